This is an optimization exercise on Yosys and OpenROAD, whose aim is small area, a short achievable clock period and few clock cycles per item, not a production implementation. Only simulation tests tie the RTL to the original design; equivalence was not proved. The runs stand in the order in which they began. Some may have run side by side, so a run need not build on the results above it, and the first need not be the original design. Some runs may be left out. An edit can pass the tests and still lose a function that they never use. In runs 10 to 18 the design's own scripts or RTL, not TritonCTS, make the clock network. The flow treats the clock pin as an ideal source. Dropping or thinning the clock tree relies on that and would not hold on a real chip.

===== flow/design.v =====
module SORT_IP #(parameter IP_WIDTH = 8) (
    IN_character, IN_weight,
    OUT_character
);
input [IP_WIDTH*4-1:0]  IN_character;
input [IP_WIDTH*5-1:0]  IN_weight;
output reg [IP_WIDTH*4-1:0] OUT_character;
reg [8:0] ch_wei [0:7];
integer i,j,k;
generate
    always @(*) begin
        for (k = IP_WIDTH - 1;k >= 0;k = k - 1 ) begin 
                ch_wei[IP_WIDTH - 1 - k] = {IN_character[4*k+:4],IN_weight[5*k+:5]};
        end
        for (i = 0 ; i < IP_WIDTH - 1 ; i = i + 1 ) begin 
            for (j = i ; j >= 0 ; j = j - 1 ) begin 
                if (ch_wei[j][4:0] < ch_wei[j+1][4:0]) begin
                    {ch_wei[j],ch_wei[j+1]} = {ch_wei[j+1],ch_wei[j]};
                end
            end
        end
    end
endgenerate
always @(*) begin
    case (IP_WIDTH)
        3: OUT_character = {ch_wei[0][8:5],ch_wei[1][8:5],ch_wei[2][8:5]};
        4: OUT_character = {ch_wei[0][8:5],ch_wei[1][8:5],ch_wei[2][8:5],ch_wei[3][8:5]};
        5: OUT_character = {ch_wei[0][8:5],ch_wei[1][8:5],ch_wei[2][8:5],ch_wei[3][8:5],ch_wei[4][8:5]};
        6: OUT_character = {ch_wei[0][8:5],ch_wei[1][8:5],ch_wei[2][8:5],ch_wei[3][8:5],ch_wei[4][8:5],ch_wei[5][8:5]};
        7: OUT_character = {ch_wei[0][8:5],ch_wei[1][8:5],ch_wei[2][8:5],ch_wei[3][8:5],ch_wei[4][8:5],ch_wei[5][8:5],ch_wei[6][8:5]};
        8: OUT_character = {ch_wei[0][8:5],ch_wei[1][8:5],ch_wei[2][8:5],ch_wei[3][8:5],ch_wei[4][8:5],ch_wei[5][8:5],ch_wei[6][8:5],ch_wei[7][8:5]};
        default: OUT_character = 'b0;
    endcase
end
endmodule
module HT_TOP(
    clk,
	rst_n,
	in_valid,
    in_weight, 
	out_mode,
    out_valid, 
	out_code
);
input clk, rst_n, in_valid, out_mode;
input [2:0] in_weight;
output reg out_valid, out_code;
parameter IDLE = 2'd0;
parameter INPUT = 2'd1;
parameter ENCODE = 2'd2;
parameter OUTPUT = 2'd3;
integer i;
reg [4:0] Weight [0:15]; 
reg [1:0] c_state, n_state;
reg [2:0] cnt_tree;  
reg [4:0] cnt_8;
reg [31:0] sort_in_tmp;
reg mode;
wire [39:0] sort_weight_in;
wire [31:0] sort_out_tmp;
wire [7:0] character;
reg [6:0] huffman [0:7];
reg [2:0] tree [0:7];
reg [7:0] subtree_char [0:15];
reg [3:0] subtree_num;
reg [2:0] out_char;  
reg [2:0] out_count;  
assign sort_weight_in = {Weight[sort_in_tmp[31:28]],Weight[sort_in_tmp[27:24]],Weight[sort_in_tmp[23:20]],Weight[sort_in_tmp[19:16]]
                        ,Weight[sort_in_tmp[15:12]],Weight[sort_in_tmp[11:8]],Weight[sort_in_tmp[7:4]],Weight[sort_in_tmp[3:0]]};
assign character = subtree_char[sort_out_tmp[7:4]] | subtree_char[sort_out_tmp[3:0]];                        
SORT_IP #(.IP_WIDTH(8)) sort_8 (.IN_character(sort_in_tmp),.IN_weight(sort_weight_in),.OUT_character(sort_out_tmp));
always @(posedge clk or negedge rst_n) begin  
    if (!rst_n) begin
        c_state <= IDLE;
    end else begin
        c_state <= n_state;
    end
end
always @(*) begin  
    case (c_state)
        IDLE: begin
            if (in_valid) begin
                n_state = INPUT;
            end else begin
                n_state = c_state;
            end
        end 
        INPUT: begin
            if (cnt_8 == 5'd7) begin
                n_state = ENCODE;
            end else begin
                n_state = c_state;
            end
        end 
        ENCODE:begin
            if (cnt_8 == 5'd6) begin
                n_state = OUTPUT;
            end else begin
                n_state = c_state;
            end
        end
        OUTPUT:begin
            if (cnt_tree == tree[out_char] -1'b1 && out_count == 3'd4) begin
                n_state = IDLE;
            end else begin
                n_state = c_state;
            end
        end
        default: n_state = c_state;
    endcase
end
always @(posedge clk or negedge rst_n) begin  
    if (!rst_n) begin
        Weight[15] <= 5'd31;
        for (i = 0;i < 15 ;i = i+1 ) begin
            Weight[i] <= 5'd0;
        end
    end else begin
        case (c_state)
            IDLE: begin
                if (in_valid)
                    Weight[14]  <=  in_weight;
            end
            INPUT: begin
                case (cnt_8)
                    0:begin Weight[14]   <=  in_weight; end 
                    1:begin Weight[13]   <=  in_weight; end 
                    2:begin Weight[12]   <=  in_weight; end 
                    3:begin Weight[11]   <=  in_weight; end 
                    4:begin Weight[10]   <=  in_weight; end 
                    5:begin Weight[9]    <=  in_weight; end 
                    6:begin Weight[8]    <=  in_weight; end  
                    7:begin Weight[7]    <=  in_weight; end 
                    default: Weight[0] <= Weight[0];
                endcase
            end
            ENCODE:begin
                case (cnt_8)
                    0,1,2,3,4,5,6: begin Weight[subtree_num] <= Weight[sort_out_tmp[7:4]] + Weight[sort_out_tmp[3:0]]; end 
                    default: begin end
                endcase
            end
            default: Weight[0] <= Weight[0];
        endcase
    end
end
always @(posedge clk or negedge rst_n) begin  
    if (!rst_n) begin
        sort_in_tmp <= 32'b0;
    end else begin
        case (c_state)
            IDLE: begin
                sort_in_tmp <= {4'd14,4'd13,4'd12,4'd11,4'd10,4'd9,4'd8,4'd7};
            end
            ENCODE:begin
                case (cnt_8)
                    0,1,2,3,4,5,6: begin
                        sort_in_tmp <= {4'd15,sort_out_tmp[31:8],subtree_num};
                    end
                    default: sort_in_tmp <= sort_in_tmp;
                endcase
            end
            default: sort_in_tmp <= sort_in_tmp;
        endcase
    end
end
always @(posedge clk or negedge rst_n) begin  
    if (!rst_n) begin
        mode <= 1'b0;
    end else begin
        if (c_state == IDLE && c_state != n_state)
            mode <= out_mode;
        else
            mode <= mode;    
    end
end
always @(*) begin  
    case ({mode,out_count})
        4'b0000: begin out_char = 3'd3;  end
        4'b0001: begin out_char = 3'd2;  end
        4'b0010: begin out_char = 3'd1;  end
        4'b0011: begin out_char = 3'd0;  end
        4'b0100: begin out_char = 3'd4;  end
        4'b1000: begin out_char = 3'd3;  end
        4'b1001: begin out_char = 3'd5;  end
        4'b1010: begin out_char = 3'd2;  end
        4'b1011: begin out_char = 3'd7;  end
        4'b1100: begin out_char = 3'd6;  end
        default: begin out_char = 3'd0;  end
    endcase
end
always @(posedge clk or negedge rst_n) begin  
    if (!rst_n) begin
        cnt_8 <= 3'd0;
    end else begin
        case (c_state)
            IDLE: begin
                if (in_valid)
                    cnt_8 <= cnt_8 + 1'b1;
                else 
                    cnt_8 <= 3'd0;    
            end
            INPUT: begin 
                if (c_state != n_state)
                    cnt_8 <= 3'd0;
                else
                    cnt_8 <= cnt_8 + 1'b1;    
            end
            ENCODE: begin
               if (cnt_8 == 5'd7) begin
                    cnt_8 <= 5'd0;
               end else begin
                    cnt_8 <= cnt_8 + 1'b1; 
               end      
            end
            OUTPUT: begin 
                cnt_8 <= cnt_8 + 1'b1; 
            end    
            default: cnt_8 <= 3'd0;
        endcase
    end
end
always @(posedge clk or negedge rst_n) begin  
    if (!rst_n) begin
        cnt_tree <= 3'd0;
    end else begin
        case (c_state)
            OUTPUT: begin 
                if (cnt_tree == tree[out_char] -1'b1) begin
                    cnt_tree <= 3'd0;
                end else begin
                    cnt_tree <= cnt_tree + 1'b1;
                end 
            end    
            default: cnt_tree <= 3'd0;
        endcase
    end
end
always @(posedge clk or negedge rst_n) begin  
    if (!rst_n) begin
        out_count <= 3'd0;
    end else begin
        case (c_state)
            OUTPUT: begin 
                if(cnt_tree == tree[out_char] -1'b1)
                    out_count <= out_count + 1'b1; 
                else 
                    out_count <= out_count;    
            end    
            default: out_count <= 3'd0;
        endcase
    end
end
always @(posedge clk or negedge rst_n) begin  
    if (!rst_n) begin
        for (i = 0;i < 8 ;i = i + 1 ) begin
            huffman[i] <= 7'b0;
        end
    end else begin
        case (c_state)
            IDLE:begin
                for (i = 0;i < 8 ;i = i + 1 ) begin
                    huffman[i] <= 7'b0;
                end
            end
            ENCODE: begin
                case (cnt_8)
                    0,1,2,3,4,5,6: begin
                        if (subtree_char[sort_out_tmp[7:4]][7] == 1'b1)      begin  huffman[7] <= {huffman[7][5:0],1'b0}; end 
                        else if (subtree_char[sort_out_tmp[3:0]][7] == 1'b1) begin  huffman[7] <= {huffman[7][5:0],1'b1}; end
                        else begin huffman[7] <= huffman[7];end
                        if (subtree_char[sort_out_tmp[7:4]][6] == 1'b1)      begin  huffman[6] <= {huffman[6][5:0],1'b0}; end 
                        else if (subtree_char[sort_out_tmp[3:0]][6] == 1'b1) begin  huffman[6] <= {huffman[6][5:0],1'b1}; end
                        else begin huffman[6] <= huffman[6];end
                        if (subtree_char[sort_out_tmp[7:4]][5] == 1'b1)      begin  huffman[5] <= {huffman[5][5:0],1'b0}; end 
                        else if (subtree_char[sort_out_tmp[3:0]][5] == 1'b1) begin  huffman[5] <= {huffman[5][5:0],1'b1}; end
                        else begin huffman[5] <= huffman[5];end
                        if (subtree_char[sort_out_tmp[7:4]][4] == 1'b1)      begin  huffman[4] <= {huffman[4][5:0],1'b0}; end 
                        else if (subtree_char[sort_out_tmp[3:0]][4] == 1'b1) begin  huffman[4] <= {huffman[4][5:0],1'b1}; end
                        else begin huffman[4] <= huffman[4];end
                        if (subtree_char[sort_out_tmp[7:4]][3] == 1'b1)      begin  huffman[3] <= {huffman[3][5:0],1'b0}; end 
                        else if (subtree_char[sort_out_tmp[3:0]][3] == 1'b1) begin  huffman[3] <= {huffman[3][5:0],1'b1}; end
                        else begin huffman[3] <= huffman[3];end
                        if (subtree_char[sort_out_tmp[7:4]][2] == 1'b1)      begin  huffman[2] <= {huffman[2][5:0],1'b0}; end 
                        else if (subtree_char[sort_out_tmp[3:0]][2] == 1'b1) begin  huffman[2] <= {huffman[2][5:0],1'b1}; end
                        else begin huffman[2] <= huffman[2];end
                        if (subtree_char[sort_out_tmp[7:4]][1] == 1'b1)      begin  huffman[1] <= {huffman[1][5:0],1'b0}; end 
                        else if (subtree_char[sort_out_tmp[3:0]][1] == 1'b1) begin  huffman[1] <= {huffman[1][5:0],1'b1}; end
                        else begin huffman[1] <= huffman[1];end
                        if (subtree_char[sort_out_tmp[7:4]][0] == 1'b1)      begin  huffman[0] <= {huffman[0][5:0],1'b0}; end 
                        else if (subtree_char[sort_out_tmp[3:0]][0] == 1'b1) begin  huffman[0] <= {huffman[0][5:0],1'b1}; end
                        else begin huffman[0] <= huffman[0];end
                    end
                    default: begin end
                endcase
            end
            default: begin end
        endcase
    end
end
always @(posedge clk or negedge rst_n) begin  
    if (!rst_n) begin
        for (i = 0;i < 8 ;i = i + 1 ) begin
            tree[i] <= 3'b0;
        end
    end else begin
        case (c_state)
            IDLE:begin
                for (i = 0;i < 8 ;i = i + 1 ) begin
                    tree[i] <= 3'b0;
                end 
            end
            ENCODE: begin
                case (cnt_8)
                    0,1,2,3,4,5,6: begin
                        if (subtree_char[sort_out_tmp[7:4]][7] == 1'b1)      begin  tree[7] <= tree[7] + 1'b1; end 
                        else if (subtree_char[sort_out_tmp[3:0]][7] == 1'b1) begin  tree[7] <= tree[7] + 1'b1; end
                        else begin tree[7] <= tree[7];end
                        if (subtree_char[sort_out_tmp[7:4]][6] == 1'b1)      begin  tree[6] <= tree[6] + 1'b1; end 
                        else if (subtree_char[sort_out_tmp[3:0]][6] == 1'b1) begin  tree[6] <= tree[6] + 1'b1; end
                        else begin tree[6] <= tree[6];end
                        if (subtree_char[sort_out_tmp[7:4]][5] == 1'b1)      begin  tree[5] <= tree[5] + 1'b1; end 
                        else if (subtree_char[sort_out_tmp[3:0]][5] == 1'b1) begin  tree[5] <= tree[5] + 1'b1; end
                        else begin tree[5] <= tree[5];end
                        if (subtree_char[sort_out_tmp[7:4]][4] == 1'b1)      begin  tree[4] <= tree[4] + 1'b1; end 
                        else if (subtree_char[sort_out_tmp[3:0]][4] == 1'b1) begin  tree[4] <= tree[4] + 1'b1; end
                        else begin tree[4] <= tree[4];end
                        if (subtree_char[sort_out_tmp[7:4]][3] == 1'b1)      begin  tree[3] <= tree[3] + 1'b1; end 
                        else if (subtree_char[sort_out_tmp[3:0]][3] == 1'b1) begin  tree[3] <= tree[3] + 1'b1; end
                        else begin tree[3] <= tree[3];end
                        if (subtree_char[sort_out_tmp[7:4]][2] == 1'b1)      begin  tree[2] <= tree[2] + 1'b1; end 
                        else if (subtree_char[sort_out_tmp[3:0]][2] == 1'b1) begin  tree[2] <= tree[2] + 1'b1; end
                        else begin tree[2] <= tree[2];end
                        if (subtree_char[sort_out_tmp[7:4]][1] == 1'b1)      begin  tree[1] <= tree[1] + 1'b1; end 
                        else if (subtree_char[sort_out_tmp[3:0]][1] == 1'b1) begin  tree[1] <= tree[1] + 1'b1; end
                        else begin tree[1] <= tree[1];end
                        if (subtree_char[sort_out_tmp[7:4]][0] == 1'b1)      begin  tree[0] <= tree[0] + 1'b1; end 
                        else if (subtree_char[sort_out_tmp[3:0]][0] == 1'b1) begin  tree[0] <= tree[0] + 1'b1; end
                        else begin tree[0] <= tree[0];end
                    end
                    default: begin end
                endcase
            end
            default: begin end
        endcase
    end
end
always @(posedge clk or negedge rst_n) begin  
    if (!rst_n) begin
        subtree_char[15] <= 8'b0;
        subtree_char[14] <= 8'b1000_0000;
        subtree_char[13] <= 8'b0100_0000;
        subtree_char[12] <= 8'b0010_0000;
        subtree_char[11] <= 8'b0001_0000;
        subtree_char[10] <= 8'b0000_1000;
        subtree_char[9]  <= 8'b0000_0100;
        subtree_char[8]  <= 8'b0000_0010;
        subtree_char[7]  <= 8'b0000_0001;
        for (i = 0;i < 7 ;i = i + 1 ) begin
            subtree_char[i] <= 8'b0;
        end
    end else begin
        case (c_state)
            IDLE:begin
                subtree_char[15] <= 8'b0;
                subtree_char[14] <= 8'b1000_0000;
                subtree_char[13] <= 8'b0100_0000;
                subtree_char[12] <= 8'b0010_0000;
                subtree_char[11] <= 8'b0001_0000;
                subtree_char[10] <= 8'b0000_1000;
                subtree_char[9]  <= 8'b0000_0100;
                subtree_char[8]  <= 8'b0000_0010;
                subtree_char[7]  <= 8'b0000_0001;
                for (i = 0;i < 7 ;i = i + 1 ) begin
                    subtree_char[i] <= 8'b0;
                end
            end
            ENCODE: begin
                case (cnt_8)
                    0: begin subtree_char[6] <= character; end
                    1: begin subtree_char[5] <= character; end
                    2: begin subtree_char[4] <= character; end
                    3: begin subtree_char[3] <= character; end
                    4: begin subtree_char[2] <= character; end
                    5: begin subtree_char[1] <= character; end
                    6: begin subtree_char[0] <= character; end
                    default: begin end
                endcase
            end
            default: begin end
        endcase
    end
end
always @(*) begin  
    case (c_state)
        ENCODE: begin
            case (cnt_8)
                0: subtree_num = 3'd6;
                1: subtree_num = 3'd5;
                2: subtree_num = 3'd4;
                3: subtree_num = 3'd3;
                4: subtree_num = 3'd2;
                5: subtree_num = 3'd1;
                6: subtree_num = 3'd0;
                default: subtree_num = 3'd0;
            endcase
        end
        default: subtree_num = 3'd0;
    endcase
end
always @(*) begin  
    if (!rst_n) begin
        out_valid = 1'b0;
    end else begin
        if (c_state == OUTPUT) begin
            out_valid = 1'b1;
        end else begin
            out_valid = 1'b0;
        end
    end
end
always @(*) begin  
    if (!rst_n) begin
        out_code = 1'b0;
    end else begin
        if (c_state == OUTPUT) begin
            out_code = huffman[out_char][cnt_tree];
        end else begin
            out_code = 1'b0;
        end
    end
end
endmodule

===== flow/run.sh =====
#!/bin/bash
# synth_recipe.tcl (not shown) runs the flow's synth.tcl, then flattens the netlist and writes it again
# the make line also repeats each setting of config.mk as NAME=value (left out here)
make -C /OpenROAD-flow-scripts/flow DESIGN_CONFIG=/design/flow/config.mk WORK_HOME=/design/flow/orfs CLKGATE_MAP_FILE= SYNTH_SCRIPT=/design/flow/synth_recipe.tcl finish

===== flow/config.mk =====
export PLATFORM = sky130hd
export DESIGN_NAME = HT_TOP
export DESIGN_NICKNAME = HT_TOP
export VERILOG_FILES = /design/flow/design.v
export SDC_FILE = /design/flow/constraint.sdc
export NUM_CORES = 4
export LEC_CHECK = 0
export CAP_MARGIN = 20
export CORE_MARGIN = 2
export CORE_UTILIZATION = 40
export SLEW_MARGIN = 20

===== flow/constraint.sdc =====
create_clock -name core_clock -period 26.0 [get_ports {clk}]
set_input_delay 5.2000 -clock core_clock [delete_from_list [all_inputs] [get_ports {clk}]]
set_output_delay 5.2000 -clock core_clock [all_outputs]
set_load 0.01 [all_outputs]

==> results of run 1 <==
==> state kept, by name (all words and copies together), names as in the netlist <==
| name | flops |
|---|---|
| Weight | 61 |
| huffman | 56 |
| subtree_char | 56 |
| sort_in_tmp | 29 |
| tree | 24 |
| cnt_8 | 5 |
| cnt_tree | 3 |
| out_count | 3 |
| c_state | 2 |
| mode | 1 |
==> kinds of logic after synthesis <==
family                   after synthesis
XOR/XNOR                              24
AO/OA/AOI/OAI                       1267
AND/OR/NAND/NOR                      943
adder cells (fa/ha/maj)              116
buffers and inverters                386
flip-flops                           240
multiplexers                         344
==> synthesized netlist by cell type (12+ instances only) <==
| master | count |
|---|---|
| and3_1 | 26 |
| nor2_1 | 306 |
| a311oi_1 | 12 |
| and2_1 | 25 |
| a22oi_1 | 78 |
| a21o_1 | 48 |
| o22ai_1 | 59 |
| buf_2 | 14 |
| a31oi_1 | 51 |
| a21oi_1 | 248 |
| o22a_1 | 14 |
| o31ai_1 | 22 |
| xnor2_1 | 15 |
| a221oi_1 | 31 |
| o221ai_1 | 20 |
| clkbuf_1 | 190 |
| buf_1 | 34 |
| a22o_1 | 166 |
| o211ai_1 | 21 |
| o21ai_0 | 254 |
| inv_1 | 138 |
| a211oi_1 | 27 |
| mux2_2 | 119 |
| nor3_1 | 41 |
| nand2b_1 | 26 |
| nand2_1 | 314 |
| or2_2 | 28 |
| o21a_1 | 37 |
| ha_1 | 106 |
| a222oi_1 | 13 |
| dfrtp_1 | 240 |
| nand3b_1 | 16 |
| nand3_1 | 70 |
| mux2i_1 | 207 |
| nor2b_1 | 22 |
| nand4_1 | 23 |
==> worst max-delay path: cells and delay by family, from the launching register on <==
kind | cells | cell delay (ps)
DFF | 1 | 540
AOI/OAI and AO/OA | 52 | 11500
muxes | 9 | 3020
and+or+nand+nor | 13 | 2970
adders and majority gates | 16 | 4920
buffers and inverters | 8 | 1330
==> final cells by class <==
cell class | count | area share, %
timing repair buffer | 114 | 3.16
inverter | 142 | 1.89
multi-input combinational | 2695 | 66.5
clock inverter | 12 | 0.533
tap | 855 | 3.80
antenna | 2 | 0.0178
sequential | 240 | 21.4
clock buffer | 35 | 2.72
==> per-layer routing <==
layer	GRT usage (%)	vias up	routed length (um)
met5	0	-	13
met4	12.9	2	5330
met3	6.76	350	10000
met2	44.1	1417	43300
met1	39.8	12900	43000
li1	-	12400	-
==> per-stage QoR <==
stage	instances	hold slack [ps]	area, sq um	util, %
after global placement	4039	491	27100	42.0
after detailed placement	4039	493	27100	42.0
final	4095	510	28100	43.7
after CTS	4086	512	28000	43.4
after floorplan	3320	468	26100	-
after global routing	4093	523	28100	43.7
==> placed cells by master, fill, tap and decap left out, types with 24 or more instances in the layout <==
cell	netlist	final
nand2_1	314	313
nor2_1	306	304
o21ai_0	254	248
a21oi_1	248	247
dfrtp_1	240	236
mux2i_1	207	207
a22o_1	166	166
inv_1	138	138
mux2_2	119	119
ha_1	106	106
buf_4	4	105
a22oi_1	78	78
nand3_1	70	70
o22ai_1	59	59
a31oi_1	51	51
a21o_1	48	48
nor3_1	41	41
o21a_1	37	37
a221oi_1	31	28
or2_2	28	28
clkbuf_16	0	27
and3_1	26	26
nand2b_1	26	25
and2_1	25	25
a211oi_1	27	24
==> how the worst max path moves through the flow <==
stage | startpoint | endpoint | slack [ps] | depth (start not counted)
after floorplan | sort_in_tmp[26]$_DFFE_PN0P_ | sort_in_tmp[21]$_DFFE_PN0P_ | 990 | 114
after global placement | sort_in_tmp[27]$_DFFE_PN0P_ | sort_in_tmp[27]$_DFFE_PN0P_ | 850 | 98
after detailed placement | sort_in_tmp[27]$_DFFE_PN0P_ | sort_in_tmp[21]$_DFFE_PN0P_ | 160 | 97
after CTS | sort_in_tmp[27]$_DFFE_PN0P_ | sort_in_tmp[21]$_DFFE_PN0P_ | 110 | 97
after global routing | sort_in_tmp[26]$_DFFE_PN0P_ | sort_in_tmp[27]$_DFFE_PN0P_ | -40 | 98
final | sort_in_tmp[26]$_DFFE_PN0P_ | sort_in_tmp[27]$_DFFE_PN0P_ | 1570 | 98
==> what timing repair did <==
| action | 4_1_cts | 5_1_grt |
|---|---|---|
| resized for setup | 0 | 28 |
| setup endpoints to repair | 0 | 9 |
| buffers inserted | 0 | 5 |
| hold buffers | 0 | 0 |
==> flow_metrics.tcl, run 1 <==
set metrics [dict create \
    status "no timing/DRC/antenna violations" \
    core_area_sq_um 64500 \
    setup_slack_ps 1570 \
    grt_remaining_overflow 0 \
    r2r-end "sort_in_tmp[27]$_DFFE_PN0P_" \
    cts.htree.levels 1 \
    drive_above_1_share_pct 12.1 \
    wire_per_inst_um 24.8 \
    path_clk_slew_ps 60 \
    cts_sinks 240 \
    routed_wirelength_mm 102 \
    cts-root-buf "clkbuf_16" \
    critPathMaxFanout 24 \
    grt_pass1_vias 24800 \
    ys.flop_type "dfrtp_1" \
    drt_first_pass_iters 9 \
    end_kind "flop" \
    synth-simple-area-share_pct 16.6 \
    antenna_left 0 \
    crit_arrival_ps 24870 \
    synth-edff-count 0 \
    cp.required_ps 26440 \
    finalHoldViolations 0 \
    maxCapViolCount 0 \
    insertion_delay_ps 570 \
    start_util_pct 40.4 \
    netlist_area_sq_um 26100 \
    synthXorXnorAreaFrac_pct 0.806 \
    reg2reg_depth 98 \
    max_freq_ghz 0.0409 \
    dp_hpwl_mm 74.2 \
    ys_types 114 \
    drc_errors 0 \
    worst_path_max_delay_cell "a2111o_2" \
    grtUsageTotal_pct 29.2 \
    fin_setup_tns_ps 0 \
    synth_top_cell_area_share_pct 23.0 \
    hp-start "huffman[7][6]$_DFFE_PN0P_" \
    finClkSkew_ps 16.3 \
    cts_buffers 27 \
    start_kind "flop" \
    multi_input_area_sq_um 18700 \
    num_io_pins 9 \
    r2r-start "sort_in_tmp[26]$_DFFE_PN0P_" \
    hold_end "huffman[7][6]$_DFFE_PN0P_" \
    r2r_setup_slack_ps 1570 \
    die_x_um 259 \
    dr.first_iter.drc_count 3605 \
    fin_nets 3334 \
    path_class "flop to flop" \
    vias 27000 \
    hold_path_class "flop to flop" \
    synth_top_family_by_area "compound AO/OA/AOI/OAI gates" \
    routabilityCongestion 1.02 \
    async_flop_share_pct 100 \
    seqCellArea_sq_um 6010 \
    worstMarginPinSlew_ps 1140 \
    fin_crit_sh_pct 94.0 \
    cts_tree "yes" \
    slew_viol_final 0 \
    hold_path_depth 1 \
    area_delta_synth_final_pct 7.98 \
    synth.area.top_cells "dfrtp_1 23%, mux2i_1 7.9%, a22o_1 5.6%" \
    rows 93 \
    yosys.area.top_type "dfrtp_1" \
    setup_viol 0 \
    fill_cells 6568 \
    synth_mux_area_share_pct 14.3 \
    slowest_delay_ps 640 \
    die_y_um 259 \
    cts_max_path_buffers 3 \
    drt-vias-per-instance 6.60 \
    period_needed_ps 24430 \
    place_ws_ps 159 \
    worst_path_most_repeated_cell "a21o_1" \
    grt_max_degree 68 \
    ys_seq_area_share_pct 23.0 \
    syn_inst 3320 \
    grt_pass1_wl_mm 154 \
    portBuffers 8 \
    synthAdderAreaFrac_pct 5.52 \
    synth_seq_cells 240 \
    synth_compound_area_share_pct 34.1 \
    die_area_sq_um 67200 \
    syn_avg_cell_area_sq_um 7.85 \
    antenna_found_initial 4 \
    yosys_warnings 7 \
    slew_headroom_pct 23.5 \
]
Testbench counts, summed over its fixed seeds: cycles 80,215, items 2,400.
Power of run 1 is left out: the tool's default activity adds up to more than one toggle a clock period on the data nets, which glitch-free logic cannot reach.
==> run 2, diff against run 1 <==
==> flow/design.v (replaced) <==
module SORT_IP #(parameter IP_WIDTH = 8) (
    IN_character, IN_weight,
    OUT_character
);
input [IP_WIDTH*4-1:0]  IN_character;
input [IP_WIDTH*5-1:0]  IN_weight;
output reg [IP_WIDTH*4-1:0] OUT_character;
reg [8:0] ch_wei [0:7];
integer i,j,k;
generate
    always @(*) begin
        for (k = IP_WIDTH - 1;k >= 0;k = k - 1 ) begin 
                ch_wei[IP_WIDTH - 1 - k] = {IN_character[4*k+:4],IN_weight[5*k+:5]};
        end
        for (i = 0 ; i < IP_WIDTH - 1 ; i = i + 1 ) begin 
            for (j = i ; j >= 0 ; j = j - 1 ) begin 
                if (ch_wei[j][4:0] < ch_wei[j+1][4:0]) begin
                    {ch_wei[j],ch_wei[j+1]} = {ch_wei[j+1],ch_wei[j]};
                end
            end
        end
    end
endgenerate
always @(*) begin
    case (IP_WIDTH)
        3: OUT_character = {ch_wei[0][8:5],ch_wei[1][8:5],ch_wei[2][8:5]};
        4: OUT_character = {ch_wei[0][8:5],ch_wei[1][8:5],ch_wei[2][8:5],ch_wei[3][8:5]};
        5: OUT_character = {ch_wei[0][8:5],ch_wei[1][8:5],ch_wei[2][8:5],ch_wei[3][8:5],ch_wei[4][8:5]};
        6: OUT_character = {ch_wei[0][8:5],ch_wei[1][8:5],ch_wei[2][8:5],ch_wei[3][8:5],ch_wei[4][8:5],ch_wei[5][8:5]};
        7: OUT_character = {ch_wei[0][8:5],ch_wei[1][8:5],ch_wei[2][8:5],ch_wei[3][8:5],ch_wei[4][8:5],ch_wei[5][8:5],ch_wei[6][8:5]};
        8: OUT_character = {ch_wei[0][8:5],ch_wei[1][8:5],ch_wei[2][8:5],ch_wei[3][8:5],ch_wei[4][8:5],ch_wei[5][8:5],ch_wei[6][8:5],ch_wei[7][8:5]};
        default: OUT_character = 'b0;
    endcase
end
endmodule
module HT_TOP(
    clk,
    rst_n,
    in_valid,
    in_weight,
    out_mode,
    out_valid,
    out_code
);
input clk, rst_n, in_valid, out_mode;
input [2:0] in_weight;
output reg out_valid, out_code;
localparam IDLE = 2'd0, INPUT = 2'd1, MERGE = 2'd2, OUTPUT = 2'd3;
reg [1:0] st;
reg [2:0] cnt;
reg       mode;
reg [5:0] W [0:7];    
reg [2:0] P [0:4];    
reg [7:0] C [0:4];    
integer j, s;
wire        ins  = (st != MERGE);
wire        modx = (st == IDLE) ? out_mode : mode;
wire [5:0]  S    = W[0] + W[1];
reg  [9:0]  keep;      
reg  [9:0]  lt;        
reg  [7:0]  isnew;     
reg  [2:0]  np;        
reg  [5:0]  Wn [0:7];
reg  [5:0]  Wx [0:9];
always @(*) begin
    for (j = 0; j < 8; j = j + 1) Wx[j] = W[j];
    Wx[8] = 6'h3f; Wx[9] = 6'h3f;
    keep[9] = 1'b1; keep[8] = 1'b1;
    for (j = 0; j < 8; j = j + 1)
        keep[j] = (j >= 8 - cnt) && (W[j][2:0] >= in_weight);
    lt[0] = 1'b1; lt[1] = 1'b1; lt[8] = 1'b0; lt[9] = 1'b0;
    for (j = 2; j < 8; j = j + 1)
        lt[j] = W[j] < S;
    np = 3'd0;
    for (j = 0; j < 8; j = j + 1) begin
        if (ins) begin
            isnew[j] = !keep[j] && keep[j+1];
            if (keep[j])       Wn[j] = W[j];
            else if (keep[j+1]) Wn[j] = {3'b000, in_weight};
            else               Wn[j] = Wx[j+1];
        end else begin
            isnew[j] = lt[j+1] && !lt[j+2];
            if (lt[j+2])       Wn[j] = Wx[j+2];
            else if (lt[j+1])  Wn[j] = S;
            else               Wn[j] = Wx[j+1];
        end
        if (isnew[j]) np = np | j[2:0];
    end
end
function [2:0] leaf;    
    input       m;
    input [2:0] k;
    begin
        case ({m, k})
            4'b0_000: leaf = 3'd4;
            4'b0_001: leaf = 3'd5;
            4'b0_010: leaf = 3'd6;
            4'b0_011: leaf = 3'd7;
            4'b0_100: leaf = 3'd3;
            4'b1_000: leaf = 3'd4;
            4'b1_001: leaf = 3'd2;
            4'b1_010: leaf = 3'd5;
            4'b1_011: leaf = 3'd0;
            default:  leaf = 3'd1;
        endcase
    end
endfunction
reg [2:0] Pn [0:4];
always @(*) begin
    for (s = 0; s < 5; s = s + 1) begin
        if (ins) begin
            if (cnt == leaf(modx, s[2:0])) Pn[s] = np;
            else                          Pn[s] = P[s] - {2'b00, !keep[P[s]]};
        end else begin
            if (P[s] <= 3'd1)             Pn[s] = np;
            else                          Pn[s] = P[s] - (lt[P[s]] ? 3'd2 : 3'd1);
        end
    end
end
wire last = (st == MERGE) && (cnt == 3'd5);    
wire rS   = !lt[2];                             
always @(posedge clk or negedge rst_n) begin
    if (!rst_n) begin
        st  <= IDLE;
        cnt <= 3'd0;
    end else begin
        case (st)
            IDLE:   if (in_valid) begin st <= INPUT; cnt <= 3'd1; end
            INPUT:  begin
                        cnt <= cnt + 3'd1;
                        if (cnt == 3'd7) st <= MERGE;
                    end
            MERGE:  begin
                        cnt <= cnt + 3'd1;
                        if (last) st <= OUTPUT;
                    end
            OUTPUT: if (C[0] == 8'd0) begin st <= IDLE; cnt <= 3'd0; end
        endcase
    end
end
always @(posedge clk) begin
    if (st == IDLE) mode <= out_mode;
    for (j = 0; j < 8; j = j + 1) W[j] <= Wn[j];
    for (s = 0; s < 5; s = s + 1) P[s] <= Pn[s];
end
wire c0_one  = (C[0][7:1] == 7'd1);            
wire c0_skip = last && (P[0] == 3'd2) && (C[0] == 8'd1);
always @(posedge clk) begin
    case (st)
        IDLE, INPUT: for (s = 0; s < 5; s = s + 1) C[s] <= 8'd1;
        MERGE: begin
            if (!last) begin
                for (s = 0; s < 5; s = s + 1)
                    if (P[s] <= 3'd1) C[s] <= {C[s][6:0], P[s] == 3'd0};
            end else begin
                for (s = 1; s < 5; s = s + 1)
                    if (P[s] <= 3'd1) C[s] <= {C[s][5:0], P[s] == 3'd0, rS};
                    else              C[s] <= {C[s][6:0], !rS};
                if (P[0] <= 3'd1)  C[0] <= {C[0][6:0], P[0] == 3'd0};
                else if (c0_skip)  C[0] <= {C[0][6:0], !rS};
            end
        end
        OUTPUT: begin
            if (c0_one) begin
                C[0] <= C[1]; C[1] <= C[2]; C[2] <= C[3]; C[3] <= C[4]; C[4] <= 8'd0;
            end else begin
                C[0] <= {1'b0, C[0][7:1]};
            end
        end
    endcase
end
always @(posedge clk or negedge rst_n) begin
    if (!rst_n) begin
        out_valid <= 1'b0;
        out_code  <= 1'b0;
    end else if (last) begin
        out_valid <= !c0_skip;
        out_code  <= !c0_skip && ((P[0] <= 3'd1) ? rS : !rS);
    end else if (st == OUTPUT && C[0] != 8'd0) begin
        out_valid <= 1'b1;
        out_code  <= C[0][0];
    end else begin
        out_valid <= 1'b0;
        out_code  <= 1'b0;
    end
end
endmodule
==> flow_metrics.tcl, run 2 <==
set metrics [dict create \
    die_area_sq_um 24500 \
    netlist_area_sq_um 9300 \
    crit_buf_inv 1 \
    start_kind "input port" \
    post-cts-setup-buffers 0 \
    max_freq_ghz 0.112 \
    wire_per_inst_um 21.8 \
    synth_mux_area_share_pct 5.43 \
    dr.first_iter.drc_count 1008 \
    yosys.area.top_type "edfxtp_1" \
    insertion_delay_ps 370 \
    grt_max_degree 70 \
    synthXorXnorAreaFrac_pct 1.40 \
    cts_tree "yes" \
    worst_path_most_repeated_cell "ha_1" \
    period_needed_ps 8910 \
    cp_cell_sequence "clkdlybuf4s50_1 -> ha_1 -> nand2b_1 -> a21o_1 -> a21oi_1 -> nor2_1 -> mux4_2 -> a21oi_1 -> ha_1 -> ha_1 -> or4b_2 -> o211ai_1" \
    rows 55 \
    grtUsageTotal_pct 24.3 \
    setup_viol 0 \
    routabilityCongestion 0.904 \
    grt_pass1_wl_mm 46.3 \
    finClkSkew_ps 15.7 \
    drt-vias-per-instance 6.45 \
    synth.area.top_cells "edfxtp_1 26%, ha_1 11%, nand2_1 5.8%" \
    ys.flop_type "edfxtp_1" \
    start_util_pct 41.0 \
    layout_common_cells "144 x nand2_1, 98 x nor2_1, 88 x o21ai_0" \
    antenna_found_initial 0 \
    largest_reg_flops 46 \
    fin_crit_sh_pct 34.3 \
    drive_above_1_share_pct 6.92 \
    synth-edff-count 82 \
    cts-root-buf "clkbuf_16" \
    cts_sinks 109 \
    ys_seq_area_share_pct 32.7 \
    yosys_warnings 7 \
    fill_cells 2252 \
    grt_remaining_overflow 0 \
    insertedDiodeCount 0 \
    synthMostInstantiatedCell "nand2_1" \
    slew_viol_final 0 \
    path_class "input port to flop" \
    slowest_delay_ps 1050 \
    portBuffers 8 \
    status "no timing/DRC/antenna violations" \
    synth-simple-area-share_pct 16.9 \
    antenna_left 0 \
    synth_top_family_by_area "compound AO/OA/AOI/OAI gates" \
    vias 8549 \
    synth_compound_area_share_pct 27.5 \
    die_x_um 157 \
    cpLargestDelayFamily "buffers and inverters" \
    die_y_um 157 \
    dp_hpwl_mm 20.2 \
    timing.hold.ws_ps 540 \
    cts_max_path_buffers 2 \
    cts_resized 0 \
    reg_top3 "W x46, C x40, P x15" \
    core_area_sq_um 22700 \
    syn_avg_cell_area_sq_um 8.64 \
    async_flop_share_pct 6.42 \
    synthAdderAreaFrac_pct 11.1 \
    grt_setup_unrepaired "false" \
    syn_inst 1077 \
    routed_wirelength_mm 28.9 \
    maxCapViolCount 0 \
    drc_errors 0 \
    hold_path_class "flop to flop" \
    synth_seq_cells 109 \
    grt_pass1_vias 7987 \
    layout_commonest_cell "nand2_1" \
    ys_types 84 \
    crit_arrival_ps 9190 \
    path_clk_slew_ps 70 \
    drt_first_pass_iters 5 \
    worst_path_max_delay_cell "clkdlybuf4s50_1" \
    cp.required_ps 26290 \
    fin_setup_tns_ps 0 \
    worstMarginPinSlew_ps 1040 \
    regMostFlops "W" \
    end_kind "flop" \
    area_delta_synth_final_pct 5.78 \
    critPathMaxFanout 16 \
    ys_top_cells_by_count "144 x nand2_1, 98 x nor2_1, 88 x o21ai_0, 82 x edfxtp_1, 81 x ha_1" \
    slew_headroom_pct 30.1 \
    fin_nets 1124 \
    cts.htree.levels 3 \
    cts_buffers 9 \
    hold_buffers 0 \
    synth_top_cell_area_share_pct 26.5 \
    finalHoldViolations 0 \
    num_io_pins 9 \
]
## run 2: cell count changes in the layout (fill, tap and decap cells not counted), moves of 169 or more
cell     change
dfrtp_1    -229
a21oi_1    -177
nand2_1    -169
nor2_1     -206
mux2i_1    -188
## run 2: path summary, 6_finish.rpt
check	start	end	slack [ps]	cells after the start
min reg2reg	W[7][0]$_SDFFE_PP1N_	W[7][0]$_SDFFE_PP1N_	540	2
max	in_weight[0]	P[0][2]$_DFF_P_	17090	12
max reg2reg	W[0][2]$_DFFE_PP_	P[1][2]$_DFF_P_	20000	19
min	W[7][0]$_SDFFE_PP1N_	W[7][0]$_SDFFE_PP1N_	540	2
max in group asynchronous	rst_n	cnt[1]$_DFFE_PN0P_	20550	1
min in group asynchronous	rst_n	out_valid$_DFF_PN0_	5140	1
## run 2: area by class of cell
| class | instances | area (sq um) | share of cell area (%) |
|---|---|---|---|
| multi-input combinational | 850 | 5830 | 59.2 |
| sequential | 109 | 3040 | 30.9 |
| tap | 285 | 357 | 3.62 |
| clock buffer | 10 | 229 | 2.33 |
| timing repair buffer | 20 | 170 | 1.73 |
| inverter | 45 | 169 | 1.72 |
| clock inverter | 6 | 52.6 | 0.534 |
## run 2: routing by layer
metal  track usage (%)  share of wire [%]
met1              35.9                 46
met2              36.9                 44
met3              4.21                8.6
met4              5.90                1.7
met5                 0                  0
## run 2: worst min-delay path, cell delays in order, from the launching register on
cell	delay (ps)
dfxtp_1	350
nand2_1	70
nand3_1	70
## run 2: cells by family after synthesis
logic type / Yosys count
flops: 109
simple gates: 348
xor+xnor: 14
fa+ha+maj: 82
compound gates: 370
buf+inv: 118
mux: 36
## run 2: stage by stage
stage	area [sq um]	worst slack, ps	std cells	util [%]
global route	9840	16910	1325	43.3
global placement	9560	16760	1309	42.1
detailed placement	9560	16780	1309	42.1
floorplan	9300	17970	1077	-
CTS	9840	17150	1325	43.3
finish	9840	17090	1325	43.3
Testbench counts for the RTL of run 2, summed over its fixed seeds: cycles 77,829, items 2,400.
Power of run 2 is left out for the same reason.
==> run 3, diff against run 2 <==
==> flow/design.v (replaced) <==
module SORT_IP #(parameter IP_WIDTH = 8) (
    IN_character, IN_weight,
    OUT_character
);
input [IP_WIDTH*4-1:0]  IN_character;
input [IP_WIDTH*5-1:0]  IN_weight;
output reg [IP_WIDTH*4-1:0] OUT_character;
reg [8:0] ch_wei [0:7];
integer i,j,k;
generate
    always @(*) begin
        for (k = IP_WIDTH - 1;k >= 0;k = k - 1 ) begin 
                ch_wei[IP_WIDTH - 1 - k] = {IN_character[4*k+:4],IN_weight[5*k+:5]};
        end
        for (i = 0 ; i < IP_WIDTH - 1 ; i = i + 1 ) begin 
            for (j = i ; j >= 0 ; j = j - 1 ) begin 
                if (ch_wei[j][4:0] < ch_wei[j+1][4:0]) begin
                    {ch_wei[j],ch_wei[j+1]} = {ch_wei[j+1],ch_wei[j]};
                end
            end
        end
    end
endgenerate
always @(*) begin
    case (IP_WIDTH)
        3: OUT_character = {ch_wei[0][8:5],ch_wei[1][8:5],ch_wei[2][8:5]};
        4: OUT_character = {ch_wei[0][8:5],ch_wei[1][8:5],ch_wei[2][8:5],ch_wei[3][8:5]};
        5: OUT_character = {ch_wei[0][8:5],ch_wei[1][8:5],ch_wei[2][8:5],ch_wei[3][8:5],ch_wei[4][8:5]};
        6: OUT_character = {ch_wei[0][8:5],ch_wei[1][8:5],ch_wei[2][8:5],ch_wei[3][8:5],ch_wei[4][8:5],ch_wei[5][8:5]};
        7: OUT_character = {ch_wei[0][8:5],ch_wei[1][8:5],ch_wei[2][8:5],ch_wei[3][8:5],ch_wei[4][8:5],ch_wei[5][8:5],ch_wei[6][8:5]};
        8: OUT_character = {ch_wei[0][8:5],ch_wei[1][8:5],ch_wei[2][8:5],ch_wei[3][8:5],ch_wei[4][8:5],ch_wei[5][8:5],ch_wei[6][8:5],ch_wei[7][8:5]};
        default: OUT_character = 'b0;
    endcase
end
endmodule
module HT_TOP(
    clk,
    rst_n,
    in_valid,
    in_weight,
    out_mode,
    out_valid,
    out_code
);
input clk, rst_n, in_valid, out_mode;
input [2:0] in_weight;
output reg out_valid, out_code;
localparam IDLE = 2'd0, INPUT = 2'd1, MERGE = 2'd2, OUTPUT = 2'd3;
reg [1:0] st;
reg       vin;        
reg [2:0] win;
reg       min;
reg [2:0] cnt;
reg       mode;
reg [5:0] W [0:7];    
reg [2:0] P [0:4];    
reg [2:0] NP0, NP1, NP2;
reg [1:0] NP3, NP4;
reg       NP5;        
reg [2:0] k;          
reg [2:0] t;          
integer j, s;
function ge3;           
    input [2:0] a, b;
    integer i;
    reg c;
    begin
        c = 1'b1;
        for (i = 0; i < 3; i = i + 1)
            c = (a[i] & ~b[i]) | (a[i] & c) | (~b[i] & c);
        ge3 = c;
    end
endfunction
function ge6;           
    input [5:0] a, b;
    integer i;
    reg c;
    begin
        c = 1'b1;
        for (i = 0; i < 6; i = i + 1)
            c = (a[i] & ~b[i]) | (a[i] & c) | (~b[i] & c);
        ge6 = c;
    end
endfunction
wire        ins  = (st != MERGE);
wire        modx = (st == IDLE) ? min : mode;
wire [5:0]  S    = W[0] + W[1];
wire [5:0]  NEWW = ins ? {3'b000, win} : S;
reg  [8:0]  keep;      
reg  [9:0]  lt;        
reg  [7:0]  selN, selA, selC;
reg  [2:0]  np;        
reg  [5:0]  Wn [0:7];
reg  [5:0]  Wx [0:9];
always @(*) begin
    for (j = 0; j < 8; j = j + 1) Wx[j] = W[j];
    Wx[8] = 6'd0; Wx[9] = 6'd0;
    keep[8] = 1'b1;
    for (j = 0; j < 8; j = j + 1)
        keep[j] = (j >= 8 - cnt) && ge3(W[j][2:0], win);
    lt[0] = 1'b1; lt[1] = 1'b1; lt[8] = 1'b0; lt[9] = 1'b0;
    for (j = 2; j < 8; j = j + 1)
        lt[j] = (j < 8 - cnt) && !ge6(W[j], S);
    np = 3'd0;
    for (j = 0; j < 8; j = j + 1) begin
        selA[j] = ins && keep[j];
        selC[j] = !ins && lt[j+2];
        selN[j] = ins ? (!keep[j] && keep[j+1]) : (lt[j+1] && !lt[j+2]);
        Wn[j] = selA[j] ? Wx[j] : selC[j] ? Wx[j+2] : selN[j] ? NEWW : Wx[j+1];
        if (selN[j]) np = np | j[2:0];
    end
end
function [2:0] leaf;    
    input       m;
    input [2:0] kk;
    begin
        case ({m, kk})
            4'b0_000: leaf = 3'd4;
            4'b0_001: leaf = 3'd5;
            4'b0_010: leaf = 3'd6;
            4'b0_011: leaf = 3'd7;
            4'b0_100: leaf = 3'd3;
            4'b1_000: leaf = 3'd4;
            4'b1_001: leaf = 3'd2;
            4'b1_010: leaf = 3'd5;
            4'b1_011: leaf = 3'd0;
            default:  leaf = 3'd1;
        endcase
    end
endfunction
wire last = (st == MERGE) && (cnt == 3'd5);    
always @(posedge clk or negedge rst_n) begin
    if (!rst_n) begin
        st  <= IDLE;
        cnt <= 3'd0;
    end else begin
        case (st)
            IDLE:   if (vin) begin st <= INPUT; cnt <= 3'd1; end
            INPUT:  begin
                        cnt <= cnt + 3'd1;
                        if (cnt == 3'd7) st <= MERGE;
                    end
            MERGE:  begin
                        cnt <= cnt + 3'd1;
                        if (last) st <= OUTPUT;
                    end
            OUTPUT: if (k == 3'd5) begin st <= IDLE; cnt <= 3'd0; end
        endcase
    end
end
always @(posedge clk or negedge rst_n) begin
    if (!rst_n) vin <= 1'b0;
    else        vin <= in_valid;
end
always @(posedge clk) begin
    win <= in_weight;
    min <= out_mode;
end
always @(posedge clk) begin
    if (st == IDLE) mode <= min;
    for (j = 0; j < 4; j = j + 1) W[j] <= Wn[j];
    W[4] <= {1'b0, Wn[4][4:0]};
    W[5] <= {1'b0, Wn[5][4:0]};
    W[6] <= {2'b0, Wn[6][3:0]};
    W[7] <= {3'b0, Wn[7][2:0]};
    if (st == IDLE || st == INPUT)
        for (s = 0; s < 5; s = s + 1) begin
            if (cnt == leaf(modx, s[2:0])) P[s] <= np;
            else if (ge3(np, P[s]))       P[s] <= P[s] - 3'd1;
        end
    if (st == MERGE)
        case (cnt)
            3'd0: NP0 <= np;
            3'd1: NP1 <= np;
            3'd2: NP2 <= np;
            3'd3: NP3 <= np[1:0];
            3'd4: NP4 <= np[1:0];
            default: NP5 <= np[0];
        endcase
end
function [2:0] move;
    input [2:0] p;
    input [2:0] n;
    begin
        if (p <= 3'd1)          move = n;
        else if (!ge3(p - 3'd2, n)) move = p - 3'd2;
        else                    move = p - 3'd1;
    end
endfunction
wire       np5 = last ? np[0] : NP5;
reg  [2:0] pp [0:6];
reg  [6:0] inv, cb, below;
reg  [2:0] m;
reg        rest;
always @(*) begin
    case (k)
        3'd0: pp[0] = P[0];
        3'd1: pp[0] = P[1];
        3'd2: pp[0] = P[2];
        3'd3: pp[0] = P[3];
        default: pp[0] = P[4];
    endcase
    pp[1] = move(pp[0], NP0);
    pp[2] = move(pp[1], NP1);
    pp[3] = move(pp[2], NP2);
    pp[4] = move(pp[3], {1'b0, NP3});
    pp[5] = move(pp[4], {1'b0, NP4});
    pp[6] = move(pp[5], {2'b00, np5});
    for (j = 0; j < 7; j = j + 1) begin
        inv[j] = (pp[j] <= 3'd1);
        cb[j]  = (pp[j] == 3'd0);
    end
    inv[6] = 1'b1;
    m = 3'd0;
    for (j = 0; j < 7; j = j + 1)
        if (inv[j] && j <= t) m = j[2:0];
    rest = 1'b0;
    for (j = 0; j < 7; j = j + 1)
        if (inv[j] && j < m) rest = 1'b1;
end
always @(posedge clk or negedge rst_n) begin
    if (!rst_n) begin
        out_valid <= 1'b0;
        out_code  <= 1'b0;
        k <= 3'd0;
        t <= 3'd6;
    end else if (last || (st == OUTPUT && k != 3'd5)) begin
        out_valid <= 1'b1;
        out_code  <= cb[m];
        if (rest) t <= m - 3'd1;
        else begin t <= 3'd6; k <= k + 3'd1; end
    end else begin
        out_valid <= 1'b0;
        out_code  <= 1'b0;
        k <= 3'd0;
        t <= 3'd6;
    end
end
endmodule
==> flow_metrics.tcl, run 3 <==
set metrics [dict create \
    area_delta_synth_final_pct 8.15 \
    ys.flop_type "edfxtp_1" \
    antenna_found_initial 0 \
    post-cts-setup-buffers 0 \
    grt_pass1_vias 5704 \
    dr.first_iter.drc_count 409 \
    finalHoldViolations 0 \
    grtUsageMet1_pct 26.2 \
    cts_sinks 89 \
    insertion_delay_ps 360 \
    yosys_warnings 6 \
    grt_pass1_wl_mm 29.9 \
    timing.hold.ws_ps 574 \
    cts_resized 0 \
    synthMostInstantiatedCell "nand2_1" \
    grtUsageTotal_pct 19.0 \
    stdcell_area_sq_um 7890 \
    slowest_delay_ps 520 \
    end_kind "flop" \
    critPathMaxFanout 17 \
    place_ws_ps 15910 \
    regMostFlops "W" \
    crit_arrival_ps 10470 \
    status "no timing/DRC/antenna violations" \
    routabilityCongestion 0.910 \
    synth-edff-count 70 \
    start_kind "flop" \
    drt_first_pass_iters 7 \
    worst_path_max_delay_cell "dfrtp_1" \
    ys_top_cells_by_count "79 x nand2_1, 70 x edfxtp_1, 63 x a21oi_1, 59 x inv_1, 52 x o21ai_0" \
    cp.required_ps 26220 \
    cts_tree "yes" \
    vias 5952 \
    netlist_area_sq_um 7290 \
    place_area_sq_um 7570 \
    ys_types 101 \
    setup_viol 0 \
    grt.busiest_layer "met2" \
    grt_setup_unrepaired "false" \
    grt_max_degree 28 \
    fin_nets 843 \
    syn_avg_cell_area_sq_um 9.21 \
    synth.area.top_cells "edfxtp_1 29%, ha_1 7.9%, mux2i_1 6.0%" \
    cts.htree.levels 3 \
    slew_headroom_pct 39.8 \
    worst_path_most_repeated_cell "ha_1" \
    period_needed_ps 10250 \
    hold_buffers 0 \
    num_io_pins 9 \
    synth_seq_cells 89 \
    ys_seq_area_share_pct 35.0 \
    synth_top_cell_area_share_pct 28.8 \
    drt-vias-per-instance 5.82 \
    layout_common_cells "79 x nand2_1, 70 x edfxtp_1, 63 x a21oi_1" \
    fin_crit_sh_pct 39.4 \
    routed_wirelength_mm 18.4 \
    path_clk_slew_ps 60 \
    grt_remaining_overflow 0 \
    yosys.area.top_type "edfxtp_1" \
    cts-root-buf "clkbuf_16" \
    reg_top3 "W x41, P x15" \
    cts_buffers 9 \
    setup_slack_ps 15750 \
    hold_path_class "flop to flop" \
    maxCapViolCount 0 \
    async_flop_share_pct 15.7 \
    start_util_pct 40.7 \
    fin_setup_tns_ps 0 \
    rows 49 \
    largest_reg_flops 41 \
    drc_errors 0 \
    worstMarginPinSlew_ps 903 \
    core_area_sq_um 17900 \
    die_y_um 139 \
    syn_inst 792 \
    antenna_left 0 \
    cts_max_path_buffers 2 \
    slew_viol_final 0 \
    insertedDiodeCount 0 \
    wire_per_inst_um 18.0 \
    dp_hpwl_mm 13.9 \
    grt_util_met2_pct 31.3 \
    path_class "flop to flop" \
    drive_above_1_share_pct 8.56 \
    finClkSkew_ps 16.4 \
    grtUsageMet3_pct 2.87 \
    die_x_um 139 \
    layout_commonest_cell "nand2_1" \
    fill_cells 1764 \
    max_freq_ghz 0.0976 \
    die_area_sq_um 19300 \
    portBuffers 8 \
]
## run 3: cell count changes after synthesis, sizes merged, moves of 33 or more
cell	delta
clkbuf	-36
nand2	-64
ha	-35
nor2	-47
o21ai	-37
maj3	+33
## run 3: layout make-up
class | instances | area (sq um) | share of cell area [%]
inverter | 65 | 249 | 3.16
sequential | 89 | 2550 | 32.4
multi-input combinational | 611 | 4380 | 55.5
timing repair buffer | 13 | 118 | 1.49
clock buffer | 10 | 229 | 2.90
tap | 229 | 287 | 3.63
clock inverter | 6 | 72.6 | 0.920
## run 3: final timing paths
path	startpoint	end	slack (ps)	cells after the start
max in group asynchronous	rst_n	st[0]$_DFFE_PN0P_	20230	1
min in group asynchronous	rst_n	cnt[1]$_DFFE_PN0P_	5290	1
hold reg to reg	st[1]$_DFFE_PN0P_	st[1]$_DFFE_PN0P_	570	2
hold / removal	st[1]$_DFFE_PN0P_	st[1]$_DFFE_PN0P_	570	2
setup reg to reg	k[2]$_DFFE_PN0P_	out_code$_DFF_PN0_	15750	43
setup / recovery	k[2]$_DFFE_PN0P_	out_code$_DFF_PN0_	15750	43
## run 3: cells by family after synthesis
logic type	after synthesis	synth area share [%]
mux	50	6.97
buf+inv	92	5.06
flops	89	35.0
fa+ha+maj	80	12.7
xor+xnor	16	1.92
simple gates	229	15.7
compound gates	236	22.6
## run 3: stage by stage
step / utilization (%) / std cells
after floorplan: - / 792
after global placement: 42.3 / 1007
after detailed placement: 42.3 / 1007
after CTS: 44.0 / 1023
after global routing: 44.0 / 1023
final: 44.0 / 1023
## run 3: critical path: cells and delay by family, from the launching register on
family	cells	cell delay [ps]
AOI/OAI and AO/OA	19	4130
adders and majority gates	7	2450
buffers and inverters	4	470
DFF	1	520
muxes	1	400
and+or+nand+nor	12	2110
## run 3: metal layers
layer	wire, um	up-vias
met5	0	-
li1	-	2945
met2	8780	148
met1	8660	2840
met3	733	19
met4	226	0
Testbench counts for the RTL of run 3, summed over its fixed seeds: cycles 80,215, items 2,400.
Power of run 3 is left out for the same reason.
==> run 4, diff against run 3 <==
--- a/flow/design.v
+++ b/flow/design.v
@@ -86,6 +86,7 @@
 wire        modx = (st == IDLE) ? min : mode;
 wire [5:0]  S    = W[0] + W[1];
 wire [5:0]  NEWW = ins ? {3'b000, win} : S;
+reg  [9:0]  g;         
 reg  [8:0]  keep;      
 reg  [9:0]  lt;        
 reg  [7:0]  selN, selA, selC;
@@ -95,12 +96,16 @@
 always @(*) begin
     for (j = 0; j < 8; j = j + 1) Wx[j] = W[j];
     Wx[8] = 6'd0; Wx[9] = 6'd0;
+    g[0] = ge3(W[0][2:0], win);
+    g[1] = ge3(W[1][2:0], win);
+    for (j = 2; j < 8; j = j + 1)
+        g[j] = ge6(W[j], NEWW);
     keep[8] = 1'b1;
     for (j = 0; j < 8; j = j + 1)
-        keep[j] = (j >= 8 - cnt) && ge3(W[j][2:0], win);
+        keep[j] = (j >= 8 - cnt) && g[j];
     lt[0] = 1'b1; lt[1] = 1'b1; lt[8] = 1'b0; lt[9] = 1'b0;
     for (j = 2; j < 8; j = j + 1)
-        lt[j] = (j < 8 - cnt) && !ge6(W[j], S);
+        lt[j] = (j < 8 - cnt) && !g[j];
     np = 3'd0;
     for (j = 0; j < 8; j = j + 1) begin
         selA[j] = ins && keep[j];
@@ -178,37 +183,45 @@
             default: NP5 <= np[0];
         endcase
 end
-function [2:0] move;
-    input [2:0] p;
-    input [2:0] n;
-    begin
-        if (p <= 3'd1)          move = n;
-        else if (!ge3(p - 3'd2, n)) move = p - 3'd2;
-        else                    move = p - 3'd1;
+function [7:0] mv;
+    input [7:0] h;
+    input [2:0] q;
+    integer i;
+    reg [8:0] a;
+    begin
+        for (i = 0; i < 9; i = i + 1) a[i] = (i <= q + 1);    
+        mv = 8'd0;
+        for (i = 0; i < 8; i = i + 1) begin
+            if (i + 2 < 8) mv[i] = mv[i] | (h[i+2] & a[i+2]);
+            if (i + 1 < 8 && i + 1 >= 2) mv[i] = mv[i] | (h[i+1] & !a[i+1]);
+            if (i == q) mv[i] = mv[i] | h[0] | h[1];
+        end
     end
 endfunction
 wire       np5 = last ? np[0] : NP5;
-reg  [2:0] pp [0:6];
-reg  [6:0] inv, cb, below;
+reg  [2:0] p0;
+reg  [7:0] h [0:6];
+reg  [6:0] inv, cb;
 reg  [2:0] m;
 reg        rest;
 always @(*) begin
     case (k)
-        3'd0: pp[0] = P[0];
-        3'd1: pp[0] = P[1];
-        3'd2: pp[0] = P[2];
-        3'd3: pp[0] = P[3];
-        default: pp[0] = P[4];
+        3'd0: p0 = P[0];
+        3'd1: p0 = P[1];
+        3'd2: p0 = P[2];
+        3'd3: p0 = P[3];
+        default: p0 = P[4];
     endcase
-    pp[1] = move(pp[0], NP0);
-    pp[2] = move(pp[1], NP1);
-    pp[3] = move(pp[2], NP2);
-    pp[4] = move(pp[3], {1'b0, NP3});
-    pp[5] = move(pp[4], {1'b0, NP4});
-    pp[6] = move(pp[5], {2'b00, np5});
+    h[0] = 8'd1 << p0;
+    h[1] = mv(h[0], NP0) & 8'h7f;
+    h[2] = mv(h[1], NP1) & 8'h3f;
+    h[3] = mv(h[2], NP2) & 8'h1f;
+    h[4] = mv(h[3], {1'b0, NP3}) & 8'h0f;
+    h[5] = mv(h[4], {1'b0, NP4}) & 8'h07;
+    h[6] = mv(h[5], {2'b00, np5}) & 8'h03;
     for (j = 0; j < 7; j = j + 1) begin
-        inv[j] = (pp[j] <= 3'd1);
-        cb[j]  = (pp[j] == 3'd0);
+        inv[j] = h[j][0] | h[j][1];
+        cb[j]  = h[j][0];
     end
     inv[6] = 1'b1;
     m = 3'd0;
--- a/flow/config.mk
+++ b/flow/config.mk
@@ -5,6 +5,7 @@
 export SDC_FILE = /design/flow/constraint.sdc
 export NUM_CORES = 4
 export LEC_CHECK = 0
+export ABC_AREA = 1
 export CAP_MARGIN = 20
 export CORE_MARGIN = 2
 export CORE_UTILIZATION = 40
==> flow_metrics.tcl, run 4 <==
set metrics [dict create \
    status "no timing/DRC/antenna violations" \
    grt_max_degree 24 \
    wire_per_inst_um 13.9 \
    core_area_sq_um 16600 \
    start_util_pct 41.0 \
    drc_errors 0 \
    crit_cells 1 \
    die_x_um 135 \
    grt_pass1_vias 5455 \
    insertion_delay_ps 360 \
    netlist_area_sq_um 6830 \
    layout_commonest_cell "nand2_1" \
    layout_common_cells "228 x nand2_1, 143 x inv_1, 91 x o21ai_0" \
    vias 5891 \
    routabilityCongestion 0.827 \
    worst_path_max_delay_cell "clkdlybuf4s50_1" \
    hold_path_class "flop to flop" \
    cts_buffers 9 \
    ys_types 46 \
    cts_resized 0 \
    r2r_setup_slack_ps 20480 \
    syn_avg_cell_area_sq_um 7.41 \
    cts_max_path_buffers 2 \
    drt-vias-per-instance 5.10 \
    portBuffers 8 \
    critPathLaunch "out_code$_DFF_PN0_" \
    fin_nets 988 \
    slew_viol_final 0 \
    grt_setup_unrepaired "false" \
    yosys.area.top_type "edfxtp_1" \
    cts.htree.levels 3 \
    synth.area.top_cells "edfxtp_1 31%, nand2_1 13%, ha_1 9.0%" \
    crit_arrival_ps 1190 \
    largest_reg_flops 41 \
    num_io_pins 9 \
    fill_cells 1691 \
    post-cts-setup-buffers 0 \
    r2r-end "P[2][1]$_DFFE_PP_" \
    slew_headroom_pct 50.2 \
    die_y_um 135 \
    grtUsageTotal_pct 18.6 \
    reg_top3 "W x41, P x15" \
    ys.flop_type "edfxtp_1" \
    critPathMaxFanout 1 \
    fin_setup_tns_ps 0 \
    grt_remaining_overflow 0 \
    grt_pass1_wl_mm 27.0 \
    cts_sinks 89 \
    finClkSkew_ps 9.43 \
    synth_seq_cells 89 \
    antenna_left 0 \
    drt_first_pass_iters 5 \
    finalHoldViolations 0 \
    hold_buffers 0 \
    antenna_found_initial 0 \
    path_class "flop to primary output" \
    cp.required_ps 20800 \
    cp-endpoint "out_code" \
    synthMostInstantiatedCell "nand2_1" \
    routed_wirelength_mm 16.1 \
    cts-root-buf "clkbuf_16" \
    start_kind "flop" \
    drive_above_1_share_pct 7.59 \
    cp_cell_sequence "clkdlybuf4s50_1" \
    synth_top_cell_area_share_pct 30.8 \
    maxCapViolCount 0 \
    rows 47 \
    insertedDiodeCount 0 \
    setup_viol 0 \
    ys_seq_area_share_pct 37.4 \
    area_delta_synth_final_pct 9.20 \
    hp-start "P[4][0]$_DFFE_PP_" \
    path_clk_slew_ps 70 \
    slowest_delay_ps 520 \
    period_needed_ps 6390 \
    reg2reg_depth 20 \
    die_area_sq_um 18100 \
    crit_buf_inv 1 \
    dr.first_iter.drc_count 502 \
    end_kind "primary output" \
    cts_tree "yes" \
    fin_crit_sh_pct 24.6 \
    ys_top_cells_by_count "228 x nand2_1, 143 x inv_1, 91 x o21ai_0, 70 x edfxtp_1, 64 x nor2_1" \
    regMostFlops "W" \
    dp_hpwl_mm 12.5 \
    r2r-start "st[0]$_DFFE_PN0P_" \
    cpLargestDelayFamily "buffers and inverters" \
    syn_inst 922 \
    worstMarginPinSlew_ps 742 \
    synth-edff-count 70 \
    max_freq_ghz 0.156 \
    async_flop_share_pct 15.7 \
    yosys_warnings 6 \
]
-- run 4: cell count changes after synthesis, moves of 13 or more --
| cell | before | now |
|---|---|---|
| nand3_1 | 16 | 52 |
| clkbuf_1 | 20 | 4 |
| nor2_1 | 51 | 64 |
| maj3_1 | 33 | 1 |
| mux2i_1 | 44 | 0 |
| o21ai_0 | 52 | 91 |
| nand2_1 | 79 | 228 |
| inv_1 | 59 | 143 |
-- run 4: cell families (layout without fill, tap and decap cells) --
logic type	Yosys count	count (layout)	share of synthesized area (%)
buf+inv	166	180	9.27
xor+xnor	8	8	1.03
flops	89	89	37.4
compound gates	200	200	16.0
fa+ha+maj	51	51	9.42
simple gates	408	408	26.9
-- run 4: layout make-up --
cell class	count	area, sq um	area share (%)
clock inverters	6	73.8	0.990
well taps	220	275	3.69
clock buffers	10	239	3.20
repair buffers	10	95.1	1.27
flip-flops and latches	89	2550	34.3
inverters	154	578	7.75
multi-input cells	667	3640	48.8
-- run 4: how the worst min path moves through the flow --
stage / cells after the start / slack, ps / to
3_5_place_dp: 2 / 590 / k[1]$_DFFE_PN0P_
4_1_cts: 1 / 600 / P[4][0]$_DFFE_PP_
5_1_grt: 2 / 650 / k[1]$_DFFE_PN0P_
3_3_place_gp: 1 / 580 / P[4][0]$_DFFE_PP_
2_1_floorplan: 2 / 530 / k[1]$_DFFE_PN0P_
6_report: 1 / 600 / P[4][0]$_DFFE_PP_
-- run 4: through the flow --
stage               cells  hold WS (ps)  instance area, sq um  util, %  worst slack [ps]
global route         1156           651                  7460     44.8             19560
detailed placement   1140           587                  7150     42.9             19850
CTS                  1156           600                  7460     44.8             19600
floorplan             922           527                  6830        -             20420
finish               1156           600                  7460     44.8             19610
global placement     1140           584                  7150     42.9             19860
-- run 4: worst reg2reg max path: cells and delay by family (launching register included) --
family          cells  cell delay [ps]
compound gates     11             2170
fa+ha+maj           1              590
simple gates        3              910
buf+inv             5             1120
flops               1              420
-- run 4: layer usage --
| metal | up-vias | routed length (um) | track usage, % |
|---|---|---|---|
| met5 | - | 0 | 0 |
| met4 | 0 | 168 | 4.97 |
| met3 | 11 | 485 | 2.78 |
| met2 | 85 | 7050 | 28.7 |
| met1 | 2716 | 8370 | 27.3 |
| li1 | 3079 | - | - |
Testbench counts for the RTL of run 4, summed over its fixed seeds: cycles 80,215, items 2,400.
Power of run 4 is left out for the same reason.
==> run 5, diff against run 4 <==
--- a/flow/design.v
+++ b/flow/design.v
@@ -45,12 +45,12 @@
 input clk, rst_n, in_valid, out_mode;
 input [2:0] in_weight;
 output reg out_valid, out_code;
-localparam IDLE = 2'd0, INPUT = 2'd1, MERGE = 2'd2, OUTPUT = 2'd3;
+localparam IDLE = 2'd0, INPUT = 2'd1, MERGE = 2'd3, OUTPUT = 2'd2;    
 reg [1:0] st;
 reg       vin;        
 reg [2:0] win;
-reg       min;
-reg [2:0] cnt;
+reg [3:0] cnt;        
+wire [7:0] c;         
 reg       mode;
 reg [5:0] W [0:7];    
 reg [2:0] P [0:4];    
@@ -60,6 +60,23 @@
 reg [2:0] k;          
 reg [2:0] t;          
 integer j, s;
+assign c[0] = !cnt[3] && !cnt[0];
+assign c[1] =  cnt[0] && !cnt[1];
+assign c[2] =  cnt[1] && !cnt[2];
+assign c[3] =  cnt[2] && !cnt[3];
+assign c[4] =  cnt[3] &&  cnt[0];
+assign c[5] = !cnt[0] &&  cnt[1];
+assign c[6] = !cnt[1] &&  cnt[2];
+assign c[7] = !cnt[2] &&  cnt[3];
+wire [3:0] cnt_inc = {cnt[2:0], !cnt[3]};
+wire [5:0] kd;        
+assign kd[0] = !k[2] && !k[0];
+assign kd[1] =  k[0] && !k[1];
+assign kd[2] =  k[1] && !k[2];
+assign kd[3] =  k[2] &&  k[0];
+assign kd[4] = !k[0] &&  k[1];
+assign kd[5] = !k[1] &&  k[2];
+wire [2:0] k_inc = {k[1:0], !k[2]};
 function ge3;           
     input [2:0] a, b;
     integer i;
@@ -83,10 +100,15 @@
     end
 endfunction
 wire        ins  = (st != MERGE);
-wire        modx = (st == IDLE) ? min : mode;
 wire [5:0]  S    = W[0] + W[1];
 wire [5:0]  NEWW = ins ? {3'b000, win} : S;
 reg  [9:0]  g;         
+reg  [7:0]  below;     
+always @(*)
+    for (j = 0; j < 8; j = j + 1) begin
+        below[j] = 1'b0;
+        for (s = 0; s < 8 - j; s = s + 1) below[j] = below[j] | c[s];
+    end
 reg  [8:0]  keep;      
 reg  [9:0]  lt;        
 reg  [7:0]  selN, selA, selC;
@@ -102,10 +124,10 @@
         g[j] = ge6(W[j], NEWW);
     keep[8] = 1'b1;
     for (j = 0; j < 8; j = j + 1)
-        keep[j] = (j >= 8 - cnt) && g[j];
+        keep[j] = !below[j] && g[j];
     lt[0] = 1'b1; lt[1] = 1'b1; lt[8] = 1'b0; lt[9] = 1'b0;
     for (j = 2; j < 8; j = j + 1)
-        lt[j] = (j < 8 - cnt) && !g[j];
+        lt[j] = below[j] && !g[j];
     np = 3'd0;
     for (j = 0; j < 8; j = j + 1) begin
         selA[j] = ins && keep[j];
@@ -115,41 +137,45 @@
         if (selN[j]) np = np | j[2:0];
     end
 end
-function [2:0] leaf;    
+function isleaf;        
     input       m;
+    input [7:0] cd;
     input [2:0] kk;
     begin
         case ({m, kk})
-            4'b0_000: leaf = 3'd4;
-            4'b0_001: leaf = 3'd5;
-            4'b0_010: leaf = 3'd6;
-            4'b0_011: leaf = 3'd7;
-            4'b0_100: leaf = 3'd3;
-            4'b1_000: leaf = 3'd4;
-            4'b1_001: leaf = 3'd2;
-            4'b1_010: leaf = 3'd5;
-            4'b1_011: leaf = 3'd0;
-            default:  leaf = 3'd1;
+            4'b0_000: isleaf = cd[4];
+            4'b0_001: isleaf = cd[5];
+            4'b0_010: isleaf = cd[6];
+            4'b0_011: isleaf = cd[7];
+            4'b0_100: isleaf = cd[3];
+            4'b1_000: isleaf = cd[4];
+            4'b1_001: isleaf = cd[2];
+            4'b1_010: isleaf = cd[5];
+            4'b1_011: isleaf = cd[0];
+            default:  isleaf = cd[1];
         endcase
     end
 endfunction
-wire last = (st == MERGE) && (cnt == 3'd5);    
+wire last = (st == MERGE) && c[5];    
 always @(posedge clk or negedge rst_n) begin
     if (!rst_n) begin
         st  <= IDLE;
-        cnt <= 3'd0;
+        cnt <= 4'd0;
     end else begin
         case (st)
-            IDLE:   if (vin) begin st <= INPUT; cnt <= 3'd1; end
+            IDLE:   if (vin) begin st <= INPUT; cnt <= cnt_inc; end
             INPUT:  begin
-                        cnt <= cnt + 3'd1;
-                        if (cnt == 3'd7) st <= MERGE;
+                        cnt <= cnt_inc;
+                        if (c[7]) st <= MERGE;
                     end
             MERGE:  begin
-                        cnt <= cnt + 3'd1;
+                        cnt <= cnt_inc;
                         if (last) st <= OUTPUT;
                     end
-            OUTPUT: if (k == 3'd5) begin st <= IDLE; cnt <= 3'd0; end
+            OUTPUT: begin
+                        cnt <= 4'd0;
+                        if (kd[5]) st <= IDLE;
+                    end
         endcase
     end
 end
@@ -159,10 +185,9 @@
 end
 always @(posedge clk) begin
     win <= in_weight;
-    min <= out_mode;
 end
 always @(posedge clk) begin
-    if (st == IDLE) mode <= min;
+    if (st == IDLE && !vin) mode <= out_mode;    
     for (j = 0; j < 4; j = j + 1) W[j] <= Wn[j];
     W[4] <= {1'b0, Wn[4][4:0]};
     W[5] <= {1'b0, Wn[5][4:0]};
@@ -170,18 +195,18 @@
     W[7] <= {3'b0, Wn[7][2:0]};
     if (st == IDLE || st == INPUT)
         for (s = 0; s < 5; s = s + 1) begin
-            if (cnt == leaf(modx, s[2:0])) P[s] <= np;
+            if (isleaf(mode, c, s))      P[s] <= np;
             else if (ge3(np, P[s]))       P[s] <= P[s] - 3'd1;
         end
     if (st == MERGE)
-        case (cnt)
-            3'd0: NP0 <= np;
-            3'd1: NP1 <= np;
-            3'd2: NP2 <= np;
-            3'd3: NP3 <= np[1:0];
-            3'd4: NP4 <= np[1:0];
-            default: NP5 <= np[0];
-        endcase
+    begin
+        if (c[0]) NP0 <= np;
+        if (c[1]) NP1 <= np;
+        if (c[2]) NP2 <= np;
+        if (c[3]) NP3 <= np[1:0];
+        if (c[4]) NP4 <= np[1:0];
+        if (c[5]) NP5 <= np[0];
+    end
 end
 function [7:0] mv;
     input [7:0] h;
@@ -189,7 +214,16 @@
     integer i;
     reg [8:0] a;
     begin
-        for (i = 0; i < 9; i = i + 1) a[i] = (i <= q + 1);    
+        case (q)                                   
+            3'd0: a = 9'b0_0000_0011;
+            3'd1: a = 9'b0_0000_0111;
+            3'd2: a = 9'b0_0000_1111;
+            3'd3: a = 9'b0_0001_1111;
+            3'd4: a = 9'b0_0011_1111;
+            3'd5: a = 9'b0_0111_1111;
+            3'd6: a = 9'b0_1111_1111;
+            default: a = 9'b1_1111_1111;
+        endcase
         mv = 8'd0;
         for (i = 0; i < 8; i = i + 1) begin
             if (i + 2 < 8) mv[i] = mv[i] | (h[i+2] & a[i+2]);
@@ -201,17 +235,11 @@
 wire       np5 = last ? np[0] : NP5;
 reg  [2:0] p0;
 reg  [7:0] h [0:6];
-reg  [6:0] inv, cb;
+reg  [6:0] inv, cb, upto;
 reg  [2:0] m;
 reg        rest;
 always @(*) begin
-    case (k)
-        3'd0: p0 = P[0];
-        3'd1: p0 = P[1];
-        3'd2: p0 = P[2];
-        3'd3: p0 = P[3];
-        default: p0 = P[4];
-    endcase
+    p0 = kd[0] ? P[0] : kd[1] ? P[1] : kd[2] ? P[2] : kd[3] ? P[3] : P[4];
     h[0] = 8'd1 << p0;
     h[1] = mv(h[0], NP0) & 8'h7f;
     h[2] = mv(h[1], NP1) & 8'h3f;
@@ -224,9 +252,18 @@
         cb[j]  = h[j][0];
     end
     inv[6] = 1'b1;
+    case (t)
+        3'd0: upto = 7'b000_0001;
+        3'd1: upto = 7'b000_0011;
+        3'd2: upto = 7'b000_0111;
+        3'd3: upto = 7'b000_1111;
+        3'd4: upto = 7'b001_1111;
+        3'd5: upto = 7'b011_1111;
+        default: upto = 7'b111_1111;
+    endcase
     m = 3'd0;
     for (j = 0; j < 7; j = j + 1)
-        if (inv[j] && j <= t) m = j[2:0];
+        if (inv[j] && upto[j]) m = j[2:0];
     rest = 1'b0;
     for (j = 0; j < 7; j = j + 1)
         if (inv[j] && j < m) rest = 1'b1;
@@ -237,11 +274,11 @@
         out_code  <= 1'b0;
         k <= 3'd0;
         t <= 3'd6;
-    end else if (last || (st == OUTPUT && k != 3'd5)) begin
+    end else if (last || (st == OUTPUT && !kd[5])) begin
         out_valid <= 1'b1;
         out_code  <= cb[m];
         if (rest) t <= m - 3'd1;
-        else begin t <= 3'd6; k <= k + 3'd1; end
+        else begin t <= 3'd6; k <= k_inc; end
     end else begin
         out_valid <= 1'b0;
         out_code  <= 1'b0;
==> flow_metrics.tcl, run 5 <==
set metrics [dict create \
    cts_tree "yes" \
    synthMostInstantiatedCell "nand2_1" \
    cts.htree.levels 3 \
    cts_buffers 9 \
    dr.first_iter.drc_count 311 \
    slew_headroom_pct 35.9 \
    end_kind "primary output" \
    regMostFlops "W" \
    vias 5520 \
    drt-vias-per-instance 5.08 \
    insertion_delay_ps 350 \
    fin_setup_tns_ps 0 \
    die_y_um 130 \
    die_x_um 130 \
    routabilityCongestion 0.849 \
    slew_viol_final 0 \
    netlist_area_sq_um 6400 \
    crit_buf_inv 1 \
    antenna_left 0 \
    setup_viol 0 \
    hold_buffers 0 \
    multi_input_area_sq_um 3230 \
    post-cts-setup-buffers 0 \
    yosys_warnings 6 \
    synth_top_cell_area_share_pct 33.3 \
    ys_types 52 \
    grt_max_degree 30 \
    start_kind "flop" \
    async_flop_share_pct 16.9 \
    critPathMaxFanout 1 \
    seqCellArea_sq_um 2570 \
    grt_setup_unrepaired "false" \
    drc_errors 0 \
    synth-edff-count 71 \
    ys_top_cells_by_count "190 x nand2_1, 125 x inv_1, 84 x o21ai_0, 72 x nor2_1, 71 x edfxtp_1" \
    area_delta_synth_final_pct 8.59 \
    largest_reg_flops 41 \
    hold_path_class "flop to flop" \
    layout_common_cells "190 x nand2_1, 125 x inv_1, 84 x o21ai_0" \
    path_clk_slew_ps 60 \
    fin_nets 893 \
    layout_commonest_cell "nand2_1" \
    cts_resized 0 \
    num_io_pins 9 \
    die_area_sq_um 17000 \
    drt_first_pass_iters 5 \
    status "no timing/DRC/antenna violations" \
    hold_path_depth 2 \
    core_area_sq_um 15800 \
    cp.required_ps 20800 \
    critPathLaunch "out_code$_DFF_PN0_" \
    fin_crit_sh_pct 24.6 \
    syn_avg_cell_area_sq_um 7.46 \
    max_freq_ghz 0.156 \
    grt_pass1_vias 4899 \
    ys_seq_area_share_pct 40.2 \
    hp-start "st[0]$_DFFE_PN0P_" \
    reg_top3 "W x41, P x15, cnt x4" \
    worstMarginPinSlew_ps 956 \
    rows 46 \
    maxCapViolCount 0 \
    yosys.area.top_type "edfxtp_1" \
    portBuffers 8 \
    fill_cells 1646 \
    routed_wirelength_mm 15.3 \
    slowest_delay_ps 530 \
    r2r-start "st[1]$_DFFE_PN0P_" \
    cts-root-buf "clkbuf_16" \
    synth_seq_cells 89 \
    path_class "flop to primary output" \
    dp_hpwl_mm 11.6 \
    worst_path_max_delay_cell "clkdlybuf4s50_1" \
    ys.flop_type "edfxtp_1" \
    synth.area.top_cells "edfxtp_1 33%, nand2_1 11%, inv_1 7.3%" \
    grt_remaining_overflow 0 \
    reg2reg_depth 19 \
    antenna_found_initial 0 \
    finalHoldViolations 0 \
    syn_inst 858 \
    cpLargestDelayFamily "buffers and inverters" \
    start_util_pct 40.6 \
    cts_sinks 89 \
    insertedDiodeCount 0 \
    grtUsageTotal_pct 18.8 \
    grt_pass1_wl_mm 24.7 \
    crit_cells 1 \
    period_needed_ps 6410 \
    wire_per_inst_um 14.1 \
    drive_above_1_share_pct 8.04 \
    cp_cell_sequence "clkdlybuf4s50_1" \
    crit_arrival_ps 1210 \
    finClkSkew_ps 10.8 \
    cts_max_path_buffers 2 \
]
==> run 5: final timing paths <==
check	endpoint	slack (ps)
hold / removal	st[0]$_DFFE_PN0P_	580
max in group asynchronous	cnt[1]$_DFFE_PN0P_	20250
hold reg to reg	st[0]$_DFFE_PN0P_	580
setup reg to reg	P[3][0]$_DFFE_PP_	20750
setup / recovery	out_code	19590
min in group asynchronous	t[0]$_DFF_PN0_	5290
==> run 5: layout make-up <==
type | count | share of cell area, %
clock buffer | 13 | 3.76
timing repair buffer | 9 | 1.26
multi-input combinational | 620 | 46.5
sequential | 89 | 37.0
clock inverter | 3 | 0.234
tap | 216 | 3.89
inverter | 137 | 7.40
==> run 5: logic make-up (layout without fill, tap and decap cells) <==
group | count (synthesis) | after routing | share of synthesized area [%]
AOI/OAI and AO/OA | 192 | 192 | 16.2
xor gates and xnor gates | 8 | 8 | 1.10
adders and majority gates | 27 | 27 | 5.22
buffers and inverters | 154 | 162 | 9.68
DFF | 89 | 89 | 40.2
other | 1 | 6 | 0.0586
and+or+nand+nor | 387 | 387 | 27.6
==> run 5: metrics by stage <==
step	std cells	cell area [sq um]	worst slack (ps)	utilization (%)	hold WS (ps)
after detailed placement	1071	6670	19840	42.3	569
after global placement	1071	6670	19820	42.3	541
after CTS	1087	6950	19580	44.0	582
after floorplan	863	6420	20420	-	507
after global routing	1087	6950	19540	44.0	601
final	1087	6950	19590	44.0	579
==> run 5: metal layers <==
layer	global-route usage [%]	vias to the layer above	wire length, um
met3	2.44	17	509
met5	0	-	0
li1	-	2875	-
met4	6.82	0	264
met2	31.7	120	7260
met1	25.1	2508	7300
Testbench counts for the RTL of run 5, summed over its fixed seeds: cycles 80,215, items 2,400.
Power of run 5 is not shown: the default activity estimate is doubtful for this run.
==> run 6, diff against run 5 <==
==> flow/flow/run.sh (new file) <==
#!/bin/bash
# The standard layout, with plain buffers (buf_2) on the ports in place of the
# delay-cell buffers the port buffering picks by default.
set -euo pipefail
bash standard.sh BUFFER_PORTS_ARGS="-buffer_cell sky130_fd_sc_hd__buf_2" finish > flow_make.log 2>&1
==> flow/standard.sh (new file) <==
#!/bin/bash
# synth_recipe.tcl (not shown) runs the flow's synth.tcl, then flattens the netlist and writes it again
# the make line also repeats each setting of config.mk as NAME=value (left out here)
make -C /OpenROAD-flow-scripts/flow DESIGN_CONFIG=/design/flow/config.mk WORK_HOME=/design/flow/orfs CLKGATE_MAP_FILE= SYNTH_SCRIPT=/design/flow/synth_recipe.tcl "${@:-finish}"
removed: flow/run.sh
==> flow_metrics.tcl, run 6 <==
set metrics [dict create \
    die_x_um 130 \
    cp.required_ps 20800 \
    fin_crit_sh_pct 23.2 \
    max_freq_ghz 0.166 \
    grt_setup_unrepaired "false" \
    grtUsageMet1_pct 24.7 \
    worstMarginPinSlew_ps 1020 \
    yosys_warnings 6 \
    grt_remaining_overflow 0 \
    dp_hpwl_mm 11.6 \
    path_clk_slew_ps 70 \
    crit_buf_inv 1 \
    finalHoldViolations 0 \
    ys_seq_area_share_pct 40.2 \
    layout_common_cells "190 x nand2_1, 125 x inv_1, 84 x o21ai_0" \
    ys.flop_type "edfxtp_1" \
    start_kind "flop" \
    insertedDiodeCount 0 \
    maxCapViolCount 0 \
    syn_inst 858 \
    synth-edff-count 71 \
    fin_nets 893 \
    r2r-start "st[1]$_DFFE_PN0P_" \
    rows 46 \
    hold_path_depth 2 \
    period_needed_ps 6040 \
    async_flop_share_pct 16.9 \
    routed_wirelength_mm 15.3 \
    fin_setup_tns_ps 0 \
    ys_types 52 \
    cts-root-buf "clkbuf_16" \
    cpLargestDelayFamily "flip-flops" \
    dp_cells 1071 \
    antenna_found_initial 0 \
    grtUsageTotal_pct 19.0 \
    cts_max_path_buffers 2 \
    num_io_pins 9 \
    yosys.area.top_type "edfxtp_1" \
    end_kind "primary output" \
    slew_viol_final 0 \
    timing.hold.ws_ps 557 \
    crit_arrival_ps 840 \
    slew_headroom_pct 31.9 \
    routabilityCongestion 0.878 \
    layout_commonest_cell "nand2_1" \
    cts_tree "yes" \
    setup_viol 0 \
    cts.htree.levels 3 \
    die_y_um 130 \
    layoutNonFillerInstCount 1087 \
    start_util_pct 40.6 \
    critPathMaxFanout 1 \
    grt_pass1_vias 5097 \
    syn_avg_cell_area_sq_um 7.46 \
    drt-vias-per-instance 5.04 \
    area_delta_synth_final_pct 8.41 \
    largest_reg_flops 41 \
    core_area_sq_um 15800 \
    synth_top_cell_area_share_pct 33.3 \
    regMostFlops "W" \
    cts_resized 0 \
    worst_path_max_delay_cell "dfrtp_1" \
    cts_buffers 9 \
    post-cts-setup-buffers 0 \
    reg_top3 "W x41, P x15, cnt x4" \
    vias 5475 \
    cts_sinks 89 \
    crit_cells 1 \
    reg2reg_depth 19 \
    netlist_area_sq_um 6400 \
    drc_errors 0 \
    drt_first_pass_iters 5 \
    synthMostInstantiatedCell "nand2_1" \
    ys_top_cells_by_count "190 x nand2_1, 125 x inv_1, 84 x o21ai_0, 72 x nor2_1, 71 x edfxtp_1" \
    grt_pass1_wl_mm 25.0 \
    wire_per_inst_um 14.1 \
    status "no timing/DRC/antenna violations" \
    insertion_delay_ps 350 \
    finClkSkew_ps 10.7 \
    grtUsageMet3_pct 3.05 \
    synth_seq_cells 89 \
    slowest_delay_ps 360 \
    hold_buffers 0 \
    critPathLaunch "out_code$_DFF_PN0_" \
    grt_util_met2_pct 32.1 \
    cp-endpoint "out_code" \
    drive_above_1_share_pct 9.18 \
    r2r_setup_slack_ps 20720 \
    path_class "flop to primary output" \
    hold_path_class "flop to flop" \
    cp_cell_sequence "buf_2" \
    portBuffers 8 \
    grt_max_degree 30 \
    grt.busiest_layer "met2" \
    antenna_left 0 \
    r2r-end "P[0][0]$_DFFE_PP_" \
    dr.first_iter.drc_count 359 \
    synth.area.top_cells "edfxtp_1 33%, nand2_1 11%, inv_1 7.3%" \
    die_area_sq_um 17000 \
]
## run 6: logic make-up (layout without fill, tap and decap cells)
logic type / count (synthesis) / count (layout) / synth area share (%)
compound gates: 192 / 192 / 16.2
simple gates: 387 / 387 / 27.6
xor+xnor: 8 / 8 / 1.10
flops: 89 / 89 / 40.2
other cells: 1 / 6 / 0.0586
fa+ha+maj: 27 / 27 / 5.22
buf+inv: 154 / 162 / 9.68
## run 6: per-layer routing
metal,vias to the layer above,routed length [um]
met5,-,0
met4,0,371
met3,24,537
met2,117,7150
met1,2462,7270
li1,2872,-
## run 6: cell type report
class                   count  area, sq um
repair buffers              9         47.5
multi-input cells         620         3230
well taps                 216          270
fillers                  1617         8830
flip-flops and latches     89         2570
inverters                 137          514
clock inverters             5         63.8
clock buffers              11          243
## run 6: worst min-delay path by stage
stage	start	to	slack [ps]
final	st[0]$_DFFE_PN0P_	st[0]$_DFFE_PN0P_	560
after CTS	st[0]$_DFFE_PN0P_	st[0]$_DFFE_PN0P_	560
after detailed placement	st[0]$_DFFE_PN0P_	st[0]$_DFFE_PN0P_	540
after floorplan	st[0]$_DFFE_PN0P_	st[0]$_DFFE_PN0P_	510
after global routing	st[0]$_DFFE_PN0P_	st[0]$_DFFE_PN0P_	600
after global placement	st[0]$_DFFE_PN0P_	st[0]$_DFFE_PN0P_	540
## run 6: worst reg2reg max path: cells and delay by family, from the launching register on
kind / cells / cell delay, ps
AND/OR/NAND/NOR: 6 / 1700
AO/OA/AOI/OAI: 8 / 1180
adder cells (fa/ha/maj): 3 / 990
buffers and inverters: 2 / 710
flip-flops: 1 / 430
## run 6: through the flow
step | worst slack (ps) | cell area, sq um | utilization, %
2_1_floorplan | 20420 | 6420 | -
3_3_place_gp | 20340 | 6630 | 42.0
3_5_place_dp | 20340 | 6630 | 42.0
4_1_cts | 19950 | 6940 | 44.0
5_1_grt | 19910 | 6940 | 44.0
6_report | 19960 | 6940 | 44.0
Power of run 6 is not shown: the default activity estimate is doubtful for this run.
==> run 7, diff against run 6 <==
--- a/flow/design.v
+++ b/flow/design.v
@@ -52,7 +52,7 @@
 reg [3:0] cnt;        
 wire [7:0] c;         
 reg       mode;
-reg [5:0] W [0:7];    
+reg [4:0] W [0:7];    
 reg [2:0] P [0:4];    
 reg [2:0] NP0, NP1, NP2;
 reg [1:0] NP3, NP4;
@@ -88,20 +88,21 @@
         ge3 = c;
     end
 endfunction
-function ge6;           
-    input [5:0] a, b;
+function ge5;           
+    input [4:0] a, b;
     integer i;
     reg c;
     begin
         c = 1'b1;
-        for (i = 0; i < 6; i = i + 1)
+        for (i = 0; i < 5; i = i + 1)
             c = (a[i] & ~b[i]) | (a[i] & c) | (~b[i] & c);
-        ge6 = c;
+        ge5 = c;
     end
 endfunction
 wire        ins  = (st != MERGE);
-wire [5:0]  S    = W[0] + W[1];
-wire [5:0]  NEWW = ins ? {3'b000, win} : S;
+wire [5:0]  S6   = W[0] + W[1];
+wire [4:0]  S    = S6[5] ? 5'd31 : S6[4:0];
+wire [4:0]  NEWW = ins ? {2'b00, win} : S;
 reg  [9:0]  g;         
 reg  [7:0]  below;     
 always @(*)
@@ -113,15 +114,15 @@
 reg  [9:0]  lt;        
 reg  [7:0]  selN, selA, selC;
 reg  [2:0]  np;        
-reg  [5:0]  Wn [0:7];
-reg  [5:0]  Wx [0:9];
+reg  [4:0]  Wn [0:7];
+reg  [4:0]  Wx [0:9];
 always @(*) begin
     for (j = 0; j < 8; j = j + 1) Wx[j] = W[j];
-    Wx[8] = 6'd0; Wx[9] = 6'd0;
+    Wx[8] = 5'd0; Wx[9] = 5'd0;
     g[0] = ge3(W[0][2:0], win);
     g[1] = ge3(W[1][2:0], win);
     for (j = 2; j < 8; j = j + 1)
-        g[j] = ge6(W[j], NEWW);
+        g[j] = ge5(W[j], NEWW);
     keep[8] = 1'b1;
     for (j = 0; j < 8; j = j + 1)
         keep[j] = !below[j] && g[j];
@@ -188,11 +189,9 @@
 end
 always @(posedge clk) begin
     if (st == IDLE && !vin) mode <= out_mode;    
-    for (j = 0; j < 4; j = j + 1) W[j] <= Wn[j];
-    W[4] <= {1'b0, Wn[4][4:0]};
-    W[5] <= {1'b0, Wn[5][4:0]};
-    W[6] <= {2'b0, Wn[6][3:0]};
-    W[7] <= {3'b0, Wn[7][2:0]};
+    for (j = 0; j < 6; j = j + 1) W[j] <= Wn[j];
+    W[6] <= {1'b0, Wn[6][3:0]};     
+    W[7] <= {2'b0, Wn[7][2:0]};     
     if (st == IDLE || st == INPUT)
         for (s = 0; s < 5; s = s + 1) begin
             if (isleaf(mode, c, s))      P[s] <= np;
--- a/flow/config.mk
+++ b/flow/config.mk
@@ -9,4 +9,5 @@
 export CAP_MARGIN = 20
 export CORE_MARGIN = 2
 export CORE_UTILIZATION = 40
+export CTS_BUF_LIST = sky130_fd_sc_hd__clkbuf_8
 export SLEW_MARGIN = 20
==> flow_metrics.tcl, run 7 <==
set metrics [dict create \
    status "no timing/DRC/antenna violations" \
    hold_path_class "flop to flop" \
    die_x_um 129 \
    wire_per_inst_um 13.3 \
    dp_hpwl_mm 11.0 \
    die_y_um 129 \
    cp-endpoint "out_valid" \
    critPathLaunch "out_valid$_DFF_PN0_" \
    grt_pass1_vias 4842 \
    cts.htree.levels 3 \
    cts-root-buf "clkbuf_8" \
    hold_buffers 0 \
    antenna_left 0 \
    setup_viol 0 \
    fin_setup_tns_ps 0 \
    cp_cell_sequence "buf_2" \
    cts_max_path_buffers 2 \
    yosys.area.top_type "edfxtp_1" \
    die_area_sq_um 16500 \
    period_needed_ps 6060 \
    finClkSkew_ps 18.2 \
    place_area_sq_um 6440 \
    hold_path_depth 2 \
    grt_max_degree 26 \
    start_util_pct 40.8 \
    vias 5387 \
    area_delta_synth_final_pct 6.45 \
    post-cts-setup-buffers 0 \
    antenna_found_initial 0 \
    drt_first_pass_iters 5 \
    routed_wirelength_mm 14.2 \
    crit_arrival_ps 860 \
    ys_types 44 \
    grt_setup_unrepaired "false" \
    largest_reg_flops 37 \
    grtUsageMet3_pct 3.24 \
    cp.required_ps 20800 \
    ys_seq_area_share_pct 39.5 \
    end_kind "primary output" \
    slew_viol_final 0 \
    core_area_sq_um 15200 \
    worstMarginPinSlew_ps 840 \
    fin_nets 895 \
    drt-vias-per-instance 5.08 \
    synthMostInstantiatedCell "nand2_1" \
    cts_resized 0 \
    yosys_warnings 6 \
    start_kind "flop" \
    grt_pass1_wl_mm 23.8 \
    insertedDiodeCount 0 \
    fin_crit_sh_pct 23.3 \
    critPathMaxFanout 1 \
    dr.first_iter.drc_count 359 \
    regMostFlops "W" \
    cts_buffers 9 \
    slew_headroom_pct 43.6 \
    synth_seq_cells 85 \
    path_clk_slew_ps 90 \
    reg_top3 "W x37, P x15, cnt x4" \
    async_flop_share_pct 17.6 \
    layout_common_cells "219 x nand2_1, 132 x inv_1, 75 x o21ai_0" \
    max_freq_ghz 0.165 \
    routabilityCongestion 0.837 \
    r2r-end "P[1][2]$_DFFE_PP_" \
    stdcell_area_sq_um 6610 \
    r2r_setup_slack_ps 21270 \
    path_class "flop to primary output" \
    synth.area.top_cells "edfxtp_1 32%, nand2_1 13%, inv_1 7.9%" \
    grtUsageMet1_pct 26.1 \
    netlist_area_sq_um 6210 \
    crit_buf_inv 1 \
    drc_errors 0 \
    cpLargestDelayFamily "flip-flops" \
    grt_util_met2_pct 27.9 \
    synth-edff-count 67 \
    drive_above_1_share_pct 8.82 \
    grtUsageTotal_pct 18.0 \
    maxCapViolCount 0 \
    crit_cells 1 \
    grt.busiest_layer "met2" \
    synth_top_cell_area_share_pct 32.4 \
    worst_path_max_delay_cell "dfrtp_1" \
    slowest_delay_ps 360 \
    rows 45 \
    cts_sinks 85 \
    portBuffers 8 \
    ys.flop_type "edfxtp_1" \
    insertion_delay_ps 370 \
    r2r-start "W[1][2]$_DFFE_PN_" \
    num_io_pins 9 \
    syn_inst 856 \
    layout_commonest_cell "nand2_1" \
    grt_remaining_overflow 0 \
    reg2reg_depth 23 \
    syn_avg_cell_area_sq_um 7.25 \
    finalHoldViolations 0 \
    ys_top_cells_by_count "219 x nand2_1, 131 x inv_1, 75 x o21ai_0, 71 x nor2_1, 67 x edfxtp_1" \
    cts_tree "yes" \
]
run 7: cell count changes after synthesis, sizes merged, moves of 6 or more:
| cell | delta |
|---|---|
| o21ai | -17 |
| nand2 | +35 |
| nand3b | +6 |
| or2 | -7 |
| a21oi | -20 |
| o22ai | +12 |
| inv | +8 |
run 7: cell type report:
| type | count | area (sq um) |
|---|---|---|
| inverters | 148 | 556 |
| clock buffers | 10 | 138 |
| fillers | 1581 | 8590 |
| clock inverters | 6 | 31.3 |
| well taps | 188 | 235 |
| flip-flops and latches | 85 | 2450 |
| repair buffers | 9 | 47.5 |
| multi-input cells | 615 | 3150 |
run 7: cell families (layout without fill, tap and decap cells):
logic type | count (synthesis) | after routing | synth area share [%]
other | 1 | 5 | 0.0604
flip-flops | 85 | 85 | 39.5
adder cells (fa/ha/maj) | 22 | 22 | 4.47
AO/OA/AOI/OAI | 163 | 163 | 14.7
AND/OR/NAND/NOR | 416 | 416 | 30.0
XOR/XNOR | 9 | 9 | 1.27
buffers and inverters | 160 | 173 | 10.0
run 7: metal layers:
layer  wire [um]  vias to the layer above
met5           0                        -
met4         145                        0
met3         418                        9
met2        6230                       72
met1        7360                     2455
li1            -                     2851
run 7: through the flow:
| step | util, % | worst slack (ps) | cells | hold slack (ps) |
|---|---|---|---|---|
| 3_3_place_gp | 42.4 | 20340 | 1045 | 549 |
| 6_report | 43.5 | 19940 | 1061 | 569 |
| 3_5_place_dp | 42.4 | 20340 | 1045 | 556 |
| 4_1_cts | 43.5 | 19910 | 1061 | 578 |
| 5_1_grt | 43.5 | 19900 | 1061 | 594 |
| 2_1_floorplan | - | 20420 | 860 | 507 |
run 7: worst min path at each step:
stage	from	end	slack [ps]
3_3_place_gp	cnt[2]$_DFFE_PN0P_	cnt[3]$_DFFE_PN0P_	550
3_5_place_dp	cnt[2]$_DFFE_PN0P_	cnt[3]$_DFFE_PN0P_	560
5_1_grt	vin$_DFF_PN0_	mode$_DFFE_PP_	590
4_1_cts	cnt[2]$_DFFE_PN0P_	cnt[3]$_DFFE_PN0P_	580
2_1_floorplan	st[0]$_DFFE_PN0P_	st[0]$_DFFE_PN0P_	510
6_report	st[0]$_DFFE_PN0P_	st[0]$_DFFE_PN0P_	570
run 7: worst register-to-register path, stage by stage (launching register included):
cell and delay [ps]:
edfxtp_1 430, ha_1 390, nand3_1 90, nand2_1 110, nand2_1 60, nand2_1 70
a21oi_2 80, nand3_1 70, o21a_1 440, inv_1 280, o22ai_1 170, inv_1 60
a21o_1 170, nand2_1 70, nand2_1 70, nor2_1 400, nand2_1 100, nand2_1 180
nor2_1 70, nand2_1 520, o22ai_1 160, nand2_1 80, nand2_1 50, a21oi_1 290
Testbench counts for the RTL of run 7, summed over its fixed seeds: cycles 80,215, items 2,400.
Power of run 7 is not shown: the default activity estimate is doubtful for this run.
==> run 8, diff against run 7 <==
--- a/flow/config.mk
+++ b/flow/config.mk
@@ -10,4 +10,6 @@
 export CORE_MARGIN = 2
 export CORE_UTILIZATION = 40
 export CTS_BUF_LIST = sky130_fd_sc_hd__clkbuf_8
+export CTS_CLUSTER_DIAMETER = 100
+export CTS_CLUSTER_SIZE = 40
 export SLEW_MARGIN = 20
==> flow_metrics.tcl, run 8 <==
set metrics [dict create \
    status "no timing/DRC/antenna violations" \
    drc_errors 0 \
    drive_above_1_share_pct 8.82 \
    regMostFlops "W" \
    antenna_left 0 \
    slowest_delay_ps 360 \
    antenna_found_initial 0 \
    area_delta_synth_final_pct 6.45 \
    ys_types 44 \
    synth_top_cell_area_share_pct 32.4 \
    portBuffers 8 \
    core_area_sq_um 15200 \
    insertion_delay_ps 370 \
    die_area_sq_um 16500 \
    cts-root-buf "clkbuf_8" \
    synthMostInstantiatedCell "nand2_1" \
    wire_per_inst_um 13.3 \
    cp_cell_sequence "buf_2" \
    slew_viol_final 0 \
    fill_cells 1581 \
    drt_first_pass_iters 5 \
    layout_commonest_cell "nand2_1" \
    grt.busiest_layer "met2" \
    yosys.area.top_type "edfxtp_1" \
    finalHoldViolations 0 \
    cts_buffers 9 \
    async_flop_share_pct 17.6 \
    start_kind "flop" \
    cp.required_ps 20800 \
    layout_common_cells "219 x nand2_1, 132 x inv_1, 75 x o21ai_0" \
    critPathMaxFanout 1 \
    fin_crit_sh_pct 23.3 \
    ys_seq_area_share_pct 39.5 \
    synth.area.top_cells "edfxtp_1 32%, nand2_1 13%, inv_1 7.9%" \
    yosys_warnings 6 \
    insertedDiodeCount 0 \
    syn_avg_cell_area_sq_um 7.25 \
    drt-vias-per-instance 5.08 \
    finish.utilization_pct 43.5 \
    largest_reg_flops 37 \
    num_io_pins 9 \
    cts_resized 0 \
    cts_sinks 85 \
    start_util_pct 40.8 \
    path_clk_slew_ps 90 \
    grtUsageMet1_pct 26.1 \
    cts_max_path_buffers 2 \
    grt_max_degree 26 \
    max_freq_ghz 0.165 \
    ys_top_cells_by_count "219 x nand2_1, 131 x inv_1, 75 x o21ai_0, 71 x nor2_1, 67 x edfxtp_1" \
    syn_inst 856 \
    reg_top3 "W x37, P x15, cnt x4" \
    hold_buffers 0 \
    grt_remaining_overflow 0 \
    dr.first_iter.drc_count 359 \
    netlist_area_sq_um 6210 \
    multi_input_area_sq_um 3150 \
    dp_hpwl_mm 11.0 \
    fin_nets 895 \
    routed_wirelength_mm 14.2 \
    finClkSkew_ps 18.2 \
    cpLargestDelayFamily "flip-flops" \
    synth_seq_cells 85 \
    setup_viol 0 \
    synth-edff-count 67 \
    hold_path_class "flop to flop" \
    vias 5387 \
    grt_util_met2_pct 27.9 \
    grt_setup_unrepaired "false" \
    fin_setup_tns_ps 0 \
    slew_headroom_pct 43.6 \
    cts.htree.levels 3 \
    worstMarginPinSlew_ps 840 \
    end_kind "primary output" \
    crit_arrival_ps 860 \
    rows 45 \
    die_y_um 129 \
    post-cts-setup-buffers 0 \
    maxCapViolCount 0 \
    die_x_um 129 \
    grtUsageMet3_pct 3.24 \
    seqCellArea_sq_um 2450 \
    worst_path_max_delay_cell "dfrtp_1" \
    period_needed_ps 6060 \
    routabilityCongestion 0.837 \
    path_class "flop to primary output" \
    grt_pass1_vias 4842 \
    cts_tree "yes" \
    crit_buf_inv 1 \
    grtUsageTotal_pct 18.0 \
    ys.flop_type "edfxtp_1" \
    grt_pass1_wl_mm 23.8 \
]
run 8: cell families (layout without fill, tap and decap cells):
logic type	Yosys count	in the layout	synth area share (%)
other	1	5	0.0604
AOI/OAI and AO/OA	163	163	14.7
buffers and inverters	160	173	10.0
DFF	85	85	39.5
and+or+nand+nor	416	416	30.0
adders and majority gates	22	22	4.47
xor gates and xnor gates	9	9	1.27
run 8: worst reg2reg max path, delay by kind of cell, from the launching register on:
kind | cells | cell delay (ps)
AOI/OAI and AO/OA | 6 | 1310
adders and majority gates | 1 | 390
buffers and inverters | 2 | 340
DFF | 1 | 430
and+or+nand+nor | 14 | 1940
run 8: per-stage QoR:
stage | worst slack (ps) | hold slack (ps) | area (sq um) | std cells
floorplan | 20420 | 507 | 6220 | 860
global placement | 20340 | 549 | 6440 | 1045
detailed placement | 20340 | 556 | 6440 | 1045
CTS | 19910 | 578 | 6610 | 1061
global route | 19900 | 594 | 6610 | 1061
finish | 19940 | 569 | 6610 | 1061
run 8: path summary, 6_finish.rpt:
kind	endpoint	cells past startpoint	start	slack, ps
max	out_valid	1	out_valid$_DFF_PN0_	19940
min in group asynchronous	out_valid$_DFF_PN0_	1	rst_n	4730
min	st[0]$_DFFE_PN0P_	2	st[0]$_DFFE_PN0P_	570
max in group asynchronous	t[2]$_DFF_PN1_	1	rst_n	20960
min reg2reg	st[0]$_DFFE_PN0P_	2	st[0]$_DFFE_PN0P_	570
max reg2reg	P[1][2]$_DFFE_PP_	23	W[1][2]$_DFFE_PN_	21270
run 8: metal layers:
layer / vias up / routed length, um
li1: 2851 / -
met1: 2455 / 7360
met2: 72 / 6230
met3: 9 / 418
met4: 0 / 145
met5: - / 0
run 8: final cells by class:
type | instances | area share (%)
multi-input cells | 615 | 47.7
well taps | 188 | 3.56
clock inverters | 6 | 0.473
clock buffers | 10 | 2.08
repair buffers | 9 | 0.719
inverters | 148 | 8.40
flip-flops and latches | 85 | 37.1
Power of run 8 is not shown: the default activity estimate is doubtful for this run.
==> run 9, diff against run 8 <==
--- a/flow/design.v
+++ b/flow/design.v
@@ -57,7 +57,6 @@
 reg [2:0] NP0, NP1, NP2;
 reg [1:0] NP3, NP4;
 reg       NP5;        
-reg [2:0] k;          
 reg [2:0] t;          
 integer j, s;
 assign c[0] = !cnt[3] && !cnt[0];
@@ -69,14 +68,6 @@
 assign c[6] = !cnt[1] &&  cnt[2];
 assign c[7] = !cnt[2] &&  cnt[3];
 wire [3:0] cnt_inc = {cnt[2:0], !cnt[3]};
-wire [5:0] kd;        
-assign kd[0] = !k[2] && !k[0];
-assign kd[1] =  k[0] && !k[1];
-assign kd[2] =  k[1] && !k[2];
-assign kd[3] =  k[2] &&  k[0];
-assign kd[4] = !k[0] &&  k[1];
-assign kd[5] = !k[1] &&  k[2];
-wire [2:0] k_inc = {k[1:0], !k[2]};
 function ge3;           
     input [2:0] a, b;
     integer i;
@@ -134,7 +125,8 @@
         selA[j] = ins && keep[j];
         selC[j] = !ins && lt[j+2];
         selN[j] = ins ? (!keep[j] && keep[j+1]) : (lt[j+1] && !lt[j+2]);
-        Wn[j] = selA[j] ? Wx[j] : selC[j] ? Wx[j+2] : selN[j] ? NEWW : Wx[j+1];
+        Wn[j] = ({5{selA[j]}} & Wx[j]) | ({5{selC[j]}} & Wx[j+2]) | ({5{selN[j]}} & NEWW)
+              | ({5{!selA[j] && !selC[j] && !selN[j]}} & Wx[j+1]);
         if (selN[j]) np = np | j[2:0];
     end
 end
@@ -170,12 +162,15 @@
                         if (c[7]) st <= MERGE;
                     end
             MERGE:  begin
-                        cnt <= cnt_inc;
-                        if (last) st <= OUTPUT;
+                        if (!last)     cnt <= cnt_inc;
+                        else begin
+                            st <= OUTPUT;
+                            cnt <= rest ? 4'd0 : 4'd1;   
+                        end
                     end
             OUTPUT: begin
-                        cnt <= 4'd0;
-                        if (kd[5]) st <= IDLE;
+                        if (c[5]) begin st <= IDLE; cnt <= 4'd0; end
+                        else if (!rest) cnt <= cnt_inc;
                     end
         endcase
     end
@@ -238,7 +233,11 @@
 reg  [2:0] m;
 reg        rest;
 always @(*) begin
-    p0 = kd[0] ? P[0] : kd[1] ? P[1] : kd[2] ? P[2] : kd[3] ? P[3] : P[4];
+    if (st != OUTPUT || c[0]) p0 = P[0];
+    else if (c[1])            p0 = P[1];
+    else if (c[2])            p0 = P[2];
+    else if (c[3])            p0 = P[3];
+    else                      p0 = P[4];
     h[0] = 8'd1 << p0;
     h[1] = mv(h[0], NP0) & 8'h7f;
     h[2] = mv(h[1], NP1) & 8'h3f;
@@ -271,17 +270,14 @@
     if (!rst_n) begin
         out_valid <= 1'b0;
         out_code  <= 1'b0;
-        k <= 3'd0;
         t <= 3'd6;
-    end else if (last || (st == OUTPUT && !kd[5])) begin
+    end else if (last || (st == OUTPUT && !c[5])) begin
         out_valid <= 1'b1;
         out_code  <= cb[m];
-        if (rest) t <= m - 3'd1;
-        else begin t <= 3'd6; k <= k_inc; end
+        t <= rest ? m - 3'd1 : 3'd6;
     end else begin
         out_valid <= 1'b0;
         out_code  <= 1'b0;
-        k <= 3'd0;
         t <= 3'd6;
     end
 end
--- a/flow/config.mk
+++ b/flow/config.mk
@@ -10,6 +10,4 @@
 export CORE_MARGIN = 2
 export CORE_UTILIZATION = 40
 export CTS_BUF_LIST = sky130_fd_sc_hd__clkbuf_8
-export CTS_CLUSTER_DIAMETER = 100
-export CTS_CLUSTER_SIZE = 40
 export SLEW_MARGIN = 20
==> flow_metrics.tcl, run 9 <==
set metrics [dict create \
    drc_errors 0 \
    synth-simple-area-share_pct 34.2 \
    dr.first_iter.drc_count 416 \
    antenna_found_initial 0 \
    end_kind "primary output" \
    setup_viol 0 \
    synthXorXnorAreaFrac_pct 1.37 \
    dp_hpwl_mm 10.9 \
    post-cts-setup-buffers 0 \
    routed_wirelength_mm 14.0 \
    critPathLaunch "out_code$_DFF_PN0_" \
    r2r-start "st[0]$_DFFE_PN0P_" \
    ys.flop_type "dfxtp_1" \
    layoutNonFillerInstCount 1034 \
    drt-vias-per-instance 5.15 \
    crit_arrival_ps 870 \
    cts-root-buf "clkbuf_8" \
    slowest_delay_ps 360 \
    ys_top_cells_by_count "252 x nand2_1, 129 x inv_1, 64 x nor2_1, 56 x nand3_1, 44 x o21ai_0" \
    crit_cells 1 \
    layout_common_cells "252 x nand2_1, 131 x inv_1, 64 x nor2_1" \
    insertedDiodeCount 0 \
    r2r-end "P[4][1]$_DFFE_PP_" \
    cp.required_ps 20800 \
    start_kind "flop" \
    async_flop_share_pct 14.6 \
    synth.area.top_cells "nand2_1 16%, edfxtp_1 16%, dfxtp_1 14%" \
    grt_max_degree 22 \
    fin_nets 872 \
    worstMarginPinSlew_ps 765 \
    fill_cells 1526 \
    wire_per_inst_um 13.5 \
    cts_max_path_buffers 2 \
    synthMostInstantiatedCell "nand2_1" \
    multi_input_area_sq_um 3150 \
    slew_viol_final 0 \
    cts_buffers 9 \
    portBuffers 8 \
    stdcell_area_sq_um 6130 \
    hp-start "W[4][2]$_DFF_P_" \
    synth_mux_area_share_pct 0 \
    status "no timing/DRC/antenna violations" \
    place_area_sq_um 5940 \
    cts_sinks 82 \
    grtUsageTotal_pct 19.5 \
    cts.htree.levels 3 \
    synth_top_cell_area_share_pct 16.5 \
    r2r_setup_slack_ps 20940 \
    max_freq_ghz 0.165 \
    hold_path_depth 2 \
    vias 5326 \
    hold_buffers 0 \
    ys_seq_area_share_pct 35.0 \
    drive_above_1_share_pct 8.55 \
    crit_buf_inv 1 \
    reg_top3 "W x37, P x15, cnt x4" \
    fin_crit_sh_pct 23.4 \
    yosys.area.top_type "nand2_1" \
    period_needed_ps 6070 \
    grt_pass1_vias 4817 \
    drt_first_pass_iters 4 \
    die_x_um 124 \
    cts_resized 0 \
    synth-edff-count 30 \
    timing.hold.ws_ps 488 \
    yosys_warnings 6 \
    ys_types 42 \
    area_delta_synth_final_pct 6.87 \
    path_class "flop to primary output" \
    cts_tree "yes" \
    fin_setup_tns_ps 0 \
    maxCapViolCount 0 \
    antenna_left 0 \
    layout_commonest_cell "nand2_1" \
    netlist_area_sq_um 5730 \
    finalHoldViolations 0 \
    cpLargestDelayFamily "flip-flops" \
    cp_cell_sequence "buf_2" \
    syn_avg_cell_area_sq_um 6.82 \
    hold_path_class "flop to flop" \
    regMostFlops "W" \
    synthAdderAreaFrac_pct 4.50 \
    dp_cells 1018 \
    synth_seq_cells 82 \
    die_area_sq_um 15300 \
    worst_path_max_delay_cell "dfrtp_1" \
    seqCellArea_sq_um 2000 \
    core_area_sq_um 13900 \
    slew_headroom_pct 48.7 \
    grt_remaining_overflow 0 \
    num_io_pins 9 \
    die_y_um 124 \
    routabilityCongestion 0.826 \
    syn_inst 840 \
    synth_compound_area_share_pct 14.8 \
    grt_setup_unrepaired "false" \
    reg2reg_depth 15 \
    start_util_pct 41.1 \
    synth_top_family_by_area "simple AND/OR/NAND/NOR gates" \
    largest_reg_flops 37 \
    path_clk_slew_ps 90 \
    insertion_delay_ps 380 \
    hold_end "W[2][2]$_DFF_P_" \
    rows 43 \
    finClkSkew_ps 15.3 \
    grt_pass1_wl_mm 23.4 \
    critPathMaxFanout 1 \
]
==> run 9: cell types whose count changed after synthesis, moves of 5 or more <==
cell / previous run / this run
o22ai_1: 18 / 23
dfxtp_1: 3 / 40
o21ai_0: 75 / 44
o2111ai_1: 1 / 8
a21oi_1: 37 / 22
o221ai_1: 5 / 12
edfxtp_1: 67 / 30
nor2_1: 71 / 64
nand2_1: 219 / 252
==> run 9: worst register-to-register path, cell delays in order (launching register included) <==
cell and delay [ps]:
dfrtp_1 420, ha_1 410, inv_1 610, nand2_1 100
nand2_1 370, clkinv_1 410, o221ai_1 280, o211ai_1 130
nand2_1 120, nand4_1 200, o21ai_1 520, nor2_1 80
nand2_1 440, maj3_1 280, o21ai_1 60, a21oi_1 300
==> run 9: cells by family (layout without fill, tap and decap cells) <==
kind of cell,after synthesis,count (layout)
adder cells (fa/ha/maj),21,21
XOR/XNOR,9,9
flip-flops,82,82
AO/OA/AOI/OAI,136,136
buffers and inverters,150,164
AND/OR/NAND/NOR,442,442
==> run 9: layout make-up <==
class	instances	share of cell area [%]
Clock buffer	11	2.47
Sequential cell	82	32.7
Multi-Input combinational cell	608	51.3
Clock inverter	5	0.511
Inverter	139	8.52
Tap cell	180	3.68
Timing Repair Buffer	9	0.776
==> run 9: how the worst max path moves through the flow <==
| stage | endpoint |
|---|---|
| 2_1_floorplan | out_code |
| 3_3_place_gp | out_valid |
| 3_5_place_dp | out_code |
| 4_1_cts | out_code |
| 5_1_grt | out_code |
| 6_report | out_code |
==> run 9: through the flow <==
stage / util (%) / worst slack [ps]
6_report: 44.0 / 19930
5_1_grt: 44.0 / 19870
4_1_cts: 44.0 / 19900
3_5_place_dp: 42.7 / 20340
3_3_place_gp: 42.7 / 20340
2_1_floorplan: - / 20420
==> run 9: layer usage <==
| layer | track usage, % | routed length, um |
|---|---|---|
| met1 | 28.1 | 7390 |
| met2 | 29.5 | 5980 |
| met3 | 2.98 | 411 |
| met4 | 6.68 | 206 |
| met5 | 0 | 0 |
Testbench counts for the RTL of run 9, summed over its fixed seeds: cycles 80,215, items 2,400.
Power of run 9 is not shown: the default activity estimate is doubtful for this run.
==> run 10, diff against run 9 <==
==> flow/flow/run.sh (replaced) <==
#!/bin/bash
# The standard layout, with two changes:
# - plain buffers (buf_2) on the ports in place of the delay-cell buffers
#   that the port buffering picks by default;
# - after clock tree synthesis, flow/clktree.tcl replaces the two-level
#   clock tree with one level of four clkbuf_16, each driving the registers
#   of one quarter of the core, fed from the clock port.
set -euo pipefail
here=$(pwd)
bash standard.sh BUFFER_PORTS_ARGS="-buffer_cell sky130_fd_sc_hd__buf_2" \
  POST_CTS_TCL="$here/flow/clktree.tcl" CLKTREE_NBUF=4 finish > flow_make.log 2>&1
==> flow/flow/clktree.tcl (new file) <==
# Replace the clock tree that clock_tree_synthesis built with one level of
# NBUF clkbuf_16 buffers, each driving the registers of one region of the
# core, all fed straight from the clock port. All registers get the clock
# through one buffer of the same kind, with balanced loads.
set nbuf 4
if {[info exists ::env(CLKTREE_NBUF)]} { set nbuf $::env(CLKTREE_NBUF) }
set block [ord::get_db_block]
set db [ord::get_db]
set clkport_net [$block findNet clk]
set master [$db findMaster sky130_fd_sc_hd__clkbuf_16]

# the registers' clock pins, and the clock buffers and nets to remove
set sinks {}
set old_insts {}
foreach inst [$block getInsts] {
  set m [[$inst getMaster] getName]
  set n [$inst getName]
  if { [string match "clkbuf_*" $n] || [string match "clkload*" $n] } {
    lappend old_insts $inst
    continue
  }
  set it [$inst findITerm CLK]
  if { $it != "NULL" && $it != "" } {
    lappend sinks $it
  }
}
set old_nets {}
foreach inst $old_insts {
  foreach it [$inst getITerms] {
    set net [$it getNet]
    if { $net != "NULL" && $net != "" && [$net getName] != "clk" } {
      if { [lsearch $old_nets $net] < 0 } { lappend old_nets $net }
    }
  }
}
puts "clktree: [llength $sinks] sinks, removing [llength $old_insts] buffers and [llength $old_nets] nets"
foreach it $sinks { $it disconnect }
foreach inst $old_insts { odb::dbInst_destroy $inst }
foreach net $old_nets { odb::dbNet_destroy $net }

# split the sinks by x into nbuf groups of equal size
set pts {}
foreach it $sinks {
  set inst [$it getInst]
  set loc [$inst getLocation]
  lappend pts [list [lindex $loc 0] [lindex $loc 1] $it]
}
# groups: split by x into nx columns, each column by y into ny rows
set nx [expr {$nbuf == 4 ? 2 : $nbuf}]
set ny [expr {$nbuf / $nx}]
set pts [lsort -integer -index 0 $pts]
set n [llength $pts]
set groups {}
for {set i 0} {$i < $nx} {incr i} {
  set col [lrange $pts [expr {$i * $n / $nx}] [expr {($i + 1) * $n / $nx - 1}]]
  set col [lsort -integer -index 1 $col]
  set m [llength $col]
  for {set j 0} {$j < $ny} {incr j} {
    lappend groups [lrange $col [expr {$j * $m / $ny}] [expr {($j + 1) * $m / $ny - 1}]]
  }
}
set b 0
foreach grp $groups {
  set sx 0; set sy 0
  foreach p $grp { incr sx [lindex $p 0]; incr sy [lindex $p 1] }
  set cx [expr {$sx / [llength $grp]}]
  set cy [expr {$sy / [llength $grp]}]
  set buf [odb::dbInst_create $block $master "clkbuf_m_$b"]
  set net [odb::dbNet_create $block "clknet_m_$b"]
  $net setSigType CLOCK
  [$buf findITerm A] connect $clkport_net
  [$buf findITerm X] connect $net
  foreach p $grp { [lindex $p 2] connect $net }
  $buf setLocation $cx $cy
  $buf setPlacementStatus PLACED
  puts "clktree: buffer $b at $cx $cy drives [llength $grp] sinks"
  incr b
}
detailed_placement
check_placement -verbose
==> flow_metrics.tcl, run 10 <==
set metrics [dict create \
    reg_top3 "W x37, P x15, cnt x4" \
    synth.area.top_cells "nand2_1 16%, edfxtp_1 16%, dfxtp_1 14%" \
    slew_viol_final 0 \
    grtUsageMet1_pct 27.8 \
    fill_cells 1535 \
    grt.busiest_layer "met2" \
    die_x_um 124 \
    grt_util_met2_pct 29.7 \
    core_area_sq_um 13900 \
    finish.utilization_pct 43.4 \
    hp-start "W[4][2]$_DFF_P_" \
    setup_viol 0 \
    drc_errors 0 \
    stdcell_area_sq_um 6040 \
    async_flop_share_pct 14.6 \
    ys_types 42 \
    area_delta_synth_final_pct 5.43 \
    fin_nets 867 \
    portBuffers 8 \
    die_area_sq_um 15300 \
    insertion_delay_ps 160 \
    syn_inst 840 \
    wire_per_inst_um 13.6 \
    ys_top_cells_by_count "252 x nand2_1, 129 x inv_1, 64 x nor2_1, 56 x nand3_1, 44 x o21ai_0" \
    r2r-start "st[0]$_DFFE_PN0P_" \
    syn_avg_cell_area_sq_um 6.82 \
    cp_cell_sequence "buf_2" \
    insertedDiodeCount 0 \
    status "no timing/DRC/antenna violations" \
    path_clk_slew_ps 90 \
    netlist_area_sq_um 5730 \
    synth-edff-count 30 \
    r2r_setup_slack_ps 20930 \
    rows 43 \
    crit_arrival_ps 640 \
    num_io_pins 9 \
    yosys.area.top_type "nand2_1" \
    routed_wirelength_mm 13.9 \
    cp.required_ps 20800 \
    slew_headroom_pct 47.9 \
    regMostFlops "W" \
    largest_reg_flops 37 \
    finalHoldViolations 0 \
    synth_top_cell_area_share_pct 16.5 \
    critPathLaunch "out_valid$_DFF_PN0_" \
    hold_path_class "flop to flop" \
    layout_common_cells "252 x nand2_1, 129 x inv_1, 64 x nor2_1" \
    grt_setup_unrepaired "false" \
    die_y_um 124 \
    crit_buf_inv 1 \
    start_kind "flop" \
    yosys_warnings 6 \
    synthMostInstantiatedCell "nand2_1" \
    ys_seq_area_share_pct 35.0 \
    finClkSkew_ps 14.2 \
    vias 5281 \
    grtUsageMet3_pct 2.70 \
    dr.first_iter.drc_count 391 \
    slowest_delay_ps 360 \
    start_util_pct 41.1 \
    cpLargestDelayFamily "flip-flops" \
    hold_path_depth 2 \
    drt_first_pass_iters 5 \
    fin_setup_tns_ps 0 \
    path_class "flop to primary output" \
    antenna_found_initial 0 \
    ys.flop_type "dfxtp_1" \
    fin_crit_sh_pct 22.5 \
    maxCapViolCount 0 \
    end_kind "primary output" \
    critPathMaxFanout 1 \
    synth_seq_cells 82 \
    worst_path_max_delay_cell "dfrtp_1" \
    cts_sinks 82 \
    crit_cells 1 \
    routabilityCongestion 0.826 \
    grt_pass1_vias 4783 \
    period_needed_ps 5840 \
    reg2reg_depth 15 \
    grt_max_degree 22 \
    antenna_left 0 \
    layout_commonest_cell "nand2_1" \
    drt-vias-per-instance 5.17 \
    worstMarginPinSlew_ps 776 \
    max_freq_ghz 0.171 \
    grtUsageTotal_pct 18.9 \
    place_area_sq_um 5940 \
    drive_above_1_share_pct 7.48 \
    dp_hpwl_mm 10.9 \
    grt_remaining_overflow 0 \
    grt_pass1_wl_mm 23.1 \
]
-- run 10: path summary, 6_finish.rpt --
check                                      to
hold reg to reg               W[2][2]$_DFF_P_
setup reg to reg            P[2][2]$_DFFE_PP_
setup / recovery                    out_valid
hold / removal                W[2][2]$_DFF_P_
max in group asynchronous      t[1]$_DFF_PN1_
min in group asynchronous  cnt[2]$_DFFE_PN0P_
-- run 10: layer usage --
metal | vias up | routed length (um)
li1 | 2773 | -
met1 | 2414 | 7270
met2 | 86 | 6020
met3 | 8 | 478
met4 | 0 | 97
met5 | - | 0
-- run 10: cells by family after synthesis --
| logic type | after synthesis | synth area share, % |
|---|---|---|
| flip-flops | 82 | 35.0 |
| AO/OA/AOI/OAI | 136 | 14.8 |
| adder cells (fa/ha/maj) | 21 | 4.50 |
| buffers and inverters | 150 | 10.2 |
| AND/OR/NAND/NOR | 442 | 34.2 |
| XOR/XNOR | 9 | 1.38 |
-- run 10: layout make-up --
class,instances,area (sq um),area share [%]
Buffer,4,100,1.66
Inverter,139,522,8.63
Multi-Input combinational cell,608,3150,52.0
Sequential cell,82,2000,33.2
Tap cell,180,225,3.73
Timing Repair Buffer,9,47.5,0.787
-- run 10: stage by stage --
stage | setup slack, ps | hold WS, ps | std cells
detailed placement | 20340 | 476 | 1018
global placement | 20340 | 469 | 1018
global route | 20120 | 532 | 1022
floorplan | 20420 | 448 | 840
finish | 20160 | 485 | 1022
Power of run 10 is not shown: the default activity estimate is doubtful for this run.
==> run 11, diff against run 10 <==
--- a/flow/design.v
+++ b/flow/design.v
@@ -54,9 +54,6 @@
 reg       mode;
 reg [4:0] W [0:7];    
 reg [2:0] P [0:4];    
-reg [2:0] NP0, NP1, NP2;
-reg [1:0] NP3, NP4;
-reg       NP5;        
 reg [2:0] t;          
 integer j, s;
 assign c[0] = !cnt[3] && !cnt[0];
@@ -95,15 +92,17 @@
 wire [4:0]  S    = S6[5] ? 5'd31 : S6[4:0];
 wire [4:0]  NEWW = ins ? {2'b00, win} : S;
 reg  [9:0]  g;         
-reg  [7:0]  below;     
-always @(*)
+reg  [8:0]  below;     
+always @(*) begin
+    below[8] = 1'b0;
     for (j = 0; j < 8; j = j + 1) begin
         below[j] = 1'b0;
         for (s = 0; s < 8 - j; s = s + 1) below[j] = below[j] | c[s];
     end
+end
 reg  [8:0]  keep;      
 reg  [9:0]  lt;        
-reg  [7:0]  selN, selA, selC;
+reg  [7:0]  selN, selA, selC, selB, selP;
 reg  [2:0]  np;        
 reg  [4:0]  Wn [0:7];
 reg  [4:0]  Wx [0:9];
@@ -122,13 +121,25 @@
         lt[j] = below[j] && !g[j];
     np = 3'd0;
     for (j = 0; j < 8; j = j + 1) begin
-        selA[j] = ins && keep[j];
-        selC[j] = !ins && lt[j+2];
-        selN[j] = ins ? (!keep[j] && keep[j+1]) : (lt[j+1] && !lt[j+2]);
+        if (st == OUTPUT) begin                  
+            selA[j] = 1'b1; selC[j] = 1'b0; selN[j] = 1'b0; selB[j] = 1'b0; selP[j] = 1'b0;
+        end else if (ins) begin                  
+            selA[j] = keep[j];
+            selN[j] = !keep[j] && keep[j+1];
+            selB[j] = !keep[j] && !keep[j+1];
+            selC[j] = 1'b0; selP[j] = 1'b0;
+        end else begin                           
+            selA[j] = (j == 0) ? 1'b0 : !below[j];
+            selP[j] = (j == 0) ? 1'b0 : below[j] && !below[j+1];
+            selC[j] = below[j+1] && lt[j+2];
+            selN[j] = below[j+1] && lt[j+1] && !lt[j+2];
+            selB[j] = below[j+1] && !lt[j+1];
+        end
+        if (selN[j]) np = np | j[2:0];
+    end
+    for (j = 0; j < 8; j = j + 1)
         Wn[j] = ({5{selA[j]}} & Wx[j]) | ({5{selC[j]}} & Wx[j+2]) | ({5{selN[j]}} & NEWW)
-              | ({5{!selA[j] && !selC[j] && !selN[j]}} & Wx[j+1]);
-        if (selN[j]) np = np | j[2:0];
-    end
+              | ({5{selB[j]}} & Wx[j+1]) | ({5{selP[j]}} & {2'b00, np});
 end
 function isleaf;        
     input       m;
@@ -192,15 +203,6 @@
             if (isleaf(mode, c, s))      P[s] <= np;
             else if (ge3(np, P[s]))       P[s] <= P[s] - 3'd1;
         end
-    if (st == MERGE)
-    begin
-        if (c[0]) NP0 <= np;
-        if (c[1]) NP1 <= np;
-        if (c[2]) NP2 <= np;
-        if (c[3]) NP3 <= np[1:0];
-        if (c[4]) NP4 <= np[1:0];
-        if (c[5]) NP5 <= np[0];
-    end
 end
 function [7:0] mv;
     input [7:0] h;
@@ -226,7 +228,12 @@
         end
     end
 endfunction
-wire       np5 = last ? np[0] : NP5;
+wire [2:0] NP0 = W[7][2:0];
+wire [2:0] NP1 = W[6][2:0];
+wire [2:0] NP2 = W[5][2:0];
+wire [1:0] NP3 = W[4][1:0];
+wire [1:0] NP4 = W[3][1:0];
+wire       np5 = last ? np[0] : W[2][0];
 reg  [2:0] p0;
 reg  [7:0] h [0:6];
 reg  [6:0] inv, cb, upto;
==> flow_metrics.tcl, run 11 <==
set metrics [dict create \
    status "no timing/DRC/antenna violations" \
    antenna_left 0 \
    period_needed_ps 5840 \
    die_x_um 120 \
    drt_first_pass_iters 6 \
    insertedDiodeCount 0 \
    fin_setup_tns_ps 0 \
    synth-edff-count 16 \
    rows 42 \
    routabilityCongestion 0.943 \
    grt_pass1_wl_mm 25.7 \
    synth.area.top_cells "nand2_1 18%, dfxtp_1 15%, edfxtp_1 8.9%" \
    area_delta_synth_final_pct 5.44 \
    layout_commonest_cell "nand2_1" \
    slew_viol_final 0 \
    grt_pass1_vias 5041 \
    yosys_warnings 6 \
    ys_seq_area_share_pct 29.3 \
    stdcell_area_sq_um 5700 \
    end_kind "primary output" \
    reg_top3 "W x37, P x15, cnt x4" \
    finalHoldViolations 0 \
    drt-vias-per-instance 5.47 \
    synthMostInstantiatedCell "nand2_1" \
    max_freq_ghz 0.171 \
    path_clk_slew_ps 80 \
    path_class "flop to primary output" \
    cpLargestDelayFamily "flip-flops" \
    grt_remaining_overflow 0 \
    place_area_sq_um 5600 \
    grtUsageTotal_pct 22.0 \
    hold_path_class "flop to flop" \
    start_kind "flop" \
    async_flop_share_pct 17.6 \
    maxCapViolCount 0 \
    slowest_delay_ps 370 \
    ys_top_cells_by_count "266 x nand2_1, 101 x inv_1, 67 x nor2_1, 61 x nand3_1, 53 x o21ai_0" \
    grt_max_degree 21 \
    die_area_sq_um 14500 \
    vias 5572 \
    worstMarginPinSlew_ps 792 \
    worst_path_max_delay_cell "dfrtp_1" \
    drc_errors 0 \
    antenna_found_initial 0 \
    drive_above_1_share_pct 7.13 \
    portBuffers 8 \
    fin_nets 866 \
    syn_inst 848 \
    setup_viol 0 \
    ys_types 48 \
    cp.required_ps 20800 \
    syn_avg_cell_area_sq_um 6.38 \
    regMostFlops "W" \
    largest_reg_flops 37 \
    critPathMaxFanout 1 \
    slew_headroom_pct 47.0 \
    crit_buf_inv 1 \
    core_area_sq_um 13200 \
    insertion_delay_ps 150 \
    synth_top_cell_area_share_pct 18.5 \
    layout_common_cells "266 x nand2_1, 101 x inv_1, 67 x nor2_1" \
    num_io_pins 9 \
    routed_wirelength_mm 15.7 \
    wire_per_inst_um 15.4 \
    synth_seq_cells 68 \
    start_util_pct 40.8 \
    netlist_area_sq_um 5410 \
    crit_arrival_ps 640 \
    finClkSkew_ps 9.07 \
    cts_sinks 68 \
    timing.hold.ws_ps 502 \
    ys.flop_type "dfxtp_1" \
    yosys.area.top_type "nand2_1" \
    cp_cell_sequence "buf_2" \
    die_y_um 120 \
    dr.first_iter.drc_count 658 \
    fin_crit_sh_pct 22.5 \
    grt_setup_unrepaired "false" \
    dp_hpwl_mm 12.1 \
]
-- run 11: changes by cell type after synthesis, sizes merged, moves of 8 or more --
cell    change
inv        -28
edfxtp     -14
o21ai       +9
a22oi       +8
a21oi      +13
-- run 11: through the flow --
stage,cells,setup WS [ps],utilization (%)
after detailed placement,1014,20320,42.3
final,1018,20160,43.1
after floorplan,848,20420,-
after global routing,1018,20020,43.1
after global placement,1014,20340,42.3
-- run 11: kinds of logic after synthesis --
family                   synth area share [%]
AO/OA/AOI/OAI                            19.4
XOR/XNOR                                 1.46
adder cells (fa/ha/maj)                  3.61
buffers and inverters                    9.39
flip-flops                               29.3
AND/OR/NAND/NOR                          36.8
-- run 11: final timing paths --
| kind | end | slack, ps | cells after the start | start |
|---|---|---|---|---|
| worst max register to register | P[2][1]$_DFFE_PP_ | 20500 | 18 | st[1]$_DFFE_PN0P_ |
| worst min register to register | W[0][3]$_DFF_P_ | 500 | 2 | W[0][3]$_DFF_P_ |
| max in group asynchronous | t[2]$_DFF_PN1_ | 20740 | 1 | rst_n |
| worst min-delay path | W[0][3]$_DFF_P_ | 500 | 2 | W[0][3]$_DFF_P_ |
| min in group asynchronous | t[0]$_DFF_PN0_ | 4960 | 1 | rst_n |
| worst max-delay path | out_code | 20160 | 1 | out_code$_DFF_PN0_ |
-- run 11: layout make-up --
type | instances | area (sq um)
Fill cell | 1497 | 7540
Multi-Input combinational cell | 648 | 3320
Sequential cell | 68 | 1580
Inverter | 112 | 420
Tap cell | 176 | 220
Buffer | 4 | 100
Timing Repair Buffer | 10 | 55.1
-- run 11: layer usage --
layer	vias up	track usage, %	part of all wire [%]
li1	2824	-	-
met1	2524	32.7	48
met3	19	2.12	6.6
met5	-	0	0
met4	0	5.74	1.7
met2	205	33.9	43
Testbench counts for the RTL of run 11, summed over its fixed seeds: cycles 80,215, items 2,400.
Power of run 11 is left out: the tool's default activity adds up to more than one toggle a clock period on the data nets, which glitch-free logic cannot reach.
==> run 12, diff against run 11 <==
--- a/flow/design.v
+++ b/flow/design.v
@@ -47,15 +47,17 @@
 output reg out_valid, out_code;
 localparam IDLE = 2'd0, INPUT = 2'd1, MERGE = 2'd3, OUTPUT = 2'd2;    
 reg [1:0] st;
-reg       vin;        
-reg [2:0] win;
+reg [2:0] win;        
 reg [3:0] cnt;        
 wire [7:0] c;         
 reg       mode;
 reg [4:0] W [0:7];    
 reg [2:0] P [0:4];    
-reg [2:0] t;          
 integer j, s;
+wire       last;      
+reg  [2:0] m;         
+reg        rest;      
+wire [2:0] tn = rest ? m - 3'd1 : 3'd6;    
 assign c[0] = !cnt[3] && !cnt[0];
 assign c[1] =  cnt[0] && !cnt[1];
 assign c[2] =  cnt[1] && !cnt[2];
@@ -64,6 +66,7 @@
 assign c[5] = !cnt[0] &&  cnt[1];
 assign c[6] = !cnt[1] &&  cnt[2];
 assign c[7] = !cnt[2] &&  cnt[3];
+assign last = (st == MERGE) && c[5];
 wire [3:0] cnt_inc = {cnt[2:0], !cnt[3]};
 function ge3;           
     input [2:0] a, b;
@@ -109,7 +112,7 @@
 always @(*) begin
     for (j = 0; j < 8; j = j + 1) Wx[j] = W[j];
     Wx[8] = 5'd0; Wx[9] = 5'd0;
-    g[0] = ge3(W[0][2:0], win);
+    g[0] = 1'b0;                       
     g[1] = ge3(W[1][2:0], win);
     for (j = 2; j < 8; j = j + 1)
         g[j] = ge5(W[j], NEWW);
@@ -121,7 +124,7 @@
         lt[j] = below[j] && !g[j];
     np = 3'd0;
     for (j = 0; j < 8; j = j + 1) begin
-        if (st == OUTPUT) begin                  
+        if (st == OUTPUT || (last && j == 0)) begin   
             selA[j] = 1'b1; selC[j] = 1'b0; selN[j] = 1'b0; selB[j] = 1'b0; selP[j] = 1'b0;
         end else if (ins) begin                  
             selA[j] = keep[j];
@@ -138,7 +141,8 @@
         if (selN[j]) np = np | j[2:0];
     end
     for (j = 0; j < 8; j = j + 1)
-        Wn[j] = ({5{selA[j]}} & Wx[j]) | ({5{selC[j]}} & Wx[j+2]) | ({5{selN[j]}} & NEWW)
+        Wn[j] = ({5{selA[j] && !(j == 0 && (st == OUTPUT || last))}} & Wx[j])
+              | ({5{j == 0 && (st == OUTPUT || last)}} & {2'b00, tn}) | ({5{selC[j]}} & Wx[j+2]) | ({5{selN[j]}} & NEWW)
               | ({5{selB[j]}} & Wx[j+1]) | ({5{selP[j]}} & {2'b00, np});
 end
 function isleaf;        
@@ -160,14 +164,13 @@
         endcase
     end
 endfunction
-wire last = (st == MERGE) && c[5];    
 always @(posedge clk or negedge rst_n) begin
     if (!rst_n) begin
         st  <= IDLE;
         cnt <= 4'd0;
     end else begin
         case (st)
-            IDLE:   if (vin) begin st <= INPUT; cnt <= cnt_inc; end
+            IDLE:   if (in_valid) st <= INPUT;    
             INPUT:  begin
                         cnt <= cnt_inc;
                         if (c[7]) st <= MERGE;
@@ -186,15 +189,11 @@
         endcase
     end
 end
-always @(posedge clk or negedge rst_n) begin
-    if (!rst_n) vin <= 1'b0;
-    else        vin <= in_valid;
-end
 always @(posedge clk) begin
     win <= in_weight;
 end
 always @(posedge clk) begin
-    if (st == IDLE && !vin) mode <= out_mode;    
+    if (st == IDLE) mode <= out_mode;    
     for (j = 0; j < 6; j = j + 1) W[j] <= Wn[j];
     W[6] <= {1'b0, Wn[6][3:0]};     
     W[7] <= {2'b0, Wn[7][2:0]};     
@@ -237,8 +236,6 @@
 reg  [2:0] p0;
 reg  [7:0] h [0:6];
 reg  [6:0] inv, cb, upto;
-reg  [2:0] m;
-reg        rest;
 always @(*) begin
     if (st != OUTPUT || c[0]) p0 = P[0];
     else if (c[1])            p0 = P[1];
@@ -257,7 +254,7 @@
         cb[j]  = h[j][0];
     end
     inv[6] = 1'b1;
-    case (t)
+    case (st == OUTPUT ? W[0][2:0] : 3'd6)
         3'd0: upto = 7'b000_0001;
         3'd1: upto = 7'b000_0011;
         3'd2: upto = 7'b000_0111;
@@ -277,15 +274,12 @@
     if (!rst_n) begin
         out_valid <= 1'b0;
         out_code  <= 1'b0;
-        t <= 3'd6;
     end else if (last || (st == OUTPUT && !c[5])) begin
         out_valid <= 1'b1;
         out_code  <= cb[m];
-        t <= rest ? m - 3'd1 : 3'd6;
     end else begin
         out_valid <= 1'b0;
         out_code  <= 1'b0;
-        t <= 3'd6;
     end
 end
 endmodule
==> flow_metrics.tcl, run 12 <==
set metrics [dict create \
    status "no timing/DRC/antenna violations" \
    fin_setup_tns_ps 0 \
    path_class "flop to primary output" \
    die_area_sq_um 14100 \
    fin_crit_sh_pct 22.5 \
    period_needed_ps 5840 \
    die_y_um 119 \
    drt_first_pass_iters 5 \
    antenna_left 0 \
    cpLargestDelayFamily "flip-flops" \
    grtUsageMet1_pct 32.6 \
    vias 5512 \
    synth.area.top_cells "nand2_1 17%, dfxtp_1 15%, edfxtp_1 9.1%" \
    regMostFlops "W" \
    layout_common_cells "238 x nand2_1, 106 x inv_1, 65 x nand3_1" \
    portBuffers 8 \
    grt_util_met2_pct 34.1 \
    yosys.area.top_type "nand2_1" \
    end_kind "primary output" \
    synth_seq_cells 64 \
    num_io_pins 9 \
    slowest_delay_ps 370 \
    crit_cells 1 \
    grt_max_degree 19 \
    finClkSkew_ps 5.47 \
    grtUsageTotal_pct 22.4 \
    reg2reg_depth 15 \
    syn_avg_cell_area_sq_um 6.33 \
    drive_above_1_share_pct 7.84 \
    dr.first_iter.drc_count 510 \
    crit_arrival_ps 640 \
    cp_cell_sequence "buf_2" \
    largest_reg_flops 37 \
    grt_remaining_overflow 0 \
    reg_top3 "W x37, P x15, cnt x4" \
    cp.required_ps 20800 \
    async_flop_share_pct 12.5 \
    area_delta_synth_final_pct 5.77 \
    r2r_setup_slack_ps 20450 \
    r2r-start "st[1]$_DFFE_PN0P_" \
    insertion_delay_ps 140 \
    cts_sinks 64 \
    fin_nets 850 \
    crit_buf_inv 1 \
    start_util_pct 41.4 \
    worstMarginPinSlew_ps 864 \
    dp_hpwl_mm 12.1 \
    wire_per_inst_um 15.5 \
    ys_types 42 \
    rows 41 \
    ys.flop_type "dfxtp_1" \
    syn_inst 832 \
    synthMostInstantiatedCell "nand2_1" \
    max_freq_ghz 0.171 \
    grt_pass1_vias 5060 \
    setup_viol 0 \
    start_kind "flop" \
    worst_path_max_delay_cell "dfrtp_1" \
    yosys_warnings 6 \
    timing.hold.ws_ps 489 \
    hold_path_depth 2 \
    layoutNonFillerInstCount 1001 \
    antenna_found_initial 0 \
    netlist_area_sq_um 5270 \
    die_x_um 119 \
    critPathLaunch "out_code$_DFF_PN0_" \
    r2r-end "P[4][2]$_DFFE_PP_" \
    path_clk_slew_ps 70 \
    ys_seq_area_share_pct 28.1 \
    core_area_sq_um 12700 \
    routabilityCongestion 0.928 \
    dp_cells 997 \
    cp-endpoint "out_code" \
    grt.busiest_layer "met2" \
    hold_path_class "flop to flop" \
    drc_errors 0 \
    ys_top_cells_by_count "238 x nand2_1, 106 x inv_1, 65 x nand3_1, 62 x nor2_1, 55 x o21ai_0" \
    insertedDiodeCount 0 \
    slew_viol_final 0 \
    grt_setup_unrepaired "false" \
    maxCapViolCount 0 \
    critPathMaxFanout 1 \
    fill_cells 1423 \
    finish.utilization_pct 43.8 \
    synth_top_cell_area_share_pct 17.0 \
    slew_headroom_pct 42.3 \
    finalHoldViolations 0 \
    layout_commonest_cell "nand2_1" \
    grt_pass1_wl_mm 25.8 \
    drt-vias-per-instance 5.51 \
    synth-edff-count 16 \
    routed_wirelength_mm 15.5 \
    grtUsageMet3_pct 3.62 \
]
## run 12: cell count changes after synthesis, moves of 5 or more
| cell | change |
|---|---|
| nand2_1 | -28 |
| o221ai_1 | -7 |
| inv_1 | +5 |
| nand2_2 | +5 |
| nor2_1 | -5 |
| o211ai_1 | +5 |
## run 12: per-layer routing
metal	routed length, um	part of all wire, %
met1	7700	50
met4	289	1.9
met2	6470	42
met5	0	0
met3	1010	6.5
## run 12: cell families (layout without fill, tap and decap cells)
kind of cell    Yosys count  after routing  synth area share [%]
buf+inv                 138            135                  9.98
xor+xnor                  9              9                  1.50
simple gates            430            430                  36.2
compound gates          179            179                  21.2
flops                    64             64                  28.1
fa+ha+maj                12             12                  2.99
## run 12: area by class of cell
| type | count | area, sq um | area share, % |
|---|---|---|---|
| Timing Repair Buffer | 11 | 62.6 | 1.12 |
| Inverter | 120 | 450 | 8.09 |
| Sequential cell | 64 | 1480 | 26.6 |
| Tap cell | 172 | 215 | 3.86 |
| Buffer | 4 | 100 | 1.80 |
| Multi-Input combinational cell | 630 | 3260 | 58.5 |
## run 12: how the worst min path moves through the flow
stage	to	slack [ps]	from
after floorplan	W[2][3]$_DFF_P_	440	W[3][3]$_DFF_P_
after global placement	W[2][3]$_DFF_P_	460	W[3][3]$_DFF_P_
after detailed placement	W[2][3]$_DFF_P_	470	W[3][3]$_DFF_P_
after global routing	W[2][3]$_DFF_P_	520	W[3][3]$_DFF_P_
final	W[2][3]$_DFF_P_	490	W[3][3]$_DFF_P_
## run 12: through the flow
stage          cell area (sq um)  setup slack (ps)
6_report                    5570             20160
5_1_grt                     5570             19980
3_5_place_dp                5470             20240
3_3_place_gp                5470             20290
2_1_floorplan               5270             20420
## run 12: worst min-delay path: stages, from the launching register on
cell and delay, ps:
dfxtp_1 330, nand2_1 60, o2111ai_1 60
Testbench counts for the RTL of run 12, summed over its fixed seeds: cycles 80,215, items 2,400.
Power of run 12 is left out for the same reason.
==> run 13, diff against run 12 <==
==> flow/flow/run.sh (replaced) <==
#!/bin/bash
# The standard layout (standard.sh), with these changes:
# - synthesis maps the logic with flow/abc_area.script (flow/synth.tcl);
# - plain buffers (buf_2) on the ports in place of the delay-cell buffers
#   that the port buffering picks by default;
# - after clock tree synthesis, flow/clktree.tcl replaces the two-level
#   clock tree with one level of four clkbuf_16, each driving the registers
#   of one quarter of the core, fed from the clock port.
# Each step's full output is in orfs/logs/; make's output is in flow_make.log.
set -euo pipefail
here=$(pwd)
export FLOW_ABC_SCRIPT="$here/flow/abc_area.script"
bash standard.sh SYNTH_SCRIPT="$here/flow/synth.tcl" SETUP_SLACK_MARGIN=20.3 \
  BUFFER_PORTS_ARGS="-buffer_cell sky130_fd_sc_hd__buf_2" \
  POST_CTS_TCL="$here/flow/clktree.tcl" CLKTREE_NBUF=4 finish > flow_make.log 2>&1
==> flow/flow/abc_area.script (new file) <==
strash
dc2
dch -f
map -a
topo
dnsize -c
==> flow/flow/synth.tcl (new file) <==
# The standard flow's synthesis script (synth_recipe.tcl), with one change: Yosys's abc
# runs flow/abc_area.script (an area-oriented mapping) in place of ORFS's
# abc_area.script. Registers are mapped before abc, as in the standard
# synthesis, so they are the same.
proc synth {args} { yosys synth -nofsm -noshare {*}$args }
proc abc {args} {
  set i [lsearch $args -script]
  if {$i >= 0} {
    set args [lreplace $args [expr {$i + 1}] [expr {$i + 1}] $::env(FLOW_ABC_SCRIPT)]
  }
  yosys abc {*}$args
}
source $::env(SCRIPTS_DIR)/synth.tcl
# left out here: clear keep_hierarchy, flatten, clean up, hide names made inside functions, write 1_2_yosys.v
==> flow_metrics.tcl, run 13 <==
set metrics [dict create \
    die_area_sq_um 12600 \
    syn_avg_cell_area_sq_um 6.79 \
    grt_setup_unrepaired "true" \
    vias 5411 \
    area_delta_synth_final_pct 16.0 \
    crit_buf_inv 1 \
    yosys.area.top_type "dfxtp_1" \
    layoutNonFillerInstCount 873 \
    end_kind "primary output" \
    finalHoldViolations 0 \
    hold_path_class "flop to flop" \
    crit_arrival_ps 640 \
    fin_crit_sh_pct 22.5 \
    antenna_found_initial 0 \
    yosys_warnings 6 \
    cp_cell_sequence "buf_2" \
    path_class "flop to primary output" \
    synth.area.top_cells "dfxtp_1 17%, edfxtp_1 10%, nand2_1 9.9%" \
    syn_inst 691 \
    rows 39 \
    ys_types 35 \
    largest_reg_flops 37 \
    fin_nets 751 \
    grtUsageTotal_pct 26.3 \
    ys_seq_area_share_pct 31.6 \
    worst_path_max_delay_cell "dfrtp_1" \
    netlist_area_sq_um 4690 \
    routed_wirelength_mm 16.7 \
    die_y_um 112 \
    worstMarginPinSlew_ps 839 \
    drt_first_pass_iters 6 \
    insertedDiodeCount 0 \
    maxCapViolCount 0 \
    cts_sinks 64 \
    portBuffers 8 \
    synth_top_cell_area_share_pct 17.1 \
    status "no timing/DRC/antenna violations" \
    slowest_delay_ps 360 \
    start_util_pct 41.1 \
    drive_above_1_share_pct 12.5 \
    place_ws_ps 17810 \
    ys.flop_type "dfxtp_1" \
    grt_remaining_overflow 0 \
    regMostFlops "W" \
    dp_hpwl_mm 12.7 \
    routabilityCongestion 0.983 \
    cpLargestDelayFamily "flip-flops" \
    setup_viol 0 \
    num_io_pins 9 \
    setup_slack_ps 20160 \
    max_freq_ghz 0.171 \
    async_flop_share_pct 12.5 \
    start_kind "flop" \
    insertion_delay_ps 150 \
    fin_setup_tns_ps 0 \
    layout_common_cells "124 x nand2_1, 97 x clkinv_1, 81 x nor2_1" \
    grt_max_degree 21 \
    die_x_um 112 \
    path_clk_slew_ps 80 \
    cp.required_ps 20800 \
    ys_top_cells_by_count "124 x nand2_1, 111 x clkinv_1, 93 x nor2_1, 66 x o21ai_0, 44 x a21oi_1" \
    wire_per_inst_um 19.2 \
    finClkSkew_ps 12.1 \
    dr.first_iter.drc_count 554 \
    critPathMaxFanout 1 \
    grt_pass1_vias 5182 \
    synth-edff-count 16 \
    antenna_left 0 \
    reg_top3 "W x37, P x15, cnt x4" \
    drc_errors 0 \
    slew_viol_final 0 \
    synthMostInstantiatedCell "nand2_1" \
    grt_pass1_wl_mm 26.8 \
    dp_cells 845 \
    slew_headroom_pct 43.4 \
    synth_seq_cells 64 \
    drt-vias-per-instance 6.20 \
    layout_commonest_cell "nand2_1" \
    core_area_sq_um 11400 \
    period_needed_ps 5840 \
]
-- run 13: cell count changes after synthesis, sizes merged, moves of 8 or more --
cell,change
inv,-116
o22ai,-8
a21oi,+9
a22oi,+24
clkbuf,-11
clkinv,+107
nand2,-137
nor2,+26
o221ai,+20
nand3,-46
-- run 13: layout make-up --
| type | count | area [sq um] |
|---|---|---|
| inverter | 111 | 437 |
| sequential | 64 | 1490 |
| tap | 143 | 179 |
| buffer | 4 | 100 |
| multi-input combinational | 516 | 3000 |
| timing repair buffer | 35 | 243 |
| fill | 1175 | 5970 |
-- run 13: kinds of logic after synthesis --
family | synth area share, %
buffers and inverters | 8.88
AND/OR/NAND/NOR | 22.5
flip-flops | 31.6
adder cells (fa/ha/maj) | 3.57
XOR/XNOR | 1.31
AO/OA/AOI/OAI | 32.2
-- run 13: path summary, 6_finish.rpt --
path	startpoint	end	slack, ps	depth (start not counted)
max in group asynchronous	rst_n	cnt[1]$_DFFE_PN0P_	20890	1
max reg2reg	st[1]$_DFFE_PN0P_	cnt[2]$_DFFE_PN0P_	20590	36
max	out_valid$_DFF_PN0_	out_valid	20160	1
min	W[5][4]$_DFF_P_	W[5][4]$_DFF_P_	540	2
min in group asynchronous	rst_n	st[0]$_DFFE_PN0P_	4900	1
min reg2reg	W[5][4]$_DFF_P_	W[5][4]$_DFF_P_	540	2
-- run 13: layer usage --
layer | up-vias | global-route usage (%) | share of wire, %
met5 | - | 0 | 0
met1 | 2531 | 33.1 | 41
li1 | 2572 | - | -
met2 | 262 | 44.7 | 48
met4 | 0 | 8.62 | 2.9
met3 | 46 | 6.16 | 8.4
-- run 13: per-stage QoR --
stage | util (%) | cell area [sq um] | hold WS [ps]
2_1_floorplan | - | 4700 | 476
3_3_place_gp | 43.3 | 4940 | 516
3_5_place_dp | 43.3 | 4940 | 516
5_1_grt | 47.7 | 5450 | 573
6_report | 47.7 | 5450 | 542
Power of run 13 is left out for the same reason.
==> run 14, diff against run 13 <==
--- a/flow/flow/run.sh
+++ b/flow/flow/run.sh
@@ -10,6 +10,6 @@
 set -euo pipefail
 here=$(pwd)
 export FLOW_ABC_SCRIPT="$here/flow/abc_area.script"
-bash standard.sh SYNTH_SCRIPT="$here/flow/synth.tcl" SETUP_SLACK_MARGIN=20.3 \
+bash standard.sh SYNTH_SCRIPT="$here/flow/synth.tcl" SETUP_SLACK_MARGIN=20.2 \
   BUFFER_PORTS_ARGS="-buffer_cell sky130_fd_sc_hd__buf_2" \
   POST_CTS_TCL="$here/flow/clktree.tcl" CLKTREE_NBUF=4 finish > flow_make.log 2>&1
==> flow/flow/abc_area.script (replaced) <==
strash
dc2
&get -n
&dch -f
&nf -R 1000 -p
&put
topo
dnsize -c
==> flow_metrics.tcl, run 14 <==
set metrics [dict create \
    status "no timing/DRC/antenna violations" \
    critPathLaunch "out_valid$_DFF_PN0_" \
    grtUsageTotal_pct 23.6 \
    cp.required_ps 20800 \
    cpLargestDelayFamily "flip-flops" \
    worstMarginPinSlew_ps 869 \
    grt_max_degree 21 \
    die_x_um 112 \
    path_clk_slew_ps 80 \
    die_area_sq_um 12400 \
    ys_types 51 \
    dr.first_iter.drc_count 629 \
    largest_reg_flops 37 \
    syn_inst 604 \
    synth_top_cell_area_share_pct 17.3 \
    end_kind "primary output" \
    ys_seq_area_share_pct 32.0 \
    area_delta_synth_final_pct 10.8 \
    hold_path_class "flop to flop" \
    setup_viol 0 \
    crit_buf_inv 1 \
    routabilityCongestion 0.995 \
    crit_arrival_ps 640 \
    dp_hpwl_mm 11.1 \
    synth_seq_cells 64 \
    core_area_sq_um 11400 \
    dp_cells 765 \
    synthMostInstantiatedCell "nand2_1" \
    antenna_found_initial 0 \
    grt_pass1_wl_mm 24.2 \
    cp_cell_sequence "buf_2" \
    yosys.area.top_type "dfxtp_1" \
    drt_first_pass_iters 7 \
    grt_pass1_vias 4683 \
    max_freq_ghz 0.171 \
    r2r-end "P[2][2]$_DFFE_PP_" \
    num_io_pins 9 \
    insertion_delay_ps 140 \
    layout_commonest_cell "nand2_1" \
    worst_path_max_delay_cell "dfrtp_1" \
    regMostFlops "W" \
    r2r_setup_slack_ps 20520 \
    slew_headroom_pct 41.4 \
    drc_errors 0 \
    synth-edff-count 16 \
    portBuffers 8 \
    period_needed_ps 5840 \
    start_kind "flop" \
    slew_viol_final 0 \
    ys_top_cells_by_count "79 x nand2_1, 78 x o21ai_0, 71 x nor2_1, 46 x a21oi_1, 40 x dfxtp_1" \
    grt_setup_unrepaired "true" \
    finClkSkew_ps 8.08 \
    routed_wirelength_mm 15.1 \
    reg2reg_depth 24 \
    slowest_delay_ps 360 \
    crit_cells 1 \
    yosys_warnings 6 \
    fin_crit_sh_pct 22.4 \
    r2r-start "W[0][1]$_DFF_P_" \
    maxCapViolCount 0 \
    synth.area.top_cells "dfxtp_1 17%, edfxtp_1 10%, o21ai_0 8.4%" \
    cp-endpoint "out_valid" \
    die_y_um 112 \
    wire_per_inst_um 19.5 \
    reg_top3 "W x37, P x15, cnt x4" \
    path_class "flop to primary output" \
    start_util_pct 40.7 \
    vias 5112 \
    async_flop_share_pct 12.5 \
    critPathMaxFanout 1 \
    layoutNonFillerInstCount 773 \
    syn_avg_cell_area_sq_um 7.66 \
    rows 39 \
    insertedDiodeCount 0 \
    cts_sinks 64 \
    layout_common_cells "79 x nand2_1, 73 x o21ai_0, 69 x nor2_1" \
    fin_setup_tns_ps 0 \
    antenna_left 0 \
    drt-vias-per-instance 6.61 \
    netlist_area_sq_um 4630 \
    grt_remaining_overflow 0 \
    ys.flop_type "dfxtp_1" \
    finalHoldViolations 0 \
    fin_nets 651 \
    drive_above_1_share_pct 6.67 \
]
## run 14: cell types whose count changed after synthesis, moves of 6 or more
cell	before	now
mux2i_1	0	13
nand2b_1	0	11
nand3_1	23	13
a22oi_1	38	22
o221ai_1	25	4
a222oi_1	0	19
a21o_1	0	8
and2_0	0	6
o21ai_0	66	78
clkinv_1	111	33
nand2_1	124	79
nor2_1	93	71
nor2b_1	0	10
## run 14: cell families (layout without fill, tap and decap cells)
logic type | count (synthesis) | after routing | synth area share (%)
adder cells (fa/ha/maj) | 13 | 13 | 3.62
AND/OR/NAND/NOR | 221 | 221 | 21.5
buffers and inverters | 33 | 59 | 2.68
multiplexers | 13 | 13 | 2.81
AO/OA/AOI/OAI | 251 | 251 | 35.7
flip-flops | 64 | 64 | 32.0
XOR/XNOR | 9 | 9 | 1.70
## run 14: how the worst min path moves through the flow
| stage | from | endpoint | slack [ps] | depth (start not counted) |
|---|---|---|---|---|
| after global placement | W[5][4]$_DFF_P_ | W[5][4]$_DFF_P_ | 520 | 2 |
| after detailed placement | W[5][4]$_DFF_P_ | W[5][4]$_DFF_P_ | 530 | 2 |
| after global routing | W[5][4]$_DFF_P_ | W[5][4]$_DFF_P_ | 580 | 2 |
| final | W[5][4]$_DFF_P_ | W[5][4]$_DFF_P_ | 530 | 2 |
| after floorplan | W[5][4]$_DFF_P_ | W[3][4]$_DFF_P_ | 480 | 2 |
## run 14: cell type report
class | instances | area [sq um]
inverters | 33 | 128
repair buffers | 22 | 145
well taps | 143 | 179
fillers | 1154 | 6240
plain buffers | 4 | 100
flip-flops and latches | 64 | 1480
multi-input cells | 507 | 3090
## run 14: per-stage QoR
| stage | area (sq um) | util, % | hold WS, ps | worst slack [ps] |
|---|---|---|---|---|
| after floorplan | 4630 | - | 477 | 20420 |
| after global placement | 4930 | 43.4 | 525 | 19800 |
| after detailed placement | 4930 | 43.4 | 529 | 19390 |
| after global routing | 5130 | 45.1 | 584 | 20150 |
| final | 5130 | 45.1 | 534 | 20160 |
## run 14: worst register-to-register path, cell delays in order (launching register included)
cell      delay, ps
dfxtp_1         390
ha_1            310
a21o_1          110
a21oi_1         100
nor2b_1         120
o21ai_0          80
nand2b_1        210
nor2_1           80
a21oi_1         560
o21ai_0         380
maj3_1          440
a21oi_1         120
nor3_1           60
a21oi_1         280
nand2_1         120
nor2_1          350
nand2_1          90
o21ai_0          90
clkinv_1        140
nor2_1          290
nor3_2           90
buf_4           220
a22oi_1         210
a21oi_1         100
nor2_1          240
## run 14: per-layer routing
layer,GRT usage (%),vias to the layer above,wire length [um]
li1,-,2395,-
met1,33.7,2411,6590
met4,9.38,0,482
met5,0,-,0
met3,4.35,40,1420
met2,35.5,266,6590
Power of run 14 is left out for the same reason.
==> run 15, diff against run 14 <==
--- a/flow/flow/run.sh
+++ b/flow/flow/run.sh
@@ -10,6 +10,6 @@
 set -euo pipefail
 here=$(pwd)
 export FLOW_ABC_SCRIPT="$here/flow/abc_area.script"
-bash standard.sh SYNTH_SCRIPT="$here/flow/synth.tcl" SETUP_SLACK_MARGIN=20.2 \
+bash standard.sh SYNTH_SCRIPT="$here/flow/synth.tcl" SETUP_SLACK_MARGIN=20.1 \
   BUFFER_PORTS_ARGS="-buffer_cell sky130_fd_sc_hd__buf_2" \
   POST_CTS_TCL="$here/flow/clktree.tcl" CLKTREE_NBUF=4 finish > flow_make.log 2>&1
==> flow/flow/abc_area.script (replaced) <==
strash
dc2
&get -n
&dch -f
&nf -R 1000 -p -C 32
&put
strash
dc2
&get -n
&dch -f
&nf -R 1000 -p -C 32
&put
strash
dc2
&get -n
&dch -f
&nf -R 1000 -p -C 32
&put
topo
dnsize -c
==> flow_metrics.tcl, run 15 <==
set metrics [dict create \
    path_class "flop to primary output" \
    area_delta_synth_final_pct 10.6 \
    crit_buf_inv 1 \
    syn_inst 566 \
    antenna_found_initial 0 \
    ys_seq_area_share_pct 32.9 \
    setup_viol 0 \
    worst_path_max_delay_cell "dfrtp_1" \
    end_kind "primary output" \
    routabilityCongestion 0.971 \
    grt_max_degree 20 \
    core_area_sq_um 10900 \
    ys_types 56 \
    largest_reg_flops 37 \
    syn_avg_cell_area_sq_um 7.97 \
    synthMostInstantiatedCell "nand2_1" \
    period_needed_ps 5840 \
    synth_top_cell_area_share_pct 17.8 \
    antenna_left 0 \
    path_clk_slew_ps 70 \
    grt_remaining_overflow 0 \
    cpLargestDelayFamily "flip-flops" \
    grt_pass1_vias 4447 \
    grtUsageMet3_pct 3.82 \
    grt.busiest_layer "met2" \
    insertion_delay_ps 140 \
    synth-edff-count 16 \
    fin_setup_tns_ps 0 \
    layout_commonest_cell "nand2_1" \
    worstMarginPinSlew_ps 768 \
    stdcell_area_sq_um 4990 \
    synth_seq_cells 64 \
    grt_util_met2_pct 38.4 \
    grt_setup_unrepaired "false" \
    fin_nets 609 \
    fill_cells 1117 \
    cp_cell_sequence "buf_2" \
    seqCellArea_sq_um 1490 \
    max_freq_ghz 0.171 \
    multi_input_area_sq_um 3010 \
    ys_top_cells_by_count "73 x nand2_1, 64 x nor2_1, 64 x o21ai_0, 42 x a21oi_1, 40 x dfxtp_1" \
    drc_errors 0 \
    yosys.area.top_type "dfxtp_1" \
    drive_above_1_share_pct 6.80 \
    grt_pass1_wl_mm 22.8 \
    slowest_delay_ps 360 \
    finalHoldViolations 0 \
    routed_wirelength_mm 14.1 \
    vias 4764 \
    grtUsageMet1_pct 33.4 \
    fin_crit_sh_pct 22.5 \
    cts_sinks 64 \
    synth.area.top_cells "dfxtp_1 18%, edfxtp_1 11%, o21ai_0 7.1%" \
    drt-vias-per-instance 6.54 \
    regMostFlops "W" \
    slew_viol_final 0 \
    cp.required_ps 20800 \
    die_area_sq_um 12100 \
    dr.first_iter.drc_count 619 \
    die_y_um 110 \
    hold_path_class "flop to flop" \
    drt_first_pass_iters 9 \
    portBuffers 8 \
    place_area_sq_um 4820 \
    layout_common_cells "73 x nand2_1, 62 x o21ai_0, 61 x nor2_1" \
    ys.flop_type "dfxtp_1" \
    num_io_pins 9 \
    netlist_area_sq_um 4510 \
    yosys_warnings 6 \
    crit_arrival_ps 640 \
    start_kind "flop" \
    die_x_um 110 \
    grtUsageTotal_pct 24.1 \
    async_flop_share_pct 12.5 \
    critPathMaxFanout 1 \
    start_util_pct 41.2 \
    insertedDiodeCount 0 \
    wire_per_inst_um 19.3 \
    maxCapViolCount 0 \
    rows 38 \
    dp_hpwl_mm 10.5 \
    finClkSkew_ps 5.55 \
    reg_top3 "W x37, P x15, cnt x4" \
    status "no timing/DRC/antenna violations" \
    slew_headroom_pct 48.4 \
]
[run 15: area by class of cell]
cell class	instances	area share, %
Multi-Input combinational cell	475	60.3
Sequential cell	64	29.8
Tap cell	140	3.51
Timing Repair Buffer	18	2.31
Inverter	27	2.03
Buffer	4	2.01
[run 15: worst reg2reg max path: cells and delay by family, from the launching register on]
family / cells / cell delay [ps]
compound gates: 16 / 2910
simple gates: 10 / 1940
flops: 1 / 450
[run 15: worst paths after layout]
kind                                     from            endpoint  slack [ps]  cells past startpoint
min in group asynchronous               rst_n   st[0]$_DFFE_PN0P_        4910                      1
max reg2reg                cnt[2]$_DFFE_PN0P_  cnt[0]$_DFFE_PN0P_       20580                     26
min                           W[4][2]$_DFF_P_     W[2][2]$_DFF_P_         510                      2
max in group asynchronous               rst_n   st[1]$_DFFE_PN0P_       20870                      1
min reg2reg                   W[4][2]$_DFF_P_     W[2][2]$_DFF_P_         510                      2
max                        out_code$_DFF_PN0_            out_code       20160                      1
[run 15: routing by layer]
metal	routed length (um)	vias up
li1	-	2263
met1	6260	2263
met2	6540	213
met3	1010	25
met4	278	0
met5	0	-
[run 15: cells by family (layout without fill, tap and decap cells)]
family          after synthesis  after routing  synth area share, %
mux                          14             14                 3.16
simple gates                206            206                 20.8
flops                        64             64                 32.9
xor+xnor                      9              9                 1.75
fa+ha+maj                    13             13                 3.72
buf+inv                      27             49                 2.25
compound gates              233            233                 35.5
[run 15: through the flow]
step,instances,hold WS (ps),util (%),setup WS (ps)
6_report,728,512,45.6,20160
5_1_grt,728,533,45.6,20110
3_5_place_dp,724,503,44.1,19850
3_3_place_gp,724,506,44.1,20160
2_1_floorplan,566,455,-,20420
Power of run 15 is left out for the same reason.
==> run 16, diff against run 15 <==
==> flow/flow/run.sh (replaced) <==
#!/bin/bash
# The standard layout (standard.sh), with these changes:
# - synthesis maps the logic with flow/abc_area.script (flow/synth.tcl),
#   and leaves adders to abc too (no ADDER_MAP_FILE half/full adder cells);
# - plain buffers (buf_2) on the ports in place of the delay-cell buffers
#   that the port buffering picks by default;
# - after clock tree synthesis, flow/clktree.tcl replaces the two-level
#   clock tree with one level of four clkbuf_16, each driving the registers
#   of one quarter of the core, fed from the clock port.
# Each step's full output is in orfs/logs/; make's output is in flow_make.log.
set -euo pipefail
here=$(pwd)
export FLOW_ABC_SCRIPT="$here/flow/abc_area.script"
bash standard.sh SYNTH_SCRIPT="$here/flow/synth.tcl" ADDER_MAP_FILE= SETUP_SLACK_MARGIN=20.1 \
  BUFFER_PORTS_ARGS="-buffer_cell sky130_fd_sc_hd__buf_2" \
  POST_CTS_TCL="$here/flow/clktree.tcl" CLKTREE_NBUF=4 finish > flow_make.log 2>&1
==> flow_metrics.tcl, run 16 <==
set metrics [dict create \
    highest_layer "met4" \
    dp_hpwl_mm 10.3 \
    die_x_um 108 \
    grt_remaining_overflow 0 \
    regMostFlops "W" \
    antenna_left 0 \
    worstMarginPinSlew_ps 1110 \
    status "no timing/DRC/antenna violations" \
    syn_avg_cell_area_sq_um 7.81 \
    wl_met3_mm 1.26 \
    drt_first_pass_iters 8 \
    reg_top3 "W x37, P x15, cnt x4" \
    grt_pass1_wl_mm 23.1 \
    grt_pass1_vias 4352 \
    finalHoldViolations 0 \
    wire_per_inst_um 19.6 \
    dr.first_iter.drc_count 723 \
    ys_seq_area_share_pct 34.0 \
    die_y_um 108 \
    layout_commonest_cell "o21ai_0" \
    synth_top_cell_area_share_pct 18.4 \
    synth.area.top_cells "dfxtp_1 18%, edfxtp_1 11%, o21ai_0 9.1%" \
    end_kind "primary output" \
    core_area_sq_um 10700 \
    slowest_delay_ps 380 \
    ys_types 47 \
    path_class "flop to primary output" \
    cp_cell_sequence "buf_2" \
    crit_buf_inv 1 \
    cp.required_ps 20800 \
    worst_path_max_delay_cell "dfrtp_1" \
    drt-vias-per-instance 6.65 \
    finClkSkew_ps 6.95 \
    maxCapViolCount 0 \
    insertion_delay_ps 140 \
    period_needed_ps 5860 \
    start_kind "flop" \
    syn_inst 558 \
    start_util_pct 40.5 \
    hold_path_class "flop to flop" \
    netlist_area_sq_um 4360 \
    crit_arrival_ps 660 \
    routed_wirelength_mm 14.2 \
    drive_above_1_share_pct 8.23 \
    slew_viol_final 0 \
    portBuffers 8 \
    fin_nets 592 \
    synthMostInstantiatedCell "o21ai_0" \
    detail_route.wirelength.met1_mm 6.30 \
    grt_max_degree 21 \
    async_flop_share_pct 12.5 \
    fin_setup_tns_ps 0 \
    setup_viol 0 \
    max_freq_ghz 0.171 \
    synth-edff-count 16 \
    critPathMaxFanout 1 \
    yosys.area.top_type "dfxtp_1" \
    routabilityCongestion 0.910 \
    grtUsageTotal_pct 24.9 \
    rows 38 \
    layout_common_cells "76 x o21ai_0, 69 x nand2_1, 64 x nor2_1" \
    vias 4807 \
    fin_crit_sh_pct 22.5 \
    num_io_pins 9 \
    yosys_warnings 6 \
    antenna_found_initial 0 \
    path_clk_slew_ps 70 \
    met2WireLength_mm 6.26 \
    slew_headroom_pct 25.5 \
    cts_sinks 64 \
    die_area_sq_um 11700 \
    ys.flop_type "dfxtp_1" \
    setup_slack_ps 20140 \
    grt_setup_unrepaired "true" \
    drc_errors 0 \
    insertedDiodeCount 0 \
    area_delta_synth_final_pct 12.6 \
    largest_reg_flops 37 \
    place_ws_ps 19110 \
    ys_top_cells_by_count "79 x o21ai_0, 69 x nand2_1, 68 x nor2_1, 42 x a21oi_1, 40 x dfxtp_1" \
    cpLargestDelayFamily "flip-flops" \
    synth_seq_cells 64 \
]
==> run 16: changes by cell type after synthesis, moves of 4 or more <==
cell / before / now
ha_1: 11 / 0
nor2b_1: 12 / 16
and2_0: 2 / 8
nand2b_1: 14 / 10
o311ai_0: 8 / 1
nand3_1: 9 / 5
clkinv_1: 27 / 13
mux2i_1: 12 / 8
or2_0: 2 / 6
o21ai_0: 64 / 79
nand2_1: 73 / 69
or3_1: 1 / 5
nor2_1: 64 / 68
==> run 16: stage by stage <==
stage,utilization [%],hold WS (ps),area (sq um),instances
2_1_floorplan,-,469,4360,558
3_3_place_gp,43.1,511,4630,713
3_5_place_dp,43.1,525,4630,713
5_1_grt,45.7,572,4910,723
6_report,45.7,536,4910,723
==> run 16: path summary, 6_finish.rpt <==
path | startpoint | endpoint | slack [ps] | depth (start not counted)
worst max-delay path | out_valid$_DFF_PN0_ | out_valid | 20140 | 1
worst min-delay path | W[6][3]$_DFF_P_ | W[6][3]$_DFF_P_ | 540 | 2
worst max register to register | st[1]$_DFFE_PN0P_ | cnt[2]$_DFFE_PN0P_ | 20400 | 24
worst min register to register | W[6][3]$_DFF_P_ | W[6][3]$_DFF_P_ | 540 | 2
max in group asynchronous | rst_n | st[1]$_DFFE_PN0P_ | 20920 | 1
min in group asynchronous | rst_n | st[0]$_DFFE_PN0P_ | 4890 | 1
==> run 16: logic make-up after synthesis <==
kind of cell	share of synthesized area, %
fa+ha+maj	0.689
mux	2.10
compound gates	37.7
simple gates	22.2
buf+inv	1.12
flops	34.0
xor+xnor	2.21
==> run 16: routing by layer <==
layer	vias up	GRT usage, %
met5	-	0
met3	30	3.86
met4	0	8.79
li1	2242	-
met1	2283	35.6
met2	252	38.1
==> run 16: final cells by class <==
class,instances,area (sq um)
Timing Repair Buffer,21,138
Sequential cell,64,1490
Multi-Input combinational cell,481,2960
Tap cell,140,175
Inverter,13,52.6
Buffer,4,100
Fill cell,1100,5840
Power of run 16 is left out for the same reason.
==> run 17, diff against run 16 <==
==> flow/flow/run.sh (replaced) <==
#!/bin/bash
# The standard layout (standard.sh), with these changes:
# - synthesis maps the logic with flow/abc_area.script (flow/synth.tcl),
#   and leaves adders to abc too (no ADDER_MAP_FILE half/full adder cells);
# - plain buffers (buf_2) on the ports in place of the delay-cell buffers
#   that the port buffering picks by default;
# - after clock tree synthesis, flow/clktree.tcl replaces the two-level
#   clock tree with one level of four clkbuf_8, each driving the registers
#   of one quarter of the core, fed from the clock port.
# Each step's full output is in orfs/logs/; make's output is in flow_make.log.
set -euo pipefail
here=$(pwd)
export FLOW_ABC_SCRIPT="$here/flow/abc_area.script"
bash standard.sh SYNTH_SCRIPT="$here/flow/synth.tcl" ADDER_MAP_FILE= SETUP_SLACK_MARGIN=20.1 \
  BUFFER_PORTS_ARGS="-buffer_cell sky130_fd_sc_hd__buf_2" \
  POST_CTS_TCL="$here/flow/clktree.tcl" CLKTREE_NBUF=4 CLKTREE_CELL=sky130_fd_sc_hd__clkbuf_8 finish > flow_make.log 2>&1
--- a/flow/flow/clktree.tcl
+++ b/flow/flow/clktree.tcl
@@ -1,5 +1,5 @@
 # Replace the clock tree that clock_tree_synthesis built with one level of
-# NBUF clkbuf_16 buffers, each driving the registers of one region of the
+# NBUF clock buffers (clkbuf_16 unless CLKTREE_CELL names another), each driving the registers of one region of the
 # core, all fed straight from the clock port. All registers get the clock
 # through one buffer of the same kind, with balanced loads.
 set nbuf 4
@@ -7,7 +7,9 @@
 set block [ord::get_db_block]
 set db [ord::get_db]
 set clkport_net [$block findNet clk]
-set master [$db findMaster sky130_fd_sc_hd__clkbuf_16]
+set cell sky130_fd_sc_hd__clkbuf_16
+if {[info exists ::env(CLKTREE_CELL)]} { set cell $::env(CLKTREE_CELL) }
+set master [$db findMaster $cell]
 
 # the registers' clock pins, and the clock buffers and nets to remove
 set sinks {}
==> flow_metrics.tcl, run 17 <==
set metrics [dict create \
    ys_seq_area_share_pct 34.0 \
    hold_path_class "flop to flop" \
    layout_common_cells "76 x o21ai_0, 69 x nand2_1, 64 x nor2_1" \
    wire_per_inst_um 19.5 \
    ys.flop_type "dfxtp_1" \
    synth_top_cell_area_share_pct 18.4 \
    grt_max_degree 21 \
    r2r-start "st[1]$_DFFE_PN0P_" \
    cp.required_ps 20800 \
    crit_buf_inv 1 \
    area_delta_synth_final_pct 11.6 \
    dp_cells 713 \
    insertedDiodeCount 0 \
    setup_viol 0 \
    die_x_um 108 \
    core_area_sq_um 10700 \
    max_freq_ghz 0.170 \
    path_clk_slew_ps 100 \
    fin_setup_tns_ps 0 \
    cts_sinks 64 \
    wl_met3_mm 1.25 \
    ys_top_cells_by_count "79 x o21ai_0, 69 x nand2_1, 68 x nor2_1, 42 x a21oi_1, 40 x dfxtp_1" \
    dr.first_iter.drc_count 694 \
    status "no timing/DRC/antenna violations" \
    layout_commonest_cell "o21ai_0" \
    grt_remaining_overflow 0 \
    antenna_found_initial 0 \
    drt_first_pass_iters 10 \
    finish.utilization_pct 45.2 \
    grt_pass1_vias 4347 \
    routabilityCongestion 0.910 \
    critPathLaunch "out_valid$_DFF_PN0_" \
    detail_route.wirelength.met1_mm 6.35 \
    layoutNonFillerInstCount 723 \
    met2WireLength_mm 6.23 \
    highest_layer "met4" \
    die_y_um 108 \
    slew_viol_final 0 \
    start_util_pct 40.5 \
    maxCapViolCount 0 \
    finClkSkew_ps 8.74 \
    ys_types 47 \
    antenna_left 0 \
    fin_crit_sh_pct 22.7 \
    drive_above_1_share_pct 8.23 \
    largest_reg_flops 37 \
    die_area_sq_um 11700 \
    worstMarginPinSlew_ps 1120 \
    finalHoldViolations 0 \
    num_io_pins 9 \
    yosys.area.top_type "dfxtp_1" \
    routed_wirelength_mm 14.1 \
    yosys_warnings 6 \
    grt_setup_unrepaired "true" \
    path_class "flop to primary output" \
    portBuffers 8 \
    synth_seq_cells 64 \
    regMostFlops "W" \
    grt_pass1_wl_mm 23.0 \
    syn_avg_cell_area_sq_um 7.81 \
    hp-start "W[6][3]$_DFF_P_" \
    end_kind "primary output" \
    dp_hpwl_mm 10.3 \
    grtUsageTotal_pct 24.8 \
    worst_path_max_delay_cell "dfrtp_1" \
    timing.hold.ws_ps 538 \
    fin_nets 592 \
    critPathMaxFanout 1 \
    period_needed_ps 5890 \
    start_kind "flop" \
    drt-vias-per-instance 6.60 \
    synth-edff-count 16 \
    cp_cell_sequence "buf_2" \
    netlist_area_sq_um 4360 \
    syn_inst 558 \
    drc_errors 0 \
    crit_arrival_ps 690 \
    rows 38 \
    slew_headroom_pct 24.7 \
    reg_top3 "W x37, P x15, cnt x4" \
    synthMostInstantiatedCell "o21ai_0" \
    insertion_delay_ps 160 \
    synth.area.top_cells "dfxtp_1 18%, edfxtp_1 11%, o21ai_0 9.1%" \
    async_flop_share_pct 12.5 \
    vias 4774 \
    cpLargestDelayFamily "flip-flops" \
    slowest_delay_ps 390 \
]
-- run 17: path summary, 6_finish.rpt --
check	slack, ps	end	cells after the start
hold reg to reg	540	W[4][3]$_DFF_P_	2
setup reg to reg	20420	cnt[2]$_DFFE_PN0P_	24
max in group asynchronous	20950	st[1]$_DFFE_PN0P_	1
min in group asynchronous	4860	st[0]$_DFFE_PN0P_	1
hold / removal	540	W[4][3]$_DFF_P_	2
setup / recovery	20110	out_valid	1
-- run 17: layer usage --
metal	vias up	GRT usage, %
li1	2239	-
met1	2259	35.5
met2	248	38.1
met3	28	4.64
met4	0	7.05
met5	-	0
-- run 17: cell type report --
type                       count  area, sq um
inverter                      13         52.6
sequential                    64         1490
tap                          140          175
buffer                         4         55.1
multi-input combinational    481         2960
timing repair buffer          21          138
fill                        1103         5880
-- run 17: per-stage QoR --
step	area [sq um]	worst slack [ps]
5_1_grt	4860	20010
2_1_floorplan	4360	20420
3_3_place_gp	4630	19530
3_5_place_dp	4630	19110
6_report	4860	20110
-- run 17: logic make-up after synthesis --
kind of cell | count (synthesis) | share of synthesized area [%]
compound gates | 246 | 37.7
simple gates | 212 | 22.2
flops | 64 | 34.0
buf+inv | 13 | 1.12
xor+xnor | 11 | 2.21
mux | 9 | 2.10
fa+ha+maj | 3 | 0.689
Power of run 17 is left out for the same reason.
==> run 18, diff against run 17 <==
==> flow/flow/abc_area.script (replaced) <==
strash
dch -f
&get -n
&dch -f
&nf -R 1000 -p -C 32
&put
strash
dch -f
&get -n
&dch -f
&nf -R 1000 -p -C 32
&put
strash
dch -f
&get -n
&dch -f
&nf -R 1000 -p -C 32
&put
topo
dnsize -c
==> flow_metrics.tcl, run 18 <==
set metrics [dict create \
    status "no timing/DRC/antenna violations" \
    cp-endpoint "out_code" \
    crit_buf_inv 1 \
    crit_cells 1 \
    grt_pass1_vias 4373 \
    path_class "flop to primary output" \
    finalHoldViolations 0 \
    area_delta_synth_final_pct 10.5 \
    layoutNonFillerInstCount 723 \
    hold_path_class "flop to flop" \
    reg2reg_depth 25 \
    slew_headroom_pct 47.2 \
    yosys_warnings 6 \
    insertedDiodeCount 0 \
    antenna_left 0 \
    fin_setup_tns_ps 0 \
    ys_seq_area_share_pct 34.0 \
    num_io_pins 9 \
    synth_seq_cells 64 \
    die_area_sq_um 11700 \
    portBuffers 8 \
    dp_cells 718 \
    yosys.area.top_type "dfxtp_1" \
    async_flop_share_pct 12.5 \
    reg_top3 "W x37, P x15, cnt x4" \
    cpLargestDelayFamily "flip-flops" \
    ys_types 54 \
    dp_hpwl_mm 10.4 \
    path_clk_slew_ps 100 \
    start_util_pct 40.6 \
    slew_viol_final 0 \
    layout_commonest_cell "o21ai_0" \
    drive_above_1_share_pct 7.55 \
    routabilityCongestion 0.929 \
    largest_reg_flops 37 \
    grt_max_degree 21 \
    antenna_found_initial 0 \
    grt_remaining_overflow 0 \
    fin_crit_sh_pct 22.6 \
    fill_cells 1109 \
    r2r-start "st[0]$_DFFE_PN0P_" \
    grt_pass1_wl_mm 22.7 \
    ys.flop_type "dfxtp_1" \
    slowest_delay_ps 390 \
    cts_sinks 64 \
    drt_first_pass_iters 6 \
    start_kind "flop" \
    syn_inst 561 \
    vias 4818 \
    grt_setup_unrepaired "true" \
    core_area_sq_um 10700 \
    netlist_area_sq_um 4360 \
    synthMostInstantiatedCell "o21ai_0" \
    end_kind "primary output" \
    max_freq_ghz 0.170 \
    drc_errors 0 \
    layout_common_cells "73 x o21ai_0, 69 x nand2_1, 64 x nor2_1" \
    grtUsageTotal_pct 24.6 \
    routed_wirelength_mm 14.5 \
    ys_top_cells_by_count "77 x o21ai_0, 71 x nand2_1, 67 x nor2_1, 43 x a21oi_1, 40 x dfxtp_1" \
    die_x_um 108 \
    fin_nets 592 \
    setup_viol 0 \
    maxCapViolCount 0 \
    worstMarginPinSlew_ps 787 \
    synth_top_cell_area_share_pct 18.4 \
    dr.first_iter.drc_count 465 \
    cp_cell_sequence "buf_2" \
    die_y_um 108 \
    synth.area.top_cells "dfxtp_1 18%, edfxtp_1 11%, o21ai_0 8.8%" \
    r2r-end "cnt[1]$_DFFE_PN0P_" \
    drt-vias-per-instance 6.66 \
    syn_avg_cell_area_sq_um 7.77 \
    regMostFlops "W" \
    rows 38 \
    insertion_delay_ps 160 \
    period_needed_ps 5890 \
    critPathMaxFanout 1 \
    worst_path_max_delay_cell "dfrtp_1" \
    wire_per_inst_um 20.0 \
    r2r_setup_slack_ps 20440 \
    finClkSkew_ps 9.36 \
    crit_arrival_ps 690 \
    synth-edff-count 16 \
    critPathLaunch "out_code$_DFF_PN0_" \
    cp.required_ps 20800 \
]
run 18: cell count changes after synthesis, sizes merged, moves of 4 or more:
cell    delta
a221oi     -4
clkinv     +5
nor2b      -8
nor3       +5
o31ai      +4
o32ai      +4
run 18: worst min path at each step:
stage,startpoint,end,slack (ps),depth (start not counted)
6_report,W[5][4]$_DFF_P_,W[5][4]$_DFF_P_,560,2
5_1_grt,W[1][4]$_DFF_P_,W[0][4]$_DFF_P_,600,1
3_5_place_dp,W[5][4]$_DFF_P_,W[5][4]$_DFF_P_,550,2
3_3_place_gp,W[5][4]$_DFF_P_,W[5][4]$_DFF_P_,520,2
2_1_floorplan,W[5][4]$_DFF_P_,W[5][4]$_DFF_P_,480,2
run 18: through the flow:
step | worst slack [ps] | hold WS [ps] | cell area [sq um] | utilization (%)
detailed placement | 19150 | 549 | 4650 | 43.3
global route | 20040 | 597 | 4820 | 44.8
global placement | 19610 | 520 | 4650 | 43.2
floorplan | 20230 | 478 | 4360 | -
finish | 20110 | 557 | 4820 | 44.8
run 18: logic make-up (layout without fill, tap and decap cells):
logic type	after synthesis	in the layout	synth area share, %
multiplexers	9	9	2.10
AND/OR/NAND/NOR	206	206	21.1
AO/OA/AOI/OAI	253	253	38.9
XOR/XNOR	8	8	1.61
adder cells (fa/ha/maj)	3	3	0.689
buffers and inverters	18	40	1.55
flip-flops	64	64	34.0
run 18: area by class of cell:
cell class / count / area, sq um / share of cell area [%]
tap: 140 / 175 / 3.64
inverter: 18 / 67.6 / 1.40
buffer: 4 / 55.1 / 1.14
sequential: 64 / 1490 / 30.9
timing repair buffer: 18 / 115 / 2.39
multi-input combinational: 479 / 2920 / 60.6
run 18: metal layers:
layer	global-route usage (%)	up-vias	share of wire, %
li1	-	2264	-
met1	31.6	2294	42
met2	42.2	219	47
met3	2.95	41	6.8
met4	9.80	0	3.6
met5	0	-	0
run 18: worst register-to-register path, delay by kind of cell, from the launching register on:
kind / cells / cell delay [ps]
flip-flops: 1 / 530
multiplexers: 1 / 340
buffers and inverters: 2 / 410
AO/OA/AOI/OAI: 13 / 2640
AND/OR/NAND/NOR: 9 / 1530
Power of run 18 is left out for the same reason.

port drivers added, routing unchanged:
No port has a modelled driver above. Below, the same layouts with a new extraction and two added sets of constraints.
Step 1: set_driving_cell puts a clkbuf_16 on clk and a buf_2 on each other input, an assumption about the parent block.
Step 2 times the ports against the registers' clock, not the clock port: input delays grow and output delays shrink by t, the midpoint of the rising clock arrivals with the driver on.
Three values: ideal, step 1, step 2; two values: the first two.
| run | t, ns | setup slack, ns | worst setup path at the end |
|---|---|---|---|
| run 1 | 0.612 | 1.570 / 1.570 / 1.570 | register to register |
| run 2 | 0.409 | 17.094 / 17.120 / 16.711 | input to register |
| run 3 | 0.388 | 15.752 / 15.752 / 15.752 | register to register |
| run 4 | 0.395 | 19.606 / 19.566 / 19.888 | input, reset recovery |
| run 5 | 0.388 | 19.593 / 19.553 / 19.875 | input, reset recovery |
| run 6 | 0.385 | 19.962 / 19.924 / 20.309 | register to output |
| run 7 | 0.398 | 19.941 / 19.904 / 20.302 | register to output |
| run 8 | 0.398 | 19.941 / 19.904 / 20.302 | register to output |
| run 9 | 0.407 | 19.928 / 19.893 / 20.300 | register to output |
| run 10 | 0.238 | 20.160 / 20.073 / 20.311 | register to output |
| run 11 | 0.230 | 20.156 / 20.068 / 20.298 | register to output |
| run 12 | 0.225 | 20.156 / 20.071 / 20.244 | input to register |
| run 13 | 0.228 | 20.156 / 20.075 / 20.303 | register to output |
| run 14 | 0.221 | 20.164 / 20.083 / 20.304 | register to output |
| run 15 | 0.223 | 20.160 / 20.078 / 20.301 | register to output |
| run 16 | 0.221 | 20.143 / 20.058 / 20.279 | register to output |
| run 17 | 0.222 | 20.111 / 20.045 / 20.267 | register to output |
| run 18 | 0.225 | 20.114 / 20.045 / 20.270 | register to output |
After both steps setup and hold are still met in every run listed. The setup slack of run 2, which loses most, moves by +0.026 ns with the drivers and by -0.383 ns with both steps. The worst setup slack also covers recovery checks on asynchronous resets.
